From an optimization exercise on the open Yosys and OpenROAD flow, aimed at small area, a short achievable clock period and few clock cycles; shortcuts taken in it are not production practice.
Where RTL was checked, it was by simulation tests only, not by an equivalence proof against the original.
Order is by start time. A run may have started before the one above it ended, and the first run may already hold edits.
The series may have gaps, and a smaller design here may also do less where the tests do not look.
The RTL of runs 1 and 4 was laid out without a check of its function.
Power figures rest on the tool's default switching activity, not on a simulated workload.

==> flow/design.v <==
module JAM (CLK, RST, W, J, Cost, MatchCount, MinCost, Valid);
input CLK;
input RST;
input [6:0] Cost;
output reg [2:0] W;  
output reg [2:0] J;  
output reg [3:0] MatchCount;
output reg [9:0] MinCost;
output reg Valid;
reg [9:0] number ;
reg [2:0] state, Next_state ;
reg [2:0] compare_0, compare_1, compare_2, compare_3, compare_4, compare_5, compare_6, compare_7 ;
reg [2:0] nc_0, nc_1, nc_2, nc_3, nc_4, nc_5, nc_6, nc_7 ;
wire last_perm = (compare_0 == 3'd7 && compare_1 == 3'd6 && compare_2 == 3'd5 && compare_3 == 3'd4 && compare_4 == 3'd3 && compare_5 == 3'd2 && compare_6 == 3'd1 && compare_7 == 3'd0) ;
reg [3:0] counter ;
parameter first_compare= 3'd0, compare= 3'd1, min_count= 3'd2 ;
always @(posedge CLK or posedge RST)  
begin
	if (RST) 
	begin
	    counter <= 4'd0 ;
	end
	else begin
	if (counter == 4'd9)
	    counter <= 4'd0 ;
	else
	    counter <= counter + 1'd1 ;
	end
end
always @(posedge CLK or posedge RST)  
begin
	if (RST) 
	begin
	    W <= 3'd0 ;
	end
	else begin
	    if (counter > 4'd7)
	    W <= W ;
	    else
	    W <= W + 1'd1 ;
	end
end
always @(posedge CLK or posedge RST)  
begin
	if (RST) 
	begin
	    J <= 3'd0 ;
	end
	else begin
	    if (Next_state == first_compare || Next_state == compare || Next_state == min_count)
	    case (counter)
	    3'd0: J <= compare_1 ;
	    3'd1: J <= compare_2 ;
	    3'd2: J <= compare_3 ;
	    3'd3: J <= compare_4 ;
	    3'd4: J <= compare_5 ;
	    3'd5: J <= compare_6 ;
	    3'd6: J <= compare_7 ;
	    3'd7: J <= compare_0 ;
	    4'd9: J <= nc_0 ;
	    endcase
	end
end
always @(posedge CLK or posedge RST)  
begin
    if (RST) begin
        MinCost <= 10'd0;
    end 
    else begin 
        if (Valid)
        begin
            MinCost <= MinCost ;
        end
        else if (Next_state == first_compare)
        begin
            MinCost <= MinCost + Cost ;
        end
        else if (Next_state == min_count) 
        begin
            MinCost <= (MinCost < number) ? MinCost : number;
        end
        else begin
        	MinCost <= MinCost ;
        end
    end
end
always @(posedge CLK or posedge RST)  
begin
    if (RST) begin
        MatchCount <= 4'd1;
    end 
    else begin 
        if (!Valid && state == compare && Next_state == min_count)
        begin
            if ( number < MinCost)
            MatchCount <= 4'd1 ;
            else
            MatchCount <= (number == MinCost)? MatchCount + 1'd1 : MatchCount ; 
        end
    end
end
always @(posedge CLK or posedge RST)  
begin
    if (RST) begin
        number <= 10'd0;
    end
    else begin 
        if (counter > 4'd7) 
        begin
            number <= 10'd0 ;
        end
        else begin
            number <= number + Cost;
        end
    end
end
always @(posedge CLK or posedge RST)  
begin
    if (RST)
    begin
    	Valid <= 1'd0 ;
    end
    else begin
    	if (last_perm && state == compare && counter == 4'd8)
    	    Valid <= 1'd1 ;
    end
end
always @(*)  
begin
    nc_0 = compare_0 ;
    nc_1 = compare_1 ;
    nc_2 = compare_2 ;
    nc_3 = compare_3 ;
    nc_4 = compare_4 ;
    nc_5 = compare_5 ;
    nc_6 = compare_6 ;
    nc_7 = compare_7 ;
	if (counter == 4'd9)
	begin   
	if (compare_6 < compare_7)   
	begin
	   nc_7 = compare_6 ;
	   nc_6 = compare_7 ;
	end
    else if (compare_5 < compare_6)    
	begin
	if (compare_5 < compare_7 && compare_7 < compare_6) 
	begin
	   nc_5 = compare_7 ;
	   nc_6 = compare_5 ;
	   nc_7 = compare_6 ;
	end
	else if (compare_7 < compare_5)
	begin
	   nc_5 = compare_6 ;
	   nc_6 = compare_7 ;
	   nc_7 = compare_5 ;
    end
    end
    else if (compare_4 < compare_5)    
	begin
	    if (compare_4 < compare_7 && compare_7 < compare_6 && compare_7 < compare_5)
	    begin
	        nc_4 = compare_7 ;
	        nc_5 = compare_4 ;
	        nc_6 = compare_6 ;
	        nc_7 = compare_5 ;
	    end
	    else if (compare_4 < compare_6 && compare_7 < compare_4 && compare_7 < compare_6)
	    begin   
	        nc_4 = compare_6 ;
	        nc_5 = compare_7 ;
	        nc_6 = compare_4 ;
	        nc_7 = compare_5 ;
    	end
    	else if (compare_6 < compare_4 && compare_7 < compare_4)
    	begin
            nc_4 = compare_5 ;
            nc_5 = compare_7 ;
            nc_6 = compare_6 ;
            nc_7 = compare_4 ;
        end
    end
    else if (compare_4 > compare_3)       
    begin
    	if (compare_3 < compare_7 && compare_3 < compare_6 && compare_3 < compare_5 && compare_7 < compare_6 && compare_7 < compare_5 && compare_7 < compare_4)
    	begin
    	   nc_3 = compare_7 ;
    	   nc_4 = compare_3 ;
    	   nc_5 = compare_6 ;
    	   nc_6 = compare_5 ;
    	   nc_7 = compare_4 ;
    	end
        else if (compare_3 < compare_6 && compare_3 < compare_5 && compare_3 < compare_4 && compare_6 < compare_5 && compare_6 < compare_4)
        begin
    	   nc_3 = compare_6 ;
    	   nc_4 = compare_7 ;
    	   nc_5 = compare_3 ;
    	   nc_6 = compare_5 ;
    	   nc_7 = compare_4 ;
    	end
    	else if (compare_3 < compare_5 && compare_5 < compare_4)
        begin
    	   nc_3 = compare_5 ;
    	   nc_4 = compare_7 ;
    	   nc_5 = compare_6 ;
    	   nc_6 = compare_3 ;
    	   nc_7 = compare_4 ;
    	end
    	else if (compare_7 < compare_3 && compare_6 < compare_3 && compare_5 < compare_3)
        begin
    	   nc_3 = compare_4 ;
    	   nc_4 = compare_7 ;
    	   nc_5 = compare_6 ;
    	   nc_6 = compare_5 ;
    	   nc_7 = compare_3 ;
    	end
    end
    else if (compare_3 > compare_2)     
    begin
    	if (compare_2 < compare_7 && compare_2 < compare_6 && compare_2 < compare_5 && compare_2 < compare_4 && compare_7 < compare_6 && compare_7 < compare_5 && compare_7 < compare_4 && compare_7 < compare_3)
    	begin
    	   nc_2 = compare_7 ;
    	   nc_3 = compare_2 ;
    	   nc_4 = compare_6 ;
    	   nc_5 = compare_5 ;
    	   nc_6 = compare_4 ;
    	   nc_7 = compare_3 ;
    	end
    	else if (compare_2 < compare_6 && compare_2 < compare_5 && compare_2 < compare_4 &&  compare_6 < compare_5 && compare_6 < compare_4 && compare_6 < compare_3)
        begin
    	   nc_2 = compare_6 ;
    	   nc_3 = compare_7 ;
    	   nc_4 = compare_2 ;
    	   nc_5 = compare_5 ;
    	   nc_6 = compare_4 ;
    	   nc_7 = compare_3 ;
    	end
    	else if (compare_2 < compare_5 && compare_2 < compare_4 && compare_5 < compare_4 && compare_5 < compare_3)
        begin
    	   nc_2 = compare_5 ;
    	   nc_3 = compare_7 ;
    	   nc_4 = compare_6 ;
    	   nc_5 = compare_2 ;
    	   nc_6 = compare_4 ;
    	   nc_7 = compare_3 ;
    	end
    	else if (compare_2 < compare_4 && compare_2 < compare_3 && compare_4 < compare_3)
        begin
    	   nc_2 = compare_4 ;
    	   nc_3 = compare_7 ;
    	   nc_4 = compare_6 ;
    	   nc_5 = compare_5 ;
    	   nc_6 = compare_2 ;
    	   nc_7 = compare_3 ;
    	end
    	else if (compare_7 < compare_2 && compare_6 < compare_2 && compare_5 < compare_2 && compare_4 < compare_2)
        begin
    	   nc_2 = compare_3 ;
    	   nc_3 = compare_7 ;
    	   nc_4 = compare_6 ;
    	   nc_5 = compare_5 ;
    	   nc_6 = compare_4 ;
    	   nc_7 = compare_2 ;
    	end
    end
    else if (compare_2 > compare_1)        
    begin
    	if (compare_1 < compare_7 && compare_1 < compare_6 && compare_1 < compare_5 && compare_1 < compare_4 && compare_1 < compare_3 && compare_7 < compare_6 && compare_7 < compare_5 && compare_7 < compare_4 && compare_7 < compare_3 && compare_7 < compare_2)
    	begin
    	   nc_1 = compare_7 ;
    	   nc_2 = compare_1 ;
    	   nc_3 = compare_6 ;
    	   nc_4 = compare_5 ;
    	   nc_5 = compare_4 ;
    	   nc_6 = compare_3 ;
    	   nc_7 = compare_2 ;
    	end
    	else if (compare_1 < compare_6 && compare_1 < compare_5 && compare_1 < compare_4 && compare_1 < compare_3 && compare_6 < compare_5 && compare_6 < compare_4 && compare_6 < compare_3 && compare_6 < compare_2)
        begin
           nc_1 = compare_6 ;
    	   nc_2 = compare_7 ;
    	   nc_3 = compare_1 ;
    	   nc_4 = compare_5 ;
    	   nc_5 = compare_4 ;
    	   nc_6 = compare_3 ;
    	   nc_7 = compare_2 ;
    	end
    	else if (compare_1 < compare_5 && compare_1 < compare_4 && compare_1 < compare_3 && compare_5 < compare_4 && compare_5 < compare_3 && compare_5 < compare_2)
        begin
           nc_1 = compare_5 ;
    	   nc_2 = compare_7 ;
    	   nc_3 = compare_6 ;
    	   nc_4 = compare_1 ;
    	   nc_5 = compare_4 ;
    	   nc_6 = compare_3 ;
    	   nc_7 = compare_2 ;
    	end
    	else if (compare_1 < compare_4 && compare_1 < compare_3 && compare_4 < compare_3 && compare_4 < compare_2)
        begin
           nc_1 = compare_4 ;
    	   nc_2 = compare_7 ;
    	   nc_3 = compare_6 ;
    	   nc_4 = compare_5 ;
    	   nc_5 = compare_1 ;
    	   nc_6 = compare_3 ;
    	   nc_7 = compare_2 ;
    	end
    	else if (compare_1 < compare_3 && compare_3 < compare_2 )
        begin
           nc_1 = compare_3 ;
    	   nc_2 = compare_7 ;
    	   nc_3 = compare_6 ;
    	   nc_4 = compare_5 ;
    	   nc_5 = compare_4 ;
    	   nc_6 = compare_1 ;
    	   nc_7 = compare_2 ;
    	end
    	else if (compare_3 < compare_2 )
        begin
           nc_1 = compare_2 ;
    	   nc_2 = compare_7 ;
    	   nc_3 = compare_6 ;
    	   nc_4 = compare_5 ;
    	   nc_5 = compare_4 ;
    	   nc_6 = compare_3 ;
    	   nc_7 = compare_1 ;
    	end
    end
    else if (compare_1 > compare_0)        
    begin
    	if (compare_0 < compare_7 && compare_0 < compare_6 && compare_0 < compare_5 && compare_0 < compare_4 && compare_0 < compare_3 && compare_0 < compare_2 && compare_7 < compare_6 && compare_7 < compare_5 && compare_7 < compare_4 && compare_7 < compare_3 && compare_7 < compare_2 && compare_7 < compare_1)
    	begin
    	   nc_0 = compare_7 ;
    	   nc_1 = compare_0 ;
    	   nc_2 = compare_6 ;
    	   nc_3 = compare_5 ;
    	   nc_4 = compare_4 ;
    	   nc_5 = compare_3 ;
    	   nc_6 = compare_2 ;
    	   nc_7 = compare_1 ;
    	end
    	else if (compare_0 < compare_6 && compare_0 < compare_5 && compare_0 < compare_4 && compare_0 < compare_3 && compare_0 < compare_2 && compare_6 < compare_5 && compare_6 < compare_4 && compare_6 < compare_3 && compare_6 < compare_2 && compare_6 < compare_1)
        begin
           nc_0 = compare_6 ;
           nc_1 = compare_7 ;
    	   nc_2 = compare_0 ;
    	   nc_3 = compare_5 ;
    	   nc_4 = compare_4 ;
    	   nc_5 = compare_3 ;
    	   nc_6 = compare_2 ;
    	   nc_7 = compare_1 ;
    	end
    	else if (compare_0 < compare_5 && compare_0 < compare_4 && compare_0 < compare_3 && compare_0 < compare_2 && compare_5 < compare_4 && compare_5 < compare_3 && compare_5 < compare_2 && compare_5 < compare_1)
        begin
           nc_0 = compare_5 ;
           nc_1 = compare_7 ;
    	   nc_2 = compare_6 ;
    	   nc_3 = compare_0 ;
    	   nc_4 = compare_4 ;
    	   nc_5 = compare_3 ;
    	   nc_6 = compare_2 ;
    	   nc_7 = compare_1 ;
    	end
    	else if (compare_0 < compare_4 && compare_0 < compare_3 && compare_0 < compare_2 && compare_4 < compare_3 && compare_4 < compare_2 && compare_4 < compare_1)
        begin
           nc_0 = compare_4 ;
           nc_1 = compare_7 ;
    	   nc_2 = compare_6 ;
    	   nc_3 = compare_5 ;
    	   nc_4 = compare_0 ;
    	   nc_5 = compare_3 ;
    	   nc_6 = compare_2 ;
    	   nc_7 = compare_1 ;
    	end
    	else if (compare_0 < compare_3 && compare_0 < compare_2 && compare_3 < compare_2 && compare_3 < compare_1)
        begin
           nc_0 = compare_3 ;
           nc_1 = compare_7 ;
    	   nc_2 = compare_6 ;
    	   nc_3 = compare_5 ;
    	   nc_4 = compare_4 ;
    	   nc_5 = compare_0 ;
    	   nc_6 = compare_2 ;
    	   nc_7 = compare_1 ;
    	end
    	else if (compare_0 < compare_2 && compare_2 < compare_1)
        begin
           nc_0 = compare_2 ;
           nc_1 = compare_7 ;
    	   nc_2 = compare_6 ;
    	   nc_3 = compare_5 ;
    	   nc_4 = compare_4 ;
    	   nc_5 = compare_3 ;
    	   nc_6 = compare_0 ;
    	   nc_7 = compare_1 ;
    	end
    	else if (compare_0 < compare_1 && compare_7 < compare_0 && compare_6 < compare_0 && compare_5 < compare_0 && compare_4 < compare_0 &&  compare_7 < compare_3 && compare_7 < compare_2 )
        begin
           nc_0 = compare_1 ;
           nc_1 = compare_7 ;
    	   nc_2 = compare_6 ;
    	   nc_3 = compare_5 ;
    	   nc_4 = compare_4 ;
    	   nc_5 = compare_3 ;
    	   nc_6 = compare_2 ;
    	   nc_7 = compare_0 ;
    	end
    end
    end
end
always @(posedge CLK or posedge RST)
begin
	if (RST)
	begin
	    compare_0 <= 3'd0 ;
	    compare_1 <= 3'd1 ;
	    compare_2 <= 3'd2 ;
	    compare_3 <= 3'd3 ;
	    compare_4 <= 3'd4 ;
	    compare_5 <= 3'd5 ;
	    compare_6 <= 3'd6 ;
	    compare_7 <= 3'd7 ;
	end
	else begin
	    compare_0 <= nc_0 ;
	    compare_1 <= nc_1 ;
	    compare_2 <= nc_2 ;
	    compare_3 <= nc_3 ;
	    compare_4 <= nc_4 ;
	    compare_5 <= nc_5 ;
	    compare_6 <= nc_6 ;
	    compare_7 <= nc_7 ;
	end
end
always @(posedge CLK or posedge RST)
begin
	if (RST)
	begin
		state <= first_compare ;
	end
	else begin
	    state <= Next_state ;
	end
end
always @(*)      
begin
	case(state)
	first_compare:
	begin
	    if (counter == 4'd8 )
	    Next_state = min_count ;
	    else
	    Next_state = first_compare ;
	end
	compare:
	begin
	    if (counter == 4'd8 )
	    Next_state = min_count ;
	    else
	    Next_state = compare ;
	end
	min_count:
	begin
	    if (counter == 4'd9 )
	    Next_state = compare ;
	    else
	    Next_state = min_count ;
	end
	default: Next_state = first_compare ;
	endcase
end
endmodule
==> flow/run.sh <==
#!/bin/bash
# synth_recipe.tcl (not shown) runs the flow's synth.tcl, then flattens the netlist and writes it again
# the make line also repeats each setting of config.mk as NAME=value (left out here)
make -C /OpenROAD-flow-scripts/flow DESIGN_CONFIG=/design/flow/config.mk WORK_HOME=/design/flow/orfs CLKGATE_MAP_FILE= SYNTH_SCRIPT=/design/flow/synth_recipe.tcl finish
==> flow/config.mk <==
export PLATFORM = sky130hd
export DESIGN_NAME = JAM
export DESIGN_NICKNAME = JAM
export VERILOG_FILES = /design/flow/design.v
export SDC_FILE = /design/flow/constraint.sdc
export NUM_CORES = 4
export LEC_CHECK = 0
export CAP_MARGIN = 20
export CORE_MARGIN = 2
export CORE_UTILIZATION = 40
export SLEW_MARGIN = 20
==> flow/constraint.sdc <==
create_clock -name core_clock -period 5.0 [get_ports {CLK}]
set_input_delay 1.0000 -clock core_clock [delete_from_list [all_inputs] [get_ports {CLK}]]
set_output_delay 1.0000 -clock core_clock [all_outputs]
set_load 0.01 [all_outputs]
==> results.cfg, run 1 <==
[place]
place_ws_ns = 0.7504
place_hpwl_mm = 23.66
io_buffers = 29
place_congestion = 1.028

[setup_path]
worst_ep_arrival_time_ns = 4.55
worst_setup_path_end_kind = flip-flop
path_max_fanout = 17
path_class = flip-flop to flip-flop
crit_start = compare_5[2]
reg2reg_slack_ns = 0.67
r2r_start = compare_5[2]
worstPathRequired_ns = 5.23
cp-start-kind = flip-flop

[pwr]
p_int_uw = 1095
switching_power_uw = 477.9
p_seq_share_pct = 37.0
power_leakage_uw = 0.003862
powerDensity_nw_per_um2 = 170.5
pwr-share-comb_pct = 23.2
sw_frac_of_total_pct = 30.38
peakVddDrop_v = 0.0002711
clockPowerShare_pct = 39.9

[clocking]
clockBufferDepth = 2
numCtsBuffers = 9
htree_levels = 3
cts_root_buf = clkbuf_16
cts_tree = built
clk_latency_ns = 0.35
cts_sinks = 61
path_clk_slew_ns = 0.06
cts_resized = 0
cts_hold_buf = 0
cts_setup_buffers = 0

[logic_synthesis]
synth_cells = 1043
async_reset_ff_share_pct = 100.0
synth_top_area_cell = ha_1
synth_area_um2 = 8235
yosysTopAreaCellShare_pct = 16.26
yosysUniqueCellTypes = 86
ys_ff_latch = 61
synth_fp_nets = 1161
syn_avg_cell_area_um2 = 7.896
ys_top_cells_by_area = ha_1 16%, dfrtp_1 15%, mux2i_1 6.6%
synth_common_cells = 107 x ha_1, 93 x nand2_1, 85 x nor2_1
synth_top_flop_cell = dfrtp_1
synth_edf_count = 0
synth_most_common_cell = ha_1
ys_seq_area_share_pct = 18.73
yosysWarnings = 1

[final_layout]
area_delta_synth_final_pct = 12.05
final_nets = 1192
antenna_cells = 0
layout-drive-gt1-share_pct = 9.824

[global_routing]
antenna_found_initial = 0
grt_first_pass_wirelength_mm = 49.74
grt-ovfl-total = 0
grt_pass1_vias = 8406
grt_max_degree = 33
track_usage_pct = 29.95

[flow_run]
maxCapViolations = 0

[route]
totalWireLength_mm = 32.88
drt-initial-drc-count = 943
wire_per_inst_um = 24.38
vias = 9028
firstDrtPassIters = 5
vias_per_cell = 6.692
drc = 0
antenna_left = 0

[floorplanning]
io_pins = 30
die_w_um = 147.5
core-area_um2 = 20230
start_util_pct = 40.70
rows = 52
die_h_um = 147.5
dieArea_um2 = 21750

[sta]
max_slew_margin_pct = 28.76
setup-tns-final_ns = 0
skew_ns = 0.01615
finalHoldViolCount = 0
fin_crit_sh_pct = 86.50
report.final.slew_viol_count = 0
setup_ws_ns = 0.6748
fmax_mhz = 231.2
worst_slew_pin_slew_ns = 1.061
period_needed_ns = 4.325
setup_viol = 0
grt_setup_unrepaired = no

[worst_hold_path]
min_from = W[2]
hold_path.class = flip-flop to flip-flop

[run_status]
status = complete, no violations
## sequential cells by signal, summed over array words and instances (netlist names)
signal	count
compare_1	3
compare_6	3
Valid	1
compare_2	3
MatchCount	4
compare_5	3
counter	4
J	3
compare_7	3
compare_4	3
compare_3	3
state	2
number	10
W	3
compare_0	3
MinCost	10
## metrics by stage
| stage | total power [uW] | hold WS, ns | instance area, um2 | utilization (%) | std cells |
|---|---|---|---|---|---|
| finish | 1573 | 0.4738 | 9228 | 45.60 | 1349 |
| CTS | 1583 | 0.4731 | 9226 | 45.60 | 1349 |
| detailed placement | 950.4 | 0.4665 | 8941 | 44.19 | 1333 |
| global placement | 945.9 | 0.4593 | 8941 | 44.19 | 1333 |
| global route | 1662 | 0.5246 | 9228 | 45.60 | 1349 |
| floorplan | 798.8 | 0.4859 | 8235 | - | 1043 |
## path summary, 6_finish.rpt
kind | endpoint | cells after the start
max | compare_2[2] | 11
min | W[2] | 1
max reg2reg | compare_2[2] | 11
min reg2reg | W[2] | 1
max in group asynchronous | compare_1[0] | 3
min in group asynchronous | number[8] | 2
## power by group through the flow
stage | logic, uW | clock network [uW] | registers [uW]
floorplan | 198 | 0 | 600
global placement | 357 | 0 | 589
detailed placement | 361 | 0 | 589
CTS | 367 | 636 | 581
global route | 414 | 660 | 588
finish | 364 | 627 | 581
## placed cells by master, fill, tap and decap left out, types with 20 or more instances in the layout
cell             count
ha_1               107
nand2_1             93
nor2_1              85
a21oi_1             79
o21ai_0             67
mux2i_1             54
dfrtp_1             48
inv_1               44
buf_4               42
nand3_1             35
clkdlybuf4s50_1     29
nor3_1              24
nor4_1              22
a211oi_1            20
## logic make-up after synthesis
kind of cell               after synthesis  synth area share, %
muxes                                   65                8.067
AOI/OAI and AO/OA                      335                27.73
DFF                                     61                18.73
and+or+nand+nor                        365                22.58
buffers and inverters                   97                4.983
adders and majority gates              109                16.74
xor gates and xnor gates                11                1.170
## critical path, stage by stage, from the launching register on
cell and delay, ns:
dfstp_2 0.83, inv_1 0.22, ha_1 0.39, a21oi_2 0.23, nand2_1 0.17, or4_1 0.62, or2_0 0.44, a31oi_4 0.25
nor2_1 0.11, nor3_1 0.31, and3_1 0.29, mux2_2 0.35
## layer usage
metal	part of all wire, %	track usage, %	vias to the layer above
met5	0	0	-
met4	6.0	16.15	0
met3	11	6.173	154
met2	43	46.26	588
met1	40	39.35	4211
li1	-	-	4075
## layout make-up
type	count	area, um2
clock inverters	5	52.55
inverters	46	172.7
repair buffers	71	605.6
well taps	270	337.8
fillers	1987	11010
flip-flops and latches	61	1543
clock buffers	11	232.7
multi-input cells	885	6284
==> inputs of run 2 (changes only) <==
==> flow/design.v (replaced) <==
module JAM (CLK, RST, W, J, Cost, MatchCount, MinCost, Valid);
input CLK;
input RST;
input [6:0] Cost;
output reg [2:0] W;
output reg [2:0] J;
output reg [3:0] MatchCount;
output reg [9:0] MinCost;
output reg Valid;
localparam S_WAIT = 4'd0, S_A = 4'd1, S_B = 4'd2, S_C = 4'd3, S_FIX = 4'd4, S_WALK = 4'd5,
           S_T0 = 4'd6, S_T = 4'd7, S_PEEL = 4'd8, S_DFS = 4'd9, S_DONE = 4'd10;
integer k;
genvar g, h;
reg ld_done;
always @(posedge CLK or posedge RST) begin
    if (RST) begin
        W <= 3'd0; J <= 3'd0; ld_done <= 1'b0;
    end else if (!ld_done) begin
        {W, J} <= {W, J} + 6'd1;
        if ({W, J} == 6'd63) ld_done <= 1'b1;
    end
end
reg [6:0] cst [0:63];
always @(posedge CLK) begin
    if (!ld_done) cst[{W, J}] <= Cost;
end
reg [3:0] st;
reg [2:0] ph;           
reg [2:0] i0;           
reg [6:0] u0;           
reg [6:0] D;            
reg [2:0] j0;           
reg       j0root;       
reg [7:0] used;         
reg [7:0] pv;           
reg [6:0] w  [0:7];
reg [6:0] uc [0:7];
reg [7:0] mv [0:7];
reg [2:0] wy [0:7];
reg [7:0] wyr;
reg [2:0] pr [0:7];
reg [7:0] Dn;
reg [2:0] j1;
reg [2:0] tc;
reg [7:0] tgt [0:7];
reg [7:0] alive;
reg [2:0] lvl;
reg [3:0] lb;
reg [2:0] stk [0:6];
reg [7:0] usedc;
wire [6:0] rowc [0:7];
wire [8:0] s    [0:7];
wire [7:0] sat  [0:7];
wire [7:0] upd;
wire [7:0] tb;
generate for (g = 0; g < 8; g = g + 1) begin : scan
    assign rowc[g] = cst[{i0, g[2:0]}];
    assign s[g]    = {2'b00, rowc[g]} + {2'b00, w[g]} + {2'b00, D} - {2'b00, u0};
    assign sat[g]  = (s[g][8:7] != 2'b00) ? 8'd128 : {1'b0, s[g][6:0]};
    assign upd[g]  = !used[g] && (sat[g] < mv[g]);
    assign tb[g]   = (s[g] == 9'd0);
end endgenerate
wire [7:0] mval [0:7];
generate for (g = 0; g < 8; g = g + 1) begin : mk
    assign mval[g] = used[g] ? 8'hFF : mv[g];
end endgenerate
wire       c01 = mval[1] < mval[0];
wire       c23 = mval[3] < mval[2];
wire       c45 = mval[5] < mval[4];
wire       c67 = mval[7] < mval[6];
wire [7:0] m01 = c01 ? mval[1] : mval[0];
wire [7:0] m23 = c23 ? mval[3] : mval[2];
wire [7:0] m45 = c45 ? mval[5] : mval[4];
wire [7:0] m67 = c67 ? mval[7] : mval[6];
wire [1:0] i01 = {1'b0, c01};
wire [1:0] i23 = {1'b1, c23};
wire [1:0] i45 = {1'b0, c45};
wire [1:0] i67 = {1'b1, c67};
wire       c03 = m23 < m01;
wire       c47 = m67 < m45;
wire [7:0] m03 = c03 ? m23 : m01;
wire [7:0] m47 = c47 ? m67 : m45;
wire [2:0] i03 = {1'b0, c03 ? i23 : i01};
wire [2:0] i47 = {1'b1, c47 ? i67 : i45};
wire       c07 = m47 < m03;
wire [7:0] m07 = c07 ? m47 : m03;
wire [2:0] i07 = c07 ? i47 : i03;
wire [7:0] out_ok, in_ok;
generate for (g = 0; g < 8; g = g + 1) begin : pl
    wire [7:0] colg;
    for (h = 0; h < 8; h = h + 1) begin : cb
        assign colg[h] = tgt[h][g];
    end
    assign out_ok[g] = |(tgt[g] & alive & ~(8'd1 << g));
    assign in_ok[g]  = |(colg   & alive & ~(8'd1 << g));
end endgenerate
wire [7:0] keep = alive & out_ok & in_ok;
wire [7:0] teff = alive[lvl] ? (tgt[lvl] & alive) : (8'd1 << lvl);
wire [7:0] lbm  = lb[3] ? 8'd0 : (8'hFF << lb[2:0]);
wire [7:0] cm   = teff & ~usedc & lbm;
reg  [2:0] cj;
always @(*) begin
    cj = 3'd0;
    for (k = 7; k >= 0; k = k - 1)
        if (cm[k]) cj = k[2:0];
end
wire [2:0] sback = stk[lvl - 3'd1];
wire row_ready = ld_done || (W > ph);
always @(posedge CLK) begin
    case (st)
    S_A: begin
        for (k = 0; k < 8; k = k + 1)
            if (upd[k]) begin
                wy[k] <= j0; wyr[k] <= j0root;
            end
    end
    S_FIX: begin
        for (k = 0; k < 8; k = k + 1)
            if (used[k]) uc[k] <= uc[k] + (D - mv[k][6:0]);
    end
    S_WALK: begin
        if (wyr[j0]) begin
            pr[j0] <= ph; uc[j0] <= D;
        end else begin
            pr[j0] <= pr[wy[j0]]; uc[j0] <= uc[wy[j0]];
        end
    end
    S_T: tgt[tc] <= tb;
    S_DFS: if (lvl != 3'd7 && cm != 8'd0) stk[lvl] <= cj;
    default: ;
    endcase
end
always @(posedge CLK or posedge RST) begin
    if (RST) begin
        st <= S_WAIT; ph <= 3'd0; i0 <= 3'd0; u0 <= 7'd0; D <= 7'd0; j0 <= 3'd0; j0root <= 1'b1;
        used <= 8'd0; pv <= 8'd0; MinCost <= 10'd0; MatchCount <= 4'd0; Valid <= 1'b0;
        Dn <= 8'd0; j1 <= 3'd0; tc <= 3'd0; alive <= 8'hFF; lvl <= 3'd0; lb <= 4'd0;
        usedc <= 8'd0;
        for (k = 0; k < 8; k = k + 1) begin
            w[k] <= 7'd0; mv[k] <= 8'd128;
        end
    end else begin
        case (st)
        S_WAIT: if (row_ready) st <= S_A;
        S_A: begin
            for (k = 0; k < 8; k = k + 1)
                if (upd[k]) begin
                    mv[k] <= sat[k];
                end
            st <= S_B;
        end
        S_B: begin
            Dn <= m07; j1 <= i07; st <= S_C;
        end
        S_C: begin
            used[j1] <= 1'b1;
            D <= Dn[6:0];
            j0 <= j1; j0root <= 1'b0;
            if (pv[j1]) begin
                i0 <= pr[j1]; u0 <= uc[j1]; st <= S_A;
            end else
                st <= S_FIX;
        end
        S_FIX: begin
            for (k = 0; k < 8; k = k + 1)
                if (used[k]) begin
                    w[k]  <= w[k]  + (D - mv[k][6:0]);
                end
            MinCost <= MinCost + {3'd0, D};
            st <= S_WALK;
        end
        S_WALK: begin
            pv[j0] <= 1'b1;
            if (wyr[j0]) begin
                ph <= ph + 3'd1; i0 <= ph + 3'd1; u0 <= 7'd0; D <= 7'd0; j0root <= 1'b1;
                used <= 8'd0;
                for (k = 0; k < 8; k = k + 1) mv[k] <= 8'd128;
                st <= (ph == 3'd7) ? S_T0 : S_WAIT;
            end else begin
                j0 <= wy[j0];
            end
        end
        S_T0: begin
            i0 <= pr[0]; u0 <= uc[0]; tc <= 3'd0; st <= S_T;
        end
        S_T: begin
            i0 <= pr[tc + 3'd1]; u0 <= uc[tc + 3'd1];
            tc <= tc + 3'd1;
            if (tc == 3'd7) st <= S_PEEL;
        end
        S_PEEL: begin
            alive <= keep;
            if (keep == 8'd0) begin
                MatchCount <= 4'd1; st <= S_DONE;
            end else if (keep == alive) begin
                lvl <= 3'd0; lb <= 4'd0; usedc <= 8'd0; MatchCount <= 4'd0; st <= S_DFS;
            end
        end
        S_DFS: begin
            if (lvl == 3'd7) begin
                if (cm != 8'd0) MatchCount <= MatchCount + 4'd1;
                lvl <= 3'd6; usedc[stk[6]] <= 1'b0; lb <= {1'b0, stk[6]} + 4'd1;
            end else if (cm != 8'd0) begin
                usedc[cj] <= 1'b1; lvl <= lvl + 3'd1; lb <= 4'd0;
            end else if (lvl == 3'd0) begin
                st <= S_DONE;
            end else begin
                lvl <= lvl - 3'd1; usedc[sback] <= 1'b0; lb <= {1'b0, sback} + 4'd1;
            end
        end
        S_DONE: Valid <= 1'b1;
        default: st <= S_WAIT;
        endcase
    end
end
endmodule
==> results.cfg, run 2 <==
[final_layout]
layout-drive-gt1-share_pct = 29.92
layout_common_cells = 645 x edfxtp_1, 579 x buf_4, 400 x inv_1
final_nets = 5454
top_regs = cst x448, mv x64, tgt x64
top_register = cst
multiInputGateArea_um2 = 27230
fillers = 11280
area_delta_synth_final_pct = 24.68
seqCellArea_um2 = 24970
final_common_cell = edfxtp_1
largest_reg_flops = 448
antenna_cells = 0

[worst_hold_path]
min_from = Cost[6]
min_to = cst[48][6]
hold_path.class = input port to flip-flop
hold_depth = 1

[logic_synthesis]
ys_ff_latch = 867
syn_avg_cell_area_um2 = 12.01
async_reset_ff_share_pct = 25.61
ys_top_cells_by_area = edfxtp_1 37%, dfrtp_1 9.8%, ha_1 8.3%
synth_area_um2 = 52190
synth_cells = 4346
yosysTopAreaCellShare_pct = 37.11
yosysWarnings = 4
yosysUniqueCellTypes = 93
synth_fp_nets = 4839
ys_seq_area_share_pct = 47.80
synth_common_cells = 645 x edfxtp_1, 426 x inv_1, 347 x ha_1
synth_most_common_cell = edfxtp_1
synth_top_flop_cell = edfxtp_1
synth_top_area_cell = edfxtp_1
synth_edf_count = 645

[clocking]
path_clk_slew_ns = 0.06
clockBufferDepth = 3
htree_levels = 3
cts_tree = built
cts_hold_buf = 0
clk_latency_ns = 0.75
cts_root_buf = clkbuf_16
numCtsBuffers = 97
cts_sinks = 867

[flow_run]
maxCapViolations = 0

[floorplanning]
rows = 132
start_util_pct = 40.31
io_pins = 30
dieArea_um2 = 133400
die_h_um = 365.2
core-area_um2 = 129500
die_w_um = 365.2

[global_routing]
grt-ovfl-total = 0
grt_pass1_vias = 37100
grt.met3_usage_pct = 3.512
grt_first_pass_wirelength_mm = 235.0
antenna_found_initial = 3
grt-busiest-layer = met2
grt_max_degree = 106
grt_use_met1_pct = 32.26
track_usage_pct = 23.46
use_met2_pct = 37.80

[place]
io_buffers = 29
place_congestion = 0.9523
place_ws_ns = -1.719
place_hpwl_mm = 114.0

[sta]
skew_ns = 0.07058
grt_setup_unrepaired = yes
max_slew_margin_pct = 14.98
setup_ws_ns = -1.275
period_needed_ns = 6.275
setup_viol = 127
fin_crit_sh_pct = 125.5
finalHoldViolCount = 0
fmax_mhz = 159.4
worst_slew_pin_slew_ns = 1.272
report.final.slew_viol_count = 0

[setup_path]
path_class = flip-flop to flip-flop
r2r-end = mv[1][1]
path_max_fanout = 8
cp-start-kind = flip-flop
crit_path_top_delay_cell = dfrtp_4
cp_common_cell = buf_4
r2r_start = i0[0]
r2r_cells = 27
worstPathRequired_ns = 5.62
reg2reg_slack_ns = -1.28
worst_setup_path_end_kind = flip-flop
slowest_delay_ns = 0.55
critPathTopFamily = adder cells
worstPathBufferInverterCount = 9
worst_ep_arrival_time_ns = 6.90

[route]
antenna_left = 0
drc = 0
totalWireLength_mm = 156.8
wire_per_inst_um = 23.11
firstDrtPassIters = 9
vias = 37550
drt-initial-drc-count = 3421
vias_per_cell = 5.534

[run_status]
violations = negative setup slack
status = failed layout checks
## run 2: how the worst max path moves through the flow
stage          startpoint       end  depth (start not counted)
5_1_grt             i0[0]  wy[6][0]                         28
6_report            i0[0]  mv[1][1]                         27
3_3_place_gp        i0[0]    wyr[6]                         28
2_1_floorplan       i0[0]  mv[7][6]                         31
4_1_cts             i0[0]  wy[6][2]                         28
3_5_place_dp        i0[0]  wy[6][1]                         29
## run 2: stage by stage
step	utilization (%)	setup TNS [ns]	hold WS [ns]	cells	area, um2
after floorplan	-	-94.68	0.4226	4346	52710
after global placement	45.29	-167.44	0.4342	6493	58640
after detailed placement	45.29	-183.22	0.4507	6493	58640
after CTS	49.28	-110.49	0.4066	6750	63820
after global routing	50.26	-144.99	0.4315	6786	65070
final	50.26	-113.75	0.4597	6786	65070
## run 2: repair_timing
| action | CTS | global route |
|---|---|---|
| pin swaps | 136 | 148 |
| setup buffers | 71 | 44 |
| endpoints found under the setup margin | 170 | 170 |
| gates resized for setup | 297 | 222 |
| gates cloned | 7 | 1 |
## run 2: cell type report
cell class / instances / area share [%]
inverter: 430 / 2.488
multi-input combinational: 2880 / 41.85
tap: 1742 / 3.349
sequential: 867 / 38.37
clock buffer: 118 / 3.974
clock inverter: 64 / 1.098
timing repair buffer: 685 / 8.874
## run 2: layer usage
| layer | wire [um] | vias up |
|---|---|---|
| met5 | 9 | - |
| met4 | 6370 | 2 |
| met3 | 9245 | 330 |
| met2 | 73160 | 1238 |
| met1 | 68060 | 18780 |
| li1 | - | 17200 |
## run 2: cell families after synthesis
kind of cell             count (synthesis)  synth area share [%]
AO/OA/AOI/OAI                          925                 11.75
XOR/XNOR                               195                 3.272
flip-flops                             867                 47.80
AND/OR/NAND/NOR                        904                 7.878
adder cells (fa/ha/maj)                488                 13.65
buffers and inverters                  602                 4.430
multiplexers                           365                 11.22
## run 2: worst register-to-register path, stage by stage, from the launching register on
cell      delay (ns)
dfrtp_4         0.55
buf_12          0.18
buf_12          0.14
buf_4           0.13
buf_4           0.15
mux4_2          0.43
mux2_4          0.32
fa_1            0.49
inv_1           0.05
fa_1            0.50
inv_1           0.07
ha_4            0.27
o21a_1          0.16
o31ai_4         0.09
buf_4           0.14
and3_1          0.16
a311oi_2        0.23
buf_4           0.19
nor2b_1         0.06
ha_1            0.28
nor2b_1         0.13
o21ai_1         0.18
a31oi_1         0.11
mux2_4          0.29
a211oi_4        0.32
buf_6           0.16
o21ai_4         0.10
a32o_1          0.26
Testbench counts for the RTL of run 2, summed over its fixed seeds: cycles 2,718.
Power of run 2 is left out: the tool's default activity adds up to more than one toggle a clock period on the data nets, which glitch-free logic cannot reach.
==> inputs of run 3 (changes only) <==
==> flow/design.v (replaced) <==
module JAM (CLK, RST, W, J, Cost, MatchCount, MinCost, Valid);
input CLK;
input RST;
input [6:0] Cost;
output reg [2:0] W;
output reg [2:0] J;
output reg [3:0] MatchCount;
output reg [9:0] MinCost;
output reg Valid;
localparam S_WAIT = 4'd0, S_A1 = 4'd1, S_A2 = 4'd2, S_B1 = 4'd3, S_B2 = 4'd4, S_WALK = 4'd5,
           S_T = 4'd6, S_PEEL = 4'd7, S_DFS = 4'd8;
integer k;
genvar g, h;
reg ld_done;
always @(posedge CLK or posedge RST) begin
    if (RST) begin
        W <= 3'd0; J <= 3'd0; ld_done <= 1'b0;
    end else if (!ld_done) begin
        {W, J} <= {W, J} + 6'd1;
        if ({W, J} == 6'd63) ld_done <= 1'b1;
    end
end
reg [6:0] cst [0:63];
always @(posedge CLK) begin
    if (!ld_done) cst[{W, J}] <= Cost;
end
reg [3:0] st;
reg [2:0] ph;           
reg [2:0] i0;           
reg [7:0] K;            
reg [6:0] D;            
reg [2:0] j0;           
reg       j0root;       
reg       fx;           
reg [7:0] used;         
reg [7:0] pv;           
reg [6:0] w  [0:7];     
reg [6:0] uc [0:7];     
reg [7:0] mv [0:7];     
reg [2:0] wy [0:7];
reg [7:0] wyr;
reg [2:0] pr [0:7];     
reg [3:0] tc;
reg [7:0] treg [0:7];   
reg [7:0] m03r, m47r;
reg [2:0] i03r, i47r;
reg [7:0] alive;
reg [2:0] lvl;
reg [3:0] lb;
reg [2:0] stk [0:6];
reg [7:0] usedc;
wire [8:0] Kx = {K[7], K};
wire [8:0] s    [0:7];
wire [7:0] sat  [0:7];
wire [7:0] upd;
wire [7:0] tb;
generate for (g = 0; g < 8; g = g + 1) begin : scan
    wire [6:0] rowc = cst[{i0, g[2:0]}];
    always @(posedge CLK) treg[g] <= {1'b0, rowc} + {1'b0, w[g]};
    assign s[g]    = {1'b0, treg[g]} + Kx;
    assign sat[g]  = (s[g][8:7] != 2'b00) ? 8'd128 : {1'b0, s[g][6:0]};
    assign upd[g]  = !used[g] && (sat[g] < mv[g]);
    assign tb[g]   = (s[g] == 9'd0);
end endgenerate
wire [7:0] mval [0:7];
wire [7:0] e    [0:7];    
wire [6:0] dl   [0:7];    
generate for (g = 0; g < 8; g = g + 1) begin : mk
    assign mval[g] = used[g] ? 8'hFF : mv[g];
    assign e[g]    = mv[g] - {1'b0, uc[g]};
    assign dl[g]   = used[g] ? (D - mv[g][6:0]) : 7'd0;
end endgenerate
wire       c01 = mval[1] < mval[0];
wire       c23 = mval[3] < mval[2];
wire       c45 = mval[5] < mval[4];
wire       c67 = mval[7] < mval[6];
wire [7:0] m01 = c01 ? mval[1] : mval[0];
wire [7:0] m23 = c23 ? mval[3] : mval[2];
wire [7:0] m45 = c45 ? mval[5] : mval[4];
wire [7:0] m67 = c67 ? mval[7] : mval[6];
wire [1:0] i01 = {1'b0, c01};
wire [1:0] i23 = {1'b1, c23};
wire [1:0] i45 = {1'b0, c45};
wire [1:0] i67 = {1'b1, c67};
wire       c03 = m23 < m01;
wire       c47 = m67 < m45;
wire [7:0] m03 = c03 ? m23 : m01;
wire [7:0] m47 = c47 ? m67 : m45;
wire [2:0] i03 = {1'b0, c03 ? i23 : i01};
wire [2:0] i47 = {1'b1, c47 ? i67 : i45};
wire       c07 = m47r < m03r;
wire [7:0] m07 = c07 ? m47r : m03r;
wire [2:0] j1  = c07 ? i47r : i03r;
wire [2:0] jw   = wy[j0];
wire       jrt  = wyr[j0];
wire [6:0] ucw  = fx ? (uc[jw] + dl[jw]) : uc[jw];
wire [7:0] out_ok, in_ok;
generate for (g = 0; g < 8; g = g + 1) begin : pl
    wire [7:0] colg;
    for (h = 0; h < 8; h = h + 1) begin : cb
        assign colg[h] = mv[h][g];
    end
    assign out_ok[g] = |(mv[g] & alive & ~(8'd1 << g));
    assign in_ok[g]  = |(colg  & alive & ~(8'd1 << g));
end endgenerate
wire [7:0] keep = alive & out_ok & in_ok;
wire [7:0] teff = alive[lvl] ? (mv[lvl] & alive) : (8'd1 << lvl);
wire [7:0] lbm  = lb[3] ? 8'd0 : (8'hFF << lb[2:0]);
wire [7:0] cm   = teff & ~usedc & lbm;
reg  [2:0] cj;
always @(*) begin
    cj = 3'd0;
    for (k = 7; k >= 0; k = k - 1)
        if (cm[k]) cj = k[2:0];
end
wire [2:0] lvlm1 = lvl - 3'd1;
wire [2:0] sback = stk[lvlm1];
wire [2:0] phn = ph + 3'd1;
wire [2:0] tcm1 = tc[2:0] - 3'd1;
wire [2:0] tcm2 = tc[2:0] - 3'd2;
wire row_ready  = ld_done || (W > ph);
wire next_ready = ld_done || (W > phn);
always @(posedge CLK) begin
    case (st)
    S_A2: begin
        for (k = 0; k < 8; k = k + 1)
            if (upd[k]) begin
                wy[k] <= j0; wyr[k] <= j0root;
            end
    end
    S_WALK: begin
        if (fx)
            for (k = 0; k < 8; k = k + 1) uc[k] <= uc[k] + dl[k];
        if (jrt) begin
            pr[j0] <= ph; uc[j0] <= D;
        end else begin
            pr[j0] <= pr[jw]; uc[j0] <= ucw;
        end
    end
    S_DFS: if (lvl != 3'd7 && cm != 8'd0) stk[lvl] <= cj;
    default: ;
    endcase
end
always @(posedge CLK or posedge RST) begin
    if (RST) begin
        st <= S_WAIT; ph <= 3'd0; i0 <= 3'd0; K <= 8'd0; D <= 7'd0; j0 <= 3'd0; j0root <= 1'b1;
        fx <= 1'b0; used <= 8'd0; pv <= 8'd0; MinCost <= 10'd0; MatchCount <= 4'd0;
        Valid <= 1'b0; tc <= 4'd0; alive <= 8'hFF; lvl <= 3'd0; lb <= 4'd0; usedc <= 8'd0;
        for (k = 0; k < 8; k = k + 1) begin
            w[k] <= 7'd0; mv[k] <= 8'd128;
        end
    end else begin
        case (st)
        S_WAIT: if (row_ready) st <= S_A1;
        S_A1: st <= S_A2;
        S_A2: begin
            for (k = 0; k < 8; k = k + 1)
                if (upd[k]) mv[k] <= sat[k];
            st <= S_B1;
        end
        S_B1: begin
            m03r <= m03; m47r <= m47; i03r <= i03; i47r <= i47; st <= S_B2;
        end
        S_B2: begin
            used[j1] <= 1'b1;
            D <= m07[6:0];
            j0 <= j1; j0root <= 1'b0;
            i0 <= pr[j1]; K <= e[j1];
            fx <= 1'b1;
            st <= pv[j1] ? S_A1 : S_WALK;
        end
        S_WALK: begin
            fx <= 1'b0;
            if (fx) begin
                for (k = 0; k < 8; k = k + 1) w[k] <= w[k] + dl[k];
                MinCost <= MinCost + {3'd0, D};
            end
            pv[j0] <= 1'b1;
            if (jrt) begin
                ph <= phn; i0 <= phn; K <= 8'd0; D <= 7'd0; j0root <= 1'b1;
                used <= 8'd0;
                for (k = 0; k < 8; k = k + 1) mv[k] <= 8'd128;
                tc <= 4'd0;
                st <= (ph == 3'd7) ? S_T : (next_ready ? S_A1 : S_WAIT);
            end else begin
                j0 <= jw;
            end
        end
        S_T: begin
            i0 <= pr[tc[2:0]];
            K  <= -{1'b0, uc[tcm1]};
            if (tc >= 4'd2) mv[tcm2] <= tb;
            tc <= tc + 4'd1;
            if (tc == 4'd9) st <= S_PEEL;
        end
        S_PEEL: if (!Valid) begin
            alive <= keep;
            if (keep == 8'd0) begin
                MatchCount <= 4'd1; Valid <= 1'b1;
            end else if (keep == alive) begin
                lvl <= 3'd0; lb <= 4'd0; usedc <= 8'd0; MatchCount <= 4'd0; st <= S_DFS;
            end
        end
        S_DFS: if (!Valid) begin
            if (lvl == 3'd7) begin
                if (cm != 8'd0) MatchCount <= MatchCount + 4'd1;
                lvl <= 3'd6; usedc[stk[6]] <= 1'b0; lb <= {1'b0, stk[6]} + 4'd1;
            end else if (cm != 8'd0) begin
                usedc[cj] <= 1'b1; lvl <= lvl + 3'd1; lb <= 4'd0;
            end else if (lvl == 3'd0) begin
                Valid <= 1'b1;
            end else begin
                lvl <= lvl - 3'd1; usedc[sback] <= 1'b0; lb <= {1'b0, sback} + 4'd1;
            end
        end
        default: st <= S_WAIT;
        endcase
    end
end
endmodule
==> results.cfg, run 3 <==
[logic_synthesis]
ys_top_cells_by_area = edfxtp_1 32%, ha_1 11%, dfrtp_1 8.9%
synth_common_cells = 601 x edfxtp_1, 480 x ha_1, 406 x inv_1
synth_edf_count = 601
syn_avg_cell_area_um2 = 11.24
synth_most_common_cell = edfxtp_1
synth_cells = 4952
synth_top_flop_cell = edfxtp_1
yosysWarnings = 5
ys_seq_area_share_pct = 44.45
async_reset_ff_share_pct = 24.43
yosysUniqueCellTypes = 106
yosysTopAreaCellShare_pct = 32.44
synth_fp_nets = 5491
synth_area_um2 = 55640
synth_top_area_cell = edfxtp_1
ys_ff_latch = 880

[sta]
finalHoldViolCount = 0
setup-tns-final_ns = 0
report.final.slew_viol_count = 0
setup_viol = 0
worst_slew_pin_slew_ns = 1.147
grt_setup_unrepaired = no
max_slew_margin_pct = 23.52
period_needed_ns = 4.756
fin_crit_sh_pct = 95.12
skew_ns = 0.05034
fmax_mhz = 210.3

[flow_run]
maxCapViolations = 0

[worst_hold_path]
min_from = pv[4]
hold_path.class = flip-flop to flip-flop

[route]
wire_per_inst_um = 26.91
firstDrtPassIters = 13
vias = 41290
totalWireLength_mm = 187.8
antenna_left = 0
drc = 0
vias_per_cell = 5.916
drt-initial-drc-count = 4918

[setup_path]
crit_start = j0[0]
r2r_start = j0[0]
path_class = flip-flop to flip-flop
worstPathRequired_ns = 5.56
cp-start-kind = flip-flop
worst_setup_path_end_kind = flip-flop
worst_ep_arrival_time_ns = 5.32
path_max_fanout = 31

[clocking]
cts_sinks = 880
numCtsBuffers = 97
htree_levels = 3
cts_tree = built
clockBufferDepth = 3
path_clk_slew_ns = 0.07
cts_root_buf = clkbuf_16
clk_latency_ns = 0.75

[global_routing]
grt_pass1_vias = 39770
grt-ovfl-total = 0
grt_max_degree = 112
grt_first_pass_wirelength_mm = 273.9
track_usage_pct = 26.33
antenna_found_initial = 3

[final_layout]
final_nets = 5641
top_regs = cst x448, mv x64, treg x64
layout-drive-gt1-share_pct = 14.93
stdcell_area_um2 = 62530
largest_reg_flops = 448
instances_no_fill = 6979
final_util_pct = 45.37
layout_common_cells = 601 x edfxtp_1, 480 x ha_1, 405 x inv_1
top_register = cst
fillers = 12580
multiInputGateArea_um2 = 28600
final_common_cell = edfxtp_1
seqCellArea_um2 = 24740
area_delta_synth_final_pct = 12.40

[place]
io_buffers = 29
place_congestion = 1.027
place_inst = 6795
place_hpwl_mm = 144.0
place_area_um2 = 59040

[run_status]
status = complete, no violations

[floorplanning]
start_util_pct = 40.36
io_pins = 30
die_h_um = 376.9
core-area_um2 = 137800
dieArea_um2 = 142100
rows = 136
die_w_um = 376.9
## run 3: cell count changes after synthesis, sizes merged, moves of 54 or more
cell,delta
dfxtp,+64
fa,-87
ha,+133
nand2,+73
o21ai,+129
xor2,+54
## run 3: cell type report
type                       instances  share of cell area (%)
clock inverter                    46                   1.012
clock buffer                     135                   4.454
tap                             1794                   3.590
timing repair buffer             247                   3.177
sequential                       880                   39.56
multi-input combinational       3466                   45.73
antenna                            1                0.004002
inverter                         410                   2.467
## run 3: cells by family after synthesis
| family | share of synthesized area (%) |
|---|---|
| flops | 44.45 |
| fa+ha+maj | 12.59 |
| simple gates | 9.194 |
| buf+inv | 4.309 |
| mux | 10.97 |
| compound gates | 13.96 |
| xor+xnor | 4.518 |
## run 3: path summary, 6_finish.rpt
check                             end  slack (ns)  cells after the start
max reg2reg                  uc[6][6]        0.24                     20
max                          uc[6][6]        0.24                     20
min                             pv[4]        0.46                      1
min reg2reg                     pv[4]        0.46                      1
max in group asynchronous  MinCost[5]        3.05                      3
min in group asynchronous    mv[0][2]        0.86                      2
## run 3: timing repair
action,CTS,global route
endpoints found under the setup margin,0,59
buffers inserted,0,2
hold buffers,0,0
resized for setup,0,16
## run 3: metrics by stage
stage                     worst slack, ns  hold slack, ns
after global routing             0.009800          0.4883
final                              0.2440          0.4577
after floorplan                    0.2228          0.4233
after global placement             0.2067          0.4448
after detailed placement          0.05007          0.4507
after CTS                         0.02920          0.4633
## run 3: metal layers
metal	track usage [%]	share of wire (%)	vias up	wire [um]
met3	4.431	7.8	407	14720
li1	-	-	18570	-
met4	9.645	4.4	2	8187
met1	37.77	44	20510	83440
met2	39.93	43	1806	81430
met5	0	0.0064	-	12
## run 3: critical path: stages (launching register included)
cell and delay, ns:
dfrtp_1 0.47, inv_1 0.16, ha_1 0.23, ha_1 0.22, a22oi_1 0.22, o211ai_1 0.14, a22oi_2 0.25, buf_12 0.23
mux2i_2 0.31, o21ai_0 0.12, a22oi_1 0.27, a22oi_1 0.11, ha_1 0.34, a21o_1 0.19, a21oi_1 0.19, o21bai_1 0.09
a21oi_1 0.19, xnor2_1 0.18, nor3_1 0.09, o31a_4 0.42, o21ai_2 0.12
Testbench counts for the RTL of run 3, summed over its fixed seeds: cycles 2,889.
Power of run 3 is not shown: the default activity estimate is doubtful for this run.
==> inputs of run 4 (changes only) <==
==> flow/design.v (replaced) <==
module JAM (CLK, RST, W, J, Cost, MatchCount, MinCost, Valid);
input CLK;
input RST;
input [6:0] Cost;
output reg [2:0] W;
output reg [2:0] J;
output reg [3:0] MatchCount;
output reg [9:0] MinCost;
output reg Valid;
localparam S_WAIT = 4'd0, S_A1 = 4'd1, S_A2 = 4'd2, S_B = 4'd3, S_FIX = 4'd4, S_WALK = 4'd5,
           S_T = 4'd6, S_PEEL = 4'd7, S_DFS = 4'd8;
integer k;
genvar g, h;
reg ld_done;
always @(posedge CLK or posedge RST) begin
    if (RST) begin
        W <= 3'd0; J <= 3'd0; ld_done <= 1'b0;
    end else if (!ld_done) begin
        {W, J} <= {W, J} + 6'd1;
        if ({W, J} == 6'd63) ld_done <= 1'b1;
    end
end
reg [6:0] cst [0:63];
always @(posedge CLK) begin
    if (!ld_done) cst[{W, J}] <= Cost;
end
reg [3:0] st;
reg [2:0] ph;           
reg [8:0] win;          
reg       tmode;        
reg [7:0] K;            
reg [6:0] D;            
reg [2:0] j0;           
reg       j0root;       
reg [7:0] used;         
reg [7:0] pv;           
reg [6:0] w  [0:7];     
reg [6:0] uc [0:7];     
reg [7:0] mv [0:7];     
reg [2:0] wy [0:7];
reg [7:0] wyr;
reg [2:0] pr [0:7];     
reg [7:0] treg [0:7];   
reg [3:0] tc;
reg [7:0] alive;
reg [2:0] lvl;
reg [3:0] lb;
reg [2:0] stk [0:6];
reg [7:0] usedc;
reg       dph;
reg [7:0] cmr;
wire [7:0] e [0:7];     
generate for (g = 0; g < 8; g = g + 1) begin : ek
    wire co_unused;
    jam_add #(8) u_e (.a(tmode ? 8'd0 : mv[g]), .b(~{1'b0, uc[g]}), .ci(1'b1), .s(e[g]), .co(co_unused));
end endgenerate
reg [2:0] i0;
reg [7:0] kn;
reg [2:0] jn;
reg       more;
always @(*) begin
    i0 = win[8] ? ph : 3'd0;
    kn = 8'd0;
    jn = 3'd0;
    more = 1'b0;
    for (k = 0; k < 8; k = k + 1)
        if (win[k]) begin
            i0 = i0 | pr[k];
            kn = kn | e[k];
            jn = jn | k[2:0];
            more = more | pv[k];
        end
end
generate for (g = 0; g < 8; g = g + 1) begin : a1
    wire [6:0] rowc = cst[{i0, g[2:0]}];
    wire [6:0] ts;
    wire       tco;
    jam_add #(7) u_t (.a(rowc), .b(w[g]), .ci(1'b0), .s(ts), .co(tco));
    always @(posedge CLK) treg[g] <= {tco, ts};
end endgenerate
wire [8:0] s   [0:7];
wire [7:0] upd;
wire [7:0] tb;
generate for (g = 0; g < 8; g = g + 1) begin : a2
    wire sco, ge;
    wire [8:0] lt_unused;
    jam_add #(9) u_s (.a({1'b0, treg[g]}), .b({K[7], K}), .ci(1'b0), .s(s[g]), .co(sco));
    jam_add #(9) u_c (.a(s[g]), .b(~{1'b0, mv[g]}), .ci(1'b1), .s(lt_unused), .co(ge));
    assign upd[g] = !used[g] && !ge;
    assign tb[g]  = (s[g] == 9'd0);
end endgenerate
wire [7:0] mval [0:7];
generate for (g = 0; g < 8; g = g + 1) begin : bm
    assign mval[g] = used[g] ? 8'hFF : mv[g];
end endgenerate
wire [7:0] bwin;
generate for (g = 0; g < 8; g = g + 1) begin : bw
    wire [7:0] ok;
    for (h = 0; h < 8; h = h + 1) begin : bo
        if (h != g) begin : c
            wire [7:0] su;
            wire       co;
            jam_add #(8) u_b (.a(mval[h]), .b(~mval[g]), .ci(h > g), .s(su), .co(co));
            assign ok[h] = co;
        end else begin : c
            assign ok[h] = 1'b1;
        end
    end
    assign bwin[g] = &ok;
end endgenerate
reg [6:0] bmin;
always @(*) begin
    bmin = 7'd0;
    for (k = 0; k < 8; k = k + 1)
        if (bwin[k]) bmin = bmin | mv[k][6:0];
end
wire [6:0] dl [0:7];
wire [6:0] wfix [0:7];
wire [6:0] ufix [0:7];
wire [9:0] mcs;
wire       mco;
jam_add #(10) u_mc (.a(MinCost), .b({3'd0, D}), .ci(1'b0), .s(mcs), .co(mco));
generate for (g = 0; g < 8; g = g + 1) begin : fx
    wire [6:0] dd;
    wire       dco;
    jam_add #(7) u_d (.a(D), .b(~mv[g][6:0]), .ci(1'b1), .s(dd), .co(dco));
    assign dl[g] = used[g] ? dd : 7'd0;
    wire [6:0] wf, uf;
    wire       wco, uco;
    jam_add #(7) u_w (.a(w[g]),  .b(dl[g]), .ci(1'b0), .s(wf), .co(wco));
    jam_add #(7) u_u (.a(uc[g]), .b(dl[g]), .ci(1'b0), .s(uf), .co(uco));
    assign wfix[g] = wf;
    assign ufix[g] = uf;
end endgenerate
wire [2:0] jw  = wy[j0];
wire       jrt = wyr[j0];
wire [7:0] out_ok, in_ok;
generate for (g = 0; g < 8; g = g + 1) begin : pl
    wire [7:0] colg;
    for (h = 0; h < 8; h = h + 1) begin : cb
        assign colg[h] = mv[h][g];
    end
    assign out_ok[g] = |(mv[g] & alive & ~(8'd1 << g));
    assign in_ok[g]  = |(colg  & alive & ~(8'd1 << g));
end endgenerate
wire [7:0] keep = alive & out_ok & in_ok;
wire [7:0] teff = alive[lvl] ? (mv[lvl] & alive) : (8'd1 << lvl);
wire [7:0] lbm  = lb[3] ? 8'd0 : (8'hFF << lb[2:0]);
wire [7:0] cm   = teff & ~usedc & lbm;
reg  [2:0] cj;
always @(*) begin
    cj = 3'd0;
    for (k = 7; k >= 0; k = k - 1)
        if (cmr[k]) cj = k[2:0];
end
wire [2:0] lvlm1 = lvl - 3'd1;
wire [2:0] sback = stk[lvlm1];
wire [2:0] phn = ph + 3'd1;
wire row_ready  = ld_done || (W > ph);
wire next_ready = ld_done || (W > phn);
wire [2:0] tcm2 = tc[2:0] - 3'd2;
always @(posedge CLK) begin
    case (st)
    S_A2: begin
        for (k = 0; k < 8; k = k + 1)
            if (upd[k]) begin
                wy[k] <= j0; wyr[k] <= j0root;
            end
    end
    S_FIX: begin
        for (k = 0; k < 8; k = k + 1) uc[k] <= ufix[k];
    end
    S_WALK: begin
        if (jrt) begin
            pr[j0] <= ph; uc[j0] <= D;
        end else begin
            pr[j0] <= pr[jw]; uc[j0] <= uc[jw];
        end
    end
    S_DFS: if (dph && lvl != 3'd7 && cmr != 8'd0) stk[lvl] <= cj;
    default: ;
    endcase
end
always @(posedge CLK or posedge RST) begin
    if (RST) begin
        st <= S_WAIT; ph <= 3'd0; win <= 9'h100; tmode <= 1'b0; K <= 8'd0; D <= 7'd0;
        j0 <= 3'd0; j0root <= 1'b1; used <= 8'd0; pv <= 8'd0; MinCost <= 10'd0;
        MatchCount <= 4'd0; Valid <= 1'b0; tc <= 4'd0; alive <= 8'hFF; lvl <= 3'd0;
        lb <= 4'd0; usedc <= 8'd0; dph <= 1'b0; cmr <= 8'd0;
        for (k = 0; k < 8; k = k + 1) begin
            w[k] <= 7'd0; mv[k] <= 8'd128;
        end
    end else begin
        case (st)
        S_WAIT: if (row_ready) st <= S_A1;
        S_A1: begin
            K <= kn;
            j0 <= jn; j0root <= win[8];
            used <= used | win[7:0];
            st <= (win[8] || more) ? S_A2 : S_FIX;
        end
        S_A2: begin
            for (k = 0; k < 8; k = k + 1)
                if (upd[k]) mv[k] <= {1'b0, s[k][6:0]};
            st <= S_B;
        end
        S_B: begin
            win <= {1'b0, bwin};
            D <= bmin;
            st <= S_A1;
        end
        S_FIX: begin
            for (k = 0; k < 8; k = k + 1) w[k] <= wfix[k];
            MinCost <= mcs;
            st <= S_WALK;
        end
        S_WALK: begin
            pv[j0] <= 1'b1;
            if (jrt) begin
                ph <= phn; win <= 9'h100; D <= 7'd0;
                used <= 8'd0;
                for (k = 0; k < 8; k = k + 1) mv[k] <= 8'd128;
                tc <= 4'd0;
                if (ph == 3'd7) begin
                    tmode <= 1'b1; st <= S_T;
                end else
                    st <= next_ready ? S_A1 : S_WAIT;
            end else begin
                j0 <= jw;
            end
        end
        S_T: begin
            win <= {1'b0, 8'd1 << tc[2:0]};
            K <= kn;
            if (tc >= 4'd2) mv[tcm2] <= tb;
            tc <= tc + 4'd1;
            if (tc == 4'd9) st <= S_PEEL;
        end
        S_PEEL: if (!Valid) begin
            alive <= keep;
            if (keep == 8'd0) begin
                MatchCount <= 4'd1; Valid <= 1'b1;
            end else if (keep == alive) begin
                lvl <= 3'd0; lb <= 4'd0; usedc <= 8'd0; MatchCount <= 4'd0; dph <= 1'b0;
                st <= S_DFS;
            end
        end
        S_DFS: if (!Valid) begin
            dph <= !dph;
            if (!dph) begin
                cmr <= cm;
            end else if (lvl == 3'd7) begin
                if (cmr != 8'd0) MatchCount <= MatchCount + 4'd1;
                lvl <= 3'd6; usedc[stk[6]] <= 1'b0; lb <= {1'b0, stk[6]} + 4'd1;
            end else if (cmr != 8'd0) begin
                usedc[cj] <= 1'b1; lvl <= lvl + 3'd1; lb <= 4'd0;
            end else if (lvl == 3'd0) begin
                Valid <= 1'b1;
            end else begin
                lvl <= lvlm1; usedc[sback] <= 1'b0; lb <= {1'b0, sback} + 4'd1;
            end
        end
        default: st <= S_WAIT;
        endcase
    end
end
endmodule
module jam_add #(parameter N = 8) (a, b, ci, s, co);
input  [N-1:0] a;
input  [N-1:0] b;
input          ci;
output [N-1:0] s;
output         co;
wire [N-1:0] p  = a ^ b;
wire [N-1:0] g0 = a & b;
reg  [N-1:0] G, P;
integer i, d;
always @(*) begin
    G = g0;
    G[0] = g0[0] | (p[0] & ci);
    P = p;
    for (d = 1; d < N; d = d * 2)
        for (i = N - 1; i >= d; i = i - 1) begin
            G[i] = G[i] | (P[i] & G[i - d]);
            P[i] = P[i] & P[i - d];
        end
end
assign s  = p ^ {G[N-2:0], ci};
assign co = G[N-1];
endmodule
--- a/flow/config.mk
+++ b/flow/config.mk
@@ -10,2 +10,3 @@
 export CORE_UTILIZATION = 40
+export SETUP_SLACK_MARGIN = 1.5
 export SLEW_MARGIN = 20
==> results.cfg, run 4 <==
[route]
antenna_left = 0
drc = 0
totalWireLength_mm = 238.2
firstDrtPassIters = 12
vias_per_cell = 5.971
drt-initial-drc-count = 5186
vias = 52410
wire_per_inst_um = 27.14

[clocking]
path_clk_slew_ns = 0.07
clk_latency_ns = 0.74
cts_sinks = 875
cts_tree = built
htree_levels = 3
cts_hold_buf = 0
cts_root_buf = clkbuf_16
clockBufferDepth = 3
numCtsBuffers = 96

[floorplanning]
die_h_um = 393.1
die_w_um = 393.1
start_util_pct = 40.33
io_pins = 30
core-area_um2 = 150100
dieArea_um2 = 154500
rows = 142

[place]
place_hpwl_mm = 164.8
place_congestion = 1.039
io_buffers = 29

[final_layout]
area_delta_synth_final_pct = 21.96
largest_reg_flops = 448
final_nets = 7534
final_common_cell = nand2_1
top_register = cst
layout_common_cells = 774 x nand2_1, 754 x ha_1, 581 x edfxtp_1
layout-drive-gt1-share_pct = 20.67
top_regs = cst x448, mv x64, treg x64

[logic_synthesis]
synth_top_area_cell = edfxtp_1
ys_seq_area_share_pct = 40.48
synth_cells = 6278
yosysUniqueCellTypes = 98
synth_fp_nets = 7138
yosysWarnings = 13
synth_edf_count = 581
yosysTopAreaCellShare_pct = 28.82
syn_avg_cell_area_um2 = 9.644
synth_top_flop_cell = edfxtp_1
synth_area_um2 = 60550
synth_most_common_cell = nand2_1
async_reset_ff_share_pct = 26.29
ys_top_cells_by_area = edfxtp_1 29%, ha_1 17%, dfrtp_1 8.8%
ys_ff_latch = 875
synth_common_cells = 830 x nand2_1, 802 x ha_1, 581 x edfxtp_1

[setup_path]
crit_chain = buf_12 > buf_6 > ha_4 > fa_2 > a21o_1 > a21oi_2 > o21bai_1 > a211oi_2 > a21oi_2 > ha_1 > a21o_1 > a211oi_2 > o21ai_2 > o2bb2ai_2 > a311oi_2 > buf_4 > o21ai_1 > a2bb2oi_2
crit_path_top_delay_cell = dfrtp_2
worst_ep_arrival_time_ns = 4.44
worst_setup_path_end_kind = flip-flop
r2r_cells = 18
worstPathRequired_ns = 5.57
path_class = flip-flop to flip-flop
reg2reg_slack_ns = 1.13
r2r-end = mv[6][2]
path_max_fanout = 6
slowest_delay_ns = 0.43
r2r_start = K[0]
cp-start-kind = flip-flop

[global_routing]
track_usage_pct = 29.91
grt-ovfl-total = 0
grt_first_pass_wirelength_mm = 340.9
grt_pass1_vias = 50470
grt_max_degree = 113
antenna_found_initial = 6

[run_status]
status = complete, no violations

[worst_hold_path]
min_from = pv[4]
min_to = pv[4]
hold_path.class = flip-flop to flip-flop
hold_depth = 1

[flow_run]
maxCapViolations = 0

[sta]
fmax_mhz = 258.5
grt_setup_unrepaired = yes
setup_viol = 0
worst_slew_pin_slew_ns = 1.286
skew_ns = 0.04356
period_needed_ns = 3.868
max_slew_margin_pct = 14.06
finalHoldViolCount = 0
report.final.slew_viol_count = 0
setup-tns-final_ns = 0
fin_crit_sh_pct = 77.35
==> run 4: cell types whose count changed in the layout (fill, tap and decap cells not counted), sizes merged, moves of 110 or more <==
cell and delta:
mux4 -156, mux2 -110, buf +282, nand3 +252, a21oi +236, nand2 +509
ha +322
==> run 4: cell families (layout without fill, tap and decap cells) <==
group | after synthesis | in the layout | share of synthesized area (%)
other | 0 | 2 | 0
and+or+nand+nor | 1968 | 1970 | 14.87
adders and majority gates | 852 | 852 | 18.21
muxes | 63 | 63 | 1.176
xor gates and xnor gates | 289 | 289 | 4.181
DFF | 875 | 875 | 40.48
AOI/OAI and AO/OA | 1590 | 1595 | 16.97
buffers and inverters | 641 | 1114 | 4.121
==> run 4: metrics by stage <==
stage               std cells  hold slack, ns  cell area (um2)  utilization (%)  setup slack (ns)
global placement         8263          0.4417            64020            42.64            0.4327
CTS                      8645          0.4590            71050            47.33             1.273
detailed placement       8263          0.4446            64020            42.64            0.3061
floorplan                6278          0.4267            60570                -             1.007
global route             8774          0.4894            73840            49.18             1.038
finish                   8776          0.4560            73840            49.18             1.132
==> run 4: metal layers <==
metal	up-vias	global-route usage, %	wire, um
met5	-	0	39
met4	6	20.52	19810
met3	850	4.768	18890
met2	2588	47.04	106200
met1	25480	37.77	93250
li1	23480	-	-
==> run 4: final cells by class <==
| cell class | count | area [um2] |
|---|---|---|
| antenna | 2 | 5.005 |
| sequential | 875 | 24570 |
| clock inverter | 65 | 759.5 |
| timing repair buffer | 540 | 5365 |
| inverter | 392 | 1610 |
| fill | 13800 | 76290 |
| tap | 2016 | 2522 |
| clock buffer | 117 | 2542 |
| multi-input combinational | 4769 | 36470 |
==> run 4: what timing repair did <==
| action | CTS | global route |
|---|---|---|
| setup endpoints to repair | 259 | 239 |
| resized for setup | 487 | 377 |
| cloned | 20 | 8 |
| pin swaps | 166 | 192 |
| setup buffers | 180 | 121 |
==> run 4: worst max-delay path: cells and delay by family (launching register included) <==
family | cells | cell delay, ns
adder cells (fa/ha/maj) | 3 | 0.84
AO/OA/AOI/OAI | 12 | 1.95
buffers and inverters | 3 | 0.49
flip-flops | 1 | 0.43
==> run 4: how the worst max path moves through the flow <==
stage | startpoint | to | slack (ns) | depth (start not counted)
after CTS | K[1] | mv[2][6] | 1.27 | 16
after detailed placement | K[1] | mv[2][2] | 0.31 | 15
final | K[0] | mv[6][2] | 1.13 | 18
after floorplan | RST | D[0] | 1.01 | 1
after global placement | K[1] | mv[2][3] | 0.43 | 15
after global routing | win[2] | treg[0][7] | 1.04 | 20
Power of run 4 is not shown: the default activity estimate is doubtful for this run.
==> inputs of run 5 (changes only) <==
--- a/flow/design.v
+++ b/flow/design.v
@@ -9,4 +9,4 @@
 output reg Valid;
-localparam S_WAIT = 4'd0, S_A1 = 4'd1, S_A2 = 4'd2, S_B = 4'd3, S_FIX = 4'd4, S_WALK = 4'd5,
-           S_T = 4'd6, S_PEEL = 4'd7, S_DFS = 4'd8;
+localparam S_WAIT = 3'd0, S_A1 = 3'd1, S_A2 = 3'd2, S_B = 3'd3,
+           S_T = 3'd4, S_PEEL = 3'd5, S_DFS = 3'd6;
 integer k;
@@ -26,3 +26,3 @@
 end
-reg [3:0] st;
+reg [2:0] st;
 reg [2:0] ph;           
@@ -30,3 +30,2 @@
 reg       tmode;        
-reg [7:0] K;            
 reg [6:0] D;            
@@ -40,5 +39,11 @@
 reg [2:0] wy [0:7];
-reg [7:0] wyr;
+reg [7:0] wyr0, wyr1;   
+reg       wk;           
+reg [2:0] wj;           
+reg [2:0] wjw;          
+reg       wjr;          
+reg [6:0] wD;           
 reg [2:0] pr [0:7];     
-reg [7:0] treg [0:7];   
+reg [6:0] rowr [0:7];   
+reg [8:0] wkr  [0:7];   
 reg [3:0] tc;
@@ -51,9 +56,4 @@
 reg [7:0] cmr;
-wire [7:0] e [0:7];     
-generate for (g = 0; g < 8; g = g + 1) begin : ek
-    wire co_unused;
-    jam_add #(8) u_e (.a(tmode ? 8'd0 : mv[g]), .b(~{1'b0, uc[g]}), .ci(1'b1), .s(e[g]), .co(co_unused));
-end endgenerate
 reg [2:0] i0;
-reg [7:0] kn;
+reg [6:0] un;
 reg [2:0] jn;
@@ -62,3 +62,3 @@
     i0 = win[8] ? ph : 3'd0;
-    kn = 8'd0;
+    un = 7'd0;
     jn = 3'd0;
@@ -68,3 +68,3 @@
             i0 = i0 | pr[k];
-            kn = kn | e[k];
+            un = un | uc[k];
             jn = jn | k[2:0];
@@ -74,7 +74,12 @@
 generate for (g = 0; g < 8; g = g + 1) begin : a1
-    wire [6:0] rowc = cst[{i0, g[2:0]}];
-    wire [6:0] ts;
-    wire       tco;
-    jam_add #(7) u_t (.a(rowc), .b(w[g]), .ci(1'b0), .s(ts), .co(tco));
-    always @(posedge CLK) treg[g] <= {tco, ts};
+    always @(posedge CLK) rowr[g] <= cst[{i0, g[2:0]}];
+    wire [8:0] y1 = {2'b00, w[g]};
+    wire [8:0] y2 = {2'b00, D};
+    wire [8:0] y3 = ~{2'b00, un};
+    wire [8:0] ks = y1 ^ y2 ^ y3;
+    wire [8:0] kc = {(y1[7:0] & y2[7:0]) | (y1[7:0] & y3[7:0]) | (y2[7:0] & y3[7:0]), 1'b0};
+    wire [8:0] wks;
+    wire       wkco;
+    jam_add #(9) u_wk (.a(ks), .b(kc), .ci(1'b1), .s(wks), .co(wkco));
+    always @(posedge CLK) wkr[g] <= wks;
 end endgenerate
@@ -84,8 +89,17 @@
 generate for (g = 0; g < 8; g = g + 1) begin : a2
-    wire sco, ge;
-    wire [8:0] lt_unused;
-    jam_add #(9) u_s (.a({1'b0, treg[g]}), .b({K[7], K}), .ci(1'b0), .s(s[g]), .co(sco));
-    jam_add #(9) u_c (.a(s[g]), .b(~{1'b0, mv[g]}), .ci(1'b1), .s(lt_unused), .co(ge));
-    assign upd[g] = !used[g] && !ge;
-    assign tb[g]  = (s[g] == 9'd0);
+    wire [9:0] x1 = {3'b000, rowr[g]};
+    wire [9:0] x3 = {wkr[g][8], wkr[g]};
+    wire [9:0] x4 = ~{2'b00, mv[g]};
+    wire [9:0] s2 = x1 ^ x3 ^ x4;
+    wire [9:0] c2 = {(x1[8:0] & x3[8:0]) | (x1[8:0] & x4[8:0]) | (x3[8:0] & x4[8:0]), 1'b0};
+    wire [6:0] sf;
+    wire [9:0] df;
+    wire       sco, dco;
+    jam_add #(7)  u_s (.a(rowr[g]), .b(wkr[g][6:0]), .ci(1'b0), .s(sf), .co(sco));
+    jam_add #(10) u_c (.a(s2), .b(c2), .ci(1'b1), .s(df), .co(dco));
+    assign s[g]   = {2'b00, sf};
+    assign upd[g] = !used[g] && df[9];
+    wire [9:0] zp = x1 ^ x3;
+    wire [9:0] zo = {x1[8:0] | x3[8:0], 1'b0};
+    assign tb[g]  = (zp == zo);
 end endgenerate
@@ -93,17 +107,25 @@
 generate for (g = 0; g < 8; g = g + 1) begin : bm
-    assign mval[g] = used[g] ? 8'hFF : mv[g];
+    assign mval[g] = mv[g];
 end endgenerate
-wire [7:0] bwin;
-generate for (g = 0; g < 8; g = g + 1) begin : bw
-    wire [7:0] ok;
+wire [7:0] nb [0:7];
+generate for (g = 0; g < 8; g = g + 1) begin : bc
     for (h = 0; h < 8; h = h + 1) begin : bo
-        if (h != g) begin : c
+        if (h > g) begin : c
             wire [7:0] su;
             wire       co;
-            jam_add #(8) u_b (.a(mval[h]), .b(~mval[g]), .ci(h > g), .s(su), .co(co));
-            assign ok[h] = co;
+            jam_add #(8) u_b (.a(mval[h]), .b(~mval[g]), .ci(1'b1), .s(su), .co(co));
+            assign nb[g][h] = !co;
         end else begin : c
-            assign ok[h] = 1'b1;
+            assign nb[g][h] = 1'b0;
         end
     end
+end endgenerate
+wire [7:0] bwin;
+generate for (g = 0; g < 8; g = g + 1) begin : bw
+    wire [7:0] ok;
+    for (h = 0; h < 8; h = h + 1) begin : bo
+        if (h < g)      assign ok[h] = used[h] | nb[h][g];
+        else if (h > g) assign ok[h] = used[h] | !nb[g][h];
+        else            assign ok[h] = !used[g];
+    end
     assign bwin[g] = &ok;
@@ -116,3 +138,2 @@
 end
-wire [6:0] dl [0:7];
 wire [6:0] wfix [0:7];
@@ -123,15 +144,21 @@
 generate for (g = 0; g < 8; g = g + 1) begin : fx
-    wire [6:0] dd;
-    wire       dco;
-    jam_add #(7) u_d (.a(D), .b(~mv[g][6:0]), .ci(1'b1), .s(dd), .co(dco));
-    assign dl[g] = used[g] ? dd : 7'd0;
+    wire [6:0] nm = ~mv[g][6:0];
+    wire [6:0] ws1 = w[g] ^ D ^ nm;
+    wire [6:0] wc1 = {(w[g][5:0] & D[5:0]) | (w[g][5:0] & nm[5:0]) | (D[5:0] & nm[5:0]), 1'b0};
+    wire [6:0] us1 = uc[g] ^ D ^ nm;
+    wire [6:0] uc1 = {(uc[g][5:0] & D[5:0]) | (uc[g][5:0] & nm[5:0]) | (D[5:0] & nm[5:0]), 1'b0};
     wire [6:0] wf, uf;
     wire       wco, uco;
-    jam_add #(7) u_w (.a(w[g]),  .b(dl[g]), .ci(1'b0), .s(wf), .co(wco));
-    jam_add #(7) u_u (.a(uc[g]), .b(dl[g]), .ci(1'b0), .s(uf), .co(uco));
-    assign wfix[g] = wf;
-    assign ufix[g] = uf;
+    jam_add #(7) u_w (.a(ws1), .b(wc1), .ci(1'b1), .s(wf), .co(wco));
+    jam_add #(7) u_u (.a(us1), .b(uc1), .ci(1'b1), .s(uf), .co(uco));
+    assign wfix[g] = used[g] ? wf : w[g];
+    assign ufix[g] = used[g] ? uf : uc[g];
 end endgenerate
-wire [2:0] jw  = wy[j0];
-wire       jrt = wyr[j0];
+wire [2:0] jw  = wjw;
+wire       jrt = wjr;
+wire [2:0] jwn = wy[wjw];                                 
+wire       jrn = ph[0] ? wyr0[wjw] : wyr1[wjw];
+wire [2:0] jwe = wy[jn];                                  
+wire       jre = ph[0] ? wyr1[jn] : wyr0[jn];
+wire [2:0] phm = ph - 3'd1;
 wire [7:0] out_ok, in_ok;
@@ -166,18 +193,20 @@
             if (upd[k]) begin
-                wy[k] <= j0; wyr[k] <= j0root;
+                if (!j0root) wy[k] <= j0;
+                if (ph[0]) wyr1[k] <= j0root; else wyr0[k] <= j0root;
             end
     end
-    S_FIX: begin
-        for (k = 0; k < 8; k = k + 1) uc[k] <= ufix[k];
+    S_A1: begin
+        if (!win[8] && !more && !wk)
+            for (k = 0; k < 8; k = k + 1) uc[k] <= ufix[k];
     end
-    S_WALK: begin
+    S_DFS: if (dph && lvl != 3'd7 && cmr != 8'd0) stk[lvl] <= cj;
+    default: ;
+    endcase
+    if (wk) begin
         if (jrt) begin
-            pr[j0] <= ph; uc[j0] <= D;
+            pr[wj] <= phm; uc[wj] <= wD;
         end else begin
-            pr[j0] <= pr[jw]; uc[j0] <= uc[jw];
+            pr[wj] <= pr[jw]; uc[wj] <= uc[jw];
         end
     end
-    S_DFS: if (dph && lvl != 3'd7 && cmr != 8'd0) stk[lvl] <= cj;
-    default: ;
-    endcase
 end
@@ -185,4 +214,4 @@
     if (RST) begin
-        st <= S_WAIT; ph <= 3'd0; win <= 9'h100; tmode <= 1'b0; K <= 8'd0; D <= 7'd0;
-        j0 <= 3'd0; j0root <= 1'b1; used <= 8'd0; pv <= 8'd0; MinCost <= 10'd0;
+        st <= S_WAIT; ph <= 3'd0; win <= 9'h100; tmode <= 1'b0; D <= 7'd0;
+        j0 <= 3'd0; j0root <= 1'b1; wk <= 1'b0; wj <= 3'd0; wjw <= 3'd0; wjr <= 1'b0; wD <= 7'd0; used <= 8'd0; pv <= 8'd0; MinCost <= 10'd0;
         MatchCount <= 4'd0; Valid <= 1'b0; tc <= 4'd0; alive <= 8'hFF; lvl <= 3'd0;
@@ -195,7 +224,20 @@
         S_WAIT: if (row_ready) st <= S_A1;
-        S_A1: begin
-            K <= kn;
+        S_A1: if (win[8] || !wk) begin
             j0 <= jn; j0root <= win[8];
             used <= used | win[7:0];
-            st <= (win[8] || more) ? S_A2 : S_FIX;
+            if (win[8] || more)
+                st <= S_A2;
+            else begin
+                for (k = 0; k < 8; k = k + 1) w[k] <= wfix[k];
+                MinCost <= mcs;
+                wk <= 1'b1; wj <= jn; wjw <= jwe; wjr <= jre; wD <= D;
+                ph <= phn; win <= 9'h100; D <= 7'd0;
+                used <= 8'd0;
+                for (k = 0; k < 8; k = k + 1) mv[k] <= 8'd128;
+                tc <= 4'd0;
+                if (ph == 3'd7) begin
+                    tmode <= 1'b1; st <= S_T;
+                end else
+                    st <= next_ready ? S_A1 : S_WAIT;
+            end
         end
@@ -211,25 +253,4 @@
         end
-        S_FIX: begin
-            for (k = 0; k < 8; k = k + 1) w[k] <= wfix[k];
-            MinCost <= mcs;
-            st <= S_WALK;
-        end
-        S_WALK: begin
-            pv[j0] <= 1'b1;
-            if (jrt) begin
-                ph <= phn; win <= 9'h100; D <= 7'd0;
-                used <= 8'd0;
-                for (k = 0; k < 8; k = k + 1) mv[k] <= 8'd128;
-                tc <= 4'd0;
-                if (ph == 3'd7) begin
-                    tmode <= 1'b1; st <= S_T;
-                end else
-                    st <= next_ready ? S_A1 : S_WAIT;
-            end else begin
-                j0 <= jw;
-            end
-        end
-        S_T: begin
+        S_T: if (!wk || tc != 4'd0) begin
             win <= {1'b0, 8'd1 << tc[2:0]};
-            K <= kn;
             if (tc >= 4'd2) mv[tcm2] <= tb;
@@ -264,2 +285,6 @@
         endcase
+        if (wk) begin
+            pv[wj] <= 1'b1;
+            if (jrt) wk <= 1'b0; else begin wj <= jw; wjw <= jwn; wjr <= jrn; end
+        end
     end
--- a/flow/config.mk
+++ b/flow/config.mk
@@ -10,3 +10,3 @@
 export CORE_UTILIZATION = 40
-export SETUP_SLACK_MARGIN = 1.5
+export SETUP_SLACK_MARGIN = 2.0
 export SLEW_MARGIN = 20
==> results.cfg, run 5 <==
[flow_run]
maxCapViolations = 0

[route]
wire_per_inst_um = 24.48
wl_met2_mm = 88.40
wl_met1_mm = 86.28
antenna_left = 0
vias_per_cell = 5.615
firstDrtPassIters = 14
totalWireLength_mm = 206.9
vias = 47450
routed.top_layer = met5
drt-initial-drc-count = 5218
route.met3.wl_mm = 19.84
drc = 0

[setup_path]
slowest_delay_ns = 0.55
crit_path_top_delay_cell = fa_1
cp-start-kind = flip-flop
path_class = flip-flop to flip-flop
worstPathRequired_ns = 5.65
crit_chain = a22oi_2 > nand4_1 > buf_12 > fa_1 > inv_1 > ha_1 > nor2b_1 > o21ai_1 > a21boi_2 > o21a_1 > nor2_2 > o21bai_1 > a21oi_2 > xnor2_1
worst_setup_path_end_kind = flip-flop
path_max_fanout = 8
worst_ep_arrival_time_ns = 3.87

[clocking]
htree_levels = 3
clk_latency_ns = 0.77
cts_tree = built
numCtsBuffers = 104
cts_sinks = 952
clockBufferDepth = 3
path_clk_slew_ns = 0.06
cts_root_buf = clkbuf_16

[place]
place_hpwl_mm = 139.7
io_buffers = 29
place_congestion = 1.003
place_area_um2 = 64800

[logic_synthesis]
yosysUniqueCellTypes = 86
async_reset_ff_share_pct = 24.68
synth_cells = 6046
ys_top_cells_by_area = edfxtp_1 29%, ha_1 11%, dfrtp_1 8.9%
synth_area_um2 = 61160
synth_simple_gate_area_share_pct = 12.48
ys_ff_latch = 952
synth_common_cells = 809 x nand2_1, 789 x inv_1, 589 x edfxtp_1
ys_seq_area_share_pct = 42.76
synth_top_area_cell = edfxtp_1
synth_fp_nets = 6850
synth_most_common_cell = nand2_1
synth.area.mux_share_pct = 2.997
synth_top_family_by_area = adder cells
yosysTopAreaCellShare_pct = 28.92
synthXorXnorAreaFrac_pct = 3.938
syn_avg_cell_area_um2 = 10.12
yosysWarnings = 15
synth_edf_count = 589
synth_adder_area_share_pct = 19.22
synth_compound_area_share_pct = 12.25
synth_top_flop_cell = edfxtp_1

[final_layout]
top_regs = cst x448, wkr x72, mv x64
multiInputGateArea_um2 = 32810
layout-drive-gt1-share_pct = 16.79
seqCellArea_um2 = 26350
layout_common_cells = 783 x nand2_1, 744 x inv_1, 589 x edfxtp_1
final_common_cell = nand2_1
largest_reg_flops = 448
stdcell_area_um2 = 72140
top_register = cst
area_delta_synth_final_pct = 17.96
fillers = 13950
final_nets = 7133

[sta]
report.final.slew_viol_count = 0
finalHoldViolCount = 0
worst_slew_pin_slew_ns = 1.115
setup_viol = 0
skew_ns = 0.07711
grt_setup_unrepaired = yes
setup-tns-final_ns = 0
fin_crit_sh_pct = 64.45
period_needed_ns = 3.223
max_slew_margin_pct = 25.11
fmax_mhz = 310.3

[floorplanning]
dieArea_um2 = 156000
die_w_um = 395.0
io_pins = 30
die_h_um = 395.0
rows = 143
core-area_um2 = 151900
start_util_pct = 40.26

[global_routing]
track_usage_pct = 25.67
antenna_found_initial = 13
grt_first_pass_wirelength_mm = 299.8
grt-ovfl-total = 0
grt_max_degree = 113
grt_pass1_vias = 45620

[run_status]
status = complete, no violations

[worst_hold_path]
hold_path.class = flip-flop to flip-flop
==> run 5: routing by layer <==
layer	vias up	global-route usage [%]
met5	-	0
met2	2208	38.49
li1	21500	-
met1	23160	35.14
met3	586	5.718
met4	6	12.27
==> run 5: path summary, 6_finish.rpt <==
check / from / endpoint / slack, ns / cells after the start
worst min-delay path: pv[1] / pv[1] / 0.47 / 1
min in group asynchronous: RST / dph / 0.77 / 2
worst min register to register: pv[1] / pv[1] / 0.47 / 1
max in group asynchronous: RST / mv[7][2] / 3.22 / 3
worst max-delay path: uc[1][1] / wkr[1][7] / 1.78 / 14
worst max register to register: uc[1][1] / wkr[1][7] / 1.78 / 14
==> run 5: cells by family (layout without fill, tap and decap cells) <==
family | after synthesis | in the layout
buffers and inverters | 1016 | 1384
AO/OA/AOI/OAI | 1155 | 1160
multiplexers | 128 | 128
flip-flops | 952 | 952
XOR/XNOR | 275 | 275
other | 0 | 2
adder cells (fa/ha/maj) | 795 | 795
AND/OR/NAND/NOR | 1725 | 1725
==> run 5: what timing repair did <==
action | in CTS | in global routing
hold buffers | 0 | 0
setup endpoints to repair | 478 | 261
hold endpoints to repair | 0 | 0
cloned | 2 | 7
pin swaps | 50 | 115
buffers inserted | 119 | 107
resized for setup | 224 | 259
==> run 5: final cells by class <==
class	count	share of cell area (%)
Inverter	790	4.201
Antenna cell	2	0.006937
Timing Repair Buffer	398	5.279
Multi-Input combinational cell	4083	45.48
Tap cell	2030	3.521
Clock inverter	52	0.9452
Clock buffer	144	4.053
Sequential cell	952	36.52
==> run 5: critical path, delay by kind of cell (launching register included) <==
| family | cells | cell delay, ns |
|---|---|---|
| compound gates | 6 | 0.93 |
| xor+xnor | 1 | 0.14 |
| fa+ha+maj | 2 | 0.81 |
| buf+inv | 2 | 0.28 |
| flops | 1 | 0.51 |
| simple gates | 3 | 0.44 |
==> run 5: through the flow <==
step / hold slack, ns / utilization (%) / setup WS [ns] / cells
floorplan: 0.4274 / - / 0.9368 / 6046
global route: 0.4880 / 47.49 / 1.614 / 8449
global placement: 0.4596 / 42.65 / 1.152 / 8018
finish: 0.4720 / 47.49 / 1.777 / 8451
detailed placement: 0.4598 / 42.66 / 1.098 / 8018
CTS: 0.4731 / 46.20 / 1.852 / 8335
Testbench counts for the RTL of run 5, summed over its fixed seeds: cycles 2,634.
Power of run 5 is not shown: the default activity estimate is doubtful for this run.
==> inputs of run 6 (changes only) <==
--- a/flow/design.v
+++ b/flow/design.v
@@ -29,3 +29,2 @@
 reg [8:0] win;          
-reg       tmode;        
 reg [6:0] D;            
@@ -57,3 +56,3 @@
 reg [2:0] i0;
-reg [6:0] un;
+reg [6:0] unr;          
 reg [2:0] jn;
@@ -62,3 +61,2 @@
     i0 = win[8] ? ph : 3'd0;
-    un = 7'd0;
     jn = 3'd0;
@@ -68,3 +66,2 @@
             i0 = i0 | pr[k];
-            un = un | uc[k];
             jn = jn | k[2:0];
@@ -77,3 +74,3 @@
     wire [8:0] y2 = {2'b00, D};
-    wire [8:0] y3 = ~{2'b00, un};
+    wire [8:0] y3 = ~{2'b00, unr};
     wire [8:0] ks = y1 ^ y2 ^ y3;
@@ -133,6 +130,11 @@
 reg [6:0] bmin;
+reg [6:0] bun;
 always @(*) begin
     bmin = 7'd0;
+    bun = 7'd0;
     for (k = 0; k < 8; k = k + 1)
-        if (bwin[k]) bmin = bmin | mv[k][6:0];
+        if (bwin[k]) begin
+            bmin = bmin | mv[k][6:0];
+            bun = bun | uc[k];
+        end
 end
@@ -214,3 +216,3 @@
     if (RST) begin
-        st <= S_WAIT; ph <= 3'd0; win <= 9'h100; tmode <= 1'b0; D <= 7'd0;
+        st <= S_WAIT; ph <= 3'd0; win <= 9'h100; unr <= 7'd0; D <= 7'd0;
         j0 <= 3'd0; j0root <= 1'b1; wk <= 1'b0; wj <= 3'd0; wjw <= 3'd0; wjr <= 1'b0; wD <= 7'd0; used <= 8'd0; pv <= 8'd0; MinCost <= 10'd0;
@@ -233,3 +235,3 @@
                 wk <= 1'b1; wj <= jn; wjw <= jwe; wjr <= jre; wD <= D;
-                ph <= phn; win <= 9'h100; D <= 7'd0;
+                ph <= phn; win <= 9'h100; unr <= 7'd0; D <= 7'd0;
                 used <= 8'd0;
@@ -238,3 +240,3 @@
                 if (ph == 3'd7) begin
-                    tmode <= 1'b1; st <= S_T;
+                    st <= S_T;
                 end else
@@ -248,4 +250,5 @@
         end
-        S_B: begin
+        S_B: if (!wk) begin
             win <= {1'b0, bwin};
+            unr <= bun;
             D <= bmin;
@@ -255,2 +258,3 @@
             win <= {1'b0, 8'd1 << tc[2:0]};
+            unr <= uc[tc[2:0]];
             if (tc >= 4'd2) mv[tcm2] <= tb;
==> results.cfg, run 6 <==
[floorplanning]
dieArea_um2 = 158200
start_util_pct = 40.25
io_pins = 30
die_h_um = 397.7
core-area_um2 = 154000
rows = 144
die_w_um = 397.7

[route]
drc = 0
vias = 47920
drt-initial-drc-count = 5416
firstDrtPassIters = 12
antenna_left = 0
wire_per_inst_um = 24.98
totalWireLength_mm = 212.9
vias_per_cell = 5.623

[logic_synthesis]
synth_area_um2 = 62010
synth_common_cells = 820 x nand2_1, 799 x inv_1, 589 x edfxtp_1
synth_most_common_cell = nand2_1
ys_ff_latch = 959
syn_avg_cell_area_um2 = 10.15
synth_edf_count = 589
async_reset_ff_share_pct = 25.23
synth_top_flop_cell = edfxtp_1
ys_top_cells_by_area = edfxtp_1 29%, ha_1 11%, dfrtp_1 9.0%
yosysUniqueCellTypes = 87
yosysTopAreaCellShare_pct = 28.52
synth_fp_nets = 6914
yosysWarnings = 15
ys_seq_area_share_pct = 42.46
synth_top_area_cell = edfxtp_1
synth_cells = 6109

[clocking]
cts_tree = built
cts_sinks = 959
htree_levels = 3
clockBufferDepth = 3
cts_root_buf = clkbuf_16
clk_latency_ns = 0.78
numCtsBuffers = 105
path_clk_slew_ns = 0.07

[setup_path]
worst_ep_arrival_time_ns = 3.79
reg2reg_slack_ns = 1.85
r2r_start = mv[2][7]
path_max_fanout = 9
worst_setup_path_end_kind = flip-flop
worstPathRequired_ns = 5.63
path_class = flip-flop to flip-flop
r2r-end = D[5]
r2r_cells = 12
cp-start-kind = flip-flop

[global_routing]
track_usage_pct = 26.16
grt_pass1_vias = 46460
antenna_found_initial = 10
grt_first_pass_wirelength_mm = 307.5
grt-ovfl-total = 0
grt_max_degree = 113

[run_status]
status = complete, no violations

[place]
io_buffers = 29
place_area_um2 = 65570
place_congestion = 1.035
place_hpwl_mm = 145.4
place_ws_ns = 1.225

[worst_hold_path]
min_from = w[5][0]
hold_depth = 2
min_to = w[5][0]
hold_path.class = flip-flop to flip-flop

[final_layout]
top_register = cst
largest_reg_flops = 448
fillers = 14080
seqCellArea_um2 = 26520
final_nets = 7187
multiInputGateArea_um2 = 33610
area_delta_synth_final_pct = 18.08
final_common_cell = nand2_1
layout-drive-gt1-share_pct = 17.73
top_regs = cst x448, wkr x72, mv x64
stdcell_area_um2 = 73220
layout_common_cells = 799 x nand2_1, 746 x inv_1, 589 x edfxtp_1

[sta]
fmax_mhz = 317.3
grt_setup_unrepaired = yes
skew_ns = 0.06705
max_slew_margin_pct = 19.74
worst_slew_pin_slew_ns = 1.188
setup_ws_ns = 1.848
fin_crit_sh_pct = 63.04
report.final.slew_viol_count = 0
hold_ws_ns = 0.4754
period_needed_ns = 3.152
finalHoldViolCount = 0
setup-tns-final_ns = 0
setup_viol = 0

[flow_run]
maxCapViolations = 0
## run 6: cell count changes after synthesis, sizes merged, moves of 14 or more
| cell | previous run | this run |
|---|---|---|
| o21a | 46 | 29 |
| o21bai | 40 | 62 |
| a222oi | 30 | 49 |
| clkbuf | 159 | 188 |
| o21ai | 349 | 296 |
| buf | 67 | 51 |
| a211oi | 13 | 32 |
| a22oi | 93 | 71 |
| nand3 | 341 | 357 |
| a21oi | 273 | 325 |
| nor4 | 23 | 40 |
| nor2 | 309 | 295 |
## run 6: what timing repair did
item / in CTS / in global routing
pin swaps: 52 / 100
buffers inserted: 57 / 150
resized for setup: 236 / 287
endpoints found under the setup margin: 395 / 242
cloned: 4 / 8
hold buffers: 0 / 0
## run 6: worst max-delay path by stage
stage | startpoint | endpoint | slack (ns) | cells past startpoint
2_1_floorplan | RST | D[0] | 0.84 | 1
3_3_place_gp | lvl[2] | cmr[3] | 1.28 | 9
4_1_cts | mv[2][1] | D[5] | 1.85 | 11
3_5_place_dp | mv[6][5] | D[5] | 1.23 | 10
5_1_grt | mv[2][1] | D[3] | 1.78 | 11
6_report | mv[2][7] | D[5] | 1.85 | 12
## run 6: kinds of logic after synthesis
family | after synthesis | share of synthesized area, %
AO/OA/AOI/OAI | 1159 | 12.17
XOR/XNOR | 271 | 3.828
multiplexers | 156 | 3.664
buffers and inverters | 1042 | 6.540
flip-flops | 959 | 42.46
adder cells (fa/ha/maj) | 796 | 18.98
AND/OR/NAND/NOR | 1726 | 12.36
## run 6: area by class of cell
| type | count | share of cell area, % |
|---|---|---|
| diodes | 4 | 0.01367 |
| clock inverters | 46 | 0.8220 |
| well taps | 2044 | 3.493 |
| flip-flops and latches | 959 | 36.22 |
| clock buffers | 153 | 4.168 |
| repair buffers | 403 | 5.178 |
| inverters | 802 | 4.206 |
| multi-input cells | 4111 | 45.90 |
## run 6: metal layers
metal,vias to the layer above,share of wire [%],GRT usage [%]
met5,-,0.039,0
met4,4,5.5,11.74
met3,593,8.9,5.011
met2,2208,44,39.96
met1,23400,42,36.02
li1,21710,-,-
## run 6: through the flow
stage,instances,utilization [%]
final,8522,47.53
after global routing,8521,47.53
after CTS,8360,45.81
after detailed placement,8100,42.57
after global placement,8100,42.56
after floorplan,6109,-
## run 6: critical path: stages (launching register included)
cell	delay, ns
dfstp_2	0.59
clkinvlp_4	0.20
buf_6	0.18
ha_4	0.23
a21oi_2	0.11
o21ai_1	0.09
a21oi_2	0.23
o21ai_1	0.10
or4_4	0.60
nor3_4	0.26
buf_12	0.16
a222oi_1	0.09
a41oi_1	0.21
Testbench counts for the RTL of run 6, summed over its fixed seeds: cycles 2,648.
Power of run 6 is not shown: the default activity estimate is doubtful for this run.
==> inputs of run 7 (changes only) <==
--- a/flow/design.v
+++ b/flow/design.v
@@ -71,3 +71,8 @@
 generate for (g = 0; g < 8; g = g + 1) begin : a1
-    always @(posedge CLK) rowr[g] <= cst[{i0, g[2:0]}];
+    if (g == 7) begin : byp
+        always @(posedge CLK) rowr[g] <= (st == S_WAIT && W == ph && J == 3'd7 && !ld_done) ? Cost
+                                                                                 : cst[{i0, g[2:0]}];
+    end else begin : nob
+        always @(posedge CLK) rowr[g] <= cst[{i0, g[2:0]}];
+    end
     wire [8:0] y1 = {2'b00, w[g]};
@@ -187,3 +192,3 @@
 wire [2:0] phn = ph + 3'd1;
-wire row_ready  = ld_done || (W > ph);
+wire row_ready  = ld_done || (W > ph) || (W == ph && J == 3'd7);
 wire next_ready = ld_done || (W > phn);
@@ -225,3 +230,5 @@
         case (st)
-        S_WAIT: if (row_ready) st <= S_A1;
+        S_WAIT: if (row_ready) begin
+            j0root <= 1'b1; st <= S_A2;
+        end
         S_A1: if (win[8] || !wk) begin
==> results.cfg, run 7 <==
[global_routing]
grt-ovfl-total = 0
grt_first_pass_wirelength_mm = 309.6
antenna_found_initial = 6
track_usage_pct = 26.26
grt_max_degree = 75
grt_pass1_vias = 46860

[final_layout]
area_delta_synth_final_pct = 17.04
final_common_cell = nand2_1
top_register = cst
fillers = 14350
layout-drive-gt1-share_pct = 15.79
layout_common_cells = 810 x nand2_1, 762 x inv_1, 589 x edfxtp_1
final_nets = 7227
largest_reg_flops = 448
multiInputGateArea_um2 = 33400
seqCellArea_um2 = 26550
top_regs = cst x448, wkr x72, mv x64

[setup_path]
crit_chain = clkinvlp_4 > buf_4 > ha_1 > and2_0 > a221oi_2 > o21ai_2 > buf_4 > a2111oi_4 > buf_4 > nand3_1 > o311ai_0 > a22oi_1 > o31ai_1
r2r_cells = 13
slowest_delay_ns = 0.56
r2r_start = mv[1][7]
path_max_fanout = 7
worst_setup_path_end_kind = flip-flop
r2r-end = D[3]
cp-start-kind = flip-flop
reg2reg_slack_ns = 1.84
path_class = flip-flop to flip-flop
worst_ep_arrival_time_ns = 3.81
crit_path_top_delay_cell = dfstp_2
cp_common_cell = buf_4
worstPathRequired_ns = 5.65

[clocking]
clk_latency_ns = 0.78
cts_sinks = 959
path_clk_slew_ns = 0.07
cts_root_buf = clkbuf_16
htree_levels = 3
clockBufferDepth = 3
cts_tree = built
numCtsBuffers = 107

[logic_synthesis]
synth_common_cells = 831 x nand2_1, 806 x inv_1, 589 x edfxtp_1
syn_avg_cell_area_um2 = 10.07
yosysWarnings = 15
synth_most_common_cell = nand2_1
synth_compound_area_share_pct = 13.06
synth_edf_count = 589
synth_simple_gate_area_share_pct = 12.46
synth_top_family_by_area = adder cells
yosysUniqueCellTypes = 97
synth_cells = 6176
ys_seq_area_share_pct = 42.32
synth.area.mux_share_pct = 2.844
ys_ff_latch = 959
yosysTopAreaCellShare_pct = 28.43
ys_top_cells_by_area = edfxtp_1 28%, ha_1 11%, dfrtp_1 9.0%
synth_area_um2 = 62210
synth_top_area_cell = edfxtp_1
synth_adder_area_share_pct = 18.94
synth_fp_nets = 6982
synthXorXnorAreaFrac_pct = 3.814
synth_top_flop_cell = edfxtp_1
async_reset_ff_share_pct = 25.23

[route]
wire_per_inst_um = 25.03
totalWireLength_mm = 214.4
vias = 48990
vias_per_cell = 5.720
route.met3.wl_mm = 20.51
wl_met1_mm = 89.07
antenna_left = 0
drc = 0
wl_met2_mm = 93.79
firstDrtPassIters = 11
drt-initial-drc-count = 5654
routed.top_layer = met5

[worst_hold_path]
hold_path.class = input port to flip-flop
hold_depth = 1
min_from = Cost[6]
min_to = cst[6][6]

[sta]
fmax_mhz = 316.5
grt_setup_unrepaired = yes
report.final.slew_viol_count = 0
skew_ns = 0.05355
setup_viol = 0
period_needed_ns = 3.160
setup-tns-final_ns = 0
worst_slew_pin_slew_ns = 1.039
max_slew_margin_pct = 30.46
finalHoldViolCount = 0
fin_crit_sh_pct = 63.19

[run_status]
status = complete, no violations

[floorplanning]
start_util_pct = 40.33
die_w_um = 398.4
rows = 144
die_h_um = 398.4
core-area_um2 = 154200
io_pins = 30
dieArea_um2 = 158700

[place]
io_buffers = 29
place_congestion = 1.000
place_hpwl_mm = 144.9

[flow_run]
maxCapViolations = 0
[run 7: cell count changes in the layout (fill, tap and decap cells not counted), moves of 15 or more]
cell	previous run	this run
o21ai_0	243	294
a32oi_1	5	51
nor2_1	252	295
mux2_2	57	24
a21oi_1	257	229
buf_4	293	275
o21a_1	29	46
a222oi_1	49	33
buf_6	37	21
inv_1	746	762
xor2_1	92	77
[run 7: metrics by stage]
stage | hold WS, ns | cell area (um2) | setup slack (ns) | std cells | util (%)
floorplan | 0.4404 | 62600 | 0.8389 | 6176 | -
global placement | 0.4585 | 65520 | 1.187 | 8131 | 42.49
detailed placement | 0.4601 | 65530 | 1.109 | 8131 | 42.49
CTS | 0.4240 | 71260 | 1.940 | 8460 | 46.20
global route | 0.4666 | 72800 | 1.808 | 8560 | 47.20
finish | 0.4677 | 72810 | 1.840 | 8564 | 47.21
[run 7: per-layer routing]
metal / vias up / GRT usage [%]
met4: 4 / 11.87
li1: 21940 / -
met3: 596 / 5.102
met1: 24070 / 36.15
met2: 2378 / 40.08
met5: - / 0
[run 7: cell families after synthesis]
| logic type | count (synthesis) |
|---|---|
| multiplexers | 112 |
| AND/OR/NAND/NOR | 1752 |
| XOR/XNOR | 270 |
| adder cells (fa/ha/maj) | 797 |
| AO/OA/AOI/OAI | 1234 |
| flip-flops | 959 |
| buffers and inverters | 1052 |
[run 7: layout make-up]
class	instances	share of cell area (%)
multi-input combinational	4172	45.88
timing repair buffer	372	4.745
sequential	959	36.46
tap	2044	3.513
clock inverter	66	1.062
clock buffer	138	4.006
antenna	4	0.01375
inverter	809	4.319
[run 7: worst max-delay path, delay by kind of cell, from the launching register on]
family / cells / cell delay (ns)
DFF: 1 / 0.56
and+or+nand+nor: 2 / 0.27
AOI/OAI and AO/OA: 6 / 1.17
buffers and inverters: 4 / 0.74
adders and majority gates: 1 / 0.32
[run 7: how the worst max path moves through the flow]
stage               cells past startpoint  slack (ns)          to      from
finish                                 13        1.84        D[3]  mv[1][7]
CTS                                     8        1.94  rowr[6][4]    win[4]
global placement                        8        1.19      unr[5]  mv[6][1]
floorplan                               1        0.84        D[0]       RST
detailed placement                     12        1.11   wkr[4][8]      D[0]
global route                           13        1.81        D[3]  mv[1][7]
[run 7: timing repair]
action                     in CTS  in global routing
cloned                          7                  6
buffers inserted              118                 94
gates resized for setup       256                190
pin swaps                      24                 56
setup endpoints to repair     423                258
hold buffers                    0                  0
Testbench counts for the RTL of run 7, summed over its fixed seeds: cycles 2,600.
Power of run 7 is not shown: the default activity estimate is doubtful for this run.
==> inputs of run 8 (changes only) <==
--- a/flow/config.mk
+++ b/flow/config.mk
@@ -9,3 +9,3 @@
 export CORE_MARGIN = 2
-export CORE_UTILIZATION = 40
+export CORE_UTILIZATION = 50
 export SETUP_SLACK_MARGIN = 2.0
==> results.cfg, run 8 <==
[setup_path]
worst_setup_path_end_kind = flip-flop
path_max_fanout = 5
critPathTopFamily = compound AO/OA/AOI/OAI gates
r2r_cells = 9
worstPathBufferInverterCount = 1
worst_ep_arrival_time_ns = 3.84
worstPathRequired_ns = 5.63
path_class = flip-flop to flip-flop
slowest_delay_ns = 0.66
reg2reg_slack_ns = 1.79
cp-start-kind = flip-flop
crit_chain = clkinvlp_4 > ha_1 > nand2_1 > nor2_1 > a31oi_4 > a2111o_1 > o311ai_0 > a22oi_1 > o31ai_1
r2r_start = mv[3][7]
crit_path_top_delay_cell = dfstp_4
r2r-end = D[1]

[clocking]
cts_tree = built
path_clk_slew_ns = 0.07
clockBufferDepth = 3
numCtsBuffers = 105
cts_root_buf = clkbuf_16
cts_sinks = 959
htree_levels = 3
cts_hold_buf = 0
clk_latency_ns = 0.76

[floorplanning]
die_w_um = 356.7
io_pins = 30
die_h_um = 356.7
rows = 129
dieArea_um2 = 127300
core-area_um2 = 123600
start_util_pct = 50.31

[route]
vias_per_cell = 5.990
drc = 0
vias = 48650
antenna_left = 0
drt-initial-drc-count = 5147
firstDrtPassIters = 9
totalWireLength_mm = 210.3
wire_per_inst_um = 25.89

[final_layout]
layout_common_cells = 813 x nand2_1, 768 x inv_1, 589 x edfxtp_1
final_nets = 7196
top_regs = cst x448, wkr x72, mv x64
area_delta_synth_final_pct = 15.30
largest_reg_flops = 448
layout-drive-gt1-share_pct = 15.24
top_register = cst
final_common_cell = nand2_1

[sta]
max_slew_margin_pct = 37.49
fmax_mhz = 311.5
report.final.slew_viol_count = 0
grt_setup_unrepaired = yes
setup-tns-final_ns = 0
skew_ns = 0.04747
fin_crit_sh_pct = 64.20
setup_viol = 0
worst_slew_pin_slew_ns = 0.9342
finalHoldViolCount = 0
period_needed_ns = 3.210

[logic_synthesis]
yosysTopAreaCellShare_pct = 28.43
synth_common_cells = 831 x nand2_1, 806 x inv_1, 589 x edfxtp_1
synth_area_um2 = 62210
syn_avg_cell_area_um2 = 10.07
ys_seq_area_share_pct = 42.32
ys_top_cells_by_area = edfxtp_1 28%, ha_1 11%, dfrtp_1 9.0%
synth_fp_nets = 6982
synth_most_common_cell = nand2_1
synth_cells = 6176
async_reset_ff_share_pct = 25.23
synth_top_area_cell = edfxtp_1
ys_ff_latch = 959
synth_edf_count = 589
yosysWarnings = 15
yosysUniqueCellTypes = 97
synth_top_flop_cell = edfxtp_1

[global_routing]
grt_first_pass_wirelength_mm = 305.9
grt-ovfl-total = 0
grt_pass1_vias = 46650
grt_max_degree = 106
track_usage_pct = 32.51
antenna_found_initial = 8

[flow_run]
maxCapViolations = 0

[place]
place_congestion = 1.008
place_hpwl_mm = 143.7
io_buffers = 29

[run_status]
status = complete, no violations

[worst_hold_path]
hold_depth = 1
min_to = MinCost[9]
hold_path.class = flip-flop to flip-flop
min_from = MinCost[9]
## run 8: cell counts after synthesis
No cell type changed its count.
## run 8: kinds of logic (layout without fill, tap and decap cells)
| family | count (synthesis) | in the layout | synth area share (%) |
|---|---|---|---|
| AOI/OAI and AO/OA | 1234 | 1236 | 13.06 |
| xor gates and xnor gates | 270 | 270 | 3.814 |
| adders and majority gates | 797 | 797 | 18.94 |
| buffers and inverters | 1052 | 1351 | 6.559 |
| DFF | 959 | 959 | 42.32 |
| muxes | 112 | 112 | 2.844 |
| other | 0 | 4 | 0 |
| and+or+nand+nor | 1752 | 1756 | 12.46 |
## run 8: metrics by stage
| step | area (um2) | std cells | util [%] | worst slack, ns | hold WS (ns) |
|---|---|---|---|---|---|
| final | 71720 | 8122 | 58.01 | 1.790 | 0.4631 |
| after floorplan | 62600 | 6176 | - | 0.8389 | 0.4404 |
| after global routing | 71710 | 8118 | 58.00 | 1.754 | 0.4999 |
| after CTS | 70190 | 8029 | 56.77 | 1.869 | 0.4686 |
| after global placement | 65030 | 7730 | 52.60 | 1.144 | 0.4575 |
| after detailed placement | 65030 | 7730 | 52.60 | 1.052 | 0.4565 |
## run 8: metal layers
layer / share of wire, % / GRT usage [%]
met1: 41 / 44.36
met5: 0.011 / 0
met2: 44 / 49.32
met4: 5.5 / 15.72
met3: 9.3 / 7.018
## run 8: area by class of cell
class / instances / area, um2
Timing Repair Buffer: 344 / 3057
Antenna cell: 4 / 10.01
Multi-Input combinational cell: 4171 / 33410
Tap cell: 1637 / 2048
Inverter: 809 / 3113
Sequential cell: 959 / 26520
Fill cell: 10670 / 51910
Clock inverter: 59 / 664.4
Clock buffer: 139 / 2900
## run 8: worst max path at each step
stage,cells past startpoint,endpoint,start,slack [ns]
floorplan,1,D[0],RST,0.84
global placement,9,unr[5],mv[4][1],1.14
global route,12,D[5],mv[5][7],1.75
CTS,9,unr[5],mv[3][7],1.87
detailed placement,9,unr[5],mv[4][1],1.05
finish,9,D[1],mv[3][7],1.79
## run 8: repair_timing
item / in CTS / in global routing
endpoints found under the setup margin: 397 / 228
pin swaps: 27 / 69
resized for setup: 253 / 203
setup buffers: 95 / 84
cloned: 6 / 5
Power of run 8 is not shown: the default activity estimate is doubtful for this run.
==> inputs of run 9 (changes only) <==
--- a/flow/design.v
+++ b/flow/design.v
@@ -59,4 +59,6 @@
 reg       more;
+wire [7:0] asel = (st == S_T) ? (8'd1 << tc[2:0]) : win[7:0];
+wire [6:0] aun  = (st == S_T) ? uc[tc[2:0]] : unr;
 always @(*) begin
-    i0 = win[8] ? ph : 3'd0;
+    i0 = (win[8] && st != S_T) ? ph : 3'd0;
     jn = 3'd0;
@@ -64,3 +66,3 @@
     for (k = 0; k < 8; k = k + 1)
-        if (win[k]) begin
+        if (asel[k]) begin
             i0 = i0 | pr[k];
@@ -79,3 +81,3 @@
     wire [8:0] y2 = {2'b00, D};
-    wire [8:0] y3 = ~{2'b00, unr};
+    wire [8:0] y3 = ~{2'b00, aun};
     wire [8:0] ks = y1 ^ y2 ^ y3;
@@ -170,3 +172,4 @@
 wire [2:0] phm = ph - 3'd1;
-wire [7:0] out_ok, in_ok;
+wire [7:0] out_ok, in_ok, out_ok2, in_ok2;
+wire [7:0] keep1 = alive & out_ok & in_ok;
 generate for (g = 0; g < 8; g = g + 1) begin : pl
@@ -176,6 +179,8 @@
     end
-    assign out_ok[g] = |(mv[g] & alive & ~(8'd1 << g));
-    assign in_ok[g]  = |(colg  & alive & ~(8'd1 << g));
+    assign out_ok[g]  = |(mv[g] & alive & ~(8'd1 << g));
+    assign in_ok[g]   = |(colg  & alive & ~(8'd1 << g));
+    assign out_ok2[g] = |(mv[g] & keep1 & ~(8'd1 << g));
+    assign in_ok2[g]  = |(colg  & keep1 & ~(8'd1 << g));
 end endgenerate
-wire [7:0] keep = alive & out_ok & in_ok;
+wire [7:0] keep = keep1 & out_ok2 & in_ok2;
 wire [7:0] teff = alive[lvl] ? (mv[lvl] & alive) : (8'd1 << lvl);
@@ -194,3 +199,3 @@
 wire next_ready = ld_done || (W > phn);
-wire [2:0] tcm2 = tc[2:0] - 3'd2;
+wire [2:0] tcm1 = tc[2:0] - 3'd1;
 always @(posedge CLK) begin
@@ -264,7 +269,5 @@
         S_T: if (!wk || tc != 4'd0) begin
-            win <= {1'b0, 8'd1 << tc[2:0]};
-            unr <= uc[tc[2:0]];
-            if (tc >= 4'd2) mv[tcm2] <= tb;
+            if (tc >= 4'd1) mv[tcm1] <= tb;
             tc <= tc + 4'd1;
-            if (tc == 4'd9) st <= S_PEEL;
+            if (tc == 4'd8) st <= S_PEEL;
         end
--- a/flow/config.mk
+++ b/flow/config.mk
@@ -9,3 +9,3 @@
 export CORE_MARGIN = 2
-export CORE_UTILIZATION = 50
+export CORE_UTILIZATION = 40
 export SETUP_SLACK_MARGIN = 2.0
==> results.cfg, run 9 <==
[clocking]
htree_levels = 3
clockBufferDepth = 3
cts_hold_buf = 0
numCtsBuffers = 106
cts_root_buf = clkbuf_16
path_clk_slew_ns = 0.07
clk_latency_ns = 0.82
cts_sinks = 959
cts_tree = built

[final_layout]
final_nets = 7680
final_common_cell = inv_1
largest_reg_flops = 448
layout-drive-gt1-share_pct = 29.35
instances_no_fill = 9036
layout_common_cells = 712 x inv_1, 623 x nand2_1, 589 x edfxtp_1
antenna_cells = 0
area_delta_synth_final_pct = 30.31
top_register = cst
top_regs = cst x448, wkr x72, mv x64

[sta]
fin_crit_sh_pct = 72.23
setup_viol = 0
max_slew_margin_pct = 15.76
setup-tns-final_ns = 0
period_needed_ns = 3.611
fmax_mhz = 276.9
worst_slew_pin_slew_ns = 1.264
finalHoldViolCount = 0
skew_ns = 0.09038
report.final.slew_viol_count = 0
grt_setup_unrepaired = yes

[logic_synthesis]
ys_ff_latch = 959
yosysUniqueCellTypes = 82
synth_common_cells = 832 x nand2_1, 785 x inv_1, 589 x edfxtp_1
ys_seq_area_share_pct = 41.56
synth_most_common_cell = nand2_1
synth_fp_nets = 7112
yosysWarnings = 15
synth_edf_count = 589
async_reset_ff_share_pct = 25.23
synth_top_area_cell = edfxtp_1
synth_area_um2 = 63350
synth_cells = 6302
syn_avg_cell_area_um2 = 10.05
synth_top_flop_cell = edfxtp_1
ys_top_cells_by_area = edfxtp_1 28%, ha_1 11%, dfrtp_1 8.8%
yosysTopAreaCellShare_pct = 27.92

[global_routing]
track_usage_pct = 28.12
grt_first_pass_wirelength_mm = 340.7
grt_pass1_vias = 52080
grt_max_degree = 77
grt-ovfl-total = 0
antenna_found_initial = 4

[setup_path]
crit_chain = buf_6 > buf_6 > a222oi_1 > nand3_1 > and3_4 > a221o_1 > o31ai_4 > o22ai_2 > nor4_4 > buf_6 > nor4b_4 > buf_4 > o21ai_4 > o21ai_2
crit_path_top_delay_cell = dfstp_4
path_class = flip-flop to flip-flop
worst_ep_arrival_time_ns = 4.23
path_max_fanout = 8
worstPathRequired_ns = 5.62
slowest_delay_ns = 0.48
worst_setup_path_end_kind = flip-flop
r2r_start = alive[0]
cp-start-kind = flip-flop
crit_start = alive[0]
cp_common_cell = buf_6

[worst_hold_path]
hold_path.class = flip-flop to flip-flop
min_from = MinCost[9]

[route]
routed.top_layer = met5
totalWireLength_mm = 239.9
vias_per_cell = 5.910
wire_per_inst_um = 26.55
wl_met2_mm = 105.6
wl_met1_mm = 93.08
route.met3.wl_mm = 25.18
firstDrtPassIters = 13
antenna_left = 0
drt-initial-drc-count = 7135
drc = 0
vias = 53410

[place]
place_congestion = 1.003
place_inst = 8293
place_hpwl_mm = 148.4
io_buffers = 29

[flow_run]
maxCapViolations = 0

[floorplanning]
dieArea_um2 = 161600
rows = 146
start_util_pct = 40.14
die_h_um = 402.0
die_w_um = 402.0
core-area_um2 = 157800
io_pins = 30

[run_status]
status = complete, no violations
run 9: cell types whose count changed after synthesis, sizes merged, moves of 23 or more:
cell and delta:
mux2 +42, nand3 -30, inv -23, a32oi -33, nor2 -44, a31oi +24, a21o +60, nand4b +29
clkbuf +45, nand2b +43
run 9: critical path: cells and delay by family (launching register included):
family                 cells  cell delay [ns]
buffers and inverters      4             0.57
AO/OA/AOI/OAI              6             1.64
flip-flops                 1             0.48
AND/OR/NAND/NOR            4             0.79
run 9: worst paths after layout:
| kind | endpoint | cells after the start | slack (ns) |
|---|---|---|---|
| max in group asynchronous | wD[3] | 3 | 3.35 |
| hold / removal | MinCost[9] | 1 | 0.47 |
| setup / recovery | st[1] | 14 | 1.39 |
| hold reg to reg | MinCost[9] | 1 | 0.47 |
| setup reg to reg | st[1] | 14 | 1.39 |
| min in group asynchronous | w[3][6] | 2 | 0.68 |
run 9: per-layer routing:
layer / up-vias / GRT usage [%]
li1: 23130 / -
met2: 3090 / 43.09
met1: 26260 / 36.67
met3: 925 / 7.364
met4: 4 / 14.30
met5: - / 0
run 9: metrics by stage:
| stage | instance area [um2] | hold WS (ns) | utilization (%) | worst slack [ns] |
|---|---|---|---|---|
| 6_report | 82550 | 0.4697 | 52.30 | 1.389 |
| 3_5_place_dp | 67110 | 0.4627 | 42.52 | 0.7822 |
| 3_3_place_gp | 67110 | 0.4620 | 42.52 | 0.7753 |
| 4_1_cts | 78330 | 0.4741 | 49.63 | 1.591 |
| 5_1_grt | 82550 | 0.4828 | 52.30 | 1.299 |
| 2_1_floorplan | 64010 | 0.4414 | - | 0.8389 |
run 9: cell families (layout without fill, tap and decap cells):
family	count (synthesis)	after routing	share of synthesized area, %
fa+ha+maj	801	801	18.68
compound gates	1246	1246	12.85
xor+xnor	282	282	3.899
flops	959	959	41.56
buf+inv	1074	1724	6.543
mux	171	171	3.745
simple gates	1769	1781	12.73
run 9: repair_timing:
item                                    4_1_cts  5_1_grt
resized for setup                           996      668
cloned                                       53       30
endpoints found under the setup margin      469      413
pin swaps                                   287      415
setup buffers                               333      125
run 9: layout make-up:
class / instances / area [um2]
Clock inverter: 56 / 700.7
Tap cell: 2072 / 2592
Multi-Input combinational cell: 4281 / 38040
Fill cell: 13560 / 75280
Sequential cell: 959 / 26530
Timing Repair Buffer: 734 / 8638
Clock buffer: 146 / 2974
Inverter: 788 / 3077
Testbench counts for the RTL of run 9, summed over its fixed seeds: cycles 2,553.
Power of run 9 is not shown: the default activity estimate is doubtful for this run.
==> inputs of run 10 (changes only) <==
--- a/flow/design.v
+++ b/flow/design.v
@@ -48,9 +48,2 @@
 reg [3:0] tc;
-reg [7:0] alive;
-reg [2:0] lvl;
-reg [3:0] lb;
-reg [2:0] stk [0:6];
-reg [7:0] usedc;
-reg       dph;
-reg [7:0] cmr;
 reg [2:0] i0;
@@ -59,6 +52,4 @@
 reg       more;
-wire [7:0] asel = (st == S_T) ? (8'd1 << tc[2:0]) : win[7:0];
-wire [6:0] aun  = (st == S_T) ? uc[tc[2:0]] : unr;
 always @(*) begin
-    i0 = (win[8] && st != S_T) ? ph : 3'd0;
+    i0 = win[8] ? ph : 3'd0;
     jn = 3'd0;
@@ -66,3 +57,3 @@
     for (k = 0; k < 8; k = k + 1)
-        if (asel[k]) begin
+        if (win[k]) begin
             i0 = i0 | pr[k];
@@ -81,3 +72,3 @@
     wire [8:0] y2 = {2'b00, D};
-    wire [8:0] y3 = ~{2'b00, aun};
+    wire [8:0] y3 = ~{2'b00, unr};
     wire [8:0] ks = y1 ^ y2 ^ y3;
@@ -172,4 +163,3 @@
 wire [2:0] phm = ph - 3'd1;
-wire [7:0] out_ok, in_ok, out_ok2, in_ok2;
-wire [7:0] keep1 = alive & out_ok & in_ok;
+wire [7:0] out_ok, in_ok;
 generate for (g = 0; g < 8; g = g + 1) begin : pl
@@ -179,11 +169,9 @@
     end
-    assign out_ok[g]  = |(mv[g] & alive & ~(8'd1 << g));
-    assign in_ok[g]   = |(colg  & alive & ~(8'd1 << g));
-    assign out_ok2[g] = |(mv[g] & keep1 & ~(8'd1 << g));
-    assign in_ok2[g]  = |(colg  & keep1 & ~(8'd1 << g));
-end endgenerate
-wire [7:0] keep = keep1 & out_ok2 & in_ok2;
-wire [7:0] teff = alive[lvl] ? (mv[lvl] & alive) : (8'd1 << lvl);
-wire [7:0] lbm  = lb[3] ? 8'd0 : (8'hFF << lb[2:0]);
-wire [7:0] cm   = teff & ~usedc & lbm;
+    assign out_ok[g] = |(mv[g] & wyr1 & ~(8'd1 << g));
+    assign in_ok[g]  = |(colg  & wyr1 & ~(8'd1 << g));
+end endgenerate
+wire [7:0] keep = wyr1 & out_ok & in_ok;
+wire [7:0] teff = wyr1[j0] ? (mv[j0] & wyr1) : (8'd1 << j0);
+wire [7:0] lbm  = tc[3] ? 8'd0 : (8'hFF << tc[2:0]);
+wire [7:0] cm   = teff & ~used & lbm;
 reg  [2:0] cj;
@@ -192,6 +180,6 @@
     for (k = 7; k >= 0; k = k - 1)
-        if (cmr[k]) cj = k[2:0];
+        if (wyr0[k]) cj = k[2:0];
 end
-wire [2:0] lvlm1 = lvl - 3'd1;
-wire [2:0] sback = stk[lvlm1];
+wire [2:0] lvlm1 = j0 - 3'd1;
+wire [2:0] sback = wy[lvlm1];
 wire [2:0] phn = ph + 3'd1;
@@ -199,3 +187,3 @@
 wire next_ready = ld_done || (W > phn);
-wire [2:0] tcm1 = tc[2:0] - 3'd1;
+wire [2:0] tcm2 = tc[2:0] - 3'd2;
 always @(posedge CLK) begin
@@ -213,3 +201,8 @@
     end
-    S_DFS: if (dph && lvl != 3'd7 && cmr != 8'd0) stk[lvl] <= cj;
+    S_T: if (tc != 4'd0) wyr1 <= 8'hFF;
+    S_PEEL: if (!Valid) wyr1 <= keep;
+    S_DFS: if (!Valid) begin
+        if (!j0root) wyr0 <= cm;
+        else if (j0 != 3'd7 && wyr0 != 8'd0) wy[j0] <= cj;
+    end
     default: ;
@@ -228,4 +221,3 @@
         j0 <= 3'd0; j0root <= 1'b1; wk <= 1'b0; wj <= 3'd0; wjw <= 3'd0; wjr <= 1'b0; wD <= 7'd0; used <= 8'd0; pv <= 8'd0; MinCost <= 10'd0;
-        MatchCount <= 4'd0; Valid <= 1'b0; tc <= 4'd0; alive <= 8'hFF; lvl <= 3'd0;
-        lb <= 4'd0; usedc <= 8'd0; dph <= 1'b0; cmr <= 8'd0;
+        MatchCount <= 4'd0; Valid <= 1'b0; tc <= 4'd0;
         for (k = 0; k < 8; k = k + 1) begin
@@ -269,12 +261,13 @@
         S_T: if (!wk || tc != 4'd0) begin
-            if (tc >= 4'd1) mv[tcm1] <= tb;
+            win <= {1'b0, 8'd1 << tc[2:0]};
+            unr <= uc[tc[2:0]];
+            if (tc >= 4'd2) mv[tcm2] <= tb;
             tc <= tc + 4'd1;
-            if (tc == 4'd8) st <= S_PEEL;
+            if (tc == 4'd9) st <= S_PEEL;
         end
         S_PEEL: if (!Valid) begin
-            alive <= keep;
             if (keep == 8'd0) begin
                 MatchCount <= 4'd1; Valid <= 1'b1;
-            end else if (keep == alive) begin
-                lvl <= 3'd0; lb <= 4'd0; usedc <= 8'd0; MatchCount <= 4'd0; dph <= 1'b0;
+            end else if (keep == wyr1) begin
+                j0 <= 3'd0; tc <= 4'd0; used <= 8'd0; MatchCount <= 4'd0; j0root <= 1'b0;
                 st <= S_DFS;
@@ -283,14 +276,13 @@
         S_DFS: if (!Valid) begin
-            dph <= !dph;
-            if (!dph) begin
-                cmr <= cm;
-            end else if (lvl == 3'd7) begin
-                if (cmr != 8'd0) MatchCount <= MatchCount + 4'd1;
-                lvl <= 3'd6; usedc[stk[6]] <= 1'b0; lb <= {1'b0, stk[6]} + 4'd1;
-            end else if (cmr != 8'd0) begin
-                usedc[cj] <= 1'b1; lvl <= lvl + 3'd1; lb <= 4'd0;
-            end else if (lvl == 3'd0) begin
+            j0root <= !j0root;
+            if (!j0root) begin
+            end else if (j0 == 3'd7) begin
+                if (wyr0 != 8'd0) MatchCount <= MatchCount + 4'd1;
+                j0 <= 3'd6; used[wy[6]] <= 1'b0; tc <= {1'b0, wy[6]} + 4'd1;
+            end else if (wyr0 != 8'd0) begin
+                used[cj] <= 1'b1; j0 <= j0 + 3'd1; tc <= 4'd0;
+            end else if (j0 == 3'd0) begin
                 Valid <= 1'b1;
             end else begin
-                lvl <= lvlm1; usedc[sback] <= 1'b0; lb <= {1'b0, sback} + 4'd1;
+                j0 <= lvlm1; used[sback] <= 1'b0; tc <= {1'b0, sback} + 4'd1;
             end
==> results.cfg, run 10 <==
[route]
firstDrtPassIters = 11
wire_per_inst_um = 26.29
antenna_left = 0
drt-initial-drc-count = 5678
totalWireLength_mm = 226.3
drc = 0
vias_per_cell = 5.771
vias = 49670

[clocking]
clockBufferDepth = 3
cts_root_buf = clkbuf_16
clk_latency_ns = 0.76
htree_levels = 3
cts_sinks = 906
cts_tree = built
path_clk_slew_ns = 0.07
cts_hold_buf = 0
numCtsBuffers = 98

[setup_path]
path_class = flip-flop to flip-flop
r2r-end = D[0]
r2r_cells = 12
path_max_fanout = 8
worstPathRequired_ns = 5.61
worstPathBufferInverterCount = 5
crit_path_top_delay_cell = dfstp_2
r2r_start = mv[0][7]
cp_common_cell = buf_4
crit_chain = clkinvlp_4 > buf_6 > buf_4 > ha_1 > a21oi_2 > o21ai_2 > o32ai_2 > buf_4 > buf_8 > nor4_2 > nor4_1 > a31oi_1
critPathTopFamily = buffers and inverters
slowest_delay_ns = 0.56
worst_setup_path_end_kind = flip-flop
reg2reg_slack_ns = 1.81
worst_ep_arrival_time_ns = 3.80
cp-start-kind = flip-flop

[place]
place_area_um2 = 64920
place_hpwl_mm = 156.3
io_buffers = 29
place_congestion = 1.048

[logic_synthesis]
async_reset_ff_share_pct = 23.18
synth_edf_count = 568
ys_top_cells_by_area = edfxtp_1 28%, ha_1 11%, dfrtp_1 8.2%
yosysWarnings = 13
syn_avg_cell_area_um2 = 9.874
ys_seq_area_share_pct = 40.55
synth_simple_gate_area_share_pct = 13.19
synth_top_flop_cell = edfxtp_1
synth_top_family_by_area = adder cells
synth_compound_area_share_pct = 12.92
synthXorXnorAreaFrac_pct = 3.880
synth_top_area_cell = edfxtp_1
synth_area_um2 = 61370
yosysUniqueCellTypes = 101
synth_common_cells = 901 x nand2_1, 800 x inv_1, 568 x edfxtp_1
yosysTopAreaCellShare_pct = 27.79
ys_ff_latch = 906
synth_cells = 6215
synth_fp_nets = 7027
synth_most_common_cell = nand2_1
synth.area.mux_share_pct = 3.492
synth_adder_area_share_pct = 19.32

[final_layout]
area_delta_synth_final_pct = 17.39
stdcell_area_um2 = 72040
final_nets = 7304
top_register = cst
top_regs = cst x448, wkr x72, mv x64
final_common_cell = nand2_1
layout_common_cells = 880 x nand2_1, 743 x inv_1, 568 x edfxtp_1
fillers = 14130
layout-drive-gt1-share_pct = 17.28
largest_reg_flops = 448
final_util_pct = 47.37

[run_status]
status = complete, no violations

[sta]
worst_slew_pin_slew_ns = 1.159
max_slew_margin_pct = 22.73
skew_ns = 0.05807
fmax_mhz = 313.6
finalHoldViolCount = 0
grt_setup_unrepaired = yes
report.final.slew_viol_count = 0
period_needed_ns = 3.189
setup-tns-final_ns = 0
setup_viol = 0
fin_crit_sh_pct = 63.77

[floorplanning]
dieArea_um2 = 156600
die_w_um = 395.7
io_pins = 30
die_h_um = 395.7
core-area_um2 = 152100
rows = 143
start_util_pct = 40.35

[global_routing]
grt-ovfl-total = 0
grt_max_degree = 98
antenna_found_initial = 12
track_usage_pct = 28.20
grt_pass1_vias = 47880
grt_first_pass_wirelength_mm = 325.5

[worst_hold_path]
min_to = MinCost[9]
hold_path.class = flip-flop to flip-flop
hold_depth = 1
min_from = MinCost[9]

[flow_run]
maxCapViolations = 0
## run 10: worst max-delay path by stage
stage             start         to  slack (ns)  cells after the start
6_report       mv[0][7]       D[0]        1.81                     12
2_1_floorplan       RST       D[0]        1.28                      1
5_1_grt        mv[0][7]     unr[0]        1.79                     12
4_1_cts         used[1]     unr[4]        1.95                      8
3_3_place_gp       D[0]  wkr[0][8]        1.16                     12
3_5_place_dp       D[0]  wkr[0][8]        1.14                     12
## run 10: stage by stage
step	setup WS [ns]	instances	hold WS, ns
floorplan	1.280	6215	0.4404
global placement	1.159	8191	0.4552
detailed placement	1.138	8191	0.4578
CTS	1.950	8512	0.4738
global route	1.793	8605	0.4878
finish	1.811	8607	0.4661
## run 10: metal layers
layer	part of all wire, %	wire length (um)	track usage, %
met5	0.052	117	0
met4	6.3	14170	13.95
met3	10	23750	7.866
met2	42	96000	42.10
met1	41	92240	37.54
## run 10: timing repair
item / 4_1_cts / 5_1_grt
resized for setup: 224 / 273
endpoints found under the setup margin: 431 / 313
setup buffers: 132 / 87
pin swaps: 41 / 90
cloned: 6 / 5
## run 10: worst register-to-register path, cell delays in order (launching register included)
cell and delay, ns:
dfstp_2 0.56, clkinvlp_4 0.24, buf_6 0.21, buf_4 0.13
ha_1 0.33, a21oi_2 0.15, o21ai_2 0.09, o32ai_2 0.24
buf_4 0.19, buf_8 0.17, nor4_2 0.08, nor4_1 0.50
a31oi_1 0.17
## run 10: layout make-up
| cell class | instances | area (um2) | share of cell area [%] |
|---|---|---|---|
| multi-input cells | 4266 | 34330 | 47.65 |
| flip-flops and latches | 906 | 25050 | 34.78 |
| repair buffers | 417 | 3736 | 5.186 |
| inverters | 803 | 3139 | 4.357 |
| well taps | 2030 | 2540 | 3.526 |
| clock buffers | 120 | 2535 | 3.519 |
| clock inverters | 63 | 708.2 | 0.9830 |
| diodes | 2 | 5.005 | 0.006947 |
## run 10: kinds of logic after synthesis
kind of cell | after synthesis
mux | 140
buf+inv | 1049
flops | 906
simple gates | 1816
xor+xnor | 271
compound gates | 1230
fa+ha+maj | 803
Testbench counts for the RTL of run 10, summed over its fixed seeds: cycles 2,600.
Power of run 10 is not shown: the default activity estimate is doubtful for this run.
==> inputs of run 11 (changes only) <==
--- a/flow/config.mk
+++ b/flow/config.mk
@@ -10,3 +10,3 @@
 export CORE_UTILIZATION = 40
-export SETUP_SLACK_MARGIN = 2.0
+export SETUP_SLACK_MARGIN = 1.9
 export SLEW_MARGIN = 20
==> results.cfg, run 11 <==
[logic_synthesis]
synth_common_cells = 901 x nand2_1, 800 x inv_1, 568 x edfxtp_1
synth_top_area_cell = edfxtp_1
ys_top_cells_by_area = edfxtp_1 28%, ha_1 11%, dfrtp_1 8.2%
syn_avg_cell_area_um2 = 9.874
ys_seq_area_share_pct = 40.55
ys_ff_latch = 906
synth_cells = 6215
yosysWarnings = 13
synth_top_flop_cell = edfxtp_1
yosysTopAreaCellShare_pct = 27.79
synth_fp_nets = 7027
async_reset_ff_share_pct = 23.18
yosysUniqueCellTypes = 101
synth_area_um2 = 61370
synth_edf_count = 568
synth_most_common_cell = nand2_1

[place]
io_buffers = 29
place_inst = 8195
place_hpwl_mm = 157.5
place_congestion = 1.043

[sta]
setup-tns-final_ns = 0
max_slew_margin_pct = 29.98
period_needed_ns = 3.121
grt_setup_unrepaired = yes
fin_crit_sh_pct = 62.43
finalHoldViolCount = 0
worst_slew_pin_slew_ns = 1.050
fmax_mhz = 320.4
skew_ns = 0.06837
report.final.slew_viol_count = 0
setup_viol = 0

[clocking]
path_clk_slew_ns = 0.06
cts_hold_buf = 0
clk_latency_ns = 0.78
htree_levels = 3
cts_tree = built
numCtsBuffers = 99
clockBufferDepth = 3
cts_sinks = 906
cts_root_buf = clkbuf_16

[floorplanning]
dieArea_um2 = 156600
die_w_um = 395.7
die_h_um = 395.7
core-area_um2 = 152100
start_util_pct = 40.35
rows = 143
io_pins = 30

[route]
firstDrtPassIters = 9
vias = 49030
antenna_left = 0
wire_per_inst_um = 26.25
drt-initial-drc-count = 5844
totalWireLength_mm = 224.0
vias_per_cell = 5.744
drc = 0

[setup_path]
cp-start-kind = flip-flop
path_class = flip-flop to flip-flop
path_max_fanout = 11
worst_ep_arrival_time_ns = 3.77
worst_setup_path_end_kind = flip-flop
worstPathRequired_ns = 5.65

[final_layout]
final_nets = 7226
layout-drive-gt1-share_pct = 14.91
largest_reg_flops = 448
final_common_cell = nand2_1
layout_common_cells = 890 x nand2_1, 773 x inv_1, 568 x edfxtp_1
top_register = cst
instances_no_fill = 8536
area_delta_synth_final_pct = 15.72
final_util_pct = 46.69
fillers = 14270
top_regs = cst x448, wkr x72, mv x64

[global_routing]
track_usage_pct = 28.03
antenna_found_initial = 17
grt-ovfl-total = 0
grt_pass1_vias = 47550
grt_first_pass_wirelength_mm = 324.7
grt_max_degree = 113

[worst_hold_path]
hold_path.class = flip-flop to flip-flop

[run_status]
status = complete, no violations

[flow_run]
maxCapViolations = 0
## run 11: cell counts after synthesis
Identical to the previous run, type by type.
## run 11: path summary, 6_finish.rpt
check	from	to	slack [ns]	cells after the start
max	used[1]	unr[2]	1.88	9
min	MinCost[9]	MinCost[9]	0.47	1
max reg2reg	used[1]	unr[2]	1.88	9
min reg2reg	MinCost[9]	MinCost[9]	0.47	1
max in group asynchronous	RST	mv[4][5]	3.20	3
min in group asynchronous	RST	w[6][3]	0.75	2
## run 11: per-stage QoR
stage          worst slack, ns  instance area (um2)  hold WS, ns
3_3_place_gp             1.118                64820       0.4521
3_5_place_dp             1.143                64820       0.4575
4_1_cts                  1.881                69440       0.4508
2_1_floorplan            1.280                61630       0.4404
5_1_grt                  1.809                71010       0.4787
6_report                 1.879                71010       0.4667
## run 11: cell type report
| type | count | area [um2] | area share, % |
|---|---|---|---|
| Timing Repair Buffer | 341 | 3043 | 4.285 |
| Antenna cell | 6 | 15.01 | 0.02114 |
| Inverter | 803 | 3077 | 4.333 |
| Sequential cell | 906 | 25010 | 35.22 |
| Clock inverter | 51 | 539.3 | 0.7594 |
| Multi-Input combinational cell | 4263 | 33990 | 47.87 |
| Tap cell | 2030 | 2540 | 3.577 |
| Clock buffer | 136 | 2798 | 3.940 |
## run 11: worst max-delay path, cell delays in order, from the launching register on
cell and delay, ns:
dfrtp_1 0.83, inv_1 0.55, a21oi_1 0.29, o221ai_2 0.12, a221oi_2 0.29, o2111ai_4 0.22, buf_6 0.21, nor3_1 0.27
a2111oi_2 0.08, a31oi_1 0.17
## run 11: metal layers
| layer | up-vias | wire, um | GRT usage [%] |
|---|---|---|---|
| li1 | 21960 | - | - |
| met1 | 24030 | 92940 | 37.85 |
| met3 | 644 | 23340 | 7.961 |
| met2 | 2383 | 95720 | 42.14 |
| met5 | - | 80 | 0 |
| met4 | 12 | 11970 | 11.66 |
## run 11: timing repair
| item | 4_1_cts | 5_1_grt |
|---|---|---|
| setup endpoints to repair | 336 | 277 |
| cloned | 4 | 3 |
| gates resized for setup | 176 | 205 |
| pin swaps | 33 | 64 |
| buffers inserted | 74 | 65 |
## run 11: cell families (layout without fill, tap and decap cells)
family	after synthesis	count (layout)	synth area share [%]
adder cells (fa/ha/maj)	803	803	19.32
buffers and inverters	1049	1331	6.651
XOR/XNOR	271	271	3.880
flip-flops	906	906	40.55
other	0	6	0
AND/OR/NAND/NOR	1816	1818	13.19
multiplexers	140	140	3.492
AO/OA/AOI/OAI	1230	1231	12.92
Power of run 11 is not shown: the default activity estimate is doubtful for this run.
==> inputs of run 12 (changes only) <==
--- a/flow/design.v
+++ b/flow/design.v
@@ -192,2 +192,4 @@
         for (k = 0; k < 8; k = k + 1)
+            if (upd[k]) mv[k] <= {1'b0, s[k][6:0]};
+        for (k = 0; k < 8; k = k + 1)
             if (upd[k]) begin
@@ -197,7 +199,17 @@
     end
+    S_WAIT: if (ph == 3'd0) begin
+        for (k = 0; k < 8; k = k + 1) begin
+            w[k] <= 7'd0; mv[k] <= 8'd128;
+        end
+    end
     S_A1: begin
         if (!win[8] && !more && !wk)
-            for (k = 0; k < 8; k = k + 1) uc[k] <= ufix[k];
+            for (k = 0; k < 8; k = k + 1) begin
+                uc[k] <= ufix[k]; w[k] <= wfix[k]; mv[k] <= 8'd128;
+            end
+    end
+    S_T: if (tc != 4'd0) begin
+        wyr1 <= 8'hFF;
+        if (tc >= 4'd2) mv[tcm2] <= tb;
     end
-    S_T: if (tc != 4'd0) wyr1 <= 8'hFF;
     S_PEEL: if (!Valid) wyr1 <= keep;
@@ -222,5 +234,2 @@
         MatchCount <= 4'd0; Valid <= 1'b0; tc <= 4'd0;
-        for (k = 0; k < 8; k = k + 1) begin
-            w[k] <= 7'd0; mv[k] <= 8'd128;
-        end
     end else begin
@@ -236,3 +245,2 @@
             else begin
-                for (k = 0; k < 8; k = k + 1) w[k] <= wfix[k];
                 MinCost <= mcs;
@@ -241,3 +249,2 @@
                 used <= 8'd0;
-                for (k = 0; k < 8; k = k + 1) mv[k] <= 8'd128;
                 tc <= 4'd0;
@@ -250,4 +257,2 @@
         S_A2: begin
-            for (k = 0; k < 8; k = k + 1)
-                if (upd[k]) mv[k] <= {1'b0, s[k][6:0]};
             st <= S_B;
@@ -263,3 +268,2 @@
             unr <= uc[tc[2:0]];
-            if (tc >= 4'd2) mv[tcm2] <= tb;
             tc <= tc + 4'd1;
==> results.cfg, run 12 <==
[sta]
hold_ws_ns = 0.4793
fmax_mhz = 311.9
report.final.slew_viol_count = 0
skew_ns = 0.09211
grt_setup_unrepaired = yes
setup_viol = 0
worst_slew_pin_slew_ns = 1.149
finalHoldViolCount = 0
max_slew_margin_pct = 22.90
period_needed_ns = 3.206
fin_crit_sh_pct = 64.12
setup-tns-final_ns = 0

[setup_path]
worst_ep_arrival_time_ns = 3.84
r2r_cells = 10
path_max_fanout = 7
path_class = flip-flop to flip-flop
worst_setup_path_end_kind = flip-flop
crit_chain = inv_1 > ha_1 > a21o_1 > a221oi_2 > o211ai_1 > nand3_2 > buf_4 > o311ai_0 > a2111oi_1 > a31oi_1
path_depth = 10
crit_path_top_delay_cell = a221oi_2
reg2reg_slack_ns = 1.79
critPathTopFamily = compound AO/OA/AOI/OAI gates
slowest_delay_ns = 0.47
worstPathRequired_ns = 5.64
worstPathBufferInverterCount = 2
cp-start-kind = flip-flop

[logic_synthesis]
synth_area_um2 = 61150
synth_common_cells = 792 x nand2_1, 779 x inv_1, 688 x edfxtp_1
ys_ff_latch = 906
ys_top_cells_by_area = edfxtp_1 34%, ha_1 11%, fa_1 7.9%
synth_top_flop_cell = edfxtp_1
synth_fp_nets = 6873
yosysWarnings = 11
async_reset_ff_share_pct = 9.934
synth_most_common_cell = nand2_1
yosysUniqueCellTypes = 103
synth_edf_count = 688
yosysTopAreaCellShare_pct = 33.79
syn_avg_cell_area_um2 = 10.08
ys_seq_area_share_pct = 41.66
synth_cells = 6065
synth_top_area_cell = edfxtp_1

[clocking]
clockBufferDepth = 3
clk_latency_ns = 0.78
cts_root_buf = clkbuf_16
cts_tree = built
path_clk_slew_ns = 0.06
htree_levels = 3
cts_sinks = 906
numCtsBuffers = 101

[global_routing]
grt-ovfl-total = 0
antenna_found_initial = 15
grt_pass1_vias = 46550
grt_first_pass_wirelength_mm = 320.6
grt_max_degree = 121
track_usage_pct = 28.02

[floorplanning]
core-area_um2 = 151900
rows = 143
dieArea_um2 = 156000
start_util_pct = 40.26
die_w_um = 395.0
die_h_um = 395.0
io_pins = 30

[place]
io_buffers = 29
place_hpwl_mm = 153.7
place_congestion = 1.064

[flow_run]
maxCapViolations = 0

[route]
vias_per_cell = 5.740
drt-initial-drc-count = 5280
wire_per_inst_um = 26.44
firstDrtPassIters = 14
vias = 48750
drc = 0
totalWireLength_mm = 224.6
antenna_left = 0

[final_layout]
final_nets = 7181
top_register = cst
layout_common_cells = 789 x nand2_1, 734 x inv_1, 688 x edfxtp_1
top_regs = cst x448, wkr x72, mv x64
area_delta_synth_final_pct = 17.24
layout-drive-gt1-share_pct = 15.21
final_common_cell = nand2_1
largest_reg_flops = 448

[worst_hold_path]
hold_path.class = flip-flop to flip-flop
hold_depth = 1

[run_status]
status = complete, no violations
## run 12: cell count changes in the layout (fill, tap and decap cells not counted), sizes merged, moves of 62 or more
cell / previous run / this run
a21oi: 334 / 257
nand2: 901 / 793
dfrtp: 200 / 88
nand3: 334 / 396
edfxtp: 568 / 688
buf: 315 / 426
## run 12: layer usage
layer  vias to the layer above  part of all wire [%]  global-route usage [%]
met2                      2544                    42                   41.53
met5                         -                 0.086                       0
met1                     23620                    40                   37.03
met4                        24                   6.6                   14.26
li1                      21800                     -                       -
met3                       761                    11                   8.407
## run 12: timing repair
item | 4_1_cts | 5_1_grt
hold buffers | 0 | 0
setup buffers | 184 | 83
endpoints found under the hold margin | 0 | 0
setup endpoints to repair | 452 | 250
gates resized for setup | 145 | 210
cloned | 6 | 6
pin swaps | 26 | 98
## run 12: per-stage QoR
step / worst slack (ns) / utilization [%] / cell area, um2 / std cells
finish: 1.794 / 47.20 / 71700 / 8494
global route: 1.757 / 47.19 / 71690 / 8491
CTS: 1.828 / 46.09 / 70010 / 8400
detailed placement: 0.9418 / 42.45 / 64490 / 8019
global placement: 0.9482 / 42.45 / 64490 / 8019
floorplan: 1.644 / - / 61490 / 6065
## run 12: cells by family (layout without fill, tap and decap cells)
group                      count (synthesis)  after routing  synth area share [%]
and+or+nand+nor                         1785           1790                 13.10
AOI/OAI and AO/OA                       1161           1161                 12.42
buffers and inverters                   1037           1428                 6.595
DFF                                      906            906                 41.66
adders and majority gates                799            799                 19.31
xor gates and xnor gates                 273            273                 3.910
muxes                                    104            104                 3.012
other                                      0              3                     0
## run 12: final timing paths
check | startpoint | end
max | mv[4][5] | unr[1]
min | MinCost[9] | MinCost[9]
max reg2reg | mv[4][5] | unr[1]
min reg2reg | MinCost[9] | MinCost[9]
max in group asynchronous | RST | W[2]
min in group asynchronous | RST | pv[5]
## run 12: layout make-up
type / instances / area (um2)
Multi-Input combinational cell: 4127 / 33100
Tap cell: 2030 / 2540
Timing Repair inverter: 1 / 5.005
Antenna cell: 3 / 7.507
Sequential cell: 906 / 25540
Timing Repair Buffer: 454 / 4110
Inverter: 782 / 3035
Fill cell: 14010 / 80210
Clock inverter: 67 / 710.7
Clock buffer: 124 / 2644
Testbench counts for the RTL of run 12, summed over its fixed seeds: cycles 2,600.
Power of run 12 is not shown: the default activity estimate is doubtful for this run.

## separate check: timing with driven ports
The flow's constraints put no driver on any port. The routed layouts listed below were extracted and timed again, unchanged, in two steps. Step 1, drivers: a clkbuf_16 drives CLK and a buf_2 each remaining input, both assumed. Step 2 adds t to the input delays and takes it off the output delays; t is the mean of the earliest and latest rising clock arrival at the registers after step 1. Input paths then give back, and output paths get back, about the clock's delay inside the block. Slacks: no drivers / after step 1 / after step 2; pairs: no drivers / after step 1.
| run | t (ns) | setup slack, ns | clock arrival spread, ns | pins driven straight from the clock port |
|---|---|---|---|---|
| run 1 | 0.387 | 0.675 / 0.675 / 0.675 | 0.016 / 0.016 | 1 |
| run 2 | 0.795 | -1.275 / -1.275 / -1.275 | 0.072 / 0.072 | 1 |
| run 3 | 0.808 | 0.244 / 0.244 / 0.244 | 0.056 / 0.056 | 1 |
| run 4 | 0.789 | 1.132 / 1.132 / 1.132 | 0.044 / 0.044 | 1 |
| run 5 | 0.816 | 1.777 / 1.777 / 1.777 | 0.081 / 0.082 | 1 |
| run 6 | 0.823 | 1.848 / 1.848 / 1.848 | 0.070 / 0.070 | 1 |
| run 7 | 0.838 | 1.840 / 1.840 / 1.840 | 0.059 / 0.059 | 1 |
| run 8 | 0.813 | 1.790 / 1.790 / 1.790 | 0.047 / 0.048 | 1 |
| run 9 | 0.853 | 1.389 / 1.389 / 1.389 | 0.091 / 0.091 | 1 |
| run 10 | 0.808 | 1.811 / 1.811 / 1.811 | 0.062 / 0.061 | 1 |
| run 11 | 0.825 | 1.879 / 1.850 / 1.879 | 0.072 / 0.072 | 1 |
| run 12 | 0.813 | 1.794 / 1.794 / 1.794 | 0.092 / 0.092 | 1 |
